This is an optimization exercise on Yosys and OpenROAD, whose aim is a short achievable clock period and few clock cycles, not a production implementation.
Where RTL was checked, it was by simulation tests only, not by an equivalence proof against the original.
The runs stand in the order in which they began. Some may have run side by side, so a run need not build on the results above it, and the first need not be the original design.
Some runs may be left out. An edit can pass the tests and still lose a function that they never use.
Only the layout flow was run in runs 2 to 10, 12 to 17 and 19; the RTL was not checked for function there.
No activity file was given, so power comes from the tool's default toggle rates.

==> design.v <==
module wisc_proc (
	input clk,
	input rst,
	output [15:0] imem_addr,
	input [15:0] imem_rdata,
	output [15:0] dmem_addr,
	output [15:0] dmem_wdata,
	output dmem_en,
	output dmem_wr,
	input [15:0] dmem_rdata,
	output halt
	);
	localparam PRED = 1;
	localparam OP_HALT = 5'b00000, OP_NOP = 5'b00001;
	localparam OP_ADDI = 5'b01000, OP_SUBI = 5'b01001, OP_XORI = 5'b01010, OP_ANDNI = 5'b01011;
	localparam OP_ROLI = 5'b10100, OP_SLLI = 5'b10101, OP_RORI = 5'b10110, OP_SRLI = 5'b10111;
	localparam OP_ST = 5'b10000, OP_LD = 5'b10001, OP_STU = 5'b10011;
	localparam OP_BTR = 5'b11001, OP_ARI = 5'b11011, OP_SHR = 5'b11010;
	localparam OP_SEQ = 5'b11100, OP_SLT = 5'b11101, OP_SLE = 5'b11110, OP_SCO = 5'b11111;
	localparam OP_BEQZ = 5'b01100, OP_BNEZ = 5'b01101, OP_BLTZ = 5'b01110, OP_BGEZ = 5'b01111;
	localparam OP_LBI = 5'b11000, OP_SLBI = 5'b10010;
	localparam OP_J = 5'b00100, OP_JR = 5'b00101, OP_JAL = 5'b00110, OP_JALR = 5'b00111;
	reg [15:0] pc_f;
	reg        v_d;
	reg [15:0] ir_d, pcp2_d;
	reg        pred_d;
	reg        halted;
	reg        v_e;
	reg [15:0] a_e, b_e, sd_e;
	reg [2:0]  wr_e;
	reg        we_e, ld_e, st_e;
	reg        sub_e;                         
	reg        s_add, s_xor, s_andn, s_sh, s_btr, s_cmp, s_passb, s_slbi;
	reg [1:0]  shk_e;                         
	reg [1:0]  cmk_e;                         
	reg [15:0] dmem_addr_m, dmem_wdata_m;
	reg        en_m, wr_m_st;
	reg        ldv_m;
	reg [2:0]  wr_m;
	reg [15:0] rf0, rf1, rf2, rf3, rf4, rf5, rf6, rf7;
	function [15:0] rfread(input [2:0] s, input [15:0] r0, input [15:0] r1, input [15:0] r2,
		input [15:0] r3, input [15:0] r4, input [15:0] r5, input [15:0] r6, input [15:0] r7);
		case (s)
			3'd0: rfread = r0; 3'd1: rfread = r1; 3'd2: rfread = r2; 3'd3: rfread = r3;
			3'd4: rfread = r4; 3'd5: rfread = r5; 3'd6: rfread = r6; default: rfread = r7;
		endcase
	endfunction
	wire [15:0] ax_e = a_e ^ {16{sub_e}};
	wire [16:0] sum_e = {1'b0, ax_e} + {1'b0, b_e} + {16'b0, sub_e};
	wire [3:0] sa = b_e[3:0];
	wire [31:0] rl2 = {a_e, a_e} << sa;
	wire [31:0] rr2 = {a_e, a_e} >> sa;
	reg [15:0] sh_e;
	always @(*) begin
		case (shk_e)
			2'd0: sh_e = rl2[31:16];
			2'd1: sh_e = a_e << sa;
			2'd2: sh_e = rr2[15:0];
			default: sh_e = a_e >> sa;
		endcase
	end
	wire eq_e = (a_e == b_e);
	wire lt_e = (a_e[15] != b_e[15]) ? a_e[15] : (a_e[14:0] < b_e[14:0]);
	reg cm_e;
	always @(*) begin
		case (cmk_e)
			2'd0: cm_e = eq_e;
			2'd1: cm_e = lt_e;
			2'd2: cm_e = lt_e | eq_e;
			default: cm_e = sum_e[16];
		endcase
	end
	wire [15:0] btr_e;
	genvar gi;
	generate for (gi = 0; gi < 16; gi = gi + 1) begin : g_btr
		assign btr_e[gi] = a_e[15 - gi];
	end endgenerate
	wire [15:0] fast_e = s_slbi ? {a_e[7:0], b_e[7:0]} : b_e;
	wire [15:0] res_e =
		({16{s_add}} & sum_e[15:0]) |
		({16{s_xor}} & (a_e ^ b_e)) |
		({16{s_andn}} & (a_e & ~b_e)) |
		({16{s_sh}} & sh_e) |
		({16{s_btr}} & btr_e) |
		({16{s_cmp}} & {15'b0, cm_e}) |
		({16{s_passb | s_slbi}} & fast_e);
	wire e_wr = v_e & we_e & ~ld_e;           
	wire e_fast = s_passb | s_slbi;
	wire [4:0] op = ir_d[15:11];
	wire [2:0] rs = ir_d[10:8];
	wire [2:0] rt = ir_d[7:5];
	wire [2:0] rdr = ir_d[4:2];
	wire [1:0] fn = ir_d[1:0];
	wire vd = v_d & ~halted;
	wire [15:0] sx5 = {{11{ir_d[4]}}, ir_d[4:0]};
	wire [15:0] zx5 = {11'b0, ir_d[4:0]};
	wire [15:0] sx8 = {{8{ir_d[7]}}, ir_d[7:0]};
	wire [15:0] zx8 = {8'b0, ir_d[7:0]};
	wire [15:0] sx11 = {{5{ir_d[10]}}, ir_d[10:0]};
	wire i_alui  = (op[4:2] == 3'b010);                   
	wire i_shi   = (op[4:2] == 3'b101);                   
	wire i_st    = (op == OP_ST) | (op == OP_STU);
	wire i_stu   = (op == OP_STU);
	wire i_ld    = (op == OP_LD);
	wire i_btr   = (op == OP_BTR);
	wire i_ari   = (op == OP_ARI);
	wire i_shr   = (op == OP_SHR);
	wire i_cmp   = (op[4:2] == 3'b111);
	wire i_br    = (op[4:2] == 3'b011);
	wire i_lbi   = (op == OP_LBI);
	wire i_slbi  = (op == OP_SLBI);
	wire i_j     = (op == OP_J) | (op == OP_JAL);
	wire i_jr    = (op == OP_JR) | (op == OP_JALR);
	wire i_link  = (op == OP_JAL) | (op == OP_JALR);
	wire i_halt  = (op == OP_HALT);
	wire use_rs = i_alui | i_shi | i_st | i_ld | i_btr | i_ari | i_shr | i_cmp | i_br | i_slbi | i_jr;
	wire use_rt = i_ari | i_shr | i_cmp | i_st;
	wire writes = i_alui | i_shi | i_ld | i_stu | i_btr | i_ari | i_shr | i_cmp | i_lbi | i_slbi | i_link;
	wire [2:0] dst = (i_alui | i_shi | i_ld) ? rt :
	                 (i_stu | i_lbi | i_slbi) ? rs :
	                 i_link ? 3'd7 : rdr;
	wire [15:0] rf_a = rfread(rs, rf0, rf1, rf2, rf3, rf4, rf5, rf6, rf7);
	wire [15:0] rf_b = rfread(rt, rf0, rf1, rf2, rf3, rf4, rf5, rf6, rf7);
	wire hit_ea = e_wr & (wr_e == rs);
	wire hit_eb = e_wr & (wr_e == rt);
	wire hit_ma = ldv_m & (wr_m == rs);
	wire hit_mb = ldv_m & (wr_m == rt);
	wire [15:0] fa = hit_ea ? res_e : hit_ma ? dmem_rdata : rf_a;
	wire [15:0] fb = hit_eb ? res_e : hit_mb ? dmem_rdata : rf_b;
	wire lde = v_e & ld_e;
	wire stall_ld = lde & ((use_rs & (wr_e == rs)) | (use_rt & (wr_e == rt)));
	wire stall_jr = i_jr & ((hit_ea & ~e_fast) | hit_ma);
	wire stall = vd & (stall_ld | stall_jr);
	wire a_zero = (fa == 16'b0);
	reg br_taken;
	always @(*) begin
		case (op[1:0])
			2'b00: br_taken = a_zero;
			2'b01: br_taken = ~a_zero;
			2'b10: br_taken = fa[15];
			default: br_taken = ~fa[15];
		endcase
	end
	wire [15:0] jr_a = hit_ea ? fast_e : rf_a;
	wire [15:0] tgt_pc = pcp2_d + (i_j ? sx11 : sx8);
	wire [15:0] tgt_jr = jr_a + sx8;
	wire redir_t = (i_br & br_taken & ~pred_d) | (i_j & ~pred_d) | i_jr;    
	wire redir_n = i_br & ~br_taken & pred_d;                              
	wire redirect = vd & ~stall & (redir_t | redir_n);
	wire [15:0] redir_pc = i_jr ? tgt_jr : redir_n ? pcp2_d : tgt_pc;
	wire imm_s5 = i_alui & ~op[1] | i_st | i_ld;      
	wire [15:0] b_d = (i_ari | i_shr | i_cmp) ? fb :
	                  imm_s5 ? sx5 :
	                  i_lbi ? sx8 :
	                  i_slbi ? zx8 :
	                  i_link ? pcp2_d : zx5;
	wire [15:0] pcp2_f = pc_f + 16'd2;
	wire [4:0] fop = imem_rdata[15:11];
	wire f_j = (fop == OP_J) | (fop == OP_JAL);
	wire f_bb = (fop[4:2] == 3'b011) & imem_rdata[7];
	wire f_pred = (PRED != 0) & (f_j | f_bb);
	wire [15:0] f_off = f_j ? {{5{imem_rdata[10]}}, imem_rdata[10:0]} : {{8{imem_rdata[7]}}, imem_rdata[7:0]};
	wire [15:0] f_tgt = pcp2_f + f_off;
	always @(posedge clk) begin
		if (rst) begin
			pc_f <= 16'd0;
			v_d <= 1'b0;
			pred_d <= 1'b0;
		end else if (redirect) begin
			pc_f <= redir_pc;
			v_d <= 1'b0;
			pred_d <= 1'b0;
		end else if (!stall) begin
			pc_f <= f_pred ? f_tgt : pcp2_f;
			v_d <= 1'b1;
			pred_d <= f_pred;
		end
	end
	always @(posedge clk) begin
		if (!stall) begin
			ir_d <= imem_rdata;
			pcp2_d <= pcp2_f;
		end
	end
	always @(posedge clk) begin
		if (rst)
			halted <= 1'b0;
		else if (vd & i_halt)
			halted <= 1'b1;
	end
	assign halt = halted;
	always @(posedge clk) begin
		if (rst)
			v_e <= 1'b0;
		else
			v_e <= vd & ~stall;
	end
	always @(posedge clk) begin
		a_e <= fa;
		b_e <= b_d;
		sd_e <= fb;
		wr_e <= dst;
		we_e <= writes;
		ld_e <= i_ld;
		st_e <= i_st;
		sub_e <= (op == OP_SUBI) | (i_ari & (fn == 2'b01));
		s_add <= (i_alui & ~op[1]) | (i_ari & ~fn[1]) | i_st | i_ld;
		s_xor <= (op == OP_XORI) | (i_ari & (fn == 2'b10));
		s_andn <= (op == OP_ANDNI) | (i_ari & (fn == 2'b11));
		s_sh <= i_shi | i_shr;
		shk_e <= i_shi ? op[1:0] : fn;
		s_btr <= i_btr;
		s_cmp <= i_cmp;
		cmk_e <= op[1:0];
		s_passb <= i_lbi | i_link;
		s_slbi <= i_slbi;
	end
	always @(posedge clk) begin
		if (rst) begin
			en_m <= 1'b0;
			wr_m_st <= 1'b0;
			ldv_m <= 1'b0;
		end else begin
			en_m <= v_e & (ld_e | st_e);
			wr_m_st <= v_e & st_e;
			ldv_m <= v_e & ld_e;
		end
	end
	always @(posedge clk) begin
		dmem_addr_m <= sum_e[15:0];
		dmem_wdata_m <= sd_e;
		wr_m <= wr_e;
	end
	assign imem_addr = pc_f;
	assign dmem_addr = dmem_addr_m;
	assign dmem_wdata = dmem_wdata_m;
	assign dmem_en = en_m;
	assign dmem_wr = wr_m_st;
	wire [7:0] we_dec_e = e_wr ? (8'b1 << wr_e) : 8'b0;
	wire [7:0] we_dec_m = ldv_m ? (8'b1 << wr_m) : 8'b0;
	always @(posedge clk) begin
		if (rst) begin
			rf0 <= 16'd0; rf1 <= 16'd0; rf2 <= 16'd0; rf3 <= 16'd0;
			rf4 <= 16'd0; rf5 <= 16'd0; rf6 <= 16'd0; rf7 <= 16'd0;
		end else begin
			if (we_dec_e[0]) rf0 <= res_e; else if (we_dec_m[0]) rf0 <= dmem_rdata;
			if (we_dec_e[1]) rf1 <= res_e; else if (we_dec_m[1]) rf1 <= dmem_rdata;
			if (we_dec_e[2]) rf2 <= res_e; else if (we_dec_m[2]) rf2 <= dmem_rdata;
			if (we_dec_e[3]) rf3 <= res_e; else if (we_dec_m[3]) rf3 <= dmem_rdata;
			if (we_dec_e[4]) rf4 <= res_e; else if (we_dec_m[4]) rf4 <= dmem_rdata;
			if (we_dec_e[5]) rf5 <= res_e; else if (we_dec_m[5]) rf5 <= dmem_rdata;
			if (we_dec_e[6]) rf6 <= res_e; else if (we_dec_m[6]) rf6 <= dmem_rdata;
			if (we_dec_e[7]) rf7 <= res_e; else if (we_dec_m[7]) rf7 <= dmem_rdata;
		end
	end
endmodule
==> run.sh <==
#!/bin/bash
# synth_recipe.tcl (not shown) runs the flow's synth.tcl, then flattens the netlist and writes it again
# the make line also repeats each setting of config.mk as NAME=value (left out here)
make -C /OpenROAD-flow-scripts/flow DESIGN_CONFIG=/design/flow/config.mk WORK_HOME=/design/flow/orfs CLKGATE_MAP_FILE= SYNTH_SCRIPT=/design/flow/synth_recipe.tcl finish
==> config.mk <==
export PLATFORM = sky130hd
export DESIGN_NAME = wisc_proc
export DESIGN_NICKNAME = wisc_proc
export VERILOG_FILES = /design/flow/design.v
export SDC_FILE = /design/flow/constraint.sdc
export NUM_CORES = 4
export LEC_CHECK = 0
export CAP_MARGIN = 20
export CORE_MARGIN = 2
export CORE_UTILIZATION = 40
export PLACE_DENSITY = 0.6
export SLEW_MARGIN = 20
==> constraint.sdc <==
create_clock -name core_clock -period 10.5 [get_ports {clk}]
set_input_delay 2.1000 -clock core_clock [delete_from_list [all_inputs] [get_ports {clk}]]
set_output_delay 2.1000 -clock core_clock [all_outputs]
set_load 0.01 [all_outputs]
==> flow_metrics.env, run 1 <==
export IMPL_status="timing/DRC/antenna clean"
export IMPL_cts_sinks=285
export IMPL_overflow=0
export IMPL_dr_pass1_iters=7
export IMPL_rsz0062_at_grt="false"
export IMPL_min_delay_start="sd_e[11]$_DFF_P_"
export IMPL_ys_ff_latch=285
export IMPL_wl_per_cell_um=26.2
export IMPL_nets=2576
export IMPL_cts_buffers=36
export IMPL_io_buffers=84
export IMPL_cts_hold_buf=0
export IMPL_critical_path_class="flop to flop"
export IMPL_drt_iter0_drc=2513
export IMPL_netlist_area_um2=21200
export IMPL_vias_per_cell=6.45
export IMPL_clock_latency_ps=570
export IMPL_hold_violations=0
export IMPL_critPathMaxFanout=61
export IMPL_cts_tree="built"
export IMPL_hold_depth=0
export IMPL_syn_inst=2520
export IMPL_core_area_um2=52400
export IMPL_die_w_um=234
export IMPL_grt_pass1_wl_um=124000
export IMPL_hp_class="flop to flop"
export IMPL_clockBufferDepth=3
export IMPL_cp_start_kind="flop"
export IMPL_slew_viol_final=0
export IMPL_p_total_uw=3470
export IMPL_min_to="dmem_wdata_m[11]$_DFF_P_"
export IMPL_start_util=0.404
export IMPL_ioPinCount=85
export IMPL_fin_util=0.448
export IMPL_synth_top_flop_cell="dfxtp_1"
export IMPL_p_leak_uw=0.00891
export IMPL_yosysWarnings=1
export IMPL_dp_hpwl_um=56400
export IMPL_power_per_cell_area_nw_per_um2=148
export IMPL_track_usage=0.298
export IMPL_cp_required_ps=10970
export IMPL_cts_clk_slew_worst_paths_ps=70
export IMPL_reg2reg_depth=15
export IMPL_drcViolationCount=0
export IMPL_r2r_setup_slack_ps=4270
export IMPL_synth_area_leaders="dfxtp_1 24%, a211oi_1 7.4%, mux2_2 4.8%, mux2i_1 4.7%, nor2_1 4.6%"
export IMPL_synthMostInstantiatedCell="nor2_1"
export IMPL_rr_startpoint="b_e[1]$_DFF_P_"
export IMPL_max_cap_violations=0
export IMPL_ys_seq_area_frac=0.285
export IMPL_finalCriticalPeriod_ps=6230
export IMPL_period_share=0.593
export IMPL_htreeDepth=2
export IMPL_rows=84
export IMPL_tns_ps=0
export IMPL_antenna_found_initial=4
export IMPL_area_delta_synth_final_pct=11.0
export IMPL_r2r_end="pc_f[4]$_SDFFE_PP0P_"
export IMPL_max_freq_ghz=0.160
export IMPL_cts_resized=0
export IMPL_grt_max_degree=88
export IMPL_grt_pass1_vias=19500
export IMPL_gp_congestion=0.968
export IMPL_drt_total_wl_um=83100
export IMPL_skew_ps=29.8
export IMPL_n_fill_cell=5125
export IMPL_root_buffer="clkbuf_16"
export IMPL_die_area_um2=54800
export IMPL_drive_above_1_share=0.116
export IMPL_arrival_ps=6700
export IMPL_final_antenna_net_count=0
export IMPL_synthArstFlopShare=0
export IMPL_yosys_top_cells_count="261 x nor2_1, 253 x dfxtp_1, 209 x a211oi_1, 180 x clkbuf_1, 161 x nand2_1"
export IMPL_chipHeight_um=234
export IMPL_avgSynthCellArea_um2=8.40
export IMPL_cp_end_kind="flop"
export IMPL_ys_types=94
export IMPL_relSlewSlack=0.167
export IMPL_postCtsSetupBuffers=0
export IMPL_synth_top_area_frac=0.239
export IMPL_setup_viol=0
export IMPL_tightestPinTransition_ps=1220
export IMPL_routed_via_count=20500
export IMPL_synth_edf_count=32
export IMPL_yosys_area_top_type="dfxtp_1"
export IMPL_peakVddDrop_mv=0.0912
==> routing by layer <==
layer / share of wire / GRT usage / wire [um] / up-vias
met3: 0.089 / 0.0631 / 7390 / 220
met1: 0.43 / 0.402 / 35400 / 9942
met2: 0.44 / 0.462 / 36600 / 987
met4: 0.043 / 0.124 / 3610 / 6
met5: 0.00043 / 0 / 36 / -
li1: - / - / - / 9322
==> cells by family after synthesis <==
kind of cell,synth area share
adder cells (fa/ha/maj),0.0499
AND/OR/NAND/NOR,0.168
buffers and inverters,0.0575
XOR/XNOR,0.0381
flip-flops,0.285
AO/OA/AOI/OAI,0.263
multiplexers,0.139
==> worst max-delay path by stage <==
stage                              start                   end  slack [ps]  depth (start not counted)
final                     b_e[1]$_DFF_P_  pc_f[4]$_SDFFE_PP0P_        4270                         15
after global routing      b_e[1]$_DFF_P_  pc_f[2]$_SDFFE_PP0P_        3870                         15
after CTS                 b_e[1]$_DFF_P_  pc_f[4]$_SDFFE_PP0P_        4370                         16
after detailed placement   dmem_rdata[7]  pc_f[4]$_SDFFE_PP0P_        4320                         11
after global placement     dmem_rdata[7]  pc_f[4]$_SDFFE_PP0P_        4360                         11
after floorplan            sub_e$_DFF_P_  pc_f[4]$_SDFFE_PP0P_        5410                         19
==> critical path: stages (launching register included) <==
cell and delay, ps:
dfxtp_2 340, buf_4 660, inv_2 320, fa_1 530
xnor2_1 220, a22oi_1 220, nand2_1 110, a21oi_1 760
nand3_1 150, a211oi_1 430, nand4_2 350, a311o_1 440
or2_1 510, or4_1 600, a31o_1 230, a311oi_1 240
==> final cells by class <==
cell class / instances / area, um^2 / area share
inverter: 66 / 248 / 0.0105
antenna: 1 / 2.50 / 0.000107
sequential: 285 / 6030 / 0.257
timing repair buffer: 134 / 1210 / 0.0517
multi-input combinational: 1937 / 14000 / 0.596
clock buffer: 52 / 1030 / 0.0439
clock inverter: 12 / 111 / 0.00474
tap: 688 / 861 / 0.0366
==> cell usage in the layout (no fill, tap or decap), drive strengths merged, types with 32 or more instances in the layout <==
| cell type | netlist | final |
|---|---|---|
| nor2b | 87 | 87 |
| inv | 63 | 65 |
| clkbuf | 180 | 52 |
| nor2 | 262 | 262 |
| ha | 78 | 78 |
| nor3 | 52 | 52 |
| buf | 52 | 51 |
| xor2 | 42 | 42 |
| edfxtp | 32 | 32 |
| o21ai | 112 | 112 |
| nand2 | 161 | 161 |
| mux2i | 100 | 100 |
| xnor2 | 50 | 50 |
| a21oi | 143 | 143 |
| clkdlybuf4s50 | 0 | 83 |
| o22ai | 32 | 32 |
| mux2 | 93 | 93 |
| dfxtp | 253 | 253 |
| a211oi | 210 | 210 |
| mux4 | 39 | 39 |
==> where the power goes <==
group | switching [uW] | internal (uW) | total [uW]
Sequential | 97.9 | 1180 | 1280
Clock | 526 | 711 | 1240
Combinational | 581 | 380 | 961
Total | 1200 | 2270 | 3470
==> stage by stage <==
step / hold WS, ps / area [um^2] / cells / worst slack, ps
2_1_floorplan: 310 / 21200 / 2520 / 5410
3_3_place_gp: 313 / 22400 / 3110 / 4360
3_5_place_dp: 313 / 22400 / 3110 / 4320
4_1_cts: 326 / 23500 / 3174 / 4370
5_1_grt: 329 / 23500 / 3175 / 3870
6_report: 325 / 23500 / 3175 / 4270
Testbench counts, summed over its fixed seeds: cycles 36,798.
==> inputs of run 2 (changes only) <==
--- a/design.v
+++ b/design.v
@@ -1,3 +1,39 @@
+module ks_add16 (
+	input [15:0] a,
+	input [15:0] b,
+	input cin,
+	output [15:0] s,
+	output cout
+	);
+	wire [15:0] p0 = a ^ b;
+	wire [15:0] g0 = (a & b) | {15'b0, p0[0] & cin};
+	wire [15:0] pp0 = {p0[15:1], 1'b0};
+	wire [15:0] g1 = g0 | (pp0 & {g0[14:0], 1'b0});
+	wire [15:0] p1 = pp0 & {pp0[14:0], 1'b0};
+	wire [15:0] g2 = g1 | (p1 & {g1[13:0], 2'b0});
+	wire [15:0] p2 = p1 & {p1[13:0], 2'b0};
+	wire [15:0] g3 = g2 | (p2 & {g2[11:0], 4'b0});
+	wire [15:0] p3 = p2 & {p2[11:0], 4'b0};
+	wire [15:0] g4 = g3 | (p3 & {g3[7:0], 8'b0});
+	assign s = p0 ^ {g4[14:0], cin};
+	assign cout = g4[15];
+endmodule
+module ks_add8 (
+	input [7:0] a,
+	input [7:0] b,
+	output [7:0] s,
+	output cout
+	);
+	wire [7:0] p0 = a ^ b;
+	wire [7:0] g0 = a & b;
+	wire [7:0] g1 = g0 | (p0 & {g0[6:0], 1'b0});
+	wire [7:0] p1 = p0 & {p0[6:0], 1'b0};
+	wire [7:0] g2 = g1 | (p1 & {g1[5:0], 2'b0});
+	wire [7:0] p2 = p1 & {p1[5:0], 2'b0};
+	wire [7:0] g3 = g2 | (p2 & {g2[3:0], 4'b0});
+	assign s = p0 ^ {g3[6:0], 1'b0};
+	assign cout = g3[7];
+endmodule
 module wisc_proc (
 	input clk,
 	input rst,
@@ -46,7 +82,8 @@
 		endcase
 	endfunction
 	wire [15:0] ax_e = a_e ^ {16{sub_e}};
-	wire [16:0] sum_e = {1'b0, ax_e} + {1'b0, b_e} + {16'b0, sub_e};
+	wire [16:0] sum_e;
+	ks_add16 u_add_e (.a(ax_e), .b(b_e), .cin(sub_e), .s(sum_e[15:0]), .cout(sum_e[16]));
 	wire [3:0] sa = b_e[3:0];
 	wire [31:0] rl2 = {a_e, a_e} << sa;
 	wire [31:0] rr2 = {a_e, a_e} >> sa;
@@ -60,7 +97,10 @@
 		endcase
 	end
 	wire eq_e = (a_e == b_e);
-	wire lt_e = (a_e[15] != b_e[15]) ? a_e[15] : (a_e[14:0] < b_e[14:0]);
+	wire [15:0] dif_e;
+	wire ge_u_e;                                   
+	ks_add16 u_cmp_e (.a(a_e), .b(~b_e), .cin(1'b1), .s(dif_e), .cout(ge_u_e));
+	wire lt_e = (a_e[15] != b_e[15]) ? a_e[15] : ~ge_u_e;
 	reg cm_e;
 	always @(*) begin
 		case (cmk_e)
@@ -131,7 +171,14 @@
 	wire stall_ld = lde & ((use_rs & (wr_e == rs)) | (use_rt & (wr_e == rt)));
 	wire stall_jr = i_jr & ((hit_ea & ~e_fast) | hit_ma);
 	wire stall = vd & (stall_ld | stall_jr);
-	wire a_zero = (fa == 16'b0);
+	wire [15:0] zx_e = ax_e ^ b_e;
+	wire [15:0] zc_e = {ax_e[14:0] | b_e[14:0], sub_e};
+	wire zadd_e = (zx_e == zc_e);                  
+	wire zres_e = s_add ? zadd_e :
+	              s_xor ? eq_e :
+	              s_cmp ? ~cm_e :
+	              (res_e == 16'b0);
+	wire a_zero = hit_ea ? zres_e : hit_ma ? (dmem_rdata == 16'b0) : (rf_a == 16'b0);
 	reg br_taken;
 	always @(*) begin
 		case (op[1:0])
@@ -142,10 +189,12 @@
 		endcase
 	end
 	wire [15:0] jr_a = hit_ea ? fast_e : rf_a;
-	wire [15:0] tgt_pc = pcp2_d + (i_j ? sx11 : sx8);
-	wire [15:0] tgt_jr = jr_a + sx8;
-	wire redir_t = (i_br & br_taken & ~pred_d) | (i_j & ~pred_d) | i_jr;    
-	wire redir_n = i_br & ~br_taken & pred_d;                              
+	wire [15:0] tgt_pc, tgt_jr;
+	ks_add16 u_add_pc (.a(pcp2_d), .b(i_j ? sx11 : sx8), .cin(1'b0), .s(tgt_pc), .cout());
+	ks_add16 u_add_jr (.a(jr_a), .b(sx8), .cin(1'b0), .s(tgt_jr), .cout());
+	wire br_off = |ir_d[7:0];
+	wire redir_t = (i_br & br_off & br_taken & ~pred_d) | (i_j & ~pred_d) | i_jr;    
+	wire redir_n = i_br & br_off & ~br_taken & pred_d;                              
 	wire redirect = vd & ~stall & (redir_t | redir_n);
 	wire [15:0] redir_pc = i_jr ? tgt_jr : redir_n ? pcp2_d : tgt_pc;
 	wire imm_s5 = i_alui & ~op[1] | i_st | i_ld;      
@@ -157,21 +206,44 @@
 	wire [15:0] pcp2_f = pc_f + 16'd2;
 	wire [4:0] fop = imem_rdata[15:11];
 	wire f_j = (fop == OP_J) | (fop == OP_JAL);
-	wire f_bb = (fop[4:2] == 3'b011) & imem_rdata[7];
+	wire f_bb = (fop[4:2] == 3'b011) & (imem_rdata[7] | fop[0]);
 	wire f_pred = (PRED != 0) & (f_j | f_bb);
-	wire [15:0] f_off = f_j ? {{5{imem_rdata[10]}}, imem_rdata[10:0]} : {{8{imem_rdata[7]}}, imem_rdata[7:0]};
-	wire [15:0] f_tgt = pcp2_f + f_off;
+	wire [8:0] f_lo;
+	ks_add8 u_add_f (.a(pcp2_f[7:0]), .b(imem_rdata[7:0]), .s(f_lo[7:0]), .cout(f_lo[8]));
+	wire [7:0] ph = pcp2_f[15:8];
+	wire [7:0] ph_m4 = ph - 8'd4, ph_m3 = ph - 8'd3, ph_m2 = ph - 8'd2, ph_m1 = ph - 8'd1;
+	wire [7:0] ph_p1 = ph + 8'd1, ph_p2 = ph + 8'd2, ph_p3 = ph + 8'd3, ph_p4 = ph + 8'd4;
+	reg [7:0] hj0, hj1;
+	always @(*) begin
+		case (imem_rdata[10:8])
+			3'd0: begin hj0 = ph;    hj1 = ph_p1; end
+			3'd1: begin hj0 = ph_p1; hj1 = ph_p2; end
+			3'd2: begin hj0 = ph_p2; hj1 = ph_p3; end
+			3'd3: begin hj0 = ph_p3; hj1 = ph_p4; end
+			3'd4: begin hj0 = ph_m4; hj1 = ph_m3; end
+			3'd5: begin hj0 = ph_m3; hj1 = ph_m2; end
+			3'd6: begin hj0 = ph_m2; hj1 = ph_m1; end
+			default: begin hj0 = ph_m1; hj1 = ph; end
+		endcase
+	end
+	wire [7:0] hb0 = imem_rdata[7] ? ph_m1 : ph;
+	wire [7:0] hb1 = imem_rdata[7] ? ph : ph_p1;
+	wire [7:0] f_hi0 = f_j ? hj0 : hb0;
+	wire [7:0] f_hi1 = f_j ? hj1 : hb1;
+	wire [15:0] f_tgt = {f_lo[8] ? f_hi1 : f_hi0, f_lo[7:0]};
+	wire f_take = f_pred & ~redirect & ~stall & ~rst;
+	wire [15:0] pc_other = rst ? 16'd0 : redirect ? redir_pc : stall ? (pc_f & {16{~rst}}) : pcp2_f;
+	wire [15:0] pc_next = f_take ? f_tgt : pc_other;
+	always @(posedge clk)
+		pc_f <= pc_next;
 	always @(posedge clk) begin
 		if (rst) begin
-			pc_f <= 16'd0;
 			v_d <= 1'b0;
 			pred_d <= 1'b0;
 		end else if (redirect) begin
-			pc_f <= redir_pc;
 			v_d <= 1'b0;
 			pred_d <= 1'b0;
 		end else if (!stall) begin
-			pc_f <= f_pred ? f_tgt : pcp2_f;
 			v_d <= 1'b1;
 			pred_d <= f_pred;
 		end
==> flow/run.sh (new file) <==
#!/bin/bash
# Standard layout, with timing repair aimed well below the design's
# clock period (the constraints are unchanged; only the repair target).
set -euo pipefail
MARGIN=${MARGIN:-7.3}
bash standard.sh SETUP_SLACK_MARGIN=$MARGIN TNS_END_PERCENT=100 finish > standard.log 2>&1
==> standard.sh (new file) <==
#!/bin/bash
# synth_recipe.tcl (not shown) runs the flow's synth.tcl, then flattens the netlist and writes it again
# the make line also repeats each setting of config.mk as NAME=value (left out here)
make -C /OpenROAD-flow-scripts/flow DESIGN_CONFIG=/design/flow/config.mk WORK_HOME=/design/flow/orfs CLKGATE_MAP_FILE= SYNTH_SCRIPT=/design/flow/synth_recipe.tcl "${@:-finish}"
--- a/config.mk
+++ b/config.mk
@@ -9,4 +9,6 @@
 export CORE_MARGIN = 2
 export CORE_UTILIZATION = 40
 export PLACE_DENSITY = 0.6
+export SETUP_SLACK_MARGIN = 5
 export SLEW_MARGIN = 20
+export TNS_END_PERCENT = 100
removed: run.sh
==> flow_metrics.env, run 2 <==
export IMPL_status="timing/DRC/antenna clean"
export IMPL_rsz0062_at_grt="true"
export IMPL_cp_required_ps=10970
export IMPL_pre_cts_slack_ps=4460
export IMPL_wl_per_cell_um=27.0
export IMPL_vias_per_cell=6.60
export IMPL_power_per_cell_area_nw_per_um2=138
export IMPL_crit_chain="buf_4 -> xor2_2 -> inv_1 -> ha_4 -> o21a_1 -> or2_4 -> a41oi_4 -> o311ai_4 -> nor4_4 -> nand4_1 -> nor4_4 -> nand4_4 -> buf_6 -> o221a_4 -> and3_4 -> or4_4 -> o31ai_2"
export IMPL_dr_pass1_iters=8
export IMPL_fin_util=0.506
export IMPL_synth_area_leaders="dfxtp_1 22%, a211oi_1 7.3%, nor2_1 5.1%, ha_1 5.1%, mux2i_1 4.4%"
export IMPL_overflow=0
export IMPL_drive_above_1_share=0.251
export IMPL_area_delta_synth_final_pct=25.5
export IMPL_relSlewSlack=0.262
export IMPL_worst_path_buf_inv=3
export IMPL_cts_sinks=285
export IMPL_routed_via_count=25300
export IMPL_io_buffers=84
export IMPL_setup_ws_ps=6190
export IMPL_avgSynthCellArea_um2=7.93
export IMPL_synthMostInstantiatedCell="nor2_1"
export IMPL_synth_top_flop_cell="dfxtp_1"
export IMPL_cts_tree="built"
export IMPL_start_util=0.404
export IMPL_critPathMaxFanout=8
export IMPL_cp_common_cell="nor4_4"
export IMPL_tns_ps=0
export IMPL_drcViolationCount=0
export IMPL_setup_viol=0
export IMPL_skew_ps=35.0
export IMPL_critical_path_class="flop to flop"
export IMPL_root_buffer="clkbuf_16"
export IMPL_slowest_delay_ps=430
export IMPL_n_fill_cell=5363
export IMPL_ys_types=93
export IMPL_max_freq_ghz=0.232
export IMPL_cp_end_kind="flop"
export IMPL_htreeDepth=2
export IMPL_final_area_um2=29200
export IMPL_synth_top_area_frac=0.217
export IMPL_core_area_um2=57600
export IMPL_ys_ff_latch=285
export IMPL_final_cell_mix="297 x nor2_1, 216 x a211oi_1, 216 x dfxtp_1, 198 x nand2_1, 167 x buf_4"
export IMPL_grt_max_degree=90
export IMPL_final_antenna_net_count=0
export IMPL_arrival_ps=4790
export IMPL_yosys_top_cells_count="317 x nor2_1, 252 x dfxtp_1, 225 x a211oi_1, 207 x clkbuf_1, 206 x nand2_1"
export IMPL_yosys_area_top_type="dfxtp_1"
export IMPL_yosysWarnings=1
export IMPL_p_total_uw=4030
export IMPL_drt_total_wl_um=103000
export IMPL_chipHeight_um=245
export IMPL_ys_seq_area_frac=0.260
export IMPL_hold_violations=0
export IMPL_synth_edf_count=33
export IMPL_hp_class="flop to flop"
export IMPL_clockBufferDepth=3
export IMPL_tightestPinTransition_ps=1100
export IMPL_clock_latency_ps=580
export IMPL_path_delay_family="simple AND/OR/NAND/NOR gates"
export IMPL_placed_area_um2=24700
export IMPL_grt_pass1_wl_um=152000
export IMPL_ioPinCount=85
export IMPL_track_usage=0.331
export IMPL_drt_iter0_drc=3215
export IMPL_peakVddDrop_mv=0.0995
export IMPL_rows=88
export IMPL_cts_buffers=36
export IMPL_cts_hold_buf=0
export IMPL_slew_viol_final=0
export IMPL_max_cap_violations=0
export IMPL_cp_start_kind="flop"
export IMPL_p_leak_uw=0.0112
export IMPL_die_w_um=245
export IMPL_die_area_um2=60000
export IMPL_critPathSlowestCell="or4_4"
export IMPL_syn_inst=2930
export IMPL_synthArstFlopShare=0
export IMPL_nets=3166
export IMPL_antenna_found_initial=3
export IMPL_finalCriticalPeriod_ps=4310
export IMPL_gp_congestion=0.979
export IMPL_dp_hpwl_um=66200
export IMPL_cts_clk_slew_worst_paths_ps=60
export IMPL_grt_pass1_vias=23600
export IMPL_netlist_area_um2=23200
export IMPL_n_antenna_cell=0
export IMPL_final_common_cell="nor2_1"
export IMPL_period_share=0.411
-- run 2: final timing paths --
check	start	end	slack, ps	cells past startpoint
min reg2reg	sd_e[6]$_DFF_P_	dmem_wdata_m[6]$_DFF_P_	320	0
max reg2reg	sub_e$_DFF_P_	pc_f[7]$_DFF_P_	6190	17
min	sd_e[6]$_DFF_P_	dmem_wdata_m[6]$_DFF_P_	320	0
max	sub_e$_DFF_P_	pc_f[7]$_DFF_P_	6190	17
-- run 2: per-layer routing --
metal  global-route usage  share of wire  vias to the layer above
li1                     -              -                    11100
met2                0.488           0.43                     1677
met5                    0        0.00025                        -
met4                0.171          0.063                        4
met3               0.0698           0.11                      364
met1                0.452           0.40                    12100
-- run 2: timing repair --
| action | 4_1_cts | 5_1_grt |
|---|---|---|
| cloned | 13 | 2 |
| endpoints found under the hold margin | 0 | 0 |
| endpoints found under the setup margin | 284 | 189 |
| setup buffers | 90 | 65 |
| gates resized for setup | 577 | 194 |
| pin swaps | 58 | 69 |
-- run 2: cells by family (layout without fill, tap and decap cells) --
family,count (synthesis),after routing,synth area share
compound gates,912,913,0.268
xor+xnor,122,122,0.0460
fa+ha+maj,100,100,0.0550
buf+inv,355,484,0.0617
flops,285,285,0.260
mux,211,211,0.114
simple gates,945,946,0.196
-- run 2: cell type report --
type	count	area (um^2)	area share
multi-input cells	2292	17300	0.592
flip-flops and latches	285	6140	0.211
repair buffers	329	3270	0.112
well taps	765	957	0.0328
clock buffers	45	955	0.0327
inverters	89	357	0.0122
clock inverters	21	201	0.00691
-- run 2: metrics by stage --
step / cells / hold slack, ps
floorplan: 2930 / 310
global placement: 3590 / 314
global route: 3826 / 332
CTS: 3759 / 325
finish: 3826 / 323
detailed placement: 3590 / 312
-- run 2: report_power, final --
part | switching (uW) | internal, uW | total, uW
logic | 864 | 632 | 1500
clock network | 544 | 706 | 1250
registers | 98.9 | 1190 | 1290
==> inputs of run 3 (changes only) <==
--- a/design.v
+++ b/design.v
@@ -131,7 +131,7 @@
 	wire [2:0] rt = ir_d[7:5];
 	wire [2:0] rdr = ir_d[4:2];
 	wire [1:0] fn = ir_d[1:0];
-	wire vd = v_d & ~halted;
+	wire vd = v_d & ~halted & ~mis_e;           
 	wire [15:0] sx5 = {{11{ir_d[4]}}, ir_d[4:0]};
 	wire [15:0] zx5 = {11'b0, ir_d[4:0]};
 	wire [15:0] sx8 = {{8{ir_d[7]}}, ir_d[7:0]};
@@ -171,30 +171,41 @@
 	wire stall_ld = lde & ((use_rs & (wr_e == rs)) | (use_rt & (wr_e == rt)));
 	wire stall_jr = i_jr & ((hit_ea & ~e_fast) | hit_ma);
 	wire stall = vd & (stall_ld | stall_jr);
-	wire [15:0] zx_e = ax_e ^ b_e;
-	wire [15:0] zc_e = {ax_e[14:0] | b_e[14:0], sub_e};
-	wire zadd_e = (zx_e == zc_e);                  
-	wire zres_e = s_add ? zadd_e :
-	              s_xor ? eq_e :
-	              s_cmp ? ~cm_e :
-	              (res_e == 16'b0);
-	wire a_zero = hit_ea ? zres_e : hit_ma ? (dmem_rdata == 16'b0) : (rf_a == 16'b0);
+	wire br_late = (hit_ea & ~e_fast) | (~hit_ea & hit_ma);
+	wire [15:0] fa_br = hit_ea ? fast_e : rf_a;
+	wire a_zero = (fa_br == 16'b0);
 	reg br_taken;
 	always @(*) begin
 		case (op[1:0])
 			2'b00: br_taken = a_zero;
 			2'b01: br_taken = ~a_zero;
-			2'b10: br_taken = fa[15];
-			default: br_taken = ~fa[15];
+			2'b10: br_taken = fa_br[15];
+			default: br_taken = ~fa_br[15];
 		endcase
 	end
+	reg        br_e, bpred_e;
+	reg [1:0]  bop_e;
+	reg [15:0] btgt_e, bfall_e;
+	wire ae_zero = (a_e == 16'b0);
+	reg btaken_e;
+	always @(*) begin
+		case (bop_e)
+			2'b00: btaken_e = ae_zero;
+			2'b01: btaken_e = ~ae_zero;
+			2'b10: btaken_e = a_e[15];
+			default: btaken_e = ~a_e[15];
+		endcase
+	end
+	wire mis_e = v_e & br_e & (btaken_e != bpred_e);
+	wire [15:0] mis_pc = btaken_e ? btgt_e : bfall_e;
 	wire [15:0] jr_a = hit_ea ? fast_e : rf_a;
 	wire [15:0] tgt_pc, tgt_jr;
 	ks_add16 u_add_pc (.a(pcp2_d), .b(i_j ? sx11 : sx8), .cin(1'b0), .s(tgt_pc), .cout());
 	ks_add16 u_add_jr (.a(jr_a), .b(sx8), .cin(1'b0), .s(tgt_jr), .cout());
 	wire br_off = |ir_d[7:0];
-	wire redir_t = (i_br & br_off & br_taken & ~pred_d) | (i_j & ~pred_d) | i_jr;    
-	wire redir_n = i_br & br_off & ~br_taken & pred_d;                              
+	wire br_now = i_br & br_off & ~br_late;
+	wire redir_t = (br_now & br_taken & ~pred_d) | (i_j & ~pred_d) | i_jr;    
+	wire redir_n = br_now & ~br_taken & pred_d;                              
 	wire redirect = vd & ~stall & (redir_t | redir_n);
 	wire [15:0] redir_pc = i_jr ? tgt_jr : redir_n ? pcp2_d : tgt_pc;
 	wire imm_s5 = i_alui & ~op[1] | i_st | i_ld;      
@@ -231,8 +242,8 @@
 	wire [7:0] f_hi0 = f_j ? hj0 : hb0;
 	wire [7:0] f_hi1 = f_j ? hj1 : hb1;
 	wire [15:0] f_tgt = {f_lo[8] ? f_hi1 : f_hi0, f_lo[7:0]};
-	wire f_take = f_pred & ~redirect & ~stall & ~rst;
-	wire [15:0] pc_other = rst ? 16'd0 : redirect ? redir_pc : stall ? (pc_f & {16{~rst}}) : pcp2_f;
+	wire f_take = f_pred & ~mis_e & ~redirect & ~stall & ~rst;
+	wire [15:0] pc_other = rst ? 16'd0 : mis_e ? mis_pc : redirect ? redir_pc : stall ? (pc_f & {16{~rst}}) : pcp2_f;
 	wire [15:0] pc_next = f_take ? f_tgt : pc_other;
 	always @(posedge clk)
 		pc_f <= pc_next;
@@ -240,7 +251,7 @@
 		if (rst) begin
 			v_d <= 1'b0;
 			pred_d <= 1'b0;
-		end else if (redirect) begin
+		end else if (mis_e | redirect) begin
 			v_d <= 1'b0;
 			pred_d <= 1'b0;
 		end else if (!stall) begin
@@ -285,6 +296,11 @@
 		s_cmp <= i_cmp;
 		cmk_e <= op[1:0];
 		s_passb <= i_lbi | i_link;
+		br_e <= i_br & br_off & br_late;
+		bpred_e <= pred_d;
+		bop_e <= op[1:0];
+		btgt_e <= tgt_pc;
+		bfall_e <= pcp2_d;
 		s_slbi <= i_slbi;
 	end
 	always @(posedge clk) begin
--- a/config.mk
+++ b/config.mk
@@ -11,4 +11,6 @@
 export PLACE_DENSITY = 0.6
 export SETUP_SLACK_MARGIN = 5
 export SLEW_MARGIN = 20
+export SYNTH_HIERARCHICAL = 1
+export SYNTH_MINIMUM_KEEP_SIZE = 0
 export TNS_END_PERCENT = 100
==> flow_metrics.env, run 3 <==
export IMPL_syn_inst=2942
export IMPL_hold_violations=0
export IMPL_gp_congestion=0.982
export IMPL_antenna_found_initial=1
export IMPL_startpoint="ir_d[9]$_DFFE_PP_"
export IMPL_crit_chain="buf_12 -> xor2_4 -> or4_4 -> buf_12 -> and2_4 -> nor2_4 -> inv_2 -> fa_2 -> nand2b_4 -> a21oi_4 -> o211ai_2 -> a2111o_1 -> o211ai_2 -> nor2_2 -> a211oi_2 -> o31ai_1 -> a22oi_1"
export IMPL_final_common_cell="dfxtp_1"
export IMPL_clock_latency_ps=600
export IMPL_dp_hpwl_um=69200
export IMPL_setup_viol=0
export IMPL_status="timing/DRC/antenna clean"
export IMPL_dr_pass1_iters=6
export IMPL_cp_end_kind="flop"
export IMPL_root_buffer="clkbuf_16"
export IMPL_max_cap_violations=0
export IMPL_drcViolationCount=0
export IMPL_pre_cts_slack_ps=5190
export IMPL_p_total_uw=4660
export IMPL_ioPinCount=85
export IMPL_critical_path_class="flop to flop"
export IMPL_io_buffers=84
export IMPL_track_usage=0.323
export IMPL_relSlewSlack=0.143
export IMPL_yosysWarnings=7
export IMPL_die_w_um=252
export IMPL_htreeDepth=2
export IMPL_wl_per_cell_um=27.4
export IMPL_setup_ws_ps=6480
export IMPL_cts_buffers=41
export IMPL_area_delta_synth_final_pct=29.7
export IMPL_grt_pass1_wl_um=158000
export IMPL_max_freq_ghz=0.249
export IMPL_reg2reg_depth=17
export IMPL_grt_pass1_vias=25000
export IMPL_rr_startpoint="ir_d[9]$_DFFE_PP_"
export IMPL_critPathSlowestCell="or4_4"
export IMPL_drt_total_wl_um=107000
export IMPL_slew_viol_final=0
export IMPL_r2r_setup_slack_ps=6480
export IMPL_drive_above_1_share=0.319
export IMPL_cp_start_kind="flop"
export IMPL_overflow=0
export IMPL_cts_clk_slew_worst_paths_ps=60
export IMPL_rsz0062_at_grt="true"
export IMPL_vias_per_cell=6.72
export IMPL_period_share=0.382
export IMPL_critPathMaxFanout=5
export IMPL_cts_sinks=319
export IMPL_n_fill_cell=5511
export IMPL_hp_class="flop to flop"
export IMPL_finalCriticalPeriod_ps=4020
export IMPL_final_antenna_net_count=0
export IMPL_skew_ps=45.4
export IMPL_avgSynthCellArea_um2=8.39
export IMPL_start_util=0.402
export IMPL_nets=3238
export IMPL_tightestPinTransition_ps=1280
export IMPL_die_area_um2=63700
export IMPL_peakVddDrop_mv=0.129
export IMPL_clockBufferDepth=3
export IMPL_cp_required_ps=10980
export IMPL_tns_ps=0
export IMPL_routed_via_count=26400
export IMPL_cts_tree="built"
export IMPL_final_cell_mix="252 x dfxtp_1, 236 x nor2_1, 202 x nand2_1, 199 x buf_4, 174 x a211oi_1"
export IMPL_rows=91
export IMPL_slowest_delay_ps=530
export IMPL_cp_endpoint="pc_f[10]$_DFF_P_"
export IMPL_arrival_ps=4500
export IMPL_power_per_cell_area_nw_per_um2=146
export IMPL_drt_iter0_drc=3302
export IMPL_core_area_um2=61400
export IMPL_chipHeight_um=252
export IMPL_r2r_end="pc_f[10]$_DFF_P_"
export IMPL_p_leak_uw=0.0121
export IMPL_grt_max_degree=80
export IMPL_netlist_area_um2=24700
## run 3: changes by cell type in the layout (fill, tap and decap cells not counted), sizes merged, moves of 20 or more
cell	before	now
a211oi	226	247
buf	299	341
dfxtp	252	286
mux2	74	99
nand2b	41	21
nand3	75	50
nor2	317	263
o211ai	18	57
o22ai	49	28
## run 3: area by class of cell
class                      count  area [um^2]  share of cell area
clock buffer                  50         1110              0.0347
timing repair buffer         384         3790               0.118
sequential                   319         6820               0.213
clock inverter                22          244             0.00762
inverter                      88          400              0.0125
tap                          790          988              0.0309
multi-input combinational   2267        18700               0.583
antenna                        2         5.00            0.000156
## run 3: stage by stage
stage                     instance area, um^2  utilization  std cells  hold slack (ps)
after CTS                               30700        0.501       3866              289
after global routing                    32000        0.522       3920              301
after detailed placement                26000        0.424       3609              313
final                                   32000        0.522       3922              292
after floorplan                         24900            -       2943              310
after global placement                  26000        0.424       3609              314
## run 3: worst min-delay path by stage
stage / end / depth (start not counted) / from
final: dmem_wdata_m[12]$_DFF_P_ / 0 / sd_e[12]$_DFF_P_
after global routing: dmem_wdata_m[12]$_DFF_P_ / 0 / sd_e[12]$_DFF_P_
after CTS: dmem_wdata_m[12]$_DFF_P_ / 0 / sd_e[12]$_DFF_P_
after detailed placement: dmem_wdata_m[11]$_DFF_P_ / 0 / sd_e[11]$_DFF_P_
after global placement: dmem_wdata_m[5]$_DFF_P_ / 0 / sd_e[5]$_DFF_P_
after floorplan: dmem_wdata_m[0]$_DFF_P_ / 0 / sd_e[0]$_DFF_P_
## run 3: what timing repair did
action                     in CTS  in global routing
cloned                         16                  4
pin swaps                     124                 93
setup endpoints to repair     281                204
hold buffers                    0                  0
resized for setup             653                173
setup buffers                 169                 49
## run 3: power breakdown
part | internal [uW] | switching (uW) | total [uW]
Clock | 854 | 603 | 1460
Sequential | 1360 | 141 | 1500
Combinational | 725 | 979 | 1700
## run 3: worst max-delay path: cells and delay by family (launching register included)
kind                     cells  cell delay (ps)
AND/OR/NAND/NOR              5             1000
buffers and inverters        3              400
AO/OA/AOI/OAI                7             1420
flip-flops                   1              500
XOR/XNOR                     1              190
adder cells (fa/ha/maj)      1              400
## run 3: routing by layer
layer	track usage	part of all wire
met1	0.427	0.40
met2	0.499	0.44
met3	0.0670	0.10
met4	0.158	0.057
met5	0	0
==> inputs of run 4 (changes only) <==
--- a/design.v
+++ b/design.v
@@ -171,9 +171,14 @@
 	wire stall_ld = lde & ((use_rs & (wr_e == rs)) | (use_rt & (wr_e == rt)));
 	wire stall_jr = i_jr & ((hit_ea & ~e_fast) | hit_ma);
 	wire stall = vd & (stall_ld | stall_jr);
-	wire br_late = (hit_ea & ~e_fast) | (~hit_ea & hit_ma);
+	wire [15:0] zx_e = ax_e ^ b_e;
+	wire [15:0] zc_e = {ax_e[14:0] | b_e[14:0], sub_e};
+	wire zadd_e = (zx_e == zc_e);                  
+	wire e_zq = s_add | s_xor;                     
+	wire ze_e = s_add ? zadd_e : eq_e;
+	wire br_late = (hit_ea & ~e_fast & ~(e_zq & ~op[1])) | (~hit_ea & hit_ma);
 	wire [15:0] fa_br = hit_ea ? fast_e : rf_a;
-	wire a_zero = (fa_br == 16'b0);
+	wire a_zero = (hit_ea & e_zq) ? ze_e : (fa_br == 16'b0);
 	reg br_taken;
 	always @(*) begin
 		case (op[1:0])
==> flow_metrics.env, run 4 <==
export IMPL_cp_common_cell="buf_4"
export IMPL_root_buffer="clkbuf_16"
export IMPL_hold_violations=0
export IMPL_netlist_area_um2=24400
export IMPL_max_cap_violations=0
export IMPL_wl_per_cell_um=27.2
export IMPL_arrival_ps=4450
export IMPL_critPathSlowestCell="or4_1"
export IMPL_core_area_um2=60400
export IMPL_area_delta_synth_final_pct=30.6
export IMPL_cp_start_kind="flop"
export IMPL_htreeDepth=2
export IMPL_die_area_um2=63000
export IMPL_path_delay_family="simple AND/OR/NAND/NOR gates"
export IMPL_worst_path_buf_inv=6
export IMPL_cp_end_kind="flop"
export IMPL_start_util=0.405
export IMPL_setup_ws_ps=6390
export IMPL_cts_hold_buf=0
export IMPL_crit_chain="buf_4 -> buf_4 -> buf_12 -> xnor2_2 -> nand4_1 -> buf_6 -> or4_1 -> o21ai_1 -> a41oi_2 -> xnor2_2 -> mux2i_1 -> buf_4 -> buf_4 -> a31oi_4 -> or4_4"
export IMPL_setup_viol=0
export IMPL_io_buffers=84
export IMPL_final_cell_mix="244 x dfxtp_1, 223 x nor2_1, 209 x nand2_1, 173 x buf_4, 138 x a211oi_1"
export IMPL_cts_buffers=39
export IMPL_drive_above_1_share=0.318
export IMPL_n_fill_cell=5436
export IMPL_critPathMaxFanout=10
export IMPL_grt_pass1_wl_um=156000
export IMPL_pre_cts_slack_ps=5060
export IMPL_placed_area_um2=25900
export IMPL_rsz0062_at_grt="true"
export IMPL_cts_sinks=319
export IMPL_ioPinCount=85
export IMPL_cp_required_ps=10840
export IMPL_skew_ps=39.8
export IMPL_period_share=0.392
export IMPL_p_leak_uw=0.0122
export IMPL_avgSynthCellArea_um2=8.36
export IMPL_cts_clk_slew_worst_paths_ps=60
export IMPL_die_w_um=251
export IMPL_antenna_found_initial=4
export IMPL_met2_usage=0.514
export IMPL_track_usage=0.323
export IMPL_multi_input_area_um2=18300
export IMPL_seqCellArea_um2=6840
export IMPL_cts_tree="built"
export IMPL_chipHeight_um=251
export IMPL_drcViolationCount=0
export IMPL_routed_via_count=25400
export IMPL_busiest_layer="met2"
export IMPL_met3_usage=0.0554
export IMPL_r2r_setup_slack_ps=6390
export IMPL_slowest_delay_ps=550
export IMPL_status="timing/DRC/antenna clean"
export IMPL_finalCriticalPeriod_ps=4110
export IMPL_power_per_cell_area_nw_per_um2=151
export IMPL_clock_latency_ps=610
export IMPL_relSlewSlack=0.232
export IMPL_hp_class="flop to flop"
export IMPL_max_freq_ghz=0.243
export IMPL_drt_total_wl_um=106000
export IMPL_dr_pass1_iters=6
export IMPL_critical_path_class="flop to flop"
export IMPL_reg2reg_depth=15
export IMPL_peakVddDrop_mv=0.0941
export IMPL_syn_inst=2920
export IMPL_yosysWarnings=7
export IMPL_grt_pass1_vias=24500
export IMPL_clockBufferDepth=3
export IMPL_tns_ps=0
export IMPL_dp_hpwl_um=66100
export IMPL_overflow=0
export IMPL_gp_congestion=0.945
export IMPL_final_common_cell="dfxtp_1"
export IMPL_tightestPinTransition_ps=1150
export IMPL_drt_iter0_drc=3056
export IMPL_nets=3229
export IMPL_final_area_um2=31900
export IMPL_slew_viol_final=0
export IMPL_grt_max_degree=103
export IMPL_grt_util_met1=0.416
export IMPL_vias_per_cell=6.53
export IMPL_final_antenna_net_count=0
export IMPL_hold_depth=0
export IMPL_crit_cells=15
export IMPL_rows=90
## run 4: cell types whose count changed in the layout (fill, tap and decap cells not counted), moves of 13 or more
cell / previous run / this run
o21ai_1: 7 / 36
a211oi_2: 71 / 86
buf_6: 61 / 79
xnor2_1: 51 / 79
mux2i_1: 84 / 97
buf_4: 199 / 173
nor2_1: 236 / 223
o21ai_0: 112 / 125
a211oi_1: 174 / 138
nand2b_1: 17 / 33
## run 4: what timing repair did
item                       CTS  global route
pin swaps                   87            78
setup endpoints to repair  278           226
buffers inserted           144            58
gates resized for setup    700           151
cloned                      20             4
## run 4: worst paths after layout
check,from,to
min reg2reg,sd_e[15]$_DFF_P_,dmem_wdata_m[15]$_DFF_P_
max reg2reg,ir_d[8]$_DFFE_PP_,pc_f[0]$_DFFE_PP_
min,sd_e[15]$_DFF_P_,dmem_wdata_m[15]$_DFF_P_
max,ir_d[8]$_DFFE_PP_,pc_f[0]$_DFFE_PP_
## run 4: layout make-up
type	instances	share of cell area
well taps	782	0.0307
multi-input cells	2237	0.574
clock inverters	26	0.0114
flip-flops and latches	319	0.214
diodes	1	0.0000785
inverters	105	0.0148
repair buffers	376	0.122
clock buffers	46	0.0327
## run 4: metal layers
metal  up-vias  routed length (um)
met4         0                5970
li1      11200                   -
met5         -                   0
met1     12400               41900
met2      1450               48500
met3       328                9470
## run 4: stage by stage
step	util	instances	hold slack (ps)	total power (uW)
6_report	0.528	3892	311	4820
5_1_grt	0.528	3892	317	4990
4_1_cts	0.508	3828	309	4680
3_5_place_dp	0.429	3592	312	2870
3_3_place_gp	0.429	3592	314	2850
2_1_floorplan	-	2921	310	2420
## run 4: where the power goes
| group | internal [uW] | switching [uW] | leakage (uW) |
|---|---|---|---|
| Clock | 898 | 623 | 0.000674 |
| Sequential | 1360 | 124 | 0.00273 |
| Combinational | 784 | 1030 | 0.00875 |
==> inputs of run 5 (changes only) <==
--- a/design.v
+++ b/design.v
@@ -161,14 +161,10 @@
 	                 i_link ? 3'd7 : rdr;
 	wire [15:0] rf_a = rfread(rs, rf0, rf1, rf2, rf3, rf4, rf5, rf6, rf7);
 	wire [15:0] rf_b = rfread(rt, rf0, rf1, rf2, rf3, rf4, rf5, rf6, rf7);
-	wire hit_ea = e_wr & (wr_e == rs);
-	wire hit_eb = e_wr & (wr_e == rt);
-	wire hit_ma = ldv_m & (wr_m == rs);
-	wire hit_mb = ldv_m & (wr_m == rt);
+	reg hit_ea, hit_eb, hit_ma, hit_mb, ldh_a, ldh_b;
 	wire [15:0] fa = hit_ea ? res_e : hit_ma ? dmem_rdata : rf_a;
 	wire [15:0] fb = hit_eb ? res_e : hit_mb ? dmem_rdata : rf_b;
-	wire lde = v_e & ld_e;
-	wire stall_ld = lde & ((use_rs & (wr_e == rs)) | (use_rt & (wr_e == rt)));
+	wire stall_ld = (use_rs & ldh_a) | (use_rt & ldh_b);
 	wire stall_jr = i_jr & ((hit_ea & ~e_fast) | hit_ma);
 	wire stall = vd & (stall_ld | stall_jr);
 	wire [15:0] zx_e = ax_e ^ b_e;
@@ -203,10 +199,11 @@
 	end
 	wire mis_e = v_e & br_e & (btaken_e != bpred_e);
 	wire [15:0] mis_pc = btaken_e ? btgt_e : bfall_e;
-	wire [15:0] jr_a = hit_ea ? fast_e : rf_a;
-	wire [15:0] tgt_pc, tgt_jr;
+	wire [15:0] tgt_pc, tgt_jr_rf, tgt_jr_e;
 	ks_add16 u_add_pc (.a(pcp2_d), .b(i_j ? sx11 : sx8), .cin(1'b0), .s(tgt_pc), .cout());
-	ks_add16 u_add_jr (.a(jr_a), .b(sx8), .cin(1'b0), .s(tgt_jr), .cout());
+	ks_add16 u_add_jr (.a(rf_a), .b(sx8), .cin(1'b0), .s(tgt_jr_rf), .cout());
+	ks_add16 u_add_je (.a(fast_e), .b(sx8), .cin(1'b0), .s(tgt_jr_e), .cout());
+	wire [15:0] tgt_jr = hit_ea ? tgt_jr_e : tgt_jr_rf;
 	wire br_off = |ir_d[7:0];
 	wire br_now = i_br & br_off & ~br_late;
 	wire redir_t = (br_now & br_taken & ~pred_d) | (i_j & ~pred_d) | i_jr;    
@@ -223,29 +220,14 @@
 	wire [4:0] fop = imem_rdata[15:11];
 	wire f_j = (fop == OP_J) | (fop == OP_JAL);
 	wire f_bb = (fop[4:2] == 3'b011) & (imem_rdata[7] | fop[0]);
-	wire f_pred = (PRED != 0) & (f_j | f_bb);
+	wire f_short = (imem_rdata[10:8] == {3{imem_rdata[7]}});
+	wire f_pred = (PRED != 0) & ((f_j & f_short) | f_bb);
 	wire [8:0] f_lo;
 	ks_add8 u_add_f (.a(pcp2_f[7:0]), .b(imem_rdata[7:0]), .s(f_lo[7:0]), .cout(f_lo[8]));
 	wire [7:0] ph = pcp2_f[15:8];
-	wire [7:0] ph_m4 = ph - 8'd4, ph_m3 = ph - 8'd3, ph_m2 = ph - 8'd2, ph_m1 = ph - 8'd1;
-	wire [7:0] ph_p1 = ph + 8'd1, ph_p2 = ph + 8'd2, ph_p3 = ph + 8'd3, ph_p4 = ph + 8'd4;
-	reg [7:0] hj0, hj1;
-	always @(*) begin
-		case (imem_rdata[10:8])
-			3'd0: begin hj0 = ph;    hj1 = ph_p1; end
-			3'd1: begin hj0 = ph_p1; hj1 = ph_p2; end
-			3'd2: begin hj0 = ph_p2; hj1 = ph_p3; end
-			3'd3: begin hj0 = ph_p3; hj1 = ph_p4; end
-			3'd4: begin hj0 = ph_m4; hj1 = ph_m3; end
-			3'd5: begin hj0 = ph_m3; hj1 = ph_m2; end
-			3'd6: begin hj0 = ph_m2; hj1 = ph_m1; end
-			default: begin hj0 = ph_m1; hj1 = ph; end
-		endcase
-	end
-	wire [7:0] hb0 = imem_rdata[7] ? ph_m1 : ph;
-	wire [7:0] hb1 = imem_rdata[7] ? ph : ph_p1;
-	wire [7:0] f_hi0 = f_j ? hj0 : hb0;
-	wire [7:0] f_hi1 = f_j ? hj1 : hb1;
+	wire [7:0] ph_m1 = ph - 8'd1, ph_p1 = ph + 8'd1;
+	wire [7:0] f_hi0 = imem_rdata[7] ? ph_m1 : ph;
+	wire [7:0] f_hi1 = imem_rdata[7] ? ph : ph_p1;
 	wire [15:0] f_tgt = {f_lo[8] ? f_hi1 : f_hi0, f_lo[7:0]};
 	wire f_take = f_pred & ~mis_e & ~redirect & ~stall & ~rst;
 	wire [15:0] pc_other = rst ? 16'd0 : mis_e ? mis_pc : redirect ? redir_pc : stall ? (pc_f & {16{~rst}}) : pcp2_f;
@@ -277,6 +259,25 @@
 			halted <= 1'b1;
 	end
 	assign halt = halted;
+	wire [2:0] rs_n = stall ? rs : imem_rdata[10:8];
+	wire [2:0] rt_n = stall ? rt : imem_rdata[7:5];
+	wire go_e = vd & ~stall;
+	wire ew_n = go_e & writes & ~i_ld;
+	wire el_n = go_e & i_ld;
+	wire ml_n = v_e & ld_e;
+	always @(posedge clk) begin
+		if (rst) begin
+			hit_ea <= 1'b0; hit_eb <= 1'b0; hit_ma <= 1'b0; hit_mb <= 1'b0;
+			ldh_a <= 1'b0; ldh_b <= 1'b0;
+		end else begin
+			hit_ea <= ew_n & (dst == rs_n);
+			hit_eb <= ew_n & (dst == rt_n);
+			ldh_a <= el_n & (dst == rs_n);
+			ldh_b <= el_n & (dst == rt_n);
+			hit_ma <= ml_n & (wr_e == rs_n);
+			hit_mb <= ml_n & (wr_e == rt_n);
+		end
+	end
 	always @(posedge clk) begin
 		if (rst)
 			v_e <= 1'b0;
==> flow_metrics.env, run 5 <==
export IMPL_status="timing/DRC/antenna clean"
export IMPL_slew_viol_final=0
export IMPL_tightestPinTransition_ps=957
export IMPL_p_leak_uw=0.0127
export IMPL_power_per_cell_area_nw_per_um2=139
export IMPL_final_common_cell="dfxtp_1"
export IMPL_overflow=0
export IMPL_root_buffer="clkbuf_16"
export IMPL_critical_path_class="primary input to flop"
export IMPL_gp_congestion=1.04
export IMPL_skew_ps=18.7
export IMPL_path_delay_family="simple AND/OR/NAND/NOR gates"
export IMPL_grt_pass1_vias=23500
export IMPL_dp_cells=3480
export IMPL_dp_hpwl_um=61900
export IMPL_final_cells=3834
export IMPL_htreeDepth=2
export IMPL_critPathMaxFanout=3
export IMPL_drt_total_wl_um=101000
export IMPL_rows=89
export IMPL_antenna_found_initial=2
export IMPL_max_freq_ghz=0.245
export IMPL_netlist_area_um2=23600
export IMPL_dr_wl_met3_um=10400
export IMPL_routed_via_count=24700
export IMPL_cp_common_cell="a21oi_2"
export IMPL_slowest_delay_ps=460
export IMPL_avgSynthCellArea_um2=8.43
export IMPL_final_antenna_net_count=0
export IMPL_chipHeight_um=247
export IMPL_yosysWarnings=7
export IMPL_drt_iter0_drc=2875
export IMPL_track_usage=0.315
export IMPL_cts_buffers=38
export IMPL_arrival_ps=4550
export IMPL_critPathSlowestCell="or4_4"
export IMPL_cts_tree="built"
export IMPL_core_area_um2=58700
export IMPL_syn_inst=2799
export IMPL_drive_above_1_share=0.341
export IMPL_worst_path_buf_inv=2
export IMPL_hold_violations=0
export IMPL_setup_viol=0
export IMPL_top_layer="met5"
export IMPL_wl_per_cell_um=26.4
export IMPL_vias_per_cell=6.43
export IMPL_pre_cts_slack_ps=5130
export IMPL_rsz0062_at_grt="true"
export IMPL_wl_met2_um=44600
export IMPL_cts_clk_slew_worst_paths_ps=70
export IMPL_drcViolationCount=0
export IMPL_cp_required_ps=10970
export IMPL_clockBufferDepth=3
export IMPL_cp_end_kind="flop"
export IMPL_cts_sinks=325
export IMPL_crit_chain="buf_8 -> ha_4 -> inv_2 -> fa_2 -> nor2b_4 -> o21ai_2 -> a21oi_2 -> a211oi_4 -> a21oi_2 -> nor2b_2 -> nand2_1 -> or4_4 -> nor3_4 -> a31oi_2 -> xor2_1 -> o32ai_1 -> a21o_1"
export IMPL_ioPinCount=85
export IMPL_grt_max_degree=81
export IMPL_setup_ws_ps=6420
export IMPL_cts_hold_buf=0
export IMPL_peakVddDrop_mv=0.113
export IMPL_dr_pass1_iters=8
export IMPL_grt_pass1_wl_um=147000
export IMPL_start_util=0.402
export IMPL_max_cap_violations=0
export IMPL_period_share=0.389
export IMPL_area_delta_synth_final_pct=36.2
export IMPL_final_cell_mix="252 x dfxtp_1, 234 x nor2_1, 200 x nand2_1, 197 x buf_4, 141 x a21oi_1"
export IMPL_nets=3193
export IMPL_clock_latency_ps=580
export IMPL_die_area_um2=60900
export IMPL_relSlewSlack=0.361
export IMPL_tns_ps=0
export IMPL_io_buffers=84
export IMPL_wl_met1_um=40100
export IMPL_hp_class="flop to flop"
export IMPL_finalCriticalPeriod_ps=4080
export IMPL_die_w_um=247
export IMPL_cp_start_kind="primary input"
run 5: layer usage:
metal | vias to the layer above | GRT usage
li1 | 10800 | -
met1 | 12000 | 0.405
met2 | 1446 | 0.489
met3 | 410 | 0.0747
met4 | 2 | 0.162
met5 | - | 0
run 5: stage by stage:
| stage | power, uW | utilization | cell area [um^2] | hold WS [ps] |
|---|---|---|---|---|
| floorplan | 2210 | - | 24100 | 310 |
| global placement | 2570 | 0.430 | 25300 | 314 |
| detailed placement | 2580 | 0.431 | 25300 | 312 |
| CTS | 4280 | 0.516 | 30300 | 323 |
| global route | 4630 | 0.548 | 32100 | 329 |
| finish | 4480 | 0.548 | 32100 | 321 |
run 5: path summary, 6_finish.rpt:
path / startpoint / depth (start not counted) / slack (ps) / endpoint
worst max-delay path: imem_rdata[0] / 17 / 6420 / pc_f[15]$_DFF_P_
worst min-delay path: sd_e[13]$_DFF_P_ / 0 / 320 / dmem_wdata_m[13]$_DFF_P_
worst max register to register: ir_d[12]$_DFFE_PP_ / 14 / 6420 / pc_f[10]$_DFF_P_
worst min register to register: sd_e[13]$_DFF_P_ / 0 / 320 / dmem_wdata_m[13]$_DFF_P_
run 5: area by class of cell:
| type | instances | area (um^2) |
|---|---|---|
| fillers | 5078 | 26500 |
| multi-input cells | 2138 | 18100 |
| flip-flops and latches | 325 | 6970 |
| repair buffers | 423 | 4370 |
| clock buffers | 51 | 1070 |
| well taps | 773 | 967 |
| inverters | 106 | 425 |
| clock inverters | 16 | 246 |
| repair inverters | 1 | 5.00 |
| diodes | 1 | 2.50 |
run 5: report_power, final:
group	switching, uW	internal, uW	total (uW)
Sequential	105	1350	1460
Clock	585	848	1430
Combinational	874	713	1590
Total	1560	2920	4480
run 5: timing repair:
| item | CTS | global route |
|---|---|---|
| resized for setup | 692 | 238 |
| gates cloned | 21 | 10 |
| endpoints found under the setup margin | 268 | 201 |
| setup buffers | 186 | 68 |
| pin swaps | 98 | 85 |
run 5: worst register-to-register path, stage by stage, from the launching register on:
cell,delay [ps]
edfxtp_1,570
buf_4,240
or4b_2,620
nor4_2,340
a31oi_1,180
a21oi_2,310
and2_4,220
nor3_2,50
o41ai_2,340
a21oi_2,150
buf_4,170
nor2_4,180
buf_6,160
mux2_4,300
a21o_1,150
==> inputs of run 6 (changes only) <==
--- a/design.v
+++ b/design.v
@@ -81,9 +81,10 @@
 			3'd4: rfread = r4; 3'd5: rfread = r5; 3'd6: rfread = r6; default: rfread = r7;
 		endcase
 	endfunction
-	wire [15:0] ax_e = a_e ^ {16{sub_e}};
 	wire [16:0] sum_e;
-	ks_add16 u_add_e (.a(ax_e), .b(b_e), .cin(sub_e), .s(sum_e[15:0]), .cout(sum_e[16]));
+	wire [15:0] dsub_e;
+	ks_add16 u_add_e (.a(a_e), .b(b_e), .cin(1'b0), .s(sum_e[15:0]), .cout(sum_e[16]));
+	ks_add16 u_sub_e (.a(~a_e), .b(b_e), .cin(1'b1), .s(dsub_e), .cout());
 	wire [3:0] sa = b_e[3:0];
 	wire [31:0] rl2 = {a_e, a_e} << sa;
 	wire [31:0] rr2 = {a_e, a_e} >> sa;
@@ -118,6 +119,7 @@
 	wire [15:0] fast_e = s_slbi ? {a_e[7:0], b_e[7:0]} : b_e;
 	wire [15:0] res_e =
 		({16{s_add}} & sum_e[15:0]) |
+		({16{sub_e}} & dsub_e) |
 		({16{s_xor}} & (a_e ^ b_e)) |
 		({16{s_andn}} & (a_e & ~b_e)) |
 		({16{s_sh}} & sh_e) |
@@ -165,23 +167,25 @@
 	wire [15:0] fa = hit_ea ? res_e : hit_ma ? dmem_rdata : rf_a;
 	wire [15:0] fb = hit_eb ? res_e : hit_mb ? dmem_rdata : rf_b;
 	wire stall_ld = (use_rs & ldh_a) | (use_rt & ldh_b);
-	wire stall_jr = i_jr & ((hit_ea & ~e_fast) | hit_ma);
-	wire stall = vd & (stall_ld | stall_jr);
-	wire [15:0] zx_e = ax_e ^ b_e;
-	wire [15:0] zc_e = {ax_e[14:0] | b_e[14:0], sub_e};
-	wire zadd_e = (zx_e == zc_e);                  
-	wire e_zq = s_add | s_xor;                     
-	wire ze_e = s_add ? zadd_e : eq_e;
+	wire stall = vd & stall_ld;
+	wire zadd_e = ((a_e ^ b_e) == {a_e[14:0] | b_e[14:0], 1'b0});      
+	wire zsub_e = ((~a_e ^ b_e) == {~a_e[14:0] | b_e[14:0], 1'b1});    
+	wire e_zq = s_add | sub_e | s_xor;             
+	wire ze_e = s_add ? zadd_e : sub_e ? zsub_e : eq_e;
 	wire br_late = (hit_ea & ~e_fast & ~(e_zq & ~op[1])) | (~hit_ea & hit_ma);
-	wire [15:0] fa_br = hit_ea ? fast_e : rf_a;
-	wire a_zero = (hit_ea & e_zq) ? ze_e : (fa_br == 16'b0);
+	wire [7:0] rz = {rf7 == 16'b0, rf6 == 16'b0, rf5 == 16'b0, rf4 == 16'b0,
+	                 rf3 == 16'b0, rf2 == 16'b0, rf1 == 16'b0, rf0 == 16'b0};
+	wire [7:0] rn = {rf7[15], rf6[15], rf5[15], rf4[15], rf3[15], rf2[15], rf1[15], rf0[15]};
+	wire fe_zero = (fast_e == 16'b0);
+	wire a_zero = hit_ea ? (e_zq ? ze_e : fe_zero) : rz[rs];
+	wire a_neg = hit_ea ? fast_e[15] : rn[rs];
 	reg br_taken;
 	always @(*) begin
 		case (op[1:0])
 			2'b00: br_taken = a_zero;
 			2'b01: br_taken = ~a_zero;
-			2'b10: br_taken = fa_br[15];
-			default: br_taken = ~fa_br[15];
+			2'b10: br_taken = a_neg;
+			default: br_taken = ~a_neg;
 		endcase
 	end
 	reg        br_e, bpred_e;
@@ -197,19 +201,19 @@
 			default: btaken_e = ~a_e[15];
 		endcase
 	end
-	wire mis_e = v_e & br_e & (btaken_e != bpred_e);
-	wire [15:0] mis_pc = btaken_e ? btgt_e : bfall_e;
-	wire [15:0] tgt_pc, tgt_jr_rf, tgt_jr_e;
+	reg        jr_e;
+	wire [15:0] jrt_e;
+	ks_add16 u_add_jr (.a(a_e), .b(btgt_e), .cin(1'b0), .s(jrt_e), .cout());
+	wire mis_e = v_e & ((br_e & (btaken_e != bpred_e)) | jr_e);
+	wire [15:0] mis_pc = jr_e ? jrt_e : btaken_e ? btgt_e : bfall_e;
+	wire [15:0] tgt_pc;
 	ks_add16 u_add_pc (.a(pcp2_d), .b(i_j ? sx11 : sx8), .cin(1'b0), .s(tgt_pc), .cout());
-	ks_add16 u_add_jr (.a(rf_a), .b(sx8), .cin(1'b0), .s(tgt_jr_rf), .cout());
-	ks_add16 u_add_je (.a(fast_e), .b(sx8), .cin(1'b0), .s(tgt_jr_e), .cout());
-	wire [15:0] tgt_jr = hit_ea ? tgt_jr_e : tgt_jr_rf;
 	wire br_off = |ir_d[7:0];
 	wire br_now = i_br & br_off & ~br_late;
-	wire redir_t = (br_now & br_taken & ~pred_d) | (i_j & ~pred_d) | i_jr;    
+	wire redir_t = (br_now & br_taken & ~pred_d) | (i_j & ~pred_d);    
 	wire redir_n = br_now & ~br_taken & pred_d;                              
 	wire redirect = vd & ~stall & (redir_t | redir_n);
-	wire [15:0] redir_pc = i_jr ? tgt_jr : redir_n ? pcp2_d : tgt_pc;
+	wire [15:0] redir_pc = redir_n ? pcp2_d : tgt_pc;
 	wire imm_s5 = i_alui & ~op[1] | i_st | i_ld;      
 	wire [15:0] b_d = (i_ari | i_shr | i_cmp) ? fb :
 	                  imm_s5 ? sx5 :
@@ -229,9 +233,15 @@
 	wire [7:0] f_hi0 = imem_rdata[7] ? ph_m1 : ph;
 	wire [7:0] f_hi1 = imem_rdata[7] ? ph : ph_p1;
 	wire [15:0] f_tgt = {f_lo[8] ? f_hi1 : f_hi0, f_lo[7:0]};
-	wire f_take = f_pred & ~mis_e & ~redirect & ~stall & ~rst;
-	wire [15:0] pc_other = rst ? 16'd0 : mis_e ? mis_pc : redirect ? redir_pc : stall ? (pc_f & {16{~rst}}) : pcp2_f;
-	wire [15:0] pc_next = f_take ? f_tgt : pc_other;
+	wire sel_mis = ~rst & mis_e;
+	wire sel_red = ~rst & redirect;               
+	wire sel_hold = ~rst & stall;                 
+	wire quiet = ~rst & ~mis_e & ~redirect & ~stall;
+	wire sel_f = quiet & f_pred;
+	wire sel_seq = quiet & ~f_pred;
+	wire [15:0] pc_next = ({16{sel_f}} & f_tgt) | ({16{sel_mis}} & mis_pc) |
+	                      ({16{sel_red}} & redir_pc) | ({16{sel_hold}} & pc_f) |
+	                      ({16{sel_seq}} & pcp2_f);
 	always @(posedge clk)
 		pc_f <= pc_next;
 	always @(posedge clk) begin
@@ -293,7 +303,7 @@
 		ld_e <= i_ld;
 		st_e <= i_st;
 		sub_e <= (op == OP_SUBI) | (i_ari & (fn == 2'b01));
-		s_add <= (i_alui & ~op[1]) | (i_ari & ~fn[1]) | i_st | i_ld;
+		s_add <= (op == OP_ADDI) | (i_ari & (fn == 2'b00)) | i_st | i_ld;
 		s_xor <= (op == OP_XORI) | (i_ari & (fn == 2'b10));
 		s_andn <= (op == OP_ANDNI) | (i_ari & (fn == 2'b11));
 		s_sh <= i_shi | i_shr;
@@ -305,7 +315,8 @@
 		br_e <= i_br & br_off & br_late;
 		bpred_e <= pred_d;
 		bop_e <= op[1:0];
-		btgt_e <= tgt_pc;
+		btgt_e <= i_jr ? sx8 : tgt_pc;
+		jr_e <= i_jr;
 		bfall_e <= pcp2_d;
 		s_slbi <= i_slbi;
 	end
==> flow_metrics.env, run 6 <==
export IMPL_core_area_um2=57900
export IMPL_peakVddDrop_mv=0.122
export IMPL_crit_chain="buf_8 -> ha_4 -> inv_2 -> fa_2 -> nor2b_4 -> o21ai_2 -> a21oi_2 -> a211oi_2 -> a21oi_2 -> nor2b_4 -> nor3b_4 -> nand2_2 -> nor3b_2 -> a32oi_1 -> xor2_1 -> o211ai_1"
export IMPL_min_to="dmem_wdata_m[5]$_DFF_P_"
export IMPL_grt_max_degree=106
export IMPL_max_freq_ghz=0.253
export IMPL_grt_pass1_vias=23400
export IMPL_cts_tree="built"
export IMPL_tightestPinTransition_ps=1160
export IMPL_cts_buffers=42
export IMPL_gp_congestion=0.974
export IMPL_tns_ps=0
export IMPL_finalCriticalPeriod_ps=3960
export IMPL_chipHeight_um=247
export IMPL_overflow=0
export IMPL_htreeDepth=2
export IMPL_cp_end_kind="flop"
export IMPL_relSlewSlack=0.226
export IMPL_start_util=0.407
export IMPL_critPathMaxFanout=2
export IMPL_status="timing/DRC/antenna clean"
export IMPL_slowest_delay_ps=370
export IMPL_dp_hpwl_um=63900
export IMPL_n_antenna_cell=0
export IMPL_vias_per_cell=6.61
export IMPL_worst_path_buf_inv=2
export IMPL_rsz0062_at_grt="true"
export IMPL_power_per_cell_area_nw_per_um2=156
export IMPL_p_leak_uw=0.0121
export IMPL_avgSynthCellArea_um2=8.54
export IMPL_area_delta_synth_final_pct=31.1
export IMPL_drt_total_wl_um=102000
export IMPL_path_delay_family="simple AND/OR/NAND/NOR gates"
export IMPL_antenna_found_initial=1
export IMPL_slew_viol_final=0
export IMPL_root_buffer="clkbuf_16"
export IMPL_clock_latency_ps=590
export IMPL_skew_ps=34.3
export IMPL_max_cap_violations=0
export IMPL_hold_violations=0
export IMPL_die_w_um=247
export IMPL_ioPinCount=85
export IMPL_cts_clk_slew_worst_paths_ps=60
export IMPL_syn_inst=2758
export IMPL_grt_pass1_wl_um=150000
export IMPL_p_total_uw=4800
export IMPL_setup_viol=0
export IMPL_rr_startpoint="b_e[0]$_DFF_P_"
export IMPL_drt_iter0_drc=3423
export IMPL_hp_class="flop to flop"
export IMPL_final_antenna_net_count=0
export IMPL_reg2reg_depth=17
export IMPL_cp_required_ps=11000
export IMPL_setup_ws_ps=6540
export IMPL_dr_pass1_iters=9
export IMPL_cts_sinks=326
export IMPL_hold_depth=0
export IMPL_nets=3080
export IMPL_period_share=0.377
export IMPL_clockBufferDepth=3
export IMPL_wl_per_cell_um=27.3
export IMPL_r2r_end="rf4[8]$_SDFFE_PP0P_"
export IMPL_critPathSlowestCell="fa_2"
export IMPL_critical_path_class="primary input to flop"
export IMPL_arrival_ps=4460
export IMPL_netlist_area_um2=23500
export IMPL_final_cell_mix="252 x dfxtp_1, 240 x nor2_1, 187 x nand2_1, 160 x buf_4, 148 x a211oi_1"
export IMPL_track_usage=0.323
export IMPL_routed_via_count=24600
export IMPL_pre_cts_slack_ps=5150
export IMPL_r2r_setup_slack_ps=6740
export IMPL_cp_start_kind="primary input"
export IMPL_min_delay_start="sd_e[5]$_DFF_P_"
export IMPL_rows=88
export IMPL_fin_util=0.533
export IMPL_drcViolationCount=0
export IMPL_cts_hold_buf=0
export IMPL_io_buffers=84
export IMPL_final_common_cell="dfxtp_1"
export IMPL_drive_above_1_share=0.311
export IMPL_yosysWarnings=7
export IMPL_crit_cells=16
export IMPL_die_area_um2=60800
run 6: metal layers:
layer / track usage / routed length [um] / up-vias
li1: - / - / 10600
met1: 0.443 / 42000 / 12000
met2: 0.480 / 43400 / 1572
met3: 0.0747 / 11100 / 359
met4: 0.144 / 5000 / 2
met5: 0 / 13 / -
run 6: cell type report:
type                            instances  area [um^2]
Fill cell                            5231        27000
Multi-Input combinational cell       2118        17600
Sequential cell                       326         6940
Timing Repair Buffer                  343         3540
Clock buffer                           53         1190
Tap cell                              765          957
Inverter                               88          379
Clock inverter                         22          298
run 6: worst max path at each step:
| stage | from | endpoint | slack, ps |
|---|---|---|---|
| after floorplan | imem_rdata[0] | pc_f[15]$_DFF_P_ | 6110 |
| after global placement | imem_rdata[0] | pc_f[15]$_DFF_P_ | 5230 |
| after detailed placement | imem_rdata[0] | pc_f[15]$_DFF_P_ | 5150 |
| after CTS | imem_rdata[0] | pc_f[15]$_DFF_P_ | 6540 |
| after global routing | imem_rdata[0] | pc_f[15]$_DFF_P_ | 6390 |
| final | imem_rdata[0] | pc_f[15]$_DFF_P_ | 6540 |
run 6: timing repair:
item                                    in CTS  in global routing
pin swaps                                  113                 74
gates cloned                                19                  2
endpoints found under the setup margin     238                165
resized for setup                          663                144
setup buffers                              137                 39
run 6: worst reg2reg max path, stage by stage (launching register included):
cell and delay [ps]:
dfxtp_4 360, buf_12 110, buf_8 110, fa_2 240, inv_2 50, fa_2 370
nor2b_4 170, o2111ai_4 170, buf_6 190, a21boi_4 190, or4b_4 160, nand3_4 60
a222oi_1 350, nand2_1 150, a221oi_4 290, a21boi_4 350, buf_6 180, a211oi_2 70
run 6: power by group:
part / internal (uW) / leakage [uW] / switching [uW]
combinational: 774 / 0.00857 / 977
sequential: 1370 / 0.00279 / 114
clock: 956 / 0.000739 / 608
run 6: stage by stage:
| step | instance area (um^2) | std cells | hold WS [ps] |
|---|---|---|---|
| global route | 30900 | 3715 | 328 |
| CTS | 29900 | 3674 | 325 |
| floorplan | 23800 | 2761 | 310 |
| detailed placement | 25100 | 3443 | 312 |
| finish | 30900 | 3715 | 324 |
| global placement | 25100 | 3443 | 312 |
==> inputs of run 7 (changes only) <==
--- a/design.v
+++ b/design.v
@@ -84,30 +84,35 @@
 	wire [16:0] sum_e;
 	wire [15:0] dsub_e;
 	ks_add16 u_add_e (.a(a_e), .b(b_e), .cin(1'b0), .s(sum_e[15:0]), .cout(sum_e[16]));
-	ks_add16 u_sub_e (.a(~a_e), .b(b_e), .cin(1'b1), .s(dsub_e), .cout());
+	wire ge_ba_e;                                  
+	ks_add16 u_sub_e (.a(~a_e), .b(b_e), .cin(1'b1), .s(dsub_e), .cout(ge_ba_e));
 	wire [3:0] sa = b_e[3:0];
-	wire [31:0] rl2 = {a_e, a_e} << sa;
-	wire [31:0] rr2 = {a_e, a_e} >> sa;
-	reg [15:0] sh_e;
+	wire [3:0] amt = shk_e[1] ? (4'd0 - sa) : sa;
+	wire [15:0] r1 = amt[0] ? {a_e[14:0], a_e[15]} : a_e;
+	wire [15:0] r2 = amt[1] ? {r1[13:0], r1[15:14]} : r1;
+	wire [15:0] r4 = amt[2] ? {r2[11:0], r2[15:12]} : r2;
+	wire [15:0] r8 = amt[3] ? {r4[7:0], r4[15:8]} : r4;
+	reg [15:0] shm;
+	integer si;
 	always @(*) begin
-		case (shk_e)
-			2'd0: sh_e = rl2[31:16];
-			2'd1: sh_e = a_e << sa;
-			2'd2: sh_e = rr2[15:0];
-			default: sh_e = a_e >> sa;
-		endcase
+		for (si = 0; si < 16; si = si + 1)
+			case (shk_e)
+				2'd1: shm[si] = (si >= sa);
+				2'd3: shm[si] = (si + sa <= 15);
+				default: shm[si] = 1'b1;
+			endcase
 	end
+	wire [15:0] sh_e = r8 & shm;
 	wire eq_e = (a_e == b_e);
-	wire [15:0] dif_e;
-	wire ge_u_e;                                   
-	ks_add16 u_cmp_e (.a(a_e), .b(~b_e), .cin(1'b1), .s(dif_e), .cout(ge_u_e));
-	wire lt_e = (a_e[15] != b_e[15]) ? a_e[15] : ~ge_u_e;
+	wire sgn_d = a_e[15] ^ b_e[15];
+	wire lt_e = sgn_d ? a_e[15] : (ge_ba_e & ~eq_e);
+	wire le_e = sgn_d ? a_e[15] : ge_ba_e;
 	reg cm_e;
 	always @(*) begin
 		case (cmk_e)
 			2'd0: cm_e = eq_e;
 			2'd1: cm_e = lt_e;
-			2'd2: cm_e = lt_e | eq_e;
+			2'd2: cm_e = le_e;
 			default: cm_e = sum_e[16];
 		endcase
 	end
@@ -167,7 +172,8 @@
 	wire [15:0] fa = hit_ea ? res_e : hit_ma ? dmem_rdata : rf_a;
 	wire [15:0] fb = hit_eb ? res_e : hit_mb ? dmem_rdata : rf_b;
 	wire stall_ld = (use_rs & ldh_a) | (use_rt & ldh_b);
-	wire stall = vd & stall_ld;
+	wire stall_jr = i_jr & ((hit_ea & ~e_fast) | hit_ma);
+	wire stall = vd & (stall_ld | stall_jr);
 	wire zadd_e = ((a_e ^ b_e) == {a_e[14:0] | b_e[14:0], 1'b0});      
 	wire zsub_e = ((~a_e ^ b_e) == {~a_e[14:0] | b_e[14:0], 1'b1});    
 	wire e_zq = s_add | sub_e | s_xor;             
@@ -201,19 +207,19 @@
 			default: btaken_e = ~a_e[15];
 		endcase
 	end
-	reg        jr_e;
-	wire [15:0] jrt_e;
-	ks_add16 u_add_jr (.a(a_e), .b(btgt_e), .cin(1'b0), .s(jrt_e), .cout());
-	wire mis_e = v_e & ((br_e & (btaken_e != bpred_e)) | jr_e);
-	wire [15:0] mis_pc = jr_e ? jrt_e : btaken_e ? btgt_e : bfall_e;
-	wire [15:0] tgt_pc;
+	wire mis_e = v_e & br_e & (btaken_e != bpred_e);
+	wire [15:0] mis_pc = btaken_e ? btgt_e : bfall_e;
+	wire [15:0] tgt_pc, tgt_jr_rf, tgt_jr_e;
 	ks_add16 u_add_pc (.a(pcp2_d), .b(i_j ? sx11 : sx8), .cin(1'b0), .s(tgt_pc), .cout());
+	ks_add16 u_add_jr (.a(rf_a), .b(sx8), .cin(1'b0), .s(tgt_jr_rf), .cout());
+	ks_add16 u_add_je (.a(fast_e), .b(sx8), .cin(1'b0), .s(tgt_jr_e), .cout());
+	wire [15:0] tgt_jr = hit_ea ? tgt_jr_e : tgt_jr_rf;
 	wire br_off = |ir_d[7:0];
 	wire br_now = i_br & br_off & ~br_late;
-	wire redir_t = (br_now & br_taken & ~pred_d) | (i_j & ~pred_d);    
+	wire redir_t = (br_now & br_taken & ~pred_d) | (i_j & ~pred_d) | i_jr;    
 	wire redir_n = br_now & ~br_taken & pred_d;                              
 	wire redirect = vd & ~stall & (redir_t | redir_n);
-	wire [15:0] redir_pc = redir_n ? pcp2_d : tgt_pc;
+	wire [15:0] redir_pc = i_jr ? tgt_jr : redir_n ? pcp2_d : tgt_pc;
 	wire imm_s5 = i_alui & ~op[1] | i_st | i_ld;      
 	wire [15:0] b_d = (i_ari | i_shr | i_cmp) ? fb :
 	                  imm_s5 ? sx5 :
@@ -315,8 +321,7 @@
 		br_e <= i_br & br_off & br_late;
 		bpred_e <= pred_d;
 		bop_e <= op[1:0];
-		btgt_e <= i_jr ? sx8 : tgt_pc;
-		jr_e <= i_jr;
+		btgt_e <= tgt_pc;
 		bfall_e <= pcp2_d;
 		s_slbi <= i_slbi;
 	end
==> flow_metrics.env, run 7 <==
export IMPL_relSlewSlack=0.240
export IMPL_syn_inst=2726
export IMPL_overflow=0
export IMPL_final_cells=3752
export IMPL_multi_input_area_um2=17800
export IMPL_wl_per_cell_um=27.4
export IMPL_hold_violations=0
export IMPL_pwr_share_clk=0.298
export IMPL_dp_hpwl_um=67100
export IMPL_gp_congestion=0.980
export IMPL_tns_ps=0
export IMPL_seqCellArea_um2=6980
export IMPL_fin_util=0.532
export IMPL_cp_end_kind="flop"
export IMPL_root_buffer="clkbuf_16"
export IMPL_swShare=0.363
export IMPL_cts_buffers=39
export IMPL_status="timing/DRC/antenna clean"
export IMPL_grt_pass1_wl_um=150000
export IMPL_max_freq_ghz=0.238
export IMPL_pwr_share_seq=0.322
export IMPL_final_common_cell="dfxtp_1"
export IMPL_vias_per_cell=6.49
export IMPL_cts_clk_slew_worst_paths_ps=60
export IMPL_critPathMaxFanout=3
export IMPL_nets=3127
export IMPL_arrival_ps=4640
export IMPL_max_cap_violations=0
export IMPL_cp_required_ps=10930
export IMPL_n_fill_cell=5304
export IMPL_start_util=0.402
export IMPL_power_frac_comb=0.380
export IMPL_antenna_found_initial=2
export IMPL_clock_latency_ps=590
export IMPL_final_cell_mix="242 x dfxtp_1, 194 x buf_4, 187 x nor2_1, 170 x a211oi_1, 141 x mux2i_1"
export IMPL_netlist_area_um2=23700
export IMPL_switchingPower_uw=1670
export IMPL_track_usage=0.323
export IMPL_drcViolationCount=0
export IMPL_grt_max_degree=90
export IMPL_power_per_cell_area_nw_per_um2=147
export IMPL_cts_hold_buf=0
export IMPL_critical_path_class="primary input to flop"
export IMPL_skew_ps=31.8
export IMPL_die_area_um2=61100
export IMPL_setup_viol=0
export IMPL_p_int_uw=2930
export IMPL_peakVddDrop_mv=0.147
export IMPL_n_antenna_cell=0
export IMPL_die_w_um=247
export IMPL_p_leak_uw=0.0121
export IMPL_cts_tree="built"
export IMPL_area_delta_synth_final_pct=32.3
export IMPL_rows=89
export IMPL_p_total_uw=4610
export IMPL_drt_total_wl_um=103000
export IMPL_tightestPinTransition_ps=1130
export IMPL_hp_class="flop to flop"
export IMPL_ioPinCount=85
export IMPL_grt_pass1_vias=23400
export IMPL_avgSynthCellArea_um2=8.68
export IMPL_core_area_um2=58800
export IMPL_pre_cts_slack_ps=5160
export IMPL_dp_cells=3425
export IMPL_final_antenna_net_count=0
export IMPL_slew_viol_final=0
export IMPL_htreeDepth=2
export IMPL_rsz0062_at_grt="true"
export IMPL_finalCriticalPeriod_ps=4210
export IMPL_setup_ws_ps=6290
export IMPL_cp_start_kind="primary input"
export IMPL_drt_iter0_drc=2926
export IMPL_cts_sinks=325
export IMPL_yosysWarnings=7
export IMPL_dr_pass1_iters=9
export IMPL_io_buffers=84
export IMPL_drive_above_1_share=0.327
export IMPL_routed_via_count=24400
export IMPL_period_share=0.401
export IMPL_chipHeight_um=247
export IMPL_clockBufferDepth=3
==> run 7: changes by cell type in the layout (fill, tap and decap cells not counted), sizes merged, moves of 22 or more <==
| cell | change |
|---|---|
| buf | +35 |
| nand2 | -45 |
| mux2i | +65 |
| inv | +29 |
| nor2 | -40 |
| o21ai | -43 |
| mux4 | -27 |
| a21o | -22 |
| a22oi | -27 |
| xnor2 | +22 |
==> run 7: final cells by class <==
class,count,area share
Clock buffer,53,0.0344
Clock inverter,17,0.00611
Inverter,121,0.0159
Multi-Input combinational cell,2082,0.569
Sequential cell,325,0.223
Tap cell,773,0.0309
Timing Repair Buffer,381,0.121
==> run 7: critical path, cell delays in order <==
cell and delay (ps):
buf_8 80, ha_4 120, inv_2 30, fa_2 360
nor2b_4 120, o21ai_2 70, a21oi_2 220, a211oi_2 80
a21oi_2 150, nand2b_1 110, or4_4 450, nor2b_4 130
nand4_1 130, a21oi_2 200, xnor2_1 140, o221ai_1 150
==> run 7: through the flow <==
step	hold WS (ps)	area (um^2)
3_3_place_gp	312	25200
6_report	325	31300
5_1_grt	333	31300
3_5_place_dp	312	25200
2_1_floorplan	310	23800
4_1_cts	325	29500
==> run 7: final timing paths <==
| check | slack (ps) | endpoint | from | cells past startpoint |
|---|---|---|---|---|
| setup / recovery | 6290 | pc_f[15]$_DFF_P_ | imem_rdata[0] | 16 |
| hold / removal | 320 | dmem_wdata_m[10]$_DFF_P_ | sd_e[10]$_DFF_P_ | 0 |
| setup reg to reg | 6410 | pc_f[14]$_DFF_P_ | ir_d[9]$_DFFE_PN_ | 17 |
| hold reg to reg | 320 | dmem_wdata_m[10]$_DFF_P_ | sd_e[10]$_DFF_P_ | 0 |
==> run 7: metal layers <==
| layer | global-route usage | share of wire | wire (um) | up-vias |
|---|---|---|---|---|
| li1 | - | - | - | 10700 |
| met5 | 0 | 0 | 0 | - |
| met3 | 0.0618 | 0.097 | 10000 | 326 |
| met4 | 0.143 | 0.054 | 5580 | 0 |
| met2 | 0.503 | 0.44 | 45000 | 1469 |
| met1 | 0.432 | 0.41 | 42200 | 11900 |
==> run 7: timing repair <==
action,CTS,global route
setup buffers,151,85
endpoints found under the setup margin,286,168
resized for setup,601,225
pin swaps,108,123
gates cloned,15,6
==> run 7: power by group through the flow <==
stage	clock network, uW	registers [uW]	logic (uW)
after floorplan	0	1470	878
after global placement	0	1520	1240
after detailed placement	0	1520	1260
after CTS	1390	1480	1540
after global routing	1440	1490	1840
final	1370	1480	1750
==> inputs of run 8 (changes only) <==
--- a/design.v
+++ b/design.v
@@ -211,7 +211,16 @@
 	wire [15:0] mis_pc = btaken_e ? btgt_e : bfall_e;
 	wire [15:0] tgt_pc, tgt_jr_rf, tgt_jr_e;
 	ks_add16 u_add_pc (.a(pcp2_d), .b(i_j ? sx11 : sx8), .cin(1'b0), .s(tgt_pc), .cout());
-	ks_add16 u_add_jr (.a(rf_a), .b(sx8), .cin(1'b0), .s(tgt_jr_rf), .cout());
+	wire [15:0] jt0, jt1, jt2, jt3, jt4, jt5, jt6, jt7;
+	ks_add16 u_jt0 (.a(rf0), .b(sx8), .cin(1'b0), .s(jt0), .cout());
+	ks_add16 u_jt1 (.a(rf1), .b(sx8), .cin(1'b0), .s(jt1), .cout());
+	ks_add16 u_jt2 (.a(rf2), .b(sx8), .cin(1'b0), .s(jt2), .cout());
+	ks_add16 u_jt3 (.a(rf3), .b(sx8), .cin(1'b0), .s(jt3), .cout());
+	ks_add16 u_jt4 (.a(rf4), .b(sx8), .cin(1'b0), .s(jt4), .cout());
+	ks_add16 u_jt5 (.a(rf5), .b(sx8), .cin(1'b0), .s(jt5), .cout());
+	ks_add16 u_jt6 (.a(rf6), .b(sx8), .cin(1'b0), .s(jt6), .cout());
+	ks_add16 u_jt7 (.a(rf7), .b(sx8), .cin(1'b0), .s(jt7), .cout());
+	assign tgt_jr_rf = rfread(rs, jt0, jt1, jt2, jt3, jt4, jt5, jt6, jt7);
 	ks_add16 u_add_je (.a(fast_e), .b(sx8), .cin(1'b0), .s(tgt_jr_e), .cout());
 	wire [15:0] tgt_jr = hit_ea ? tgt_jr_e : tgt_jr_rf;
 	wire br_off = |ir_d[7:0];
==> flow_metrics.env, run 8 <==
export IMPL_drive_above_1_share=0.259
export IMPL_netlist_area_um2=30600
export IMPL_max_cap_violations=0
export IMPL_arrival_ps=4510
export IMPL_ioPinCount=85
export IMPL_startpoint="imem_rdata[0]"
export IMPL_cts_clk_slew_worst_paths_ps=60
export IMPL_multi_input_area_um2=24000
export IMPL_rr_startpoint="ir_d[0]$_DFFE_PN_"
export IMPL_nets=3978
export IMPL_grt_pass1_wl_um=187000
export IMPL_rows=101
export IMPL_final_common_cell="dfxtp_1"
export IMPL_crit_chain="buf_8 -> ha_4 -> inv_2 -> fa_2 -> nor2b_4 -> o21ai_4 -> a21oi_2 -> a211oi_2 -> a21oi_2 -> nor2b_4 -> or3b_4 -> nor3_2 -> o21ai_1 -> xnor2_1 -> a211o_1"
export IMPL_drcViolationCount=0
export IMPL_max_freq_ghz=0.248
export IMPL_clock_latency_ps=600
export IMPL_io_buffers=84
export IMPL_min_delay_start="sd_e[4]$_DFF_P_"
export IMPL_area_delta_synth_final_pct=21.3
export IMPL_cp_start_kind="primary input"
export IMPL_start_util=0.403
export IMPL_grt_max_degree=84
export IMPL_die_w_um=280
export IMPL_cts_sinks=325
export IMPL_cts_tree="built"
export IMPL_critical_path_class="primary input to flop"
export IMPL_power_per_cell_area_nw_per_um2=128
export IMPL_chipHeight_um=280
export IMPL_cts_buffers=40
export IMPL_htreeDepth=2
export IMPL_overflow=0
export IMPL_routed_via_count=30800
export IMPL_critPathMaxFanout=3
export IMPL_p_total_uw=4740
export IMPL_hold_ws_ps=331
export IMPL_gp_congestion=1.02
export IMPL_seqCellArea_um2=6960
export IMPL_status="timing/DRC/antenna clean"
export IMPL_finalCriticalPeriod_ps=4030
export IMPL_cp_required_ps=10990
export IMPL_core_area_um2=75800
export IMPL_relSlewSlack=0.187
export IMPL_drt_iter0_drc=4258
export IMPL_setup_viol=0
export IMPL_rsz0062_at_grt="true"
export IMPL_slew_viol_final=0
export IMPL_final_cell_mix="252 x dfxtp_1, 251 x nor2_1, 219 x a211oi_1, 211 x nand2_1, 200 x a21oi_1"
export IMPL_avgSynthCellArea_um2=8.53
export IMPL_syn_inst=3585
export IMPL_period_share=0.383
export IMPL_tns_ps=0
export IMPL_dr_pass1_iters=8
export IMPL_cp_end_kind="flop"
export IMPL_skew_ps=26.3
export IMPL_grt_pass1_vias=28200
export IMPL_peakVddDrop_mv=0.105
export IMPL_r2r_setup_slack_ps=6490
export IMPL_antenna_found_initial=4
export IMPL_drt_total_wl_um=130000
export IMPL_p_leak_uw=0.0145
export IMPL_track_usage=0.316
export IMPL_hp_class="flop to flop"
export IMPL_tightestPinTransition_ps=1190
export IMPL_root_buffer="clkbuf_16"
export IMPL_wl_per_cell_um=27.8
export IMPL_dp_hpwl_um=91600
export IMPL_yosysWarnings=7
export IMPL_vias_per_cell=6.57
export IMPL_n_fill_cell=7138
export IMPL_critPathSlowestCell="or3b_4"
export IMPL_clockBufferDepth=3
export IMPL_hold_violations=0
export IMPL_die_area_um2=78600
export IMPL_final_antenna_net_count=0
export IMPL_slowest_delay_ps=410
-- run 8: path summary, 6_finish.rpt --
check                            endpoint  cells past startpoint
hold reg to reg   dmem_wdata_m[4]$_DFF_P_                      0
hold / removal    dmem_wdata_m[4]$_DFF_P_                      0
setup reg to reg         pc_f[13]$_DFF_P_                     15
setup / recovery         pc_f[15]$_DFF_P_                     15
-- run 8: critical path, delay by kind of cell --
family,cells,cell delay [ps]
buffers and inverters,2,100
XOR/XNOR,1,130
AND/OR/NAND/NOR,4,850
adder cells (fa/ha/maj),2,480
AO/OA/AOI/OAI,6,820
-- run 8: final cells by class --
type | instances | share of cell area
diodes | 1 | 0.0000675
clock buffers | 59 | 0.0322
clock inverters | 12 | 0.00496
inverters | 183 | 0.0191
multi-input cells | 2856 | 0.648
flip-flops and latches | 325 | 0.188
well taps | 978 | 0.0330
repair buffers | 276 | 0.0744
-- run 8: routing by layer --
metal,up-vias,track usage,part of all wire
met5,-,0.00813,0.00066
met4,4,0.162,0.060
met3,427,0.0727,0.11
met2,1906,0.470,0.42
met1,14800,0.424,0.40
li1,13700,-,-
-- run 8: power by group --
group	switching, uW	internal, uW	total [uW]	leakage, uW
clock network	610	867	1480	0.000676
registers	139	1370	1510	0.00278
logic	1030	726	1750	0.0110
total	1780	2960	4740	0.0145
-- run 8: stage by stage --
stage                      util  worst slack, ps  cell area [um^2]  cells
after CTS                 0.473             6470             35900   4645
after global routing      0.489             6320             37100   4689
after detailed placement  0.424             5140             32100   4475
after global placement    0.424             5140             32100   4474
final                     0.489             6470             37100   4690
after floorplan               -             6000             30800   3595
-- run 8: timing repair --
item,in CTS,in global routing
gates cloned,9,6
hold endpoints to repair,0,0
resized for setup,600,164
setup endpoints to repair,285,192
pin swaps,120,84
hold buffers,0,0
setup buffers,90,38
==> inputs of run 9 (changes only) <==
--- a/design.v
+++ b/design.v
@@ -34,6 +34,26 @@
 	assign s = p0 ^ {g3[6:0], 1'b0};
 	assign cout = g3[7];
 endmodule
+module ao4x16 (
+	input s0, input [15:0] d0,
+	input s1, input [15:0] d1,
+	input s2, input [15:0] d2,
+	input s3, input [15:0] d3,
+	output [15:0] y
+	);
+	assign y = ({16{s0}} & d0) | ({16{s1}} & d1) | ({16{s2}} & d2) | ({16{s3}} & d3);
+endmodule
+module ao5x16 (
+	input s0, input [15:0] d0,
+	input s1, input [15:0] d1,
+	input s2, input [15:0] d2,
+	input s3, input [15:0] d3,
+	input s4, input [15:0] d4,
+	output [15:0] y
+	);
+	assign y = ({16{s0}} & d0) | ({16{s1}} & d1) | ({16{s2}} & d2) | ({16{s3}} & d3) |
+	           ({16{s4}} & d4);
+endmodule
 module wisc_proc (
 	input clk,
 	input rst,
@@ -122,15 +142,15 @@
 		assign btr_e[gi] = a_e[15 - gi];
 	end endgenerate
 	wire [15:0] fast_e = s_slbi ? {a_e[7:0], b_e[7:0]} : b_e;
-	wire [15:0] res_e =
-		({16{s_add}} & sum_e[15:0]) |
-		({16{sub_e}} & dsub_e) |
+	wire [15:0] early_e =
 		({16{s_xor}} & (a_e ^ b_e)) |
 		({16{s_andn}} & (a_e & ~b_e)) |
 		({16{s_sh}} & sh_e) |
 		({16{s_btr}} & btr_e) |
-		({16{s_cmp}} & {15'b0, cm_e}) |
 		({16{s_passb | s_slbi}} & fast_e);
+	wire [15:0] res_e;
+	ao4x16 u_res (.s0(s_add), .d0(sum_e[15:0]), .s1(sub_e), .d1(dsub_e),
+		.s2(s_cmp), .d2({15'b0, cm_e}), .s3(1'b1), .d3(early_e), .y(res_e));
 	wire e_wr = v_e & we_e & ~ld_e;           
 	wire e_fast = s_passb | s_slbi;
 	wire [4:0] op = ir_d[15:11];
@@ -169,8 +189,11 @@
 	wire [15:0] rf_a = rfread(rs, rf0, rf1, rf2, rf3, rf4, rf5, rf6, rf7);
 	wire [15:0] rf_b = rfread(rt, rf0, rf1, rf2, rf3, rf4, rf5, rf6, rf7);
 	reg hit_ea, hit_eb, hit_ma, hit_mb, ldh_a, ldh_b;
-	wire [15:0] fa = hit_ea ? res_e : hit_ma ? dmem_rdata : rf_a;
-	wire [15:0] fb = hit_eb ? res_e : hit_mb ? dmem_rdata : rf_b;
+	wire [15:0] fa, fb;
+	ao4x16 u_fa (.s0(hit_ea), .d0(res_e), .s1(~hit_ea & hit_ma), .d1(dmem_rdata),
+		.s2(~hit_ea & ~hit_ma), .d2(rf_a), .s3(1'b0), .d3(16'b0), .y(fa));
+	ao4x16 u_fb (.s0(hit_eb), .d0(res_e), .s1(~hit_eb & hit_mb), .d1(dmem_rdata),
+		.s2(~hit_eb & ~hit_mb), .d2(rf_b), .s3(1'b0), .d3(16'b0), .y(fb));
 	wire stall_ld = (use_rs & ldh_a) | (use_rt & ldh_b);
 	wire stall_jr = i_jr & ((hit_ea & ~e_fast) | hit_ma);
 	wire stall = vd & (stall_ld | stall_jr);
@@ -230,11 +253,15 @@
 	wire redirect = vd & ~stall & (redir_t | redir_n);
 	wire [15:0] redir_pc = i_jr ? tgt_jr : redir_n ? pcp2_d : tgt_pc;
 	wire imm_s5 = i_alui & ~op[1] | i_st | i_ld;      
-	wire [15:0] b_d = (i_ari | i_shr | i_cmp) ? fb :
+	wire use_b = i_ari | i_shr | i_cmp;
+	wire [15:0] imm_d =
 	                  imm_s5 ? sx5 :
 	                  i_lbi ? sx8 :
 	                  i_slbi ? zx8 :
 	                  i_link ? pcp2_d : zx5;
+	wire [15:0] b_d;
+	ao4x16 u_bd (.s0(use_b & hit_eb), .d0(res_e), .s1(use_b & ~hit_eb & hit_mb), .d1(dmem_rdata),
+		.s2(use_b & ~hit_eb & ~hit_mb), .d2(rf_b), .s3(~use_b), .d3(imm_d), .y(b_d));
 	wire [15:0] pcp2_f = pc_f + 16'd2;
 	wire [4:0] fop = imem_rdata[15:11];
 	wire f_j = (fop == OP_J) | (fop == OP_JAL);
@@ -254,9 +281,9 @@
 	wire quiet = ~rst & ~mis_e & ~redirect & ~stall;
 	wire sel_f = quiet & f_pred;
 	wire sel_seq = quiet & ~f_pred;
-	wire [15:0] pc_next = ({16{sel_f}} & f_tgt) | ({16{sel_mis}} & mis_pc) |
-	                      ({16{sel_red}} & redir_pc) | ({16{sel_hold}} & pc_f) |
-	                      ({16{sel_seq}} & pcp2_f);
+	wire [15:0] pc_next;
+	ao5x16 u_pcn (.s0(sel_f), .d0(f_tgt), .s1(sel_mis), .d1(mis_pc), .s2(sel_red), .d2(redir_pc),
+		.s3(sel_hold), .d3(pc_f), .s4(sel_seq), .d4(pcp2_f), .y(pc_next));
 	always @(posedge clk)
 		pc_f <= pc_next;
 	always @(posedge clk) begin
@@ -357,19 +384,20 @@
 	assign dmem_wr = wr_m_st;
 	wire [7:0] we_dec_e = e_wr ? (8'b1 << wr_e) : 8'b0;
 	wire [7:0] we_dec_m = ldv_m ? (8'b1 << wr_m) : 8'b0;
+	wire [7:0] rsel_e = {8{~rst}} & we_dec_e;
+	wire [7:0] rsel_m = {8{~rst}} & ~we_dec_e & we_dec_m;
+	wire [7:0] rsel_h = {8{~rst}} & ~we_dec_e & ~we_dec_m;
+	wire [15:0] rd0, rd1, rd2, rd3, rd4, rd5, rd6, rd7;
+	ao4x16 u_rw0 (.s0(rsel_e[0]), .d0(res_e), .s1(rsel_m[0]), .d1(dmem_rdata), .s2(rsel_h[0]), .d2(rf0), .s3(1'b0), .d3(16'b0), .y(rd0));
+	ao4x16 u_rw1 (.s0(rsel_e[1]), .d0(res_e), .s1(rsel_m[1]), .d1(dmem_rdata), .s2(rsel_h[1]), .d2(rf1), .s3(1'b0), .d3(16'b0), .y(rd1));
+	ao4x16 u_rw2 (.s0(rsel_e[2]), .d0(res_e), .s1(rsel_m[2]), .d1(dmem_rdata), .s2(rsel_h[2]), .d2(rf2), .s3(1'b0), .d3(16'b0), .y(rd2));
+	ao4x16 u_rw3 (.s0(rsel_e[3]), .d0(res_e), .s1(rsel_m[3]), .d1(dmem_rdata), .s2(rsel_h[3]), .d2(rf3), .s3(1'b0), .d3(16'b0), .y(rd3));
+	ao4x16 u_rw4 (.s0(rsel_e[4]), .d0(res_e), .s1(rsel_m[4]), .d1(dmem_rdata), .s2(rsel_h[4]), .d2(rf4), .s3(1'b0), .d3(16'b0), .y(rd4));
+	ao4x16 u_rw5 (.s0(rsel_e[5]), .d0(res_e), .s1(rsel_m[5]), .d1(dmem_rdata), .s2(rsel_h[5]), .d2(rf5), .s3(1'b0), .d3(16'b0), .y(rd5));
+	ao4x16 u_rw6 (.s0(rsel_e[6]), .d0(res_e), .s1(rsel_m[6]), .d1(dmem_rdata), .s2(rsel_h[6]), .d2(rf6), .s3(1'b0), .d3(16'b0), .y(rd6));
+	ao4x16 u_rw7 (.s0(rsel_e[7]), .d0(res_e), .s1(rsel_m[7]), .d1(dmem_rdata), .s2(rsel_h[7]), .d2(rf7), .s3(1'b0), .d3(16'b0), .y(rd7));
 	always @(posedge clk) begin
-		if (rst) begin
-			rf0 <= 16'd0; rf1 <= 16'd0; rf2 <= 16'd0; rf3 <= 16'd0;
-			rf4 <= 16'd0; rf5 <= 16'd0; rf6 <= 16'd0; rf7 <= 16'd0;
-		end else begin
-			if (we_dec_e[0]) rf0 <= res_e; else if (we_dec_m[0]) rf0 <= dmem_rdata;
-			if (we_dec_e[1]) rf1 <= res_e; else if (we_dec_m[1]) rf1 <= dmem_rdata;
-			if (we_dec_e[2]) rf2 <= res_e; else if (we_dec_m[2]) rf2 <= dmem_rdata;
-			if (we_dec_e[3]) rf3 <= res_e; else if (we_dec_m[3]) rf3 <= dmem_rdata;
-			if (we_dec_e[4]) rf4 <= res_e; else if (we_dec_m[4]) rf4 <= dmem_rdata;
-			if (we_dec_e[5]) rf5 <= res_e; else if (we_dec_m[5]) rf5 <= dmem_rdata;
-			if (we_dec_e[6]) rf6 <= res_e; else if (we_dec_m[6]) rf6 <= dmem_rdata;
-			if (we_dec_e[7]) rf7 <= res_e; else if (we_dec_m[7]) rf7 <= dmem_rdata;
-		end
+		rf0 <= rd0; rf1 <= rd1; rf2 <= rd2; rf3 <= rd3;
+		rf4 <= rd4; rf5 <= rd5; rf6 <= rd6; rf7 <= rd7;
 	end
 endmodule
==> flow_metrics.env, run 9 <==
export IMPL_status="complete, but fails checks"
export IMPL_violatedChecks="max-slew violations"
export IMPL_cp_common_cell="o211ai_1"
export IMPL_skew_ps=37.6
export IMPL_netlist_area_um2=32100
export IMPL_htreeDepth=2
export IMPL_wl_per_cell_um=29.8
export IMPL_clock_latency_ps=600
export IMPL_final_antenna_net_count=0
export IMPL_critPathSlowestCell="o221ai_1"
export IMPL_cts_hold_buf=0
export IMPL_slew_viol_final=4
export IMPL_path_delay_family="compound AO/OA/AOI/OAI gates"
export IMPL_arrival_ps=4700
export IMPL_gp_congestion=1.07
export IMPL_fin_util=0.498
export IMPL_track_usage=0.349
export IMPL_antenna_found_initial=5
export IMPL_drt_total_wl_um=152000
export IMPL_cts_sinks=325
export IMPL_hold_violations=0
export IMPL_max_freq_ghz=0.237
export IMPL_p_total_uw=6590
export IMPL_rsz0062_at_grt="true"
export IMPL_hold_depth=0
export IMPL_dp_hpwl_um=103000
export IMPL_avgSynthCellArea_um2=8.72
export IMPL_die_area_um2=82700
export IMPL_grt_max_degree=53
export IMPL_critPathMaxFanout=46
export IMPL_cts_tree="built"
export IMPL_core_area_um2=79300
export IMPL_min_to="dmem_wdata_m[3]$_DFF_P_"
export IMPL_p_leak_uw=0.0157
export IMPL_vias_per_cell=6.60
export IMPL_nets=4309
export IMPL_crit_chain="buf_8 -> ha_1 -> a21oi_2 -> o211ai_1 -> a21oi_2 -> o21bai_1 -> xnor2_1 -> mux2_2 -> o221ai_1 -> o211ai_1 -> o21ai_0 -> o21ai_0 -> nand2_1 -> o211ai_1 -> a22oi_1 -> nand2_1"
export IMPL_cp_end_kind="flop"
export IMPL_drt_iter0_drc=4916
export IMPL_reg2reg_depth=16
export IMPL_chipHeight_um=287
export IMPL_hp_class="flop to flop"
export IMPL_final_cell_mix="421 x nand2_1, 307 x a22oi_2, 250 x dfxtp_1, 225 x ha_1, 198 x conb_1"
export IMPL_r2r_setup_slack_ps=6280
export IMPL_power_per_cell_area_nw_per_um2=167
export IMPL_cp_required_ps=10980
export IMPL_syn_inst=3686
export IMPL_area_delta_synth_final_pct=22.8
export IMPL_clockBufferDepth=3
export IMPL_critical_path_class="flop to flop"
export IMPL_cts_buffers=39
export IMPL_drive_above_1_share=0.298
export IMPL_cp_start_kind="flop"
export IMPL_io_buffers=84
export IMPL_routed_via_count=33600
export IMPL_min_delay_start="sd_e[3]$_DFF_P_"
export IMPL_start_util=0.406
export IMPL_relSlewSlack=-0.0953
export IMPL_cts_clk_slew_worst_paths_ps=60
export IMPL_slowest_delay_ps=490
export IMPL_root_buffer="clkbuf_16"
export IMPL_r2r_end="pc_f[15]$_DFF_P_"
export IMPL_finalCriticalPeriod_ps=4220
export IMPL_grt_pass1_vias=30300
export IMPL_grt_pass1_wl_um=212000
export IMPL_dr_pass1_iters=10
export IMPL_ioPinCount=85
export IMPL_overflow=0
export IMPL_tns_ps=0
export IMPL_die_w_um=287
export IMPL_tightestPinTransition_ps=1640
export IMPL_period_share=0.402
export IMPL_drcViolationCount=0
export IMPL_max_cap_violations=0
export IMPL_final_common_cell="nand2_1"
export IMPL_rr_startpoint="ir_d[6]$_DFFE_PN_"
export IMPL_n_fill_cell=7457
export IMPL_worst_path_buf_inv=1
export IMPL_peakVddDrop_mv=0.106
export IMPL_setup_viol=0
export IMPL_yosysWarnings=7
export IMPL_rows=103
run 9: worst max path at each step:
stage | from | endpoint | slack [ps] | depth (start not counted)
finish | ir_d[6]$_DFFE_PN_ | pc_f[15]$_DFF_P_ | 6280 | 16
global route | imem_rdata[0] | pc_f[15]$_DFF_P_ | 6180 | 16
CTS | imem_rdata[2] | pc_f[15]$_DFF_P_ | 6370 | 14
detailed placement | imem_rdata[0] | pc_f[15]$_DFF_P_ | 5170 | 16
global placement | imem_rdata[0] | pc_f[14]$_DFF_P_ | 5210 | 16
floorplan | imem_rdata[0] | pc_f[15]$_DFF_P_ | 6040 | 15
run 9: layout make-up:
| class | instances | area, um^2 | share of cell area |
|---|---|---|---|
| clock inverters | 17 | 230 | 0.00583 |
| diodes | 3 | 7.51 | 0.000190 |
| well taps | 1050 | 1310 | 0.0333 |
| multi-input cells | 3141 | 25900 | 0.657 |
| flip-flops and latches | 325 | 6930 | 0.176 |
| clock buffers | 55 | 1130 | 0.0286 |
| inverters | 182 | 714 | 0.0181 |
| repair buffers | 323 | 3230 | 0.0817 |
run 9: timing repair:
item / in CTS / in global routing
setup endpoints to repair: 276 / 215
resized for setup: 538 / 245
buffers inserted: 108 / 58
pin swaps: 123 / 252
cloned: 11 / 3
run 9: where the power goes:
group	switching [uW]	internal, uW
Sequential	337	1480
Clock	627	859
Combinational	1960	1330
run 9: metal layers:
layer | vias up | track usage | share of wire
met1 | 16100 | 0.463 | 0.39
met5 | - | 0 | 0.00060
met4 | 6 | 0.194 | 0.069
met2 | 2363 | 0.490 | 0.40
li1 | 14500 | - | -
met3 | 593 | 0.118 | 0.14
run 9: per-stage QoR:
stage / worst slack, ps / instances / hold WS (ps) / area, um^2
final: 6280 / 5096 / 326 / 39500
after global routing: 6180 / 5093 / 334 / 39500
after detailed placement: 5170 / 4840 / 312 / 34100
after floorplan: 6040 / 3882 / 310 / 33200
after CTS: 6370 / 5031 / 326 / 37800
after global placement: 5210 / 4840 / 312 / 34000
==> inputs of run 10 (changes only) <==
--- a/design.v
+++ b/design.v
@@ -54,6 +54,17 @@
 	assign y = ({16{s0}} & d0) | ({16{s1}} & d1) | ({16{s2}} & d2) | ({16{s3}} & d3) |
 	           ({16{s4}} & d4);
 endmodule
+module ftgt (
+	input [7:0] lo,
+	input c8,
+	input neg,
+	input [7:0] ph, input [7:0] ph_m1, input [7:0] ph_p1,
+	output [15:0] tgt
+	);
+	wire [7:0] h0 = neg ? ph_m1 : ph;
+	wire [7:0] h1 = neg ? ph : ph_p1;
+	assign tgt = {c8 ? h1 : h0, lo};
+endmodule
 module wisc_proc (
 	input clk,
 	input rst,
@@ -272,9 +283,9 @@
 	ks_add8 u_add_f (.a(pcp2_f[7:0]), .b(imem_rdata[7:0]), .s(f_lo[7:0]), .cout(f_lo[8]));
 	wire [7:0] ph = pcp2_f[15:8];
 	wire [7:0] ph_m1 = ph - 8'd1, ph_p1 = ph + 8'd1;
-	wire [7:0] f_hi0 = imem_rdata[7] ? ph_m1 : ph;
-	wire [7:0] f_hi1 = imem_rdata[7] ? ph : ph_p1;
-	wire [15:0] f_tgt = {f_lo[8] ? f_hi1 : f_hi0, f_lo[7:0]};
+	wire [15:0] f_tgt;
+	ftgt u_ftgt (.lo(f_lo[7:0]), .c8(f_lo[8]), .neg(imem_rdata[7]), .ph(ph), .ph_m1(ph_m1),
+		.ph_p1(ph_p1), .tgt(f_tgt));
 	wire sel_mis = ~rst & mis_e;
 	wire sel_red = ~rst & redirect;               
 	wire sel_hold = ~rst & stall;                 
==> flow_metrics.env, run 10 <==
export IMPL_status="timing/DRC/antenna clean"
export IMPL_r2r_setup_slack_ps=6560
export IMPL_netlist_area_um2=32400
export IMPL_p_leak_uw=0.0159
export IMPL_max_freq_ghz=0.254
export IMPL_power_per_cell_area_nw_per_um2=154
export IMPL_drt_iter0_drc=4866
export IMPL_hold_violations=0
export IMPL_rows=104
export IMPL_tightestPinTransition_ps=1220
export IMPL_vias_per_cell=6.54
export IMPL_track_usage=0.335
export IMPL_drive_above_1_share=0.304
export IMPL_clockBufferDepth=3
export IMPL_reg2reg_depth=15
export IMPL_grt_max_degree=61
export IMPL_cts_buffers=39
export IMPL_critPathMaxFanout=4
export IMPL_nets=4275
export IMPL_drt_total_wl_um=146000
export IMPL_rr_startpoint="rf1[0]$_DFF_P_"
export IMPL_wl_per_cell_um=28.8
export IMPL_avgSynthCellArea_um2=8.79
export IMPL_clock_latency_ps=600
export IMPL_routed_via_count=33200
export IMPL_drcViolationCount=0
export IMPL_root_buffer="clkbuf_16"
export IMPL_skew_ps=38.6
export IMPL_cts_clk_slew_worst_paths_ps=60
export IMPL_die_area_um2=83200
export IMPL_setup_viol=0
export IMPL_finalCriticalPeriod_ps=3940
export IMPL_final_common_cell="nand2_1"
export IMPL_startpoint="imem_rdata[0]"
export IMPL_gp_congestion=1.03
export IMPL_cp_end_kind="flop"
export IMPL_grt_pass1_wl_um=208000
export IMPL_peakVddDrop_mv=0.109
export IMPL_grt_pass1_vias=30300
export IMPL_yosysWarnings=7
export IMPL_rsz0062_at_grt="true"
export IMPL_relSlewSlack=0.165
export IMPL_min_delay_start="sd_e[6]$_DFF_P_"
export IMPL_placed_area_um2=34200
export IMPL_final_area_um2=39900
export IMPL_area_delta_synth_final_pct=23.2
export IMPL_antenna_found_initial=3
export IMPL_overflow=0
export IMPL_start_util=0.403
export IMPL_period_share=0.376
export IMPL_critical_path_class="primary input to flop"
export IMPL_htreeDepth=2
export IMPL_cp_start_kind="primary input"
export IMPL_ioPinCount=85
export IMPL_syn_inst=3679
export IMPL_dp_hpwl_um=101000
export IMPL_slew_viol_final=0
export IMPL_cts_sinks=325
export IMPL_chipHeight_um=288
export IMPL_final_antenna_net_count=0
export IMPL_hp_class="flop to flop"
export IMPL_die_w_um=288
export IMPL_io_buffers=84
export IMPL_tns_ps=0
export IMPL_core_area_um2=80300
export IMPL_min_to="dmem_wdata_m[6]$_DFF_P_"
export IMPL_dr_pass1_iters=9
export IMPL_final_cells=5072
export IMPL_max_cap_violations=0
export IMPL_dp_cells=4824
export IMPL_r2r_end="pc_f[14]$_DFF_P_"
export IMPL_cts_tree="built"
export IMPL_final_cell_mix="353 x nand2_1, 324 x a22oi_2, 247 x dfxtp_1, 214 x ha_1, 198 x conb_1"
export IMPL_hold_depth=0
export IMPL_cp_required_ps=10960
export IMPL_arrival_ps=4400
-- run 10: worst max path at each step --
| stage | to | slack (ps) | depth (start not counted) |
|---|---|---|---|
| 2_1_floorplan | pc_f[14]$_DFF_P_ | 6220 | 16 |
| 3_3_place_gp | pc_f[15]$_DFF_P_ | 5130 | 13 |
| 3_5_place_dp | pc_f[13]$_DFF_P_ | 5030 | 13 |
| 4_1_cts | pc_f[8]$_DFF_P_ | 6640 | 15 |
| 5_1_grt | pc_f[10]$_DFF_P_ | 6460 | 15 |
| 6_report | pc_f[8]$_DFF_P_ | 6560 | 15 |
-- run 10: metrics by stage --
step / power (uW) / worst slack [ps] / hold slack [ps] / util
after floorplan: 3330 / 6220 / 310 / -
after global placement: 4130 / 5130 / 311 / 0.425
after detailed placement: 4130 / 5030 / 315 / 0.425
after CTS: 5850 / 6640 / 329 / 0.478
after global routing: 6330 / 6460 / 333 / 0.497
final: 6130 / 6560 / 327 / 0.497
-- run 10: repair_timing --
item	in CTS	in global routing
hold buffers	0	0
endpoints found under the hold margin	0	0
cloned	22	4
endpoints found under the setup margin	252	245
gates resized for setup	645	226
setup buffers	101	42
pin swaps	247	197
-- run 10: metal layers --
metal  GRT usage  share of wire  vias to the layer above
met2       0.483           0.41                     2237
met3      0.0962           0.13                      553
met1       0.453           0.40                    16000
met4       0.170          0.062                        6
met5     0.00341        0.00097                        -
li1            -              -                    14400
-- run 10: worst max-delay path: stages --
cell      delay [ps]
buf_8             80
ha_4             130
inv_2             30
fa_2             360
nor2b_4          120
o21ai_2           80
a21oi_2          190
a211oi_2          80
a21oi_4          250
buf_12           150
buf_16           110
mux2i_1          170
mux2i_1          110
a222oi_1         380
nand2_1           80
-- run 10: cell type report --
type / count / area (um^2)
Clock buffer: 54 / 1140
Timing Repair Buffer: 306 / 3140
Inverter: 181 / 702
Tap cell: 1060 / 1330
Fill cell: 7528 / 40400
Antenna cell: 4 / 10.0
Clock inverter: 17 / 191
Sequential cell: 325 / 6950
Multi-Input combinational cell: 3125 / 26400
-- run 10: report_power, final --
group          total (uW)  internal (uW)  switching [uW]
clock                1450            840             611
combinational        2940           1180            1750
sequential           1740           1440             299
==> inputs of run 11 (changes only) <==
--- a/design.v
+++ b/design.v
@@ -34,37 +34,6 @@
 	assign s = p0 ^ {g3[6:0], 1'b0};
 	assign cout = g3[7];
 endmodule
-module ao4x16 (
-	input s0, input [15:0] d0,
-	input s1, input [15:0] d1,
-	input s2, input [15:0] d2,
-	input s3, input [15:0] d3,
-	output [15:0] y
-	);
-	assign y = ({16{s0}} & d0) | ({16{s1}} & d1) | ({16{s2}} & d2) | ({16{s3}} & d3);
-endmodule
-module ao5x16 (
-	input s0, input [15:0] d0,
-	input s1, input [15:0] d1,
-	input s2, input [15:0] d2,
-	input s3, input [15:0] d3,
-	input s4, input [15:0] d4,
-	output [15:0] y
-	);
-	assign y = ({16{s0}} & d0) | ({16{s1}} & d1) | ({16{s2}} & d2) | ({16{s3}} & d3) |
-	           ({16{s4}} & d4);
-endmodule
-module ftgt (
-	input [7:0] lo,
-	input c8,
-	input neg,
-	input [7:0] ph, input [7:0] ph_m1, input [7:0] ph_p1,
-	output [15:0] tgt
-	);
-	wire [7:0] h0 = neg ? ph_m1 : ph;
-	wire [7:0] h1 = neg ? ph : ph_p1;
-	assign tgt = {c8 ? h1 : h0, lo};
-endmodule
 module wisc_proc (
 	input clk,
 	input rst,
@@ -115,35 +84,30 @@
 	wire [16:0] sum_e;
 	wire [15:0] dsub_e;
 	ks_add16 u_add_e (.a(a_e), .b(b_e), .cin(1'b0), .s(sum_e[15:0]), .cout(sum_e[16]));
-	wire ge_ba_e;                                  
-	ks_add16 u_sub_e (.a(~a_e), .b(b_e), .cin(1'b1), .s(dsub_e), .cout(ge_ba_e));
+	ks_add16 u_sub_e (.a(~a_e), .b(b_e), .cin(1'b1), .s(dsub_e), .cout());
 	wire [3:0] sa = b_e[3:0];
-	wire [3:0] amt = shk_e[1] ? (4'd0 - sa) : sa;
-	wire [15:0] r1 = amt[0] ? {a_e[14:0], a_e[15]} : a_e;
-	wire [15:0] r2 = amt[1] ? {r1[13:0], r1[15:14]} : r1;
-	wire [15:0] r4 = amt[2] ? {r2[11:0], r2[15:12]} : r2;
-	wire [15:0] r8 = amt[3] ? {r4[7:0], r4[15:8]} : r4;
-	reg [15:0] shm;
-	integer si;
+	wire [31:0] rl2 = {a_e, a_e} << sa;
+	wire [31:0] rr2 = {a_e, a_e} >> sa;
+	reg [15:0] sh_e;
 	always @(*) begin
-		for (si = 0; si < 16; si = si + 1)
-			case (shk_e)
-				2'd1: shm[si] = (si >= sa);
-				2'd3: shm[si] = (si + sa <= 15);
-				default: shm[si] = 1'b1;
-			endcase
+		case (shk_e)
+			2'd0: sh_e = rl2[31:16];
+			2'd1: sh_e = a_e << sa;
+			2'd2: sh_e = rr2[15:0];
+			default: sh_e = a_e >> sa;
+		endcase
 	end
-	wire [15:0] sh_e = r8 & shm;
 	wire eq_e = (a_e == b_e);
-	wire sgn_d = a_e[15] ^ b_e[15];
-	wire lt_e = sgn_d ? a_e[15] : (ge_ba_e & ~eq_e);
-	wire le_e = sgn_d ? a_e[15] : ge_ba_e;
+	wire [15:0] dif_e;
+	wire ge_u_e;                                   
+	ks_add16 u_cmp_e (.a(a_e), .b(~b_e), .cin(1'b1), .s(dif_e), .cout(ge_u_e));
+	wire lt_e = (a_e[15] != b_e[15]) ? a_e[15] : ~ge_u_e;
 	reg cm_e;
 	always @(*) begin
 		case (cmk_e)
 			2'd0: cm_e = eq_e;
 			2'd1: cm_e = lt_e;
-			2'd2: cm_e = le_e;
+			2'd2: cm_e = lt_e | eq_e;
 			default: cm_e = sum_e[16];
 		endcase
 	end
@@ -153,15 +117,15 @@
 		assign btr_e[gi] = a_e[15 - gi];
 	end endgenerate
 	wire [15:0] fast_e = s_slbi ? {a_e[7:0], b_e[7:0]} : b_e;
-	wire [15:0] early_e =
+	wire [15:0] res_e =
+		({16{s_add}} & sum_e[15:0]) |
+		({16{sub_e}} & dsub_e) |
 		({16{s_xor}} & (a_e ^ b_e)) |
 		({16{s_andn}} & (a_e & ~b_e)) |
 		({16{s_sh}} & sh_e) |
 		({16{s_btr}} & btr_e) |
+		({16{s_cmp}} & {15'b0, cm_e}) |
 		({16{s_passb | s_slbi}} & fast_e);
-	wire [15:0] res_e;
-	ao4x16 u_res (.s0(s_add), .d0(sum_e[15:0]), .s1(sub_e), .d1(dsub_e),
-		.s2(s_cmp), .d2({15'b0, cm_e}), .s3(1'b1), .d3(early_e), .y(res_e));
 	wire e_wr = v_e & we_e & ~ld_e;           
 	wire e_fast = s_passb | s_slbi;
 	wire [4:0] op = ir_d[15:11];
@@ -200,11 +164,8 @@
 	wire [15:0] rf_a = rfread(rs, rf0, rf1, rf2, rf3, rf4, rf5, rf6, rf7);
 	wire [15:0] rf_b = rfread(rt, rf0, rf1, rf2, rf3, rf4, rf5, rf6, rf7);
 	reg hit_ea, hit_eb, hit_ma, hit_mb, ldh_a, ldh_b;
-	wire [15:0] fa, fb;
-	ao4x16 u_fa (.s0(hit_ea), .d0(res_e), .s1(~hit_ea & hit_ma), .d1(dmem_rdata),
-		.s2(~hit_ea & ~hit_ma), .d2(rf_a), .s3(1'b0), .d3(16'b0), .y(fa));
-	ao4x16 u_fb (.s0(hit_eb), .d0(res_e), .s1(~hit_eb & hit_mb), .d1(dmem_rdata),
-		.s2(~hit_eb & ~hit_mb), .d2(rf_b), .s3(1'b0), .d3(16'b0), .y(fb));
+	wire [15:0] fa = hit_ea ? res_e : hit_ma ? dmem_rdata : rf_a;
+	wire [15:0] fb = hit_eb ? res_e : hit_mb ? dmem_rdata : rf_b;
 	wire stall_ld = (use_rs & ldh_a) | (use_rt & ldh_b);
 	wire stall_jr = i_jr & ((hit_ea & ~e_fast) | hit_ma);
 	wire stall = vd & (stall_ld | stall_jr);
@@ -245,16 +206,7 @@
 	wire [15:0] mis_pc = btaken_e ? btgt_e : bfall_e;
 	wire [15:0] tgt_pc, tgt_jr_rf, tgt_jr_e;
 	ks_add16 u_add_pc (.a(pcp2_d), .b(i_j ? sx11 : sx8), .cin(1'b0), .s(tgt_pc), .cout());
-	wire [15:0] jt0, jt1, jt2, jt3, jt4, jt5, jt6, jt7;
-	ks_add16 u_jt0 (.a(rf0), .b(sx8), .cin(1'b0), .s(jt0), .cout());
-	ks_add16 u_jt1 (.a(rf1), .b(sx8), .cin(1'b0), .s(jt1), .cout());
-	ks_add16 u_jt2 (.a(rf2), .b(sx8), .cin(1'b0), .s(jt2), .cout());
-	ks_add16 u_jt3 (.a(rf3), .b(sx8), .cin(1'b0), .s(jt3), .cout());
-	ks_add16 u_jt4 (.a(rf4), .b(sx8), .cin(1'b0), .s(jt4), .cout());
-	ks_add16 u_jt5 (.a(rf5), .b(sx8), .cin(1'b0), .s(jt5), .cout());
-	ks_add16 u_jt6 (.a(rf6), .b(sx8), .cin(1'b0), .s(jt6), .cout());
-	ks_add16 u_jt7 (.a(rf7), .b(sx8), .cin(1'b0), .s(jt7), .cout());
-	assign tgt_jr_rf = rfread(rs, jt0, jt1, jt2, jt3, jt4, jt5, jt6, jt7);
+	ks_add16 u_add_jr (.a(rf_a), .b(sx8), .cin(1'b0), .s(tgt_jr_rf), .cout());
 	ks_add16 u_add_je (.a(fast_e), .b(sx8), .cin(1'b0), .s(tgt_jr_e), .cout());
 	wire [15:0] tgt_jr = hit_ea ? tgt_jr_e : tgt_jr_rf;
 	wire br_off = |ir_d[7:0];
@@ -264,15 +216,11 @@
 	wire redirect = vd & ~stall & (redir_t | redir_n);
 	wire [15:0] redir_pc = i_jr ? tgt_jr : redir_n ? pcp2_d : tgt_pc;
 	wire imm_s5 = i_alui & ~op[1] | i_st | i_ld;      
-	wire use_b = i_ari | i_shr | i_cmp;
-	wire [15:0] imm_d =
+	wire [15:0] b_d = (i_ari | i_shr | i_cmp) ? fb :
 	                  imm_s5 ? sx5 :
 	                  i_lbi ? sx8 :
 	                  i_slbi ? zx8 :
 	                  i_link ? pcp2_d : zx5;
-	wire [15:0] b_d;
-	ao4x16 u_bd (.s0(use_b & hit_eb), .d0(res_e), .s1(use_b & ~hit_eb & hit_mb), .d1(dmem_rdata),
-		.s2(use_b & ~hit_eb & ~hit_mb), .d2(rf_b), .s3(~use_b), .d3(imm_d), .y(b_d));
 	wire [15:0] pcp2_f = pc_f + 16'd2;
 	wire [4:0] fop = imem_rdata[15:11];
 	wire f_j = (fop == OP_J) | (fop == OP_JAL);
@@ -283,18 +231,18 @@
 	ks_add8 u_add_f (.a(pcp2_f[7:0]), .b(imem_rdata[7:0]), .s(f_lo[7:0]), .cout(f_lo[8]));
 	wire [7:0] ph = pcp2_f[15:8];
 	wire [7:0] ph_m1 = ph - 8'd1, ph_p1 = ph + 8'd1;
-	wire [15:0] f_tgt;
-	ftgt u_ftgt (.lo(f_lo[7:0]), .c8(f_lo[8]), .neg(imem_rdata[7]), .ph(ph), .ph_m1(ph_m1),
-		.ph_p1(ph_p1), .tgt(f_tgt));
+	wire [7:0] f_hi0 = imem_rdata[7] ? ph_m1 : ph;
+	wire [7:0] f_hi1 = imem_rdata[7] ? ph : ph_p1;
+	wire [15:0] f_tgt = {f_lo[8] ? f_hi1 : f_hi0, f_lo[7:0]};
 	wire sel_mis = ~rst & mis_e;
 	wire sel_red = ~rst & redirect;               
 	wire sel_hold = ~rst & stall;                 
 	wire quiet = ~rst & ~mis_e & ~redirect & ~stall;
 	wire sel_f = quiet & f_pred;
 	wire sel_seq = quiet & ~f_pred;
-	wire [15:0] pc_next;
-	ao5x16 u_pcn (.s0(sel_f), .d0(f_tgt), .s1(sel_mis), .d1(mis_pc), .s2(sel_red), .d2(redir_pc),
-		.s3(sel_hold), .d3(pc_f), .s4(sel_seq), .d4(pcp2_f), .y(pc_next));
+	wire [15:0] pc_next = ({16{sel_f}} & f_tgt) | ({16{sel_mis}} & mis_pc) |
+	                      ({16{sel_red}} & redir_pc) | ({16{sel_hold}} & pc_f) |
+	                      ({16{sel_seq}} & pcp2_f);
 	always @(posedge clk)
 		pc_f <= pc_next;
 	always @(posedge clk) begin
@@ -395,20 +343,19 @@
 	assign dmem_wr = wr_m_st;
 	wire [7:0] we_dec_e = e_wr ? (8'b1 << wr_e) : 8'b0;
 	wire [7:0] we_dec_m = ldv_m ? (8'b1 << wr_m) : 8'b0;
-	wire [7:0] rsel_e = {8{~rst}} & we_dec_e;
-	wire [7:0] rsel_m = {8{~rst}} & ~we_dec_e & we_dec_m;
-	wire [7:0] rsel_h = {8{~rst}} & ~we_dec_e & ~we_dec_m;
-	wire [15:0] rd0, rd1, rd2, rd3, rd4, rd5, rd6, rd7;
-	ao4x16 u_rw0 (.s0(rsel_e[0]), .d0(res_e), .s1(rsel_m[0]), .d1(dmem_rdata), .s2(rsel_h[0]), .d2(rf0), .s3(1'b0), .d3(16'b0), .y(rd0));
-	ao4x16 u_rw1 (.s0(rsel_e[1]), .d0(res_e), .s1(rsel_m[1]), .d1(dmem_rdata), .s2(rsel_h[1]), .d2(rf1), .s3(1'b0), .d3(16'b0), .y(rd1));
-	ao4x16 u_rw2 (.s0(rsel_e[2]), .d0(res_e), .s1(rsel_m[2]), .d1(dmem_rdata), .s2(rsel_h[2]), .d2(rf2), .s3(1'b0), .d3(16'b0), .y(rd2));
-	ao4x16 u_rw3 (.s0(rsel_e[3]), .d0(res_e), .s1(rsel_m[3]), .d1(dmem_rdata), .s2(rsel_h[3]), .d2(rf3), .s3(1'b0), .d3(16'b0), .y(rd3));
-	ao4x16 u_rw4 (.s0(rsel_e[4]), .d0(res_e), .s1(rsel_m[4]), .d1(dmem_rdata), .s2(rsel_h[4]), .d2(rf4), .s3(1'b0), .d3(16'b0), .y(rd4));
-	ao4x16 u_rw5 (.s0(rsel_e[5]), .d0(res_e), .s1(rsel_m[5]), .d1(dmem_rdata), .s2(rsel_h[5]), .d2(rf5), .s3(1'b0), .d3(16'b0), .y(rd5));
-	ao4x16 u_rw6 (.s0(rsel_e[6]), .d0(res_e), .s1(rsel_m[6]), .d1(dmem_rdata), .s2(rsel_h[6]), .d2(rf6), .s3(1'b0), .d3(16'b0), .y(rd6));
-	ao4x16 u_rw7 (.s0(rsel_e[7]), .d0(res_e), .s1(rsel_m[7]), .d1(dmem_rdata), .s2(rsel_h[7]), .d2(rf7), .s3(1'b0), .d3(16'b0), .y(rd7));
 	always @(posedge clk) begin
-		rf0 <= rd0; rf1 <= rd1; rf2 <= rd2; rf3 <= rd3;
-		rf4 <= rd4; rf5 <= rd5; rf6 <= rd6; rf7 <= rd7;
+		if (rst) begin
+			rf0 <= 16'd0; rf1 <= 16'd0; rf2 <= 16'd0; rf3 <= 16'd0;
+			rf4 <= 16'd0; rf5 <= 16'd0; rf6 <= 16'd0; rf7 <= 16'd0;
+		end else begin
+			if (we_dec_e[0]) rf0 <= res_e; else if (we_dec_m[0]) rf0 <= dmem_rdata;
+			if (we_dec_e[1]) rf1 <= res_e; else if (we_dec_m[1]) rf1 <= dmem_rdata;
+			if (we_dec_e[2]) rf2 <= res_e; else if (we_dec_m[2]) rf2 <= dmem_rdata;
+			if (we_dec_e[3]) rf3 <= res_e; else if (we_dec_m[3]) rf3 <= dmem_rdata;
+			if (we_dec_e[4]) rf4 <= res_e; else if (we_dec_m[4]) rf4 <= dmem_rdata;
+			if (we_dec_e[5]) rf5 <= res_e; else if (we_dec_m[5]) rf5 <= dmem_rdata;
+			if (we_dec_e[6]) rf6 <= res_e; else if (we_dec_m[6]) rf6 <= dmem_rdata;
+			if (we_dec_e[7]) rf7 <= res_e; else if (we_dec_m[7]) rf7 <= dmem_rdata;
+		end
 	end
 endmodule
==> flow_metrics.env, run 11 <==
export IMPL_finalCriticalPeriod_ps=3790
export IMPL_peakVddDrop_mv=0.129
export IMPL_drt_iter0_drc=3207
export IMPL_power_per_cell_area_nw_per_um2=157
export IMPL_slew_viol_final=0
export IMPL_cts_tree="built"
export IMPL_n_fill_cell=5363
export IMPL_fin_util=0.534
export IMPL_grt_max_degree=74
export IMPL_cp_start_kind="flop"
export IMPL_drive_above_1_share=0.353
export IMPL_power_frac_comb=0.413
export IMPL_crit_chain="buf_12 -> buf_12 -> mux2_4 -> a221oi_4 -> a31oi_2 -> o22a_2 -> ha_4 -> a21o_1 -> o21bai_4 -> a31oi_4 -> buf_12 -> buf_4 -> a311oi_2 -> mux2i_1 -> nor2_1 -> a311oi_2 -> o221ai_2"
export IMPL_io_buffers=84
export IMPL_die_area_um2=63700
export IMPL_final_antenna_net_count=0
export IMPL_clock_latency_ps=590
export IMPL_arrival_ps=4230
export IMPL_pwr_share_seq=0.299
export IMPL_grt_util_met1=0.442
export IMPL_syn_inst=2824
export IMPL_netlist_area_um2=24700
export IMPL_drt_total_wl_um=107000
export IMPL_max_freq_ghz=0.264
export IMPL_met3_usage=0.0644
export IMPL_critical_path_class="flop to flop"
export IMPL_dp_hpwl_um=69400
export IMPL_slowest_delay_ps=450
export IMPL_p_int_uw=3240
export IMPL_cp_end_kind="flop"
export IMPL_yosysWarnings=7
export IMPL_tns_ps=0
export IMPL_met2_usage=0.491
export IMPL_cts_sinks=325
export IMPL_area_delta_synth_final_pct=32.9
export IMPL_wl_per_cell_um=27.7
export IMPL_hp_class="flop to flop"
export IMPL_period_share=0.361
export IMPL_track_usage=0.324
export IMPL_htreeDepth=2
export IMPL_core_area_um2=61400
export IMPL_rows=91
export IMPL_critPathMaxFanout=6
export IMPL_final_cell_mix="248 x dfxtp_1, 214 x nor2_1, 209 x buf_4, 178 x nand2_1, 141 x a211oi_1"
export IMPL_tightestPinTransition_ps=1070
export IMPL_drcViolationCount=0
export IMPL_skew_ps=28.0
export IMPL_final_common_cell="dfxtp_1"
export IMPL_cp_common_cell="buf_12"
export IMPL_setup_viol=0
export IMPL_critPathSlowestCell="edfxtp_1"
export IMPL_path_delay_family="compound AO/OA/AOI/OAI gates"
export IMPL_pwr_share_clk=0.288
export IMPL_gp_congestion=1.02
export IMPL_die_w_um=252
export IMPL_nets=3226
export IMPL_relSlewSlack=0.265
export IMPL_antenna_found_initial=7
export IMPL_clockBufferDepth=3
export IMPL_vias_per_cell=6.64
export IMPL_root_buffer="clkbuf_16"
export IMPL_overflow=0
export IMPL_cts_buffers=39
export IMPL_status="timing/DRC/antenna clean"
export IMPL_rsz0062_at_grt="true"
export IMPL_max_cap_violations=0
export IMPL_chipHeight_um=252
export IMPL_dr_pass1_iters=6
export IMPL_worst_path_buf_inv=4
export IMPL_swShare=0.371
export IMPL_p_leak_uw=0.0127
export IMPL_grt_pass1_vias=24400
export IMPL_avgSynthCellArea_um2=8.74
export IMPL_cts_clk_slew_worst_paths_ps=60
export IMPL_hold_violations=0
export IMPL_start_util=0.402
export IMPL_ioPinCount=85
export IMPL_switchingPower_uw=1920
export IMPL_busiest_layer="met2"
export IMPL_grt_pass1_wl_um=158000
export IMPL_cp_required_ps=10940
export IMPL_routed_via_count=25700
-- run 11: power groups by stage --
stage	Sequential [uW]	Clock, uW	Combinational, uW
5_1_grt	1550	1540	2250
4_1_cts	1540	1490	1920
3_5_place_dp	1570	0	1530
3_3_place_gp	1570	0	1510
2_1_floorplan	1520	0	1050
6_report	1540	1490	2130
-- run 11: worst paths after layout --
path | slack, ps | from | cells after the start | endpoint
setup / recovery | 6710 | ir_d[8]$_DFFE_PN_ | 17 | pc_f[13]$_DFF_P_
hold / removal | 320 | sd_e[14]$_DFF_P_ | 0 | dmem_wdata_m[14]$_DFF_P_
hold reg to reg | 320 | sd_e[14]$_DFF_P_ | 0 | dmem_wdata_m[14]$_DFF_P_
setup reg to reg | 6710 | ir_d[8]$_DFFE_PN_ | 17 | pc_f[13]$_DFF_P_
-- run 11: metrics by stage --
step	cell area (um^2)	worst slack, ps	total power [uW]	hold WS (ps)	std cells
finish	32800	6710	5160	325	3869
global route	32800	6620	5340	332	3869
global placement	26200	5170	3080	310	3540
CTS	31400	6730	4940	324	3802
detailed placement	26200	5130	3090	312	3540
floorplan	24800	6370	2560	310	2828
-- run 11: layout make-up --
class	instances	area (um^2)	area share
timing repair inverter	3	26.3	0.000801
sequential	325	6920	0.211
antenna	1	2.50	0.0000763
multi-input combinational	2180	19100	0.581
inverter	102	445	0.0136
clock buffer	51	1110	0.0340
timing repair buffer	397	3980	0.121
clock inverter	20	268	0.00816
tap	790	988	0.0301
-- run 11: what timing repair did --
item | 4_1_cts | 5_1_grt
setup buffers | 173 | 59
gates cloned | 18 | 5
gates resized for setup | 735 | 182
hold buffers | 0 | 0
pin swaps | 135 | 140
setup endpoints to repair | 231 | 170
-- run 11: per-layer routing --
metal | vias up | part of all wire
met2 | 1619 | 0.43
met1 | 12500 | 0.41
met4 | 4 | 0.057
met5 | - | 0.00016
li1 | 11100 | -
met3 | 386 | 0.11
-- run 11: worst reg2reg max path: stages (launching register included) --
cell and delay (ps):
edfxtp_1 450, buf_12 190, buf_12 140, mux2_4 310
a221oi_4 240, a31oi_2 90, o22a_2 260, ha_4 230
a21o_1 220, o21bai_4 200, a31oi_4 220, buf_12 150
buf_4 100, a311oi_2 110, mux2i_1 180, nor2_1 80
a311oi_2 350, o221ai_2 130
Testbench counts for the RTL of run 11, summed over its fixed seeds: cycles 36,225.
==> inputs of run 12 (changes only) <==
--- a/design.v
+++ b/design.v
@@ -34,6 +34,46 @@
 	assign s = p0 ^ {g3[6:0], 1'b0};
 	assign cout = g3[7];
 endmodule
+module ao4x16 (
+	input s0, input [15:0] d0,
+	input s1, input [15:0] d1,
+	input s2, input [15:0] d2,
+	input s3, input [15:0] d3,
+	output [15:0] y
+	);
+	assign y = ({16{s0}} & d0) | ({16{s1}} & d1) | ({16{s2}} & d2) | ({16{s3}} & d3);
+endmodule
+module ao5x16 (
+	input s0, input [15:0] d0,
+	input s1, input [15:0] d1,
+	input s2, input [15:0] d2,
+	input s3, input [15:0] d3,
+	input s4, input [15:0] d4,
+	output [15:0] y
+	);
+	assign y = ({16{s0}} & d0) | ({16{s1}} & d1) | ({16{s2}} & d2) | ({16{s3}} & d3) |
+	           ({16{s4}} & d4);
+endmodule
+module ftgt (
+	input [7:0] lo,
+	input c8,
+	input neg,
+	input [7:0] ph, input [7:0] ph_m1, input [7:0] ph_p1,
+	output [15:0] tgt
+	);
+	wire [7:0] h0 = neg ? ph_m1 : ph;
+	wire [7:0] h1 = neg ? ph : ph_p1;
+	assign tgt = {c8 ? h1 : h0, lo};
+endmodule
+module ao8x16 (
+	input [7:0] s,
+	input [15:0] d0, input [15:0] d1, input [15:0] d2, input [15:0] d3,
+	input [15:0] d4, input [15:0] d5, input [15:0] d6, input [15:0] d7,
+	output [15:0] y
+	);
+	assign y = ({16{s[0]}} & d0) | ({16{s[1]}} & d1) | ({16{s[2]}} & d2) | ({16{s[3]}} & d3) |
+	           ({16{s[4]}} & d4) | ({16{s[5]}} & d5) | ({16{s[6]}} & d6) | ({16{s[7]}} & d7);
+endmodule
 module wisc_proc (
 	input clk,
 	input rst,
@@ -84,30 +124,35 @@
 	wire [16:0] sum_e;
 	wire [15:0] dsub_e;
 	ks_add16 u_add_e (.a(a_e), .b(b_e), .cin(1'b0), .s(sum_e[15:0]), .cout(sum_e[16]));
-	ks_add16 u_sub_e (.a(~a_e), .b(b_e), .cin(1'b1), .s(dsub_e), .cout());
+	wire ge_ba_e;                                  
+	ks_add16 u_sub_e (.a(~a_e), .b(b_e), .cin(1'b1), .s(dsub_e), .cout(ge_ba_e));
 	wire [3:0] sa = b_e[3:0];
-	wire [31:0] rl2 = {a_e, a_e} << sa;
-	wire [31:0] rr2 = {a_e, a_e} >> sa;
-	reg [15:0] sh_e;
+	wire [3:0] amt = shk_e[1] ? (4'd0 - sa) : sa;
+	wire [15:0] r1 = amt[0] ? {a_e[14:0], a_e[15]} : a_e;
+	wire [15:0] r2 = amt[1] ? {r1[13:0], r1[15:14]} : r1;
+	wire [15:0] r4 = amt[2] ? {r2[11:0], r2[15:12]} : r2;
+	wire [15:0] r8 = amt[3] ? {r4[7:0], r4[15:8]} : r4;
+	reg [15:0] shm;
+	integer si;
 	always @(*) begin
-		case (shk_e)
-			2'd0: sh_e = rl2[31:16];
-			2'd1: sh_e = a_e << sa;
-			2'd2: sh_e = rr2[15:0];
-			default: sh_e = a_e >> sa;
-		endcase
+		for (si = 0; si < 16; si = si + 1)
+			case (shk_e)
+				2'd1: shm[si] = (si >= sa);
+				2'd3: shm[si] = (si + sa <= 15);
+				default: shm[si] = 1'b1;
+			endcase
 	end
+	wire [15:0] sh_e = r8 & shm;
 	wire eq_e = (a_e == b_e);
-	wire [15:0] dif_e;
-	wire ge_u_e;                                   
-	ks_add16 u_cmp_e (.a(a_e), .b(~b_e), .cin(1'b1), .s(dif_e), .cout(ge_u_e));
-	wire lt_e = (a_e[15] != b_e[15]) ? a_e[15] : ~ge_u_e;
+	wire sgn_d = a_e[15] ^ b_e[15];
+	wire lt_e = sgn_d ? a_e[15] : (ge_ba_e & ~eq_e);
+	wire le_e = sgn_d ? a_e[15] : ge_ba_e;
 	reg cm_e;
 	always @(*) begin
 		case (cmk_e)
 			2'd0: cm_e = eq_e;
 			2'd1: cm_e = lt_e;
-			2'd2: cm_e = lt_e | eq_e;
+			2'd2: cm_e = le_e;
 			default: cm_e = sum_e[16];
 		endcase
 	end
@@ -117,15 +162,15 @@
 		assign btr_e[gi] = a_e[15 - gi];
 	end endgenerate
 	wire [15:0] fast_e = s_slbi ? {a_e[7:0], b_e[7:0]} : b_e;
-	wire [15:0] res_e =
-		({16{s_add}} & sum_e[15:0]) |
-		({16{sub_e}} & dsub_e) |
+	wire [15:0] early_e =
 		({16{s_xor}} & (a_e ^ b_e)) |
 		({16{s_andn}} & (a_e & ~b_e)) |
 		({16{s_sh}} & sh_e) |
 		({16{s_btr}} & btr_e) |
-		({16{s_cmp}} & {15'b0, cm_e}) |
 		({16{s_passb | s_slbi}} & fast_e);
+	wire [15:0] res_e;
+	ao4x16 u_res (.s0(s_add), .d0(sum_e[15:0]), .s1(sub_e), .d1(dsub_e),
+		.s2(s_cmp), .d2({15'b0, cm_e}), .s3(1'b1), .d3(early_e), .y(res_e));
 	wire e_wr = v_e & we_e & ~ld_e;           
 	wire e_fast = s_passb | s_slbi;
 	wire [4:0] op = ir_d[15:11];
@@ -164,8 +209,11 @@
 	wire [15:0] rf_a = rfread(rs, rf0, rf1, rf2, rf3, rf4, rf5, rf6, rf7);
 	wire [15:0] rf_b = rfread(rt, rf0, rf1, rf2, rf3, rf4, rf5, rf6, rf7);
 	reg hit_ea, hit_eb, hit_ma, hit_mb, ldh_a, ldh_b;
-	wire [15:0] fa = hit_ea ? res_e : hit_ma ? dmem_rdata : rf_a;
-	wire [15:0] fb = hit_eb ? res_e : hit_mb ? dmem_rdata : rf_b;
+	wire [15:0] fa, fb;
+	ao4x16 u_fa (.s0(hit_ea), .d0(res_e), .s1(~hit_ea & hit_ma), .d1(dmem_rdata),
+		.s2(~hit_ea & ~hit_ma), .d2(rf_a), .s3(1'b0), .d3(16'b0), .y(fa));
+	ao4x16 u_fb (.s0(hit_eb), .d0(res_e), .s1(~hit_eb & hit_mb), .d1(dmem_rdata),
+		.s2(~hit_eb & ~hit_mb), .d2(rf_b), .s3(1'b0), .d3(16'b0), .y(fb));
 	wire stall_ld = (use_rs & ldh_a) | (use_rt & ldh_b);
 	wire stall_jr = i_jr & ((hit_ea & ~e_fast) | hit_ma);
 	wire stall = vd & (stall_ld | stall_jr);
@@ -206,21 +254,33 @@
 	wire [15:0] mis_pc = btaken_e ? btgt_e : bfall_e;
 	wire [15:0] tgt_pc, tgt_jr_rf, tgt_jr_e;
 	ks_add16 u_add_pc (.a(pcp2_d), .b(i_j ? sx11 : sx8), .cin(1'b0), .s(tgt_pc), .cout());
-	ks_add16 u_add_jr (.a(rf_a), .b(sx8), .cin(1'b0), .s(tgt_jr_rf), .cout());
+	wire [15:0] jt0, jt1, jt2, jt3, jt4, jt5, jt6, jt7;
+	ks_add16 u_jt0 (.a(rf0), .b(sx8), .cin(1'b0), .s(jt0), .cout());
+	ks_add16 u_jt1 (.a(rf1), .b(sx8), .cin(1'b0), .s(jt1), .cout());
+	ks_add16 u_jt2 (.a(rf2), .b(sx8), .cin(1'b0), .s(jt2), .cout());
+	ks_add16 u_jt3 (.a(rf3), .b(sx8), .cin(1'b0), .s(jt3), .cout());
+	ks_add16 u_jt4 (.a(rf4), .b(sx8), .cin(1'b0), .s(jt4), .cout());
+	ks_add16 u_jt5 (.a(rf5), .b(sx8), .cin(1'b0), .s(jt5), .cout());
+	ks_add16 u_jt6 (.a(rf6), .b(sx8), .cin(1'b0), .s(jt6), .cout());
+	ks_add16 u_jt7 (.a(rf7), .b(sx8), .cin(1'b0), .s(jt7), .cout());
+	ao8x16 u_jtsel (.s(8'b1 << rs), .d0(jt0), .d1(jt1), .d2(jt2), .d3(jt3), .d4(jt4), .d5(jt5),
+		.d6(jt6), .d7(jt7), .y(tgt_jr_rf));
 	ks_add16 u_add_je (.a(fast_e), .b(sx8), .cin(1'b0), .s(tgt_jr_e), .cout());
-	wire [15:0] tgt_jr = hit_ea ? tgt_jr_e : tgt_jr_rf;
 	wire br_off = |ir_d[7:0];
 	wire br_now = i_br & br_off & ~br_late;
 	wire redir_t = (br_now & br_taken & ~pred_d) | (i_j & ~pred_d) | i_jr;    
 	wire redir_n = br_now & ~br_taken & pred_d;                              
 	wire redirect = vd & ~stall & (redir_t | redir_n);
-	wire [15:0] redir_pc = i_jr ? tgt_jr : redir_n ? pcp2_d : tgt_pc;
 	wire imm_s5 = i_alui & ~op[1] | i_st | i_ld;      
-	wire [15:0] b_d = (i_ari | i_shr | i_cmp) ? fb :
+	wire use_b = i_ari | i_shr | i_cmp;
+	wire [15:0] imm_d =
 	                  imm_s5 ? sx5 :
 	                  i_lbi ? sx8 :
 	                  i_slbi ? zx8 :
 	                  i_link ? pcp2_d : zx5;
+	wire [15:0] b_d;
+	ao4x16 u_bd (.s0(use_b & hit_eb), .d0(res_e), .s1(use_b & ~hit_eb & hit_mb), .d1(dmem_rdata),
+		.s2(use_b & ~hit_eb & ~hit_mb), .d2(rf_b), .s3(~use_b), .d3(imm_d), .y(b_d));
 	wire [15:0] pcp2_f = pc_f + 16'd2;
 	wire [4:0] fop = imem_rdata[15:11];
 	wire f_j = (fop == OP_J) | (fop == OP_JAL);
@@ -231,18 +291,21 @@
 	ks_add8 u_add_f (.a(pcp2_f[7:0]), .b(imem_rdata[7:0]), .s(f_lo[7:0]), .cout(f_lo[8]));
 	wire [7:0] ph = pcp2_f[15:8];
 	wire [7:0] ph_m1 = ph - 8'd1, ph_p1 = ph + 8'd1;
-	wire [7:0] f_hi0 = imem_rdata[7] ? ph_m1 : ph;
-	wire [7:0] f_hi1 = imem_rdata[7] ? ph : ph_p1;
-	wire [15:0] f_tgt = {f_lo[8] ? f_hi1 : f_hi0, f_lo[7:0]};
+	wire [15:0] f_tgt;
+	ftgt u_ftgt (.lo(f_lo[7:0]), .c8(f_lo[8]), .neg(imem_rdata[7]), .ph(ph), .ph_m1(ph_m1),
+		.ph_p1(ph_p1), .tgt(f_tgt));
 	wire sel_mis = ~rst & mis_e;
 	wire sel_red = ~rst & redirect;               
 	wire sel_hold = ~rst & stall;                 
 	wire quiet = ~rst & ~mis_e & ~redirect & ~stall;
 	wire sel_f = quiet & f_pred;
 	wire sel_seq = quiet & ~f_pred;
-	wire [15:0] pc_next = ({16{sel_f}} & f_tgt) | ({16{sel_mis}} & mis_pc) |
-	                      ({16{sel_red}} & redir_pc) | ({16{sel_hold}} & pc_f) |
-	                      ({16{sel_seq}} & pcp2_f);
+	wire [7:0] pc_sel = {sel_seq, sel_hold, sel_mis, sel_f,
+	                     sel_red & ~i_jr & ~redir_n, sel_red & ~i_jr & redir_n,
+	                     sel_red & i_jr & ~hit_ea, sel_red & i_jr & hit_ea};
+	wire [15:0] pc_next;
+	ao8x16 u_pcn (.s(pc_sel), .d0(tgt_jr_e), .d1(tgt_jr_rf), .d2(pcp2_d), .d3(tgt_pc),
+		.d4(f_tgt), .d5(mis_pc), .d6(pc_f), .d7(pcp2_f), .y(pc_next));
 	always @(posedge clk)
 		pc_f <= pc_next;
 	always @(posedge clk) begin
@@ -343,19 +406,20 @@
 	assign dmem_wr = wr_m_st;
 	wire [7:0] we_dec_e = e_wr ? (8'b1 << wr_e) : 8'b0;
 	wire [7:0] we_dec_m = ldv_m ? (8'b1 << wr_m) : 8'b0;
+	wire [7:0] rsel_e = {8{~rst}} & we_dec_e;
+	wire [7:0] rsel_m = {8{~rst}} & ~we_dec_e & we_dec_m;
+	wire [7:0] rsel_h = {8{~rst}} & ~we_dec_e & ~we_dec_m;
+	wire [15:0] rd0, rd1, rd2, rd3, rd4, rd5, rd6, rd7;
+	ao4x16 u_rw0 (.s0(rsel_e[0]), .d0(res_e), .s1(rsel_m[0]), .d1(dmem_rdata), .s2(rsel_h[0]), .d2(rf0), .s3(1'b0), .d3(16'b0), .y(rd0));
+	ao4x16 u_rw1 (.s0(rsel_e[1]), .d0(res_e), .s1(rsel_m[1]), .d1(dmem_rdata), .s2(rsel_h[1]), .d2(rf1), .s3(1'b0), .d3(16'b0), .y(rd1));
+	ao4x16 u_rw2 (.s0(rsel_e[2]), .d0(res_e), .s1(rsel_m[2]), .d1(dmem_rdata), .s2(rsel_h[2]), .d2(rf2), .s3(1'b0), .d3(16'b0), .y(rd2));
+	ao4x16 u_rw3 (.s0(rsel_e[3]), .d0(res_e), .s1(rsel_m[3]), .d1(dmem_rdata), .s2(rsel_h[3]), .d2(rf3), .s3(1'b0), .d3(16'b0), .y(rd3));
+	ao4x16 u_rw4 (.s0(rsel_e[4]), .d0(res_e), .s1(rsel_m[4]), .d1(dmem_rdata), .s2(rsel_h[4]), .d2(rf4), .s3(1'b0), .d3(16'b0), .y(rd4));
+	ao4x16 u_rw5 (.s0(rsel_e[5]), .d0(res_e), .s1(rsel_m[5]), .d1(dmem_rdata), .s2(rsel_h[5]), .d2(rf5), .s3(1'b0), .d3(16'b0), .y(rd5));
+	ao4x16 u_rw6 (.s0(rsel_e[6]), .d0(res_e), .s1(rsel_m[6]), .d1(dmem_rdata), .s2(rsel_h[6]), .d2(rf6), .s3(1'b0), .d3(16'b0), .y(rd6));
+	ao4x16 u_rw7 (.s0(rsel_e[7]), .d0(res_e), .s1(rsel_m[7]), .d1(dmem_rdata), .s2(rsel_h[7]), .d2(rf7), .s3(1'b0), .d3(16'b0), .y(rd7));
 	always @(posedge clk) begin
-		if (rst) begin
-			rf0 <= 16'd0; rf1 <= 16'd0; rf2 <= 16'd0; rf3 <= 16'd0;
-			rf4 <= 16'd0; rf5 <= 16'd0; rf6 <= 16'd0; rf7 <= 16'd0;
-		end else begin
-			if (we_dec_e[0]) rf0 <= res_e; else if (we_dec_m[0]) rf0 <= dmem_rdata;
-			if (we_dec_e[1]) rf1 <= res_e; else if (we_dec_m[1]) rf1 <= dmem_rdata;
-			if (we_dec_e[2]) rf2 <= res_e; else if (we_dec_m[2]) rf2 <= dmem_rdata;
-			if (we_dec_e[3]) rf3 <= res_e; else if (we_dec_m[3]) rf3 <= dmem_rdata;
-			if (we_dec_e[4]) rf4 <= res_e; else if (we_dec_m[4]) rf4 <= dmem_rdata;
-			if (we_dec_e[5]) rf5 <= res_e; else if (we_dec_m[5]) rf5 <= dmem_rdata;
-			if (we_dec_e[6]) rf6 <= res_e; else if (we_dec_m[6]) rf6 <= dmem_rdata;
-			if (we_dec_e[7]) rf7 <= res_e; else if (we_dec_m[7]) rf7 <= dmem_rdata;
-		end
+		rf0 <= rd0; rf1 <= rd1; rf2 <= rd2; rf3 <= rd3;
+		rf4 <= rd4; rf5 <= rd5; rf6 <= rd6; rf7 <= rd7;
 	end
 endmodule
--- a/config.mk
+++ b/config.mk
@@ -5,12 +5,12 @@
 export SDC_FILE = /design/flow/constraint.sdc
 export NUM_CORES = 4
 export LEC_CHECK = 0
-export CAP_MARGIN = 20
+export CAP_MARGIN = 40
 export CORE_MARGIN = 2
 export CORE_UTILIZATION = 40
 export PLACE_DENSITY = 0.6
 export SETUP_SLACK_MARGIN = 5
-export SLEW_MARGIN = 20
+export SLEW_MARGIN = 40
 export SYNTH_HIERARCHICAL = 1
 export SYNTH_MINIMUM_KEEP_SIZE = 0
 export TNS_END_PERCENT = 100
==> flow_metrics.env, run 12 <==
export IMPL_rr_startpoint="ir_d[1]$_DFFE_PN_"
export IMPL_routed_via_count=32500
export IMPL_hold_ws_ps=327
export IMPL_hp_class="flop to flop"
export IMPL_dr_pass1_iters=9
export IMPL_cp_end_kind="flop"
export IMPL_core_area_um2=79300
export IMPL_grt_max_degree=57
export IMPL_drive_above_1_share=0.286
export IMPL_reg2reg_depth=11
export IMPL_peakVddDrop_mv=0.0959
export IMPL_cts_sinks=325
export IMPL_critPathMaxFanout=26
export IMPL_area_delta_synth_final_pct=21.0
export IMPL_die_area_um2=82700
export IMPL_syn_inst=3672
export IMPL_max_freq_ghz=0.262
export IMPL_chipHeight_um=288
export IMPL_max_cap_violations=0
export IMPL_min_delay_start="sd_e[4]$_DFF_P_"
export IMPL_tightestPinTransition_ps=1140
export IMPL_clock_latency_ps=610
export IMPL_io_buffers=84
export IMPL_finalCriticalPeriod_ps=3820
export IMPL_slew_viol_final=0
export IMPL_fin_util=0.491
export IMPL_final_area_um2=38900
export IMPL_drcViolationCount=0
export IMPL_cts_tree="built"
export IMPL_relSlewSlack=0.239
export IMPL_root_buffer="clkbuf_16"
export IMPL_hold_violations=0
export IMPL_grt_pass1_wl_um=209000
export IMPL_drt_total_wl_um=150000
export IMPL_antenna_found_initial=4
export IMPL_avgSynthCellArea_um2=8.76
export IMPL_power_per_cell_area_nw_per_um2=168
export IMPL_critical_path_class="flop to flop"
export IMPL_gp_congestion=1.03
export IMPL_rows=103
export IMPL_cp_start_kind="flop"
export IMPL_hold_depth=0
export IMPL_drt_iter0_drc=4167
export IMPL_yosysWarnings=7
export IMPL_netlist_area_um2=32200
export IMPL_setup_viol=0
export IMPL_cts_hold_buf=0
export IMPL_cp_required_ps=10980
export IMPL_dp_hpwl_um=105000
export IMPL_track_usage=0.343
export IMPL_tns_ps=0
export IMPL_final_cell_mix="351 x nand2_1, 336 x a22oi_2, 248 x dfxtp_1, 222 x ha_1, 198 x conb_1"
export IMPL_clockBufferDepth=3
export IMPL_final_common_cell="nand2_1"
export IMPL_die_w_um=288
export IMPL_start_util=0.406
export IMPL_placed_area_um2=33800
export IMPL_ioPinCount=85
export IMPL_arrival_ps=4290
export IMPL_cts_buffers=40
export IMPL_cts_clk_slew_worst_paths_ps=60
export IMPL_wl_per_cell_um=29.6
export IMPL_rsz0062_at_grt="true"
export IMPL_final_antenna_net_count=0
export IMPL_skew_ps=40.3
export IMPL_htreeDepth=2
export IMPL_p_leak_uw=0.0155
export IMPL_startpoint="ir_d[1]$_DFFE_PN_"
export IMPL_grt_pass1_vias=29500
export IMPL_nets=4260
export IMPL_vias_per_cell=6.45
export IMPL_overflow=0
export IMPL_status="timing/DRC/antenna clean"
export IMPL_period_share=0.364
run 12: changes by cell type in the layout (fill, tap and decap cells not counted), sizes merged, moves of 76 or more:
cell	delta
a211oi	-166
inv	+85
a21oi	+83
ha	+106
conb	+192
nor2b	-79
mux2	-76
a22oi	+487
nand2	+199
run 12: power by group:
group	total, uW	switching (uW)	internal [uW]
logic	3110	1870	1240
registers	1820	348	1470
clock network	1600	638	963
total	6530	2860	3680
run 12: timing repair:
action,in CTS,in global routing
resized for setup,501,255
pin swaps,124,216
setup endpoints to repair,283,208
cloned,14,5
endpoints found under the hold margin,0,0
setup buffers,89,53
run 12: path summary, 6_finish.rpt:
kind,to,slack [ps]
worst max-delay path,pc_f[13]$_DFF_P_,6680
worst min-delay path,dmem_wdata_m[4]$_DFF_P_,330
worst max register to register,pc_f[13]$_DFF_P_,6680
worst min register to register,dmem_wdata_m[4]$_DFF_P_,330
run 12: cell type report:
class                      count  area [um^2]
sequential                   325         6950
inverter                     188          727
clock inverter                30          493
tap                         1050         1310
timing repair buffer         300         2820
fill                        7593        40400
multi-input combinational   3109        25600
antenna                        3         7.51
clock buffer                  43         1010
run 12: critical path: stages, from the launching register on:
cell      delay (ps)
edfxtp_1         320
buf_4            390
ha_1             340
a211oi_1         330
o211ai_1         180
a21oi_2          300
o21ai_1          130
xor2_1           180
a22oi_1          520
nand4_1          490
a22oi_1          340
nand4_1          120
run 12: metrics by stage:
step	instances	power, uW	setup WS [ps]
6_report	5048	6530	6680
5_1_grt	5046	6760	6640
4_1_cts	4986	6200	6840
3_5_place_dp	4810	4360	5500
3_3_place_gp	4806	4350	5280
2_1_floorplan	3868	3490	6440
run 12: routing by layer:
layer | share of wire | track usage | up-vias
met5 | 0.00011 | 0.00523 | -
met4 | 0.068 | 0.185 | 2
met3 | 0.11 | 0.0801 | 525
met2 | 0.42 | 0.507 | 1914
met1 | 0.40 | 0.461 | 15700
li1 | - | - | 14400
==> inputs of run 13 (changes only) <==
--- a/design.v
+++ b/design.v
@@ -127,11 +127,13 @@
 	wire ge_ba_e;                                  
 	ks_add16 u_sub_e (.a(~a_e), .b(b_e), .cin(1'b1), .s(dsub_e), .cout(ge_ba_e));
 	wire [3:0] sa = b_e[3:0];
-	wire [3:0] amt = shk_e[1] ? (4'd0 - sa) : sa;
-	wire [15:0] r1 = amt[0] ? {a_e[14:0], a_e[15]} : a_e;
-	wire [15:0] r2 = amt[1] ? {r1[13:0], r1[15:14]} : r1;
-	wire [15:0] r4 = amt[2] ? {r2[11:0], r2[15:12]} : r2;
-	wire [15:0] r8 = amt[3] ? {r4[7:0], r4[15:8]} : r4;
+	wire rgt = shk_e[1];
+	wire [3:0] sl = sa & {4{~rgt}};
+	wire [3:0] sr = sa & {4{rgt}};
+	wire [15:0] r1 = ({16{sl[0]}} & {a_e[14:0], a_e[15]}) | ({16{sr[0]}} & {a_e[0], a_e[15:1]}) | ({16{~sa[0]}} & a_e);
+	wire [15:0] r2 = ({16{sl[1]}} & {r1[13:0], r1[15:14]}) | ({16{sr[1]}} & {r1[1:0], r1[15:2]}) | ({16{~sa[1]}} & r1);
+	wire [15:0] r4 = ({16{sl[2]}} & {r2[11:0], r2[15:12]}) | ({16{sr[2]}} & {r2[3:0], r2[15:4]}) | ({16{~sa[2]}} & r2);
+	wire [15:0] r8 = sa[3] ? {r4[7:0], r4[15:8]} : r4;
 	reg [15:0] shm;
 	integer si;
 	always @(*) begin
@@ -145,17 +147,10 @@
 	wire [15:0] sh_e = r8 & shm;
 	wire eq_e = (a_e == b_e);
 	wire sgn_d = a_e[15] ^ b_e[15];
-	wire lt_e = sgn_d ? a_e[15] : (ge_ba_e & ~eq_e);
-	wire le_e = sgn_d ? a_e[15] : ge_ba_e;
-	reg cm_e;
-	always @(*) begin
-		case (cmk_e)
-			2'd0: cm_e = eq_e;
-			2'd1: cm_e = lt_e;
-			2'd2: cm_e = le_e;
-			default: cm_e = sum_e[16];
-		endcase
-	end
+	wire c_seq = cmk_e == 2'd0, c_slt = cmk_e == 2'd1, c_sle = cmk_e == 2'd2, c_sco = cmk_e == 2'd3;
+	wire cm_early = (c_seq & eq_e) | ((c_slt | c_sle) & sgn_d & a_e[15]);
+	wire k_ge = ~sgn_d & ((c_slt & ~eq_e) | c_sle);
+	wire cm_late = (k_ge & ge_ba_e) | (c_sco & sum_e[16]);
 	wire [15:0] btr_e;
 	genvar gi;
 	generate for (gi = 0; gi < 16; gi = gi + 1) begin : g_btr
@@ -167,10 +162,11 @@
 		({16{s_andn}} & (a_e & ~b_e)) |
 		({16{s_sh}} & sh_e) |
 		({16{s_btr}} & btr_e) |
-		({16{s_passb | s_slbi}} & fast_e);
+		({16{s_passb | s_slbi}} & fast_e) |
+		{15'b0, s_cmp & cm_early};
 	wire [15:0] res_e;
 	ao4x16 u_res (.s0(s_add), .d0(sum_e[15:0]), .s1(sub_e), .d1(dsub_e),
-		.s2(s_cmp), .d2({15'b0, cm_e}), .s3(1'b1), .d3(early_e), .y(res_e));
+		.s2(s_cmp), .d2({15'b0, cm_late}), .s3(1'b1), .d3(early_e), .y(res_e));
 	wire e_wr = v_e & we_e & ~ld_e;           
 	wire e_fast = s_passb | s_slbi;
 	wire [4:0] op = ir_d[15:11];
@@ -218,9 +214,8 @@
 	wire stall_jr = i_jr & ((hit_ea & ~e_fast) | hit_ma);
 	wire stall = vd & (stall_ld | stall_jr);
 	wire zadd_e = ((a_e ^ b_e) == {a_e[14:0] | b_e[14:0], 1'b0});      
-	wire zsub_e = ((~a_e ^ b_e) == {~a_e[14:0] | b_e[14:0], 1'b1});    
 	wire e_zq = s_add | sub_e | s_xor;             
-	wire ze_e = s_add ? zadd_e : sub_e ? zsub_e : eq_e;
+	wire ze_e = s_add ? zadd_e : eq_e;             
 	wire br_late = (hit_ea & ~e_fast & ~(e_zq & ~op[1])) | (~hit_ea & hit_ma);
 	wire [7:0] rz = {rf7 == 16'b0, rf6 == 16'b0, rf5 == 16'b0, rf4 == 16'b0,
 	                 rf3 == 16'b0, rf2 == 16'b0, rf1 == 16'b0, rf0 == 16'b0};
==> flow/run.sh (replaced) <==
#!/bin/bash
# Standard layout, with timing repair aimed well below the design's
# clock period (the constraints are unchanged; only the repair target).
set -euo pipefail
MARGIN=${MARGIN:-6.9}
bash standard.sh SETUP_SLACK_MARGIN=$MARGIN TNS_END_PERCENT=100 finish > standard.log 2>&1
==> flow_metrics.env, run 13 <==
export IMPL_core_area_um2=80700
export IMPL_r2r_end="pc_f[9]$_DFF_P_"
export IMPL_drcViolationCount=0
export IMPL_netlist_area_um2=32700
export IMPL_reg2reg_depth=11
export IMPL_cts_tree="built"
export IMPL_avgSynthCellArea_um2=8.81
export IMPL_root_buffer="clkbuf_16"
export IMPL_drt_total_wl_um=137000
export IMPL_drive_above_1_share=0.206
export IMPL_rsz0062_at_grt="true"
export IMPL_vias_per_cell=6.40
export IMPL_routed_via_count=32000
export IMPL_critPathMaxFanout=27
export IMPL_tns_ps=0
export IMPL_final_antenna_net_count=0
export IMPL_switchingPower_uw=2370
export IMPL_n_fill_cell=7914
export IMPL_max_freq_ghz=0.264
export IMPL_dr_pass1_iters=8
export IMPL_slew_viol_final=0
export IMPL_htreeDepth=2
export IMPL_relSlewSlack=0.376
export IMPL_startpoint="ir_d[1]$_DFFE_PN_"
export IMPL_nets=4212
export IMPL_rows=104
export IMPL_start_util=0.405
export IMPL_die_area_um2=84000
export IMPL_setup_viol=0
export IMPL_status="timing/DRC/antenna clean"
export IMPL_track_usage=0.307
export IMPL_cp_required_ps=10960
export IMPL_period_share=0.360
export IMPL_cp_start_kind="flop"
export IMPL_grt_pass1_wl_um=195000
export IMPL_p_leak_uw=0.0149
export IMPL_hold_ws_ps=324
export IMPL_cts_sinks=325
export IMPL_cts_buffers=38
export IMPL_chipHeight_um=290
export IMPL_wl_per_cell_um=27.3
export IMPL_max_cap_violations=0
export IMPL_p_int_uw=3230
export IMPL_grt_pass1_vias=28900
export IMPL_area_delta_synth_final_pct=13.9
export IMPL_cp_end_kind="flop"
export IMPL_tightestPinTransition_ps=936
export IMPL_io_buffers=84
export IMPL_pwr_share_seq=0.310
export IMPL_peakVddDrop_mv=0.118
export IMPL_cp_endpoint="pc_f[9]$_DFF_P_"
export IMPL_cts_hold_buf=0
export IMPL_final_common_cell="nand2_1"
export IMPL_clockBufferDepth=3
export IMPL_arrival_ps=4240
export IMPL_power_frac_comb=0.444
export IMPL_rr_startpoint="ir_d[1]$_DFFE_PN_"
export IMPL_critical_path_class="flop to flop"
export IMPL_grt_max_degree=50
export IMPL_final_cell_mix="369 x nand2_1, 341 x a22oi_1, 254 x dfxtp_1, 227 x ha_1, 198 x conb_1"
export IMPL_power_per_cell_area_nw_per_um2=151
export IMPL_hp_class="flop to flop"
export IMPL_cts_clk_slew_worst_paths_ps=60
export IMPL_pwr_share_clk=0.246
export IMPL_yosysWarnings=7
export IMPL_skew_ps=38.8
export IMPL_dp_hpwl_um=98400
export IMPL_r2r_setup_slack_ps=6720
export IMPL_die_w_um=290
export IMPL_drt_iter0_drc=4379
export IMPL_ioPinCount=85
export IMPL_overflow=0
export IMPL_syn_inst=3709
export IMPL_hold_violations=0
export IMPL_finalCriticalPeriod_ps=3780
export IMPL_antenna_found_initial=5
export IMPL_clock_latency_ps=590
export IMPL_swShare=0.424
export IMPL_gp_congestion=1.02
==> run 13: cell types whose count changed in the layout (fill, tap and decap cells not counted), moves of 18 or more <==
cell and change:
a22oi_2 -146, clkdlybuf4s50_1 +36, nand2_1 +18, a211oi_1 +21
buf_2 -39, a22oi_1 +153, nand2_8 -19, mux2_2 +20
buf_6 -39, buf_4 -47
==> run 13: metrics by stage <==
| stage | util | area (um^2) | setup WS [ps] | std cells | total power [uW] |
|---|---|---|---|---|---|
| after detailed placement | 0.423 | 34100 | 5460 | 4846 | 3960 |
| after global routing | 0.461 | 37200 | 6640 | 4999 | 5820 |
| after CTS | 0.449 | 36200 | 6780 | 4948 | 5410 |
| final | 0.461 | 37200 | 6720 | 5001 | 5600 |
| after global placement | 0.422 | 34000 | 5230 | 4843 | 3950 |
| after floorplan | - | 33500 | 6440 | 3905 | 3200 |
==> run 13: critical path, stage by stage, from the launching register on <==
cell and delay (ps):
edfxtp_1 330, buf_4 410, ha_1 340, a211oi_1 300
o211ai_1 170, a21boi_2 200, a21boi_1 180, xnor2_1 80
a22oi_1 550, nand4_1 560, a22oi_1 370, nand4_1 120
==> run 13: cell type report <==
cell class | instances | area (um^2) | area share
timing repair buffer | 230 | 2370 | 0.0638
multi-input combinational | 3115 | 24500 | 0.658
clock inverter | 21 | 216 | 0.00582
antenna | 2 | 5.00 | 0.000135
tap | 1060 | 1330 | 0.0356
inverter | 198 | 801 | 0.0215
clock buffer | 48 | 1060 | 0.0285
sequential | 325 | 6920 | 0.186
timing repair inverter | 2 | 10.0 | 0.000269
==> run 13: power by group through the flow <==
stage	sequential (uW)	clock (uW)	combinational (uW)
3_5_place_dp	1730	0	2230
6_report	1730	1380	2490
5_1_grt	1730	1440	2650
3_3_place_gp	1730	0	2220
4_1_cts	1710	1390	2310
2_1_floorplan	1600	0	1600
==> run 13: repair_timing <==
| action | CTS | global route |
|---|---|---|
| cloned | 4 | 8 |
| pin swaps | 25 | 28 |
| gates resized for setup | 165 | 109 |
| setup buffers | 29 | 43 |
| setup endpoints to repair | 216 | 173 |
==> run 13: how the worst min path moves through the flow <==
| stage | slack (ps) | depth (start not counted) | startpoint | to |
|---|---|---|---|---|
| floorplan | 310 | 0 | sd_e[0]$_DFF_P_ | dmem_wdata_m[0]$_DFF_P_ |
| global placement | 310 | 0 | sd_e[0]$_DFF_P_ | dmem_wdata_m[0]$_DFF_P_ |
| detailed placement | 310 | 0 | sd_e[15]$_DFF_P_ | dmem_wdata_m[15]$_DFF_P_ |
| CTS | 330 | 0 | sd_e[15]$_DFF_P_ | dmem_wdata_m[15]$_DFF_P_ |
| global route | 330 | 0 | sd_e[1]$_DFF_P_ | dmem_wdata_m[1]$_DFF_P_ |
| finish | 320 | 0 | sd_e[14]$_DFF_P_ | dmem_wdata_m[14]$_DFF_P_ |
==> run 13: per-layer routing <==
metal | vias to the layer above | track usage | wire length (um)
met4 | 2 | 0.174 | 8870
li1 | 14400 | - | -
met1 | 15300 | 0.422 | 56600
met2 | 1959 | 0.430 | 54700
met3 | 406 | 0.0809 | 16300
met5 | - | 0 | 81
==> inputs of run 14 (changes only) <==
==> flow/run.sh (replaced) <==
#!/bin/bash
# Standard layout, with timing repair aimed well below the design's
# clock period (the constraints are unchanged; only the repair target).
set -euo pipefail
MARGIN=${MARGIN:-7.3}
bash standard.sh SETUP_SLACK_MARGIN=$MARGIN TNS_END_PERCENT=100 finish > standard.log 2>&1
==> flow_metrics.env, run 14 <==
export IMPL_cts_clk_slew_worst_paths_ps=60
export IMPL_chipHeight_um=290
export IMPL_drcViolationCount=0
export IMPL_die_area_um2=84000
export IMPL_cp_start_kind="flop"
export IMPL_htreeDepth=2
export IMPL_wl_per_cell_um=28.0
export IMPL_max_freq_ghz=0.263
export IMPL_critPathMaxFanout=5
export IMPL_antenna_found_initial=4
export IMPL_io_buffers=84
export IMPL_hold_violations=0
export IMPL_status="timing/DRC/antenna clean"
export IMPL_die_w_um=290
export IMPL_dr_pass1_iters=10
export IMPL_slew_viol_final=0
export IMPL_power_per_cell_area_nw_per_um2=150
export IMPL_slowest_delay_ps=650
export IMPL_clock_latency_ps=590
export IMPL_p_leak_uw=0.0157
export IMPL_avgSynthCellArea_um2=8.81
export IMPL_hp_class="flop to flop"
export IMPL_syn_inst=3709
export IMPL_track_usage=0.316
export IMPL_drt_total_wl_um=143000
export IMPL_drt_iter0_drc=4956
export IMPL_skew_ps=41.9
export IMPL_rsz0062_at_grt="true"
export IMPL_final_antenna_net_count=0
export IMPL_cp_required_ps=10960
export IMPL_cts_tree="built"
export IMPL_max_cap_violations=0
export IMPL_critical_path_class="flop to flop"
export IMPL_tns_ps=0
export IMPL_setup_viol=0
export IMPL_root_buffer="clkbuf_16"
export IMPL_routed_via_count=33200
export IMPL_fin_util=0.489
export IMPL_grt_pass1_vias=29600
export IMPL_final_cell_mix="358 x nand2_1, 277 x a22oi_1, 254 x a22oi_2, 241 x dfxtp_1, 208 x ha_1"
export IMPL_clockBufferDepth=3
export IMPL_n_fill_cell=7690
export IMPL_start_util=0.405
export IMPL_core_area_um2=80700
export IMPL_nets=4333
export IMPL_critPathSlowestCell="dfxtp_1"
export IMPL_finalCriticalPeriod_ps=3800
export IMPL_cp_end_kind="flop"
export IMPL_cts_buffers=39
export IMPL_gp_congestion=1.02
export IMPL_tightestPinTransition_ps=1160
export IMPL_rr_startpoint="rf3[0]$_DFF_P_"
export IMPL_yosysWarnings=7
export IMPL_crit_chain="fa_1 -> inv_1 -> fa_1 -> nand2b_1 -> a21oi_2 -> o2111ai_1 -> nand2_1 -> xor2_1 -> a22oi_1 -> nand4_1 -> a22oi_1 -> nand4_1"
export IMPL_netlist_area_um2=32700
export IMPL_grt_max_degree=66
export IMPL_min_delay_start="sd_e[14]$_DFF_P_"
export IMPL_arrival_ps=4260
export IMPL_final_common_cell="nand2_1"
export IMPL_rows=104
export IMPL_ioPinCount=85
export IMPL_relSlewSlack=0.222
export IMPL_dp_hpwl_um=97900
export IMPL_startpoint="rf3[0]$_DFF_P_"
export IMPL_grt_pass1_wl_um=201000
export IMPL_area_delta_synth_final_pct=20.7
export IMPL_vias_per_cell=6.48
export IMPL_overflow=0
export IMPL_cts_hold_buf=0
export IMPL_period_share=0.362
export IMPL_peakVddDrop_mv=0.112
export IMPL_drive_above_1_share=0.285
export IMPL_cts_sinks=325
==> run 14: metal layers <==
| layer | part of all wire | up-vias | global-route usage |
|---|---|---|---|
| met5 | 0.00061 | - | 0.00567 |
| met2 | 0.41 | 2208 | 0.463 |
| met3 | 0.12 | 510 | 0.0750 |
| li1 | - | 14600 | - |
| met1 | 0.41 | 15800 | 0.434 |
| met4 | 0.065 | 4 | 0.153 |
==> run 14: worst paths after layout <==
path,end,slack [ps],depth (start not counted)
worst max-delay path,pc_f[12]$_DFF_P_,6700,12
worst min-delay path,dmem_wdata_m[14]$_DFF_P_,320,0
worst max register to register,pc_f[12]$_DFF_P_,6700,12
worst min register to register,dmem_wdata_m[14]$_DFF_P_,320,0
==> run 14: repair_timing <==
| action | CTS | global route |
|---|---|---|
| endpoints found under the hold margin | 0 | 0 |
| pin swaps | 54 | 152 |
| gates cloned | 15 | 8 |
| setup buffers | 90 | 93 |
| setup endpoints to repair | 288 | 201 |
| gates resized for setup | 487 | 263 |
==> run 14: power by group <==
part	switching, uW	leakage [uW]	total, uW	internal (uW)
clock network	601	0.000643	1450	845
registers	285	0.00283	1720	1440
logic	1640	0.0122	2760	1120
total	2530	0.0157	5930	3400
==> run 14: area by class of cell <==
class | instances | area [um^2] | area share
Timing Repair Buffer | 343 | 3350 | 0.0849
Timing Repair inverter | 2 | 16.3 | 0.000412
Multi-Input combinational cell | 3122 | 25600 | 0.649
Antenna cell | 1 | 2.50 | 0.0000634
Tap cell | 1060 | 1330 | 0.0336
Inverter | 198 | 812 | 0.0206
Sequential cell | 325 | 6990 | 0.177
Clock inverter | 18 | 219 | 0.00555
Clock buffer | 52 | 1140 | 0.0289
==> run 14: critical path: cells and delay by family, from the launching register on <==
kind	cells	cell delay, ps
AOI/OAI and AO/OA	4	1180
xor gates and xnor gates	1	60
adders and majority gates	2	740
buffers and inverters	1	70
DFF	1	650
and+or+nand+nor	4	950
==> run 14: per-stage QoR <==
step	setup WS, ps	area [um^2]	hold WS [ps]	instances	power (uW)
6_report	6700	39400	324	5121	5930
5_1_grt	6620	39400	334	5120	6130
4_1_cts	6800	37400	325	5019	5570
3_5_place_dp	5490	34200	312	4844	3970
3_3_place_gp	5240	34100	313	4842	3950
2_1_floorplan	6440	33600	310	3905	3210
==> inputs of run 15 (changes only) <==
--- a/design.v
+++ b/design.v
@@ -74,6 +74,19 @@
 	assign y = ({16{s[0]}} & d0) | ({16{s[1]}} & d1) | ({16{s[2]}} & d2) | ({16{s[3]}} & d3) |
 	           ({16{s[4]}} & d4) | ({16{s[5]}} & d5) | ({16{s[6]}} & d6) | ({16{s[7]}} & d7);
 endmodule
+module add_sx8 (
+	input [15:0] a,
+	input [7:0] imm,
+	output [15:0] s
+	);
+	wire [7:0] lo;
+	wire c8;
+	ks_add8 u_lo (.a(a[7:0]), .b(imm), .s(lo), .cout(c8));
+	wire [7:0] hm1 = a[15:8] - 8'd1;
+	wire [7:0] hp1 = a[15:8] + 8'd1;
+	wire [7:0] hi = c8 ? (imm[7] ? a[15:8] : hp1) : (imm[7] ? hm1 : a[15:8]);
+	assign s = {hi, lo};
+endmodule
 module wisc_proc (
 	input clk,
 	input rst,
@@ -250,17 +263,17 @@
 	wire [15:0] tgt_pc, tgt_jr_rf, tgt_jr_e;
 	ks_add16 u_add_pc (.a(pcp2_d), .b(i_j ? sx11 : sx8), .cin(1'b0), .s(tgt_pc), .cout());
 	wire [15:0] jt0, jt1, jt2, jt3, jt4, jt5, jt6, jt7;
-	ks_add16 u_jt0 (.a(rf0), .b(sx8), .cin(1'b0), .s(jt0), .cout());
-	ks_add16 u_jt1 (.a(rf1), .b(sx8), .cin(1'b0), .s(jt1), .cout());
-	ks_add16 u_jt2 (.a(rf2), .b(sx8), .cin(1'b0), .s(jt2), .cout());
-	ks_add16 u_jt3 (.a(rf3), .b(sx8), .cin(1'b0), .s(jt3), .cout());
-	ks_add16 u_jt4 (.a(rf4), .b(sx8), .cin(1'b0), .s(jt4), .cout());
-	ks_add16 u_jt5 (.a(rf5), .b(sx8), .cin(1'b0), .s(jt5), .cout());
-	ks_add16 u_jt6 (.a(rf6), .b(sx8), .cin(1'b0), .s(jt6), .cout());
-	ks_add16 u_jt7 (.a(rf7), .b(sx8), .cin(1'b0), .s(jt7), .cout());
+	add_sx8 u_jt0 (.a(rf0), .imm(ir_d[7:0]), .s(jt0));
+	add_sx8 u_jt1 (.a(rf1), .imm(ir_d[7:0]), .s(jt1));
+	add_sx8 u_jt2 (.a(rf2), .imm(ir_d[7:0]), .s(jt2));
+	add_sx8 u_jt3 (.a(rf3), .imm(ir_d[7:0]), .s(jt3));
+	add_sx8 u_jt4 (.a(rf4), .imm(ir_d[7:0]), .s(jt4));
+	add_sx8 u_jt5 (.a(rf5), .imm(ir_d[7:0]), .s(jt5));
+	add_sx8 u_jt6 (.a(rf6), .imm(ir_d[7:0]), .s(jt6));
+	add_sx8 u_jt7 (.a(rf7), .imm(ir_d[7:0]), .s(jt7));
 	ao8x16 u_jtsel (.s(8'b1 << rs), .d0(jt0), .d1(jt1), .d2(jt2), .d3(jt3), .d4(jt4), .d5(jt5),
 		.d6(jt6), .d7(jt7), .y(tgt_jr_rf));
-	ks_add16 u_add_je (.a(fast_e), .b(sx8), .cin(1'b0), .s(tgt_jr_e), .cout());
+	add_sx8 u_add_je (.a(fast_e), .imm(ir_d[7:0]), .s(tgt_jr_e));
 	wire br_off = |ir_d[7:0];
 	wire br_now = i_br & br_off & ~br_late;
 	wire redir_t = (br_now & br_taken & ~pred_d) | (i_j & ~pred_d) | i_jr;    
==> flow_metrics.env, run 15 <==
export IMPL_tightestPinTransition_ps=1040
export IMPL_hold_violations=0
export IMPL_grt_pass1_wl_um=188000
export IMPL_n_fill_cell=7230
export IMPL_avgSynthCellArea_um2=8.90
export IMPL_grt_util_met1=0.410
export IMPL_tns_ps=0
export IMPL_cts_hold_buf=0
export IMPL_start_util=0.402
export IMPL_cp_required_ps=10970
export IMPL_yosysWarnings=7
export IMPL_vias_per_cell=6.33
export IMPL_hp_class="flop to flop"
export IMPL_track_usage=0.314
export IMPL_peakVddDrop_mv=0.124
export IMPL_arrival_ps=4610
export IMPL_cts_sinks=325
export IMPL_drive_above_1_share=0.312
export IMPL_grt_pass1_vias=28600
export IMPL_setup_ws_ps=6360
export IMPL_met2_usage=0.480
export IMPL_overflow=0
export IMPL_nets=4068
export IMPL_dr_pass1_iters=9
export IMPL_die_w_um=283
export IMPL_chipHeight_um=283
export IMPL_dp_hpwl_um=89900
export IMPL_seqCellArea_um2=7000
export IMPL_clock_latency_ps=610
export IMPL_met3_usage=0.0648
export IMPL_final_common_cell="nand2_1"
export IMPL_drt_total_wl_um=134000
export IMPL_ioPinCount=85
export IMPL_pre_cts_slack_ps=5490
export IMPL_cp_start_kind="flop"
export IMPL_slew_viol_final=0
export IMPL_netlist_area_um2=31100
export IMPL_final_cell_mix="344 x nand2_1, 297 x a22oi_2, 228 x dfxtp_1, 221 x a22oi_1, 189 x conb_1"
export IMPL_wl_per_cell_um=27.3
export IMPL_critPathMaxFanout=28
export IMPL_grt_max_degree=70
export IMPL_status="timing/DRC/antenna clean"
export IMPL_p_leak_uw=0.0153
export IMPL_cts_buffers=42
export IMPL_clockBufferDepth=3
export IMPL_routed_via_count=31000
export IMPL_drcViolationCount=0
export IMPL_core_area_um2=77200
export IMPL_root_buffer="clkbuf_16"
export IMPL_io_buffers=84
export IMPL_setup_viol=0
export IMPL_busiest_layer="met2"
export IMPL_cts_clk_slew_worst_paths_ps=60
export IMPL_area_delta_synth_final_pct=23.6
export IMPL_max_cap_violations=0
export IMPL_cts_tree="built"
export IMPL_period_share=0.394
export IMPL_gp_congestion=1.01
export IMPL_max_freq_ghz=0.242
export IMPL_multi_input_area_um2=24300
export IMPL_syn_inst=3491
export IMPL_cp_end_kind="flop"
export IMPL_skew_ps=38.8
export IMPL_rows=102
export IMPL_power_per_cell_area_nw_per_um2=162
export IMPL_drt_iter0_drc=3829
export IMPL_finalCriticalPeriod_ps=4140
export IMPL_htreeDepth=2
export IMPL_rsz0062_at_grt="true"
export IMPL_final_antenna_net_count=0
export IMPL_antenna_found_initial=2
export IMPL_relSlewSlack=0.305
export IMPL_critical_path_class="flop to flop"
export IMPL_die_area_um2=79900
==> run 15: what timing repair did <==
action / CTS / global route
endpoints found under the setup margin: 289 / 198
buffers inserted: 121 / 63
pin swaps: 78 / 169
gates resized for setup: 544 / 304
gates cloned: 13 / 13
==> run 15: path summary, 6_finish.rpt <==
| kind | startpoint | to | slack, ps | cells past startpoint |
|---|---|---|---|---|
| setup / recovery | ir_d[5]$_DFFE_PN_ | pc_f[13]$_DFF_P_ | 6360 | 13 |
| setup reg to reg | ir_d[5]$_DFFE_PN_ | pc_f[13]$_DFF_P_ | 6360 | 13 |
| hold / removal | sd_e[12]$_DFF_P_ | dmem_wdata_m[12]$_DFF_P_ | 320 | 0 |
| hold reg to reg | sd_e[12]$_DFF_P_ | dmem_wdata_m[12]$_DFF_P_ | 320 | 0 |
==> run 15: per-stage QoR <==
step / total power, uW / cells / area (um^2) / hold slack (ps) / util
floorplan: 3360 / 3678 / 31900 / 310 / -
CTS: 5880 / 4815 / 36200 / 328 / 0.469
global route: 6490 / 4894 / 38400 / 331 / 0.497
finish: 6230 / 4894 / 38400 / 324 / 0.497
detailed placement: 4050 / 4605 / 32500 / 314 / 0.420
global placement: 4030 / 4603 / 32400 / 313 / 0.420
==> run 15: critical path: stages (launching register included) <==
cell	delay [ps]
edfxtp_1	410
buf_12	160
buf_16	170
ha_2	220
or3_1	370
a211oi_2	300
a21oi_4	100
or4b_4	560
o32ai_2	240
xor2_1	100
a22oi_1	240
nand4_1	520
a22oi_2	440
nand4_1	140
==> run 15: area by class of cell <==
type	count	share of cell area
diodes	2	0.000130
repair buffers	352	0.0930
clock inverters	21	0.00727
inverters	186	0.0196
multi-input cells	2913	0.633
clock buffers	55	0.0308
flip-flops and latches	325	0.182
well taps	1040	0.0339
==> run 15: per-layer routing <==
layer | routed length (um) | share of wire
met1 | 53000 | 0.40
met2 | 57100 | 0.43
met3 | 14700 | 0.11
met4 | 8860 | 0.066
met5 | 0 | 0
==> run 15: where the power goes <==
group | switching (uW) | internal (uW) | total [uW]
Combinational | 1610 | 1220 | 2820
Sequential | 334 | 1490 | 1820
Clock | 653 | 927 | 1580
Total | 2590 | 3640 | 6230
==> inputs of run 16 (changes only) <==
--- a/design.v
+++ b/design.v
@@ -57,12 +57,9 @@
 module ftgt (
 	input [7:0] lo,
 	input c8,
-	input neg,
-	input [7:0] ph, input [7:0] ph_m1, input [7:0] ph_p1,
+	input [7:0] h0, input [7:0] h1,
 	output [15:0] tgt
 	);
-	wire [7:0] h0 = neg ? ph_m1 : ph;
-	wire [7:0] h1 = neg ? ph : ph_p1;
 	assign tgt = {c8 ? h1 : h0, lo};
 endmodule
 module ao8x16 (
@@ -300,8 +297,9 @@
 	wire [7:0] ph = pcp2_f[15:8];
 	wire [7:0] ph_m1 = ph - 8'd1, ph_p1 = ph + 8'd1;
 	wire [15:0] f_tgt;
-	ftgt u_ftgt (.lo(f_lo[7:0]), .c8(f_lo[8]), .neg(imem_rdata[7]), .ph(ph), .ph_m1(ph_m1),
-		.ph_p1(ph_p1), .tgt(f_tgt));
+	wire [7:0] f_h0 = imem_rdata[7] ? ph_m1 : ph;
+	wire [7:0] f_h1 = imem_rdata[7] ? ph : ph_p1;
+	ftgt u_ftgt (.lo(f_lo[7:0]), .c8(f_lo[8]), .h0(f_h0), .h1(f_h1), .tgt(f_tgt));
 	wire sel_mis = ~rst & mis_e;
 	wire sel_red = ~rst & redirect;               
 	wire sel_hold = ~rst & stall;                 
==> flow_metrics.env, run 16 <==
export IMPL_tightestPinTransition_ps=1040
export IMPL_clockBufferDepth=3
export IMPL_min_delay_start="sd_e[1]$_DFF_P_"
export IMPL_syn_inst=3498
export IMPL_arrival_ps=4460
export IMPL_drcViolationCount=0
export IMPL_peakVddDrop_mv=0.103
export IMPL_n_fill_cell=7268
export IMPL_setup_viol=0
export IMPL_die_w_um=282
export IMPL_rr_startpoint="ir_d[0]$_DFFE_PN_"
export IMPL_vias_per_cell=6.31
export IMPL_cp_start_kind="flop"
export IMPL_cts_hold_buf=0
export IMPL_antenna_found_initial=2
export IMPL_reg2reg_depth=17
export IMPL_critical_path_class="flop to flop"
export IMPL_rows=102
export IMPL_core_area_um2=77100
export IMPL_rsz0062_at_grt="true"
export IMPL_slew_viol_final=0
export IMPL_avgSynthCellArea_um2=8.87
export IMPL_period_share=0.379
export IMPL_routed_via_count=31100
export IMPL_nets=4108
export IMPL_cts_clk_slew_worst_paths_ps=60
export IMPL_grt_pass1_wl_um=189000
export IMPL_netlist_area_um2=31000
export IMPL_final_cell_mix="340 x nand2_1, 279 x a22oi_2, 249 x a22oi_1, 238 x dfxtp_1, 208 x buf_4"
export IMPL_critPathMaxFanout=6
export IMPL_wl_met1_um=53700
export IMPL_max_freq_ghz=0.251
export IMPL_status="timing/DRC/antenna clean"
export IMPL_dr_wl_met3_um=15500
export IMPL_htreeDepth=2
export IMPL_p_leak_uw=0.0153
export IMPL_clock_latency_ps=620
export IMPL_ioPinCount=85
export IMPL_slowest_delay_ps=550
export IMPL_cp_end_kind="flop"
export IMPL_cts_buffers=41
export IMPL_drt_total_wl_um=135000
export IMPL_multi_input_area_um2=24400
export IMPL_skew_ps=28.8
export IMPL_tns_ps=0
export IMPL_start_util=0.402
export IMPL_crit_chain="buf_12 -> buf_12 -> ha_4 -> inv_2 -> fa_2 -> nor2b_4 -> o21ai_2 -> a21oi_2 -> a211oi_2 -> a21oi_4 -> or4b_4 -> o32ai_2 -> xor2_1 -> a22oi_2 -> nand4_1 -> a22oi_2 -> nand4_1"
export IMPL_drive_above_1_share=0.317
export IMPL_min_to="dmem_wdata_m[1]$_DFF_P_"
export IMPL_area_delta_synth_final_pct=24.6
export IMPL_final_cells=4934
export IMPL_dp_hpwl_um=91200
export IMPL_seqCellArea_um2=7000
export IMPL_io_buffers=84
export IMPL_wl_met2_um=57500
export IMPL_dr_pass1_iters=8
export IMPL_finalCriticalPeriod_ps=3980
export IMPL_critPathSlowestCell="or4b_4"
export IMPL_r2r_end="pc_f[13]$_DFF_P_"
export IMPL_cts_sinks=325
export IMPL_die_area_um2=79800
export IMPL_hp_class="flop to flop"
export IMPL_final_antenna_net_count=0
export IMPL_r2r_setup_slack_ps=6520
export IMPL_track_usage=0.316
export IMPL_gp_congestion=1.02
export IMPL_cp_required_ps=10980
export IMPL_relSlewSlack=0.307
export IMPL_grt_pass1_vias=28600
export IMPL_drt_iter0_drc=3747
export IMPL_root_buffer="clkbuf_16"
export IMPL_max_cap_violations=0
export IMPL_grt_max_degree=67
export IMPL_hold_depth=0
export IMPL_overflow=0
export IMPL_dp_cells=4619
export IMPL_cts_tree="built"
export IMPL_wl_per_cell_um=27.4
export IMPL_chipHeight_um=282
export IMPL_power_per_cell_area_nw_per_um2=148
export IMPL_yosysWarnings=7
export IMPL_hold_violations=0
export IMPL_top_layer="met4"
export IMPL_final_common_cell="nand2_1"
## run 16: cell type report
| cell class | count | share of cell area |
|---|---|---|
| Clock buffer | 53 | 0.0295 |
| Inverter | 178 | 0.0185 |
| Tap cell | 1040 | 0.0337 |
| Timing Repair Buffer | 381 | 0.0981 |
| Antenna cell | 3 | 0.000194 |
| Sequential cell | 325 | 0.181 |
| Clock inverter | 21 | 0.00673 |
| Multi-Input combinational cell | 2933 | 0.632 |
## run 16: report_power, final
part	internal, uW	switching, uW	leakage, uW
Combinational	1060	1470	0.0118
Clock	854	647	0.000675
Sequential	1430	256	0.00284
Total	3350	2370	0.0153
## run 16: repair_timing
action,4_1_cts,5_1_grt
hold endpoints to repair,0,0
cloned,13,11
setup buffers,137,77
setup endpoints to repair,251,199
gates resized for setup,583,249
pin swaps,101,192
## run 16: routing by layer
metal / GRT usage / up-vias
li1: - / 13800
met1: 0.416 / 15000
met2: 0.484 / 1878
met3: 0.0643 / 438
met4: 0.169 / 0
met5: 0 / -
## run 16: worst max-delay path: cells and delay by family, from the launching register on
kind	cells	cell delay, ps
flops	1	410
simple gates	4	1140
fa+ha+maj	2	380
buf+inv	3	360
compound gates	7	1430
xor+xnor	1	110
## run 16: per-stage QoR
stage	instance area, um^2	worst slack (ps)	util	total power [uW]	hold slack (ps)
after CTS	36600	6610	0.475	5380	327
final	38700	6520	0.502	5720	324
after global routing	38700	6470	0.501	5920	338
after detailed placement	32500	5400	0.422	3650	312
after floorplan	31800	6510	-	3000	310
after global placement	32400	5190	0.421	3630	310
## run 16: worst max path at each step
| stage | slack [ps] | from | endpoint | depth (start not counted) |
|---|---|---|---|---|
| finish | 6520 | ir_d[0]$_DFFE_PN_ | pc_f[13]$_DFF_P_ | 17 |
| global route | 6470 | ir_d[0]$_DFFE_PN_ | pc_f[13]$_DFF_P_ | 17 |
| CTS | 6610 | ir_d[0]$_DFFE_PN_ | pc_f[13]$_DFF_P_ | 17 |
| detailed placement | 5400 | imem_rdata[7] | pc_f[5]$_DFF_P_ | 9 |
| global placement | 5190 | imem_rdata[7] | pc_f[5]$_DFF_P_ | 9 |
| floorplan | 6510 | imem_rdata[0] | pc_f[14]$_DFF_P_ | 12 |
==> inputs of run 17 (changes only) <==
--- a/design.v
+++ b/design.v
@@ -84,6 +84,30 @@
 	wire [7:0] hi = c8 ? (imm[7] ? a[15:8] : hp1) : (imm[7] ? hm1 : a[15:8]);
 	assign s = {hi, lo};
 endmodule
+module ao2x16 (
+	input s0, input [15:0] d0,
+	input s1, input [15:0] d1,
+	output [15:0] y
+	);
+	assign y = ({16{s0}} & d0) | ({16{s1}} & d1);
+endmodule
+module ao3x16 (
+	input s0, input [15:0] d0,
+	input s1, input [15:0] d1,
+	input s2, input [15:0] d2,
+	output [15:0] y
+	);
+	assign y = ({16{s0}} & d0) | ({16{s1}} & d1) | ({16{s2}} & d2);
+endmodule
+module ao3o1x16 (
+	input s0, input [15:0] d0,
+	input s1, input [15:0] d1,
+	input s2, input [15:0] d2,
+	input [15:0] d3,
+	output [15:0] y
+	);
+	assign y = ({16{s0}} & d0) | ({16{s1}} & d1) | ({16{s2}} & d2) | d3;
+endmodule
 module wisc_proc (
 	input clk,
 	input rst,
@@ -175,8 +199,8 @@
 		({16{s_passb | s_slbi}} & fast_e) |
 		{15'b0, s_cmp & cm_early};
 	wire [15:0] res_e;
-	ao4x16 u_res (.s0(s_add), .d0(sum_e[15:0]), .s1(sub_e), .d1(dsub_e),
-		.s2(s_cmp), .d2({15'b0, cm_late}), .s3(1'b1), .d3(early_e), .y(res_e));
+	ao3o1x16 u_res (.s0(s_add), .d0(sum_e[15:0]), .s1(sub_e), .d1(dsub_e),
+		.s2(s_cmp), .d2({15'b0, cm_late}), .d3(early_e), .y(res_e));
 	wire e_wr = v_e & we_e & ~ld_e;           
 	wire e_fast = s_passb | s_slbi;
 	wire [4:0] op = ir_d[15:11];
@@ -216,10 +240,10 @@
 	wire [15:0] rf_b = rfread(rt, rf0, rf1, rf2, rf3, rf4, rf5, rf6, rf7);
 	reg hit_ea, hit_eb, hit_ma, hit_mb, ldh_a, ldh_b;
 	wire [15:0] fa, fb;
-	ao4x16 u_fa (.s0(hit_ea), .d0(res_e), .s1(~hit_ea & hit_ma), .d1(dmem_rdata),
-		.s2(~hit_ea & ~hit_ma), .d2(rf_a), .s3(1'b0), .d3(16'b0), .y(fa));
-	ao4x16 u_fb (.s0(hit_eb), .d0(res_e), .s1(~hit_eb & hit_mb), .d1(dmem_rdata),
-		.s2(~hit_eb & ~hit_mb), .d2(rf_b), .s3(1'b0), .d3(16'b0), .y(fb));
+	ao3x16 u_fa (.s0(hit_ea), .d0(res_e), .s1(~hit_ea & hit_ma), .d1(dmem_rdata),
+		.s2(~hit_ea & ~hit_ma), .d2(rf_a),  .y(fa));
+	ao3x16 u_fb (.s0(hit_eb), .d0(res_e), .s1(~hit_eb & hit_mb), .d1(dmem_rdata),
+		.s2(~hit_eb & ~hit_mb), .d2(rf_b),  .y(fb));
 	wire stall_ld = (use_rs & ldh_a) | (use_rt & ldh_b);
 	wire stall_jr = i_jr & ((hit_ea & ~e_fast) | hit_ma);
 	wire stall = vd & (stall_ld | stall_jr);
@@ -326,11 +350,12 @@
 			pred_d <= f_pred;
 		end
 	end
+	wire [15:0] ir_n, pcp2_n;
+	ao2x16 u_irn (.s0(~stall), .d0(imem_rdata), .s1(stall), .d1(ir_d), .y(ir_n));
+	ao2x16 u_pcp2n (.s0(~stall), .d0(pcp2_f), .s1(stall), .d1(pcp2_d), .y(pcp2_n));
 	always @(posedge clk) begin
-		if (!stall) begin
-			ir_d <= imem_rdata;
-			pcp2_d <= pcp2_f;
-		end
+		ir_d <= ir_n;
+		pcp2_d <= pcp2_n;
 	end
 	always @(posedge clk) begin
 		if (rst)
@@ -416,14 +441,14 @@
 	wire [7:0] rsel_m = {8{~rst}} & ~we_dec_e & we_dec_m;
 	wire [7:0] rsel_h = {8{~rst}} & ~we_dec_e & ~we_dec_m;
 	wire [15:0] rd0, rd1, rd2, rd3, rd4, rd5, rd6, rd7;
-	ao4x16 u_rw0 (.s0(rsel_e[0]), .d0(res_e), .s1(rsel_m[0]), .d1(dmem_rdata), .s2(rsel_h[0]), .d2(rf0), .s3(1'b0), .d3(16'b0), .y(rd0));
-	ao4x16 u_rw1 (.s0(rsel_e[1]), .d0(res_e), .s1(rsel_m[1]), .d1(dmem_rdata), .s2(rsel_h[1]), .d2(rf1), .s3(1'b0), .d3(16'b0), .y(rd1));
-	ao4x16 u_rw2 (.s0(rsel_e[2]), .d0(res_e), .s1(rsel_m[2]), .d1(dmem_rdata), .s2(rsel_h[2]), .d2(rf2), .s3(1'b0), .d3(16'b0), .y(rd2));
-	ao4x16 u_rw3 (.s0(rsel_e[3]), .d0(res_e), .s1(rsel_m[3]), .d1(dmem_rdata), .s2(rsel_h[3]), .d2(rf3), .s3(1'b0), .d3(16'b0), .y(rd3));
-	ao4x16 u_rw4 (.s0(rsel_e[4]), .d0(res_e), .s1(rsel_m[4]), .d1(dmem_rdata), .s2(rsel_h[4]), .d2(rf4), .s3(1'b0), .d3(16'b0), .y(rd4));
-	ao4x16 u_rw5 (.s0(rsel_e[5]), .d0(res_e), .s1(rsel_m[5]), .d1(dmem_rdata), .s2(rsel_h[5]), .d2(rf5), .s3(1'b0), .d3(16'b0), .y(rd5));
-	ao4x16 u_rw6 (.s0(rsel_e[6]), .d0(res_e), .s1(rsel_m[6]), .d1(dmem_rdata), .s2(rsel_h[6]), .d2(rf6), .s3(1'b0), .d3(16'b0), .y(rd6));
-	ao4x16 u_rw7 (.s0(rsel_e[7]), .d0(res_e), .s1(rsel_m[7]), .d1(dmem_rdata), .s2(rsel_h[7]), .d2(rf7), .s3(1'b0), .d3(16'b0), .y(rd7));
+	ao3x16 u_rw0 (.s0(rsel_e[0]), .d0(res_e), .s1(rsel_m[0]), .d1(dmem_rdata), .s2(rsel_h[0]), .d2(rf0),  .y(rd0));
+	ao3x16 u_rw1 (.s0(rsel_e[1]), .d0(res_e), .s1(rsel_m[1]), .d1(dmem_rdata), .s2(rsel_h[1]), .d2(rf1),  .y(rd1));
+	ao3x16 u_rw2 (.s0(rsel_e[2]), .d0(res_e), .s1(rsel_m[2]), .d1(dmem_rdata), .s2(rsel_h[2]), .d2(rf2),  .y(rd2));
+	ao3x16 u_rw3 (.s0(rsel_e[3]), .d0(res_e), .s1(rsel_m[3]), .d1(dmem_rdata), .s2(rsel_h[3]), .d2(rf3),  .y(rd3));
+	ao3x16 u_rw4 (.s0(rsel_e[4]), .d0(res_e), .s1(rsel_m[4]), .d1(dmem_rdata), .s2(rsel_h[4]), .d2(rf4),  .y(rd4));
+	ao3x16 u_rw5 (.s0(rsel_e[5]), .d0(res_e), .s1(rsel_m[5]), .d1(dmem_rdata), .s2(rsel_h[5]), .d2(rf5),  .y(rd5));
+	ao3x16 u_rw6 (.s0(rsel_e[6]), .d0(res_e), .s1(rsel_m[6]), .d1(dmem_rdata), .s2(rsel_h[6]), .d2(rf6),  .y(rd6));
+	ao3x16 u_rw7 (.s0(rsel_e[7]), .d0(res_e), .s1(rsel_m[7]), .d1(dmem_rdata), .s2(rsel_h[7]), .d2(rf7),  .y(rd7));
 	always @(posedge clk) begin
 		rf0 <= rd0; rf1 <= rd1; rf2 <= rd2; rf3 <= rd3;
 		rf4 <= rd4; rf5 <= rd5; rf6 <= rd6; rf7 <= rd7;
==> flow_metrics.env, run 17 <==
export IMPL_p_leak_uw=0.0155
export IMPL_slew_viol_final=0
export IMPL_finalCriticalPeriod_ps=3830
export IMPL_wl_per_cell_um=28.9
export IMPL_clockBufferDepth=3
export IMPL_critPathMaxFanout=14
export IMPL_min_delay_start="sd_e[13]$_DFF_P_"
export IMPL_netlist_area_um2=28600
export IMPL_die_w_um=272
export IMPL_syn_inst=3319
export IMPL_dp_hpwl_um=86900
export IMPL_rows=98
export IMPL_routed_via_count=30400
export IMPL_hold_depth=0
export IMPL_skew_ps=66.1
export IMPL_r2r_end="pc_f[13]$_DFF_P_"
export IMPL_nets=3825
export IMPL_hold_violations=0
export IMPL_vias_per_cell=6.65
export IMPL_rsz0062_at_grt="true"
export IMPL_pwr_share_clk=0.348
export IMPL_arrival_ps=4320
export IMPL_grt_pass1_vias=27200
export IMPL_gp_congestion=1.03
export IMPL_root_buffer="clkbuf_16"
export IMPL_area_delta_synth_final_pct=27.5
export IMPL_grt_max_degree=80
export IMPL_die_area_um2=73800
export IMPL_yosysWarnings=7
export IMPL_start_util=0.402
export IMPL_rr_startpoint="ir_d[5]$_DFF_P_"
export IMPL_n_fill_cell=6476
export IMPL_relSlewSlack=0.380
export IMPL_critical_path_class="flop to flop"
export IMPL_final_area_um2=36500
export IMPL_cts_sinks=325
export IMPL_max_cap_violations=0
export IMPL_max_freq_ghz=0.261
export IMPL_cp_end_kind="flop"
export IMPL_io_buffers=84
export IMPL_fin_util=0.513
export IMPL_power_per_cell_area_nw_per_um2=131
export IMPL_chipHeight_um=272
export IMPL_swShare=0.367
export IMPL_htreeDepth=2
export IMPL_drcViolationCount=0
export IMPL_drive_above_1_share=0.311
export IMPL_track_usage=0.328
export IMPL_peakVddDrop_mv=0.125
export IMPL_overflow=0
export IMPL_p_int_uw=3030
export IMPL_cts_tree="built"
export IMPL_avgSynthCellArea_um2=8.63
export IMPL_pwr_share_seq=0.302
export IMPL_cts_hold_buf=0
export IMPL_hp_class="flop to flop"
export IMPL_dr_pass1_iters=13
export IMPL_power_frac_comb=0.349
export IMPL_grt_pass1_wl_um=183000
export IMPL_period_share=0.365
export IMPL_core_area_um2=71200
export IMPL_status="timing/DRC/antenna clean"
export IMPL_switchingPower_uw=1760
export IMPL_reg2reg_depth=12
export IMPL_p_total_uw=4790
export IMPL_min_to="dmem_wdata_m[13]$_DFF_P_"
export IMPL_setup_viol=0
export IMPL_tightestPinTransition_ps=926
export IMPL_drt_total_wl_um=132000
export IMPL_r2r_setup_slack_ps=6670
export IMPL_placed_area_um2=30100
export IMPL_final_cell_mix="319 x inv_1, 248 x dfxtp_1, 226 x buf_4, 180 x nand2_1, 177 x a222oi_1"
export IMPL_cp_required_ps=10990
export IMPL_ioPinCount=85
export IMPL_tns_ps=0
export IMPL_antenna_found_initial=2
export IMPL_drt_iter0_drc=5136
export IMPL_final_antenna_net_count=0
export IMPL_cts_clk_slew_worst_paths_ps=60
export IMPL_cp_start_kind="flop"
export IMPL_clock_latency_ps=630
export IMPL_final_common_cell="inv_1"
export IMPL_cts_buffers=42
==> run 17: critical path, cell delays in order (launching register included) <==
cell and delay, ps:
dfxtp_4 400, buf_12 190, ha_1 240, or3_1 390, a211oi_2 280, a21oi_4 80
or4b_4 570, o32ai_2 250, xor2_1 120, a22oi_2 250, nand4_1 410, a22oi_2 370
nand4_1 130
==> run 17: per-layer routing <==
layer	global-route usage	share of wire	up-vias
met5	0	0.00012	-
met1	0.441	0.40	14600
met3	0.0709	0.12	422
met4	0.192	0.065	2
met2	0.480	0.42	2141
li1	-	-	13100
==> run 17: final cells by class <==
type | count | area, um^2 | share of cell area
diodes | 2 | 5.00 | 0.000137
clock buffers | 54 | 1190 | 0.0325
clock inverters | 22 | 387 | 0.0106
inverters | 341 | 1330 | 0.0364
multi-input cells | 2461 | 21700 | 0.595
flip-flops and latches | 325 | 6700 | 0.183
well taps | 950 | 1190 | 0.0325
repair buffers | 404 | 4000 | 0.110
repair inverters | 2 | 12.5 | 0.000343
==> run 17: what timing repair did <==
item / 4_1_cts / 5_1_grt
hold endpoints to repair: 0 / 0
pin swaps: 143 / 261
endpoints found under the setup margin: 284 / 211
setup buffers: 135 / 100
gates resized for setup: 646 / 234
cloned: 18 / 8
==> run 17: metrics by stage <==
| stage | worst slack [ps] | cells | hold WS [ps] |
|---|---|---|---|
| floorplan | 6510 | 3335 | 310 |
| global placement | 5200 | 4213 | 312 |
| detailed placement | 5380 | 4220 | 312 |
| CTS | 6810 | 4449 | 319 |
| global route | 6660 | 4559 | 322 |
| finish | 6670 | 4561 | 322 |
==> run 17: power groups by stage <==
stage	sequential, uW	clock [uW]	combinational, uW
floorplan	1430	0	840
finish	1450	1670	1670
global placement	1470	0	1200
global route	1450	1730	1740
CTS	1440	1680	1420
detailed placement	1470	0	1210
==> run 17: worst max-delay path by stage <==
stage | start | cells after the start | endpoint | slack (ps)
floorplan | imem_rdata[0] | 12 | pc_f[14]$_DFF_P_ | 6510
CTS | ir_d[0]$_DFF_P_ | 16 | pc_f[13]$_DFF_P_ | 6810
finish | ir_d[5]$_DFF_P_ | 12 | pc_f[13]$_DFF_P_ | 6670
global placement | imem_rdata[0] | 12 | pc_f[14]$_DFF_P_ | 5200
detailed placement | imem_rdata[7] | 9 | pc_f[0]$_DFF_P_ | 5380
global route | ir_d[5]$_DFF_P_ | 12 | pc_f[13]$_DFF_P_ | 6660
==> inputs of run 18 (changes only) <==
--- a/design.v
+++ b/design.v
@@ -108,6 +108,15 @@
 	);
 	assign y = ({16{s0}} & d0) | ({16{s1}} & d1) | ({16{s2}} & d2) | d3;
 endmodule
+module ao6x16 (
+	input [5:0] s,
+	input [15:0] d0, input [15:0] d1, input [15:0] d2,
+	input [15:0] d3, input [15:0] d4, input [15:0] d5,
+	output [15:0] y
+	);
+	assign y = ({16{s[0]}} & d0) | ({16{s[1]}} & d1) | ({16{s[2]}} & d2) | ({16{s[3]}} & d3) |
+	           ({16{s[4]}} & d4) | ({16{s[5]}} & d5);
+endmodule
 module wisc_proc (
 	input clk,
 	input rst,
@@ -245,8 +254,7 @@
 	ao3x16 u_fb (.s0(hit_eb), .d0(res_e), .s1(~hit_eb & hit_mb), .d1(dmem_rdata),
 		.s2(~hit_eb & ~hit_mb), .d2(rf_b),  .y(fb));
 	wire stall_ld = (use_rs & ldh_a) | (use_rt & ldh_b);
-	wire stall_jr = i_jr & ((hit_ea & ~e_fast) | hit_ma);
-	wire stall = vd & (stall_ld | stall_jr);
+	wire stall = vd & stall_ld;
 	wire zadd_e = ((a_e ^ b_e) == {a_e[14:0] | b_e[14:0], 1'b0});      
 	wire e_zq = s_add | sub_e | s_xor;             
 	wire ze_e = s_add ? zadd_e : eq_e;             
@@ -279,25 +287,18 @@
 			default: btaken_e = ~a_e[15];
 		endcase
 	end
-	wire mis_e = v_e & br_e & (btaken_e != bpred_e);
-	wire [15:0] mis_pc = btaken_e ? btgt_e : bfall_e;
-	wire [15:0] tgt_pc, tgt_jr_rf, tgt_jr_e;
+	reg        jr_e;
+	wire [15:0] jrt_e;
+	add_sx8 u_add_jr (.a(a_e), .imm(btgt_e[7:0]), .s(jrt_e));
+	wire mis_e = v_e & ((br_e & (btaken_e != bpred_e)) | jr_e);
+	wire [15:0] mis_pc;
+	ao3x16 u_mispc (.s0(jr_e), .d0(jrt_e), .s1(~jr_e & btaken_e), .d1(btgt_e),
+		.s2(~jr_e & ~btaken_e), .d2(bfall_e), .y(mis_pc));
+	wire [15:0] tgt_pc;
 	ks_add16 u_add_pc (.a(pcp2_d), .b(i_j ? sx11 : sx8), .cin(1'b0), .s(tgt_pc), .cout());
-	wire [15:0] jt0, jt1, jt2, jt3, jt4, jt5, jt6, jt7;
-	add_sx8 u_jt0 (.a(rf0), .imm(ir_d[7:0]), .s(jt0));
-	add_sx8 u_jt1 (.a(rf1), .imm(ir_d[7:0]), .s(jt1));
-	add_sx8 u_jt2 (.a(rf2), .imm(ir_d[7:0]), .s(jt2));
-	add_sx8 u_jt3 (.a(rf3), .imm(ir_d[7:0]), .s(jt3));
-	add_sx8 u_jt4 (.a(rf4), .imm(ir_d[7:0]), .s(jt4));
-	add_sx8 u_jt5 (.a(rf5), .imm(ir_d[7:0]), .s(jt5));
-	add_sx8 u_jt6 (.a(rf6), .imm(ir_d[7:0]), .s(jt6));
-	add_sx8 u_jt7 (.a(rf7), .imm(ir_d[7:0]), .s(jt7));
-	ao8x16 u_jtsel (.s(8'b1 << rs), .d0(jt0), .d1(jt1), .d2(jt2), .d3(jt3), .d4(jt4), .d5(jt5),
-		.d6(jt6), .d7(jt7), .y(tgt_jr_rf));
-	add_sx8 u_add_je (.a(fast_e), .imm(ir_d[7:0]), .s(tgt_jr_e));
 	wire br_off = |ir_d[7:0];
 	wire br_now = i_br & br_off & ~br_late;
-	wire redir_t = (br_now & br_taken & ~pred_d) | (i_j & ~pred_d) | i_jr;    
+	wire redir_t = (br_now & br_taken & ~pred_d) | (i_j & ~pred_d);    
 	wire redir_n = br_now & ~br_taken & pred_d;                              
 	wire redirect = vd & ~stall & (redir_t | redir_n);
 	wire imm_s5 = i_alui & ~op[1] | i_st | i_ld;      
@@ -330,12 +331,11 @@
 	wire quiet = ~rst & ~mis_e & ~redirect & ~stall;
 	wire sel_f = quiet & f_pred;
 	wire sel_seq = quiet & ~f_pred;
-	wire [7:0] pc_sel = {sel_seq, sel_hold, sel_mis, sel_f,
-	                     sel_red & ~i_jr & ~redir_n, sel_red & ~i_jr & redir_n,
-	                     sel_red & i_jr & ~hit_ea, sel_red & i_jr & hit_ea};
+	wire [5:0] pc_sel = {sel_seq, sel_hold, sel_mis, sel_f,
+	                     sel_red & ~redir_n, sel_red & redir_n};
 	wire [15:0] pc_next;
-	ao8x16 u_pcn (.s(pc_sel), .d0(tgt_jr_e), .d1(tgt_jr_rf), .d2(pcp2_d), .d3(tgt_pc),
-		.d4(f_tgt), .d5(mis_pc), .d6(pc_f), .d7(pcp2_f), .y(pc_next));
+	ao6x16 u_pcn (.s(pc_sel), .d0(pcp2_d), .d1(tgt_pc),
+		.d2(f_tgt), .d3(mis_pc), .d4(pc_f), .d5(pcp2_f), .y(pc_next));
 	always @(posedge clk)
 		pc_f <= pc_next;
 	always @(posedge clk) begin
@@ -410,7 +410,8 @@
 		br_e <= i_br & br_off & br_late;
 		bpred_e <= pred_d;
 		bop_e <= op[1:0];
-		btgt_e <= tgt_pc;
+		btgt_e <= i_jr ? sx8 : tgt_pc;
+		jr_e <= i_jr;
 		bfall_e <= pcp2_d;
 		s_slbi <= i_slbi;
 	end
==> flow_metrics.env, run 18 <==
export IMPL_status="timing/DRC/antenna clean"
export IMPL_critPathMaxFanout=8
export IMPL_n_fill_cell=5145
export IMPL_power_per_cell_area_nw_per_um2=153
export IMPL_period_share=0.343
export IMPL_antenna_found_initial=0
export IMPL_cts_clk_slew_worst_paths_ps=60
export IMPL_drcViolationCount=0
export IMPL_slew_viol_final=0
export IMPL_seqCellArea_um2=6660
export IMPL_arrival_ps=4020
export IMPL_gp_congestion=0.982
export IMPL_setup_viol=0
export IMPL_skew_ps=42.4
export IMPL_multi_input_area_um2=16100
export IMPL_rr_startpoint="b_e[0]$_DFF_P_"
export IMPL_p_leak_uw=0.0128
export IMPL_drt_iter0_drc=3790
export IMPL_nets=2982
export IMPL_vias_per_cell=6.65
export IMPL_drt_total_wl_um=103000
export IMPL_finalCriticalPeriod_ps=3600
export IMPL_dr_pass1_iters=12
export IMPL_chipHeight_um=243
export IMPL_min_delay_start="sd_e[14]$_DFF_P_"
export IMPL_core_area_um2=56500
export IMPL_hold_ws_ps=326
export IMPL_wl_per_cell_um=28.4
export IMPL_peakVddDrop_mv=0.0992
export IMPL_overflow=0
export IMPL_top_layer="met4"
export IMPL_hold_violations=0
export IMPL_die_w_um=243
export IMPL_critical_path_class="primary input to flop"
export IMPL_final_common_cell="dfxtp_1"
export IMPL_reg2reg_depth=17
export IMPL_hold_depth=0
export IMPL_rsz0062_at_grt="true"
export IMPL_max_cap_violations=0
export IMPL_relSlewSlack=0.406
export IMPL_final_cell_mix="275 x dfxtp_1, 270 x inv_1, 192 x a222oi_1, 169 x nand2_1, 148 x buf_4"
export IMPL_wl_met2_um=44400
export IMPL_max_freq_ghz=0.278
export IMPL_hp_class="flop to flop"
export IMPL_cp_start_kind="primary input"
export IMPL_ioPinCount=85
export IMPL_startpoint="imem_rdata[5]"
export IMPL_drive_above_1_share=0.305
export IMPL_clock_latency_ps=570
export IMPL_final_antenna_net_count=0
export IMPL_wl_met1_um=41400
export IMPL_start_util=0.405
export IMPL_grt_pass1_vias=22500
export IMPL_grt_pass1_wl_um=148000
export IMPL_clockBufferDepth=3
export IMPL_n_antenna_cell=0
export IMPL_cts_tree="built"
export IMPL_netlist_area_um2=22900
export IMPL_grt_max_degree=62
export IMPL_cts_hold_buf=0
export IMPL_track_usage=0.327
export IMPL_cp_required_ps=10920
export IMPL_syn_inst=2616
export IMPL_cts_sinks=326
export IMPL_tightestPinTransition_ps=887
export IMPL_cp_end_kind="flop"
export IMPL_tns_ps=0
export IMPL_area_delta_synth_final_pct=29.5
export IMPL_routed_via_count=24000
export IMPL_avgSynthCellArea_um2=8.74
export IMPL_dp_hpwl_um=67600
export IMPL_cts_buffers=41
export IMPL_yosysWarnings=7
export IMPL_root_buffer="clkbuf_16"
export IMPL_rows=87
export IMPL_htreeDepth=2
export IMPL_die_area_um2=59100
export IMPL_dr_wl_met3_um=11300
export IMPL_io_buffers=84
## run 18: final timing paths
path	end	slack (ps)
min reg2reg	dmem_wdata_m[14]$_DFF_P_	330
max reg2reg	sd_e[12]$_DFF_P_	6950
max	pc_f[14]$_DFF_P_	6900
min	dmem_wdata_m[14]$_DFF_P_	330
## run 18: routing by layer
layer	GRT usage	vias up
li1	-	10400
met1	0.446	11800
met2	0.497	1544
met3	0.0636	292
met4	0.149	0
met5	0	-
## run 18: report_power, final
group | total, uW | switching [uW] | internal (uW)
clock | 1520 | 580 | 940
combinational | 1580 | 906 | 674
sequential | 1440 | 102 | 1340
## run 18: metrics by stage
| step | instances | utilization | total power [uW] | setup slack, ps | area, um^2 |
|---|---|---|---|---|---|
| 6_report | 3615 | 0.524 | 4540 | 6900 | 29600 |
| 3_5_place_dp | 3354 | 0.429 | 2620 | 5520 | 24200 |
| 5_1_grt | 3615 | 0.524 | 4700 | 6850 | 29600 |
| 3_3_place_gp | 3351 | 0.427 | 2600 | 5200 | 24100 |
| 2_1_floorplan | 2632 | - | 2240 | 6530 | 23100 |
| 4_1_cts | 3568 | 0.503 | 4390 | 6950 | 28400 |
## run 18: critical path: stages
cell and delay [ps]:
dlygate4sd2_1 300, ha_2 230, or3_1 360, a211oi_2 240, a21oi_4 60, buf_12 160, mux2_4 300, a22oi_2 160
nand3_1 100
## run 18: what timing repair did
action,in CTS,in global routing
resized for setup,604,170
cloned,18,5
setup endpoints to repair,256,206
pin swaps,129,196
buffers inserted,122,39
## run 18: area by class of cell
cell class / instances / area share
Tap cell: 756 / 0.0320
Timing Repair Buffer: 325 / 0.111
Clock buffer: 56 / 0.0386
Clock inverter: 18 / 0.00993
Sequential cell: 326 / 0.225
Multi-Input combinational cell: 1840 / 0.544
Inverter: 294 / 0.0389
Testbench counts for the RTL of run 18, summed over its fixed seeds: cycles 37,052.
==> inputs of run 19 (changes only) <==
--- a/design.v
+++ b/design.v
@@ -117,6 +117,14 @@
 	assign y = ({16{s[0]}} & d0) | ({16{s[1]}} & d1) | ({16{s[2]}} & d2) | ({16{s[3]}} & d3) |
 	           ({16{s[4]}} & d4) | ({16{s[5]}} & d5);
 endmodule
+module mux2x6 (
+	input t,
+	input [5:0] a1,
+	input [5:0] a0,
+	output [5:0] y
+	);
+	assign y = t ? a1 : a0;
+endmodule
 module wisc_proc (
 	input clk,
 	input rst,
@@ -331,8 +339,18 @@
 	wire quiet = ~rst & ~mis_e & ~redirect & ~stall;
 	wire sel_f = quiet & f_pred;
 	wire sel_seq = quiet & ~f_pred;
-	wire [5:0] pc_sel = {sel_seq, sel_hold, sel_mis, sel_f,
-	                     sel_red & ~redir_n, sel_red & redir_n};
+	function [5:0] pcsel(input t);
+		reg rt, rn, rd, qt;
+		begin
+			rt = (br_now & t & ~pred_d) | (i_j & ~pred_d);
+			rn = br_now & ~t & pred_d;
+			rd = ~rst & vd & ~stall & (rt | rn);
+			qt = ~rst & ~mis_e & ~rd & ~stall;
+			pcsel = {qt & ~f_pred, sel_hold, sel_mis, qt & f_pred, rd & ~rn, rd & rn};
+		end
+	endfunction
+	wire [5:0] pc_sel;
+	mux2x6 u_psel (.t(br_taken), .a1(pcsel(1'b1)), .a0(pcsel(1'b0)), .y(pc_sel));
 	wire [15:0] pc_next;
 	ao6x16 u_pcn (.s(pc_sel), .d0(pcp2_d), .d1(tgt_pc),
 		.d2(f_tgt), .d3(mis_pc), .d4(pc_f), .d5(pcp2_f), .y(pc_next));
==> flow_metrics.env, run 19 <==
export IMPL_status="timing/DRC/antenna clean"
export IMPL_area_delta_synth_final_pct=30.5
export IMPL_hp_class="flop to flop"
export IMPL_arrival_ps=4090
export IMPL_seqCellArea_um2=6660
export IMPL_die_area_um2=59800
export IMPL_netlist_area_um2=23200
export IMPL_nets=3070
export IMPL_power_frac_comb=0.419
export IMPL_pwr_share_clk=0.278
export IMPL_slowest_delay_ps=390
export IMPL_cts_sinks=326
export IMPL_max_freq_ghz=0.275
export IMPL_grt_pass1_wl_um=146000
export IMPL_rr_startpoint="b_e[3]$_DFF_P_"
export IMPL_p_int_uw=3190
export IMPL_drcViolationCount=0
export IMPL_relSlewSlack=0.173
export IMPL_drive_above_1_share=0.319
export IMPL_cp_required_ps=10960
export IMPL_rows=88
export IMPL_n_fill_cell=5256
export IMPL_syn_inst=2682
export IMPL_cts_clk_slew_worst_paths_ps=60
export IMPL_rsz0062_at_grt="true"
export IMPL_crit_chain="dlygate4sd2_1 -> ha_1 -> or3_1 -> a211oi_2 -> a21oi_2 -> buf_6 -> mux2_4 -> a22oi_2 -> nand3_1"
export IMPL_cp_start_kind="primary input"
export IMPL_io_buffers=84
export IMPL_critical_path_class="primary input to flop"
export IMPL_startpoint="imem_rdata[6]"
export IMPL_pwr_share_seq=0.303
export IMPL_yosysWarnings=7
export IMPL_drt_iter0_drc=4067
export IMPL_routed_via_count=24400
export IMPL_core_area_um2=57500
export IMPL_switchingPower_uw=2050
export IMPL_root_buffer="clkbuf_16"
export IMPL_grt_max_degree=58
export IMPL_cts_buffers=40
export IMPL_skew_ps=19.5
export IMPL_chipHeight_um=245
export IMPL_finalCriticalPeriod_ps=3630
export IMPL_hold_violations=0
export IMPL_antenna_found_initial=3
export IMPL_final_common_cell="inv_1"
export IMPL_swShare=0.391
export IMPL_grt_pass1_vias=22600
export IMPL_slew_viol_final=0
export IMPL_overflow=0
export IMPL_cp_endpoint="pc_f[11]$_DFF_P_"
export IMPL_tns_ps=0
export IMPL_die_w_um=245
export IMPL_track_usage=0.318
export IMPL_clockBufferDepth=3
export IMPL_setup_ws_ps=6870
export IMPL_setup_viol=0
export IMPL_power_per_cell_area_nw_per_um2=173
export IMPL_cp_end_kind="flop"
export IMPL_fin_util=0.526
export IMPL_pre_cts_slack_ps=5650
export IMPL_crit_cells=9
export IMPL_vias_per_cell=6.57
export IMPL_multi_input_area_um2=16700
export IMPL_critPathSlowestCell="or3_1"
export IMPL_ioPinCount=85
export IMPL_cts_hold_buf=0
export IMPL_reg2reg_depth=13
export IMPL_peakVddDrop_mv=0.109
export IMPL_r2r_setup_slack_ps=6980
export IMPL_path_delay_family="compound AO/OA/AOI/OAI gates"
export IMPL_max_cap_violations=0
export IMPL_r2r_end="sd_e[0]$_DFF_P_"
export IMPL_dp_hpwl_um=66400
export IMPL_cts_tree="built"
export IMPL_clock_latency_ps=590
export IMPL_wl_per_cell_um=27.3
export IMPL_htreeDepth=2
export IMPL_drt_total_wl_um=101000
export IMPL_start_util=0.403
export IMPL_tightestPinTransition_ps=1240
export IMPL_avgSynthCellArea_um2=8.63
export IMPL_period_share=0.346
export IMPL_gp_congestion=0.968
export IMPL_worst_path_buf_inv=2
export IMPL_critPathMaxFanout=8
export IMPL_p_leak_uw=0.0130
export IMPL_final_cell_mix="273 x inv_1, 270 x dfxtp_1, 190 x a222oi_1, 184 x nand2_1, 172 x buf_4"
export IMPL_dr_pass1_iters=10
export IMPL_final_antenna_net_count=0
run 19: what timing repair did:
action | in CTS | in global routing
setup buffers | 130 | 77
setup endpoints to repair | 288 | 197
gates resized for setup | 576 | 223
pin swaps | 91 | 199
gates cloned | 24 | 8
run 19: worst min path at each step:
stage                          start                       end  slack [ps]  cells past startpoint
floorplan            sd_e[0]$_DFF_P_   dmem_wdata_m[0]$_DFF_P_         310                      0
global placement     sd_e[0]$_DFF_P_   dmem_wdata_m[0]$_DFF_P_         310                      0
detailed placement  sd_e[14]$_DFF_P_  dmem_wdata_m[14]$_DFF_P_         320                      0
CTS                  sd_e[8]$_DFF_P_   dmem_wdata_m[8]$_DFF_P_         330                      0
global route        sd_e[13]$_DFF_P_  dmem_wdata_m[13]$_DFF_P_         340                      0
finish               sd_e[8]$_DFF_P_   dmem_wdata_m[8]$_DFF_P_         330                      0
run 19: routing by layer:
metal,wire length (um),vias to the layer above,global-route usage
met5,63,-,0.00817
li1,-,10600,-
met1,40900,11800,0.433
met3,11700,300,0.0693
met2,43800,1609,0.486
met4,4840,2,0.129
run 19: through the flow:
step                      cell area, um^2  hold WS (ps)  cells  total power, uW
after detailed placement            24400           319   3391             3250
after floorplan                     23600           310   2699             2750
after CTS                           28400           328   3618             4980
after global placement              24300           313   3387             3240
final                               30200           325   3709             5240
after global routing                30200           335   3708             5440
run 19: area by class of cell:
class                           instances  area share
Tap cell                              765      0.0317
Clock inverter                         17     0.00604
Inverter                              293      0.0382
Timing Repair inverter                  1    0.000166
Sequential cell                       326       0.220
Multi-Input combinational cell       1902       0.552
Antenna cell                            3    0.000248
Clock buffer                           56      0.0398
Timing Repair Buffer                  346       0.111
run 19: power groups by stage:
stage	clock network (uW)	registers, uW	logic [uW]
2_1_floorplan	0	1530	1210
3_3_place_gp	0	1610	1630
3_5_place_dp	0	1610	1640
4_1_cts	1470	1580	1930
5_1_grt	1530	1600	2320
6_report	1460	1590	2190

-- static timing again, ports no longer ideal --
In the flow no input, the clock included, has a driving cell. The finished layouts below were timed again as built, in two steps. Step 1 (the two cells are an assumption about what drives the block):
set clk [get_ports {clk}]
set_driving_cell -lib_cell sky130_fd_sc_hd__clkbuf_16 $clk
set_driving_cell -lib_cell sky130_fd_sc_hd__buf_2 [delete_from_list [all_inputs] $clk]
Step 2, shift: input delay + t, output delay - t, t = (earliest + latest rising clock arrival at the registers) / 2. This alone moves slack from input paths to output paths. Three values: ideal ports, drivers, drivers and shift; two values: the first two.
| run | t (ns) | slack for setup (ns) | worst hold slack (ns) | worst data-port slew with drivers (ns) | cell pins on the clock port's net |
|---|---|---|---|---|---|
| run 1 | 0.612 | 4.268 / 4.269 / 4.223 | 0.325 / 0.325 / 0.325 | 0.10 | 1 |
| run 2 | 0.629 | 6.187 / 6.187 / 5.595 | 0.323 / 0.323 / 0.323 | 0.12 | 1 |
| run 3 | 0.638 | 6.485 / 6.485 / 6.041 | 0.292 / 0.292 / 0.292 | 0.12 | 1 |
| run 4 | 0.648 | 6.386 / 6.386 / 5.931 | 0.311 / 0.311 / 0.311 | 0.09 | 1 |
| run 5 | 0.637 | 6.420 / 6.424 / 5.802 | 0.321 / 0.321 / 0.321 | 0.08 | 1 |
| run 6 | 0.632 | 6.544 / 6.547 / 5.915 | 0.324 / 0.324 / 0.324 | 0.10 | 1 |
| run 7 | 0.635 | 6.290 / 6.307 / 5.672 | 0.325 / 0.325 / 0.325 | 0.07 | 1 |
| run 8 | 0.658 | 6.474 / 6.487 / 5.834 | 0.331 / 0.331 / 0.331 | 0.12 | 1 |
| run 9 | 0.655 | 6.275 / 6.275 / 5.717 | 0.326 / 0.326 / 0.326 | 0.05 | 1 |
| run 10 | 0.650 | 6.557 / 6.559 / 5.916 | 0.327 / 0.327 / 0.327 | 0.06 | 1 |
| run 11 | 0.637 | 6.713 / 6.713 / 6.116 | 0.325 / 0.325 / 0.325 | 0.15 | 1 |
| run 12 | 0.652 | 6.683 / 6.683 / 6.115 | 0.327 / 0.327 / 0.327 | 0.09 | 1 |
| run 13 | 0.628 | 6.716 / 6.716 / 6.159 | 0.324 / 0.324 / 0.324 | 0.05 | 1 |
| run 14 | 0.631 | 6.704 / 6.704 / 6.162 | 0.324 / 0.324 / 0.324 | 0.06 | 1 |
| run 15 | 0.665 | 6.360 / 6.360 / 6.115 | 0.324 / 0.324 / 0.324 | 0.11 | 1 |
| run 16 | 0.669 | 6.522 / 6.522 / 6.292 | 0.324 / 0.324 / 0.324 | 0.12 | 1 |
| run 17 | 0.656 | 6.667 / 6.667 / 6.337 | 0.322 / 0.322 / 0.322 | 0.08 | 1 |
| run 18 | 0.617 | 6.899 / 6.911 / 6.293 | 0.326 / 0.326 / 0.326 | 0.06 | 1 |
| run 19 | 0.647 | 6.866 / 6.886 / 6.239 | 0.325 / 0.325 / 0.325 | 0.05 | 1 |
The setup slack of run 10, which loses most, moves by +0.002 ns with the drivers and by -0.641 ns with both steps.
